Context: an optimization exercise on an open-source flow, tuned for small area and a short achievable clock period. The choices shown serve that exercise and are no tape-out recipe.
At most, simulation tests tie the RTL to the original design; equivalence was not proved.
The runs stand in the order in which they began. Some may have run side by side, so a run need not build on the results above it, and the first need not be the original design.
The series may have gaps, and a smaller design here may also do less where the tests do not look.
For run 3, only the layout was checked, not whether the RTL still works.
Power is estimated from default activity; no workload was simulated.

<file path="design/flow/config.mk">
export PLATFORM = sky130hd
export DESIGN_NAME = CPU
export DESIGN_NICKNAME = CPU
export VERILOG_FILES = /design/flow/design.v
export SDC_FILE = /design/flow/constraint.sdc
export NUM_CORES = 4
export LEC_CHECK = 0
export CAP_MARGIN = 20
export CORE_MARGIN = 2
export CORE_UTILIZATION = 40
export SLEW_MARGIN = 20
</file>
<file path="design/flow/run.sh">
#!/bin/bash
# synth_recipe.tcl (not shown) runs the flow's synth.tcl, then flattens the netlist and writes it again
# the make line also repeats each setting of config.mk as NAME=value (left out here)
make -C /OpenROAD-flow-scripts/flow DESIGN_CONFIG=/design/flow/config.mk WORK_HOME=/design/flow/orfs CLKGATE_MAP_FILE= SYNTH_SCRIPT=/design/flow/synth_recipe.tcl finish
</file>
<file path="design/flow/constraint.sdc">
create_clock -name core_clock -period 19.0 [get_ports {clk}]
set_input_delay 3.8000 -clock core_clock [delete_from_list [all_inputs] [get_ports {clk}]]
set_output_delay 3.8000 -clock core_clock [all_outputs]
set_load 0.01 [all_outputs]
</file>
<file path="design/flow/design.v">
module ALU (reg_one, reg_two, opcode, zero_flag, out);
	input wire [18:0] reg_one, reg_two;  
	input wire [2:0] opcode;
	output reg zero_flag;
	output reg [18:0] out;
	always @(*)
		begin
		case(opcode)
			3'b000: out = reg_one + reg_two;
			3'b001: out = reg_one - reg_two;
			3'b010: out = reg_one & reg_two;
			3'b011: out = reg_one | reg_two;
			3'b100: out = ($signed(reg_one) < $signed(reg_two)) 
								? 1 : 0;
			default: out = 0;
		endcase
		zero_flag = (out == 0) ? 1'b1 : 1'b0;
	end
endmodule
module ControlUnit(
	input [18:0] instruction,
	output reg [2:0] ALU_Code,
	output reg reg_write,
	output reg mem_write,
	output reg reg_mem_flag,
	output reg branch_flag,
	output reg lea_flag,
	output reg mvz_flag,
	output reg pcm_flag,
	output reg I_Flag,
	output reg J_Flag
);
	wire [1:0] itype = instruction[18:17];  
	wire [1:0] code = instruction[16:15];  
	wire [2:0] funct  = instruction[2:0];
	always @(*) begin
	mem_write = 1'b0;
	lea_flag = 1'b0;
	mvz_flag = 1'b0;
	pcm_flag = 1'b0;
	branch_flag = 1'b0;
	reg_mem_flag = 1'b0;
	ALU_Code = 3'b000;  
		case(itype)
			2'b00: begin  
				reg_write = 1'b1;
				I_Flag = 1'b0;
				J_Flag = 1'b0;
				case(funct) 
					3'b000: ALU_Code = 3'b000;  
					3'b010: ALU_Code = 3'b001;  
					3'b100: ALU_Code = 3'b010;  
					3'b101: ALU_Code = 3'b011;  
					3'b111: ALU_Code = 3'b100;  
					3'b001: begin  
							ALU_Code = 3'b000;
							mvz_flag = 1'b1;
						end
					default: ALU_Code = 3'b000;
				endcase
			end
			2'b01: begin  
				reg_write = 1'b1;
				I_Flag = 1'b1;
				J_Flag = 1'b0;
				case(code)
					2'b00: ALU_Code = 3'b000;  
					2'b01: ALU_Code = 3'b010;  
					2'b10: begin  
							ALU_Code = 3'b000;
							reg_mem_flag = 1'b1;
						end
					2'b11: begin  
						ALU_Code = 3'b000;
						lea_flag = 1'b1;
					end
				endcase
			end
			2'b10: begin  
				reg_write = 1'b0;
				I_Flag = 1'b1;
				J_Flag = 1'b0;
				case(code)
					2'b00: begin  
							ALU_Code = 3'b000;
							mem_write = 1'b1;
						end
					2'b01: begin  
							ALU_Code = 3'b000;
							mem_write = 1'b1;
							pcm_flag = 1'b1;
						end
					2'b10: begin  
							ALU_Code = 3'b001;
							branch_flag = 1'b1;
						end
					default: ;
				endcase
			end
			2'b11: begin  
				reg_write = 1'b0;
				I_Flag = 1'b0;
				J_Flag = 1'b1;
			end
		endcase
    end
endmodule
module RAM (clk, reset, address_write, data_write, 
write_enable, address_read, data_read);
	parameter D_WIDTH = 19;
	parameter A_WIDTH = 5;
	parameter A_MAX = 32;  
	input clk;
	input reset;
	input [A_WIDTH-1:0] address_write;
	input [D_WIDTH-1:0] data_write;
	input write_enable;
	input [A_WIDTH-1:0] address_read;
	output reg [D_WIDTH-1:0] data_read;
	reg [D_WIDTH-1:0] memory [A_MAX-1:0];
	integer i;
	always @(posedge clk or posedge reset) begin
		if (reset) begin
			for (i = 0; i < A_MAX; i = i + 1) begin
				memory[i] <= 19'b0;
			end
		end
		else if (write_enable) begin
			memory[address_write] <= data_write;
		end
	end
	always @(*) begin
		data_read <= memory[address_read];
	end
endmodule
module PC(
	input clk,  
	input reset,  
	input [4:0] address,  
	output reg [4:0] newAddress  
);
    always @(posedge clk or posedge reset) begin
        if (reset) begin
            newAddress <= 5'b0;
        end
        else begin
            newAddress <= address;
        end
    end
endmodule
module Registers(
	input clk,                
	input reset, 				  
	input w_enable,           
	input [2:0] add1,         
	input [2:0] add2,         
	input [2:0] add3,         
	input [18:0] data_in,     
	output reg [18:0] reg1,   
	output reg [18:0] reg2    
);
	reg [18:0] registers [0:7];
	integer i;
	always @(*) begin
		reg1 <= (add1 == 0) ? 19'b0 : registers[add1];
		reg2 <= (add2 == 0) ? 19'b0 : registers[add2];
	end
	always @(posedge clk or posedge reset) begin
		if (reset) begin
			for (i = 0; i < 8; i = i + 1) begin
				registers[i] <= 19'b0;
			end
		end
		else begin
			if (w_enable && (add3 != 0)) begin   
				registers[add3] <= data_in;
			end
		end
	end
endmodule
module CPU(
	input clk,
	input reset,
	output [4:0] instr_addr,
	input [18:0] instr,
	output [18:0] alu_result,
	output rf_we,
	output [2:0] rf_waddr,
	output [18:0] rf_wdata,
	output mem_we,
	output [4:0] mem_waddr,
	output [18:0] mem_wdata
);
	wire [18:0] instruction = instr;
	wire [4:0] instructionAddress;
	wire [4:0] newInstructionAddress;
	wire [2:0] ALU_Code;
	wire reg_write;
	wire mem_write;
	wire reg_write_enable;
	wire I_Flag, J_Flag, branch_flag,
		reg_mem_flag, zero_flag, lea_flag, mvz_flag, pcm_flag;
	wire [1:0] flags;
	wire signed [8:0]  immediate_9bit = instruction[8:0];  
	wire signed [18:0] immediate_19bit;  
	wire [11:0]  jump_address = instruction[11:0];
	wire [2:0] add1 = instruction[14:12];  
	wire [2:0] add2 = instruction[11:9];  
	wire [2:0] add3;  
	assign add3 = I_Flag ? add2 : instruction[8:6];
	wire [18:0] reg_data1;  
	wire [18:0] reg_data2;  
	wire [4:0] read_add;
	wire [4:0] write_add = alu_result[4:0];
	assign read_add = pcm_flag ? reg_data2 : alu_result[4:0];
	reg [18:0] alu_input1;
	reg [18:0] alu_input2;
	wire [18:0] mem_data;
	wire [18:0] mem_data_in;
	wire [18:0] reg_write_data;
	assign reg_write_data = 
		mvz_flag ? reg_data1 :
		reg_mem_flag ? mem_data : alu_result;
	wire [4:0] pc_plus_1 = newInstructionAddress + 1;
	assign instructionAddress = 
		pcm_flag ? mem_data :
		J_Flag ? jump_address :
		(branch_flag && zero_flag) ? pc_plus_1 + immediate_9bit :
		pc_plus_1;
	assign mem_data_in = pcm_flag ? mem_data + 1 : reg_data2;
	assign reg_write_enable = (reg_write & ~mvz_flag) | (reg_write & zero_flag);
	PC pc (
		.clk(clk),
		.reset(reset),
		.address(instructionAddress),
		.newAddress(newInstructionAddress)
	);
	assign instr_addr = newInstructionAddress;
	assign rf_we = reg_write_enable && (add3 != 0);
	assign rf_waddr = add3;
	assign rf_wdata = reg_write_data;
	assign mem_we = mem_write;
	assign mem_waddr = write_add;
	assign mem_wdata = mem_data_in;
	ControlUnit cu (
		.instruction(instruction),
		.ALU_Code(ALU_Code),
		.reg_write(reg_write),
		.mem_write(mem_write),
		.reg_mem_flag(reg_mem_flag),
		.branch_flag(branch_flag),
		.lea_flag(lea_flag),
		.mvz_flag(mvz_flag),
		.pcm_flag(pcm_flag),
		.I_Flag(I_Flag),
		.J_Flag(J_Flag)
	);
	Registers regs (
		.clk(clk),
		.reset(reset),
		.w_enable(reg_write_enable),
		.add1(add1),
		.add2(add2),
		.add3(add3),
		.data_in(reg_write_data),
		.reg1(reg_data1),
		.reg2(reg_data2)
	);
	RAM ram (
		.clk(clk),
		.reset(reset),
		.address_write(write_add),
		.data_write(mem_data_in),
		.write_enable(mem_write),
		.address_read(read_add),
		.data_read(mem_data)
	);
	ALU alu (
		.reg_one(alu_input1),
		.reg_two(alu_input2),
		.opcode(ALU_Code),
		.zero_flag(zero_flag),
		.out(alu_result)
	);
	assign flags = {I_Flag, J_Flag};
	assign immediate_19bit = {{10{immediate_9bit[8]}}, immediate_9bit};
	always @(*) begin
		case(flags)
			2'b00: begin  
				alu_input1 <= mvz_flag ? 0 : reg_data1;
				alu_input2 <= reg_data2;
			end
			2'b10: begin  
				alu_input1 <= reg_data1;
				alu_input2 <= branch_flag ? reg_data2 : 
									lea_flag ? (reg_data2 * immediate_9bit) : immediate_19bit;
			end
			default: begin  
				alu_input1 <= reg_data1;
				alu_input2 <= reg_data2;
			end
		endcase
	end
endmodule
</file>
==> metrics.md, run 1 <==
| Metric | Value |
|---|---|
| Global-route usage over all layers | 30.1% |
| Std cell rows | roughly 120 |
| Pwr Total | 0.0101 W |
| YS warnings | 8 |
| FF+latch count, synth | approximately 750 |
| Crit path from | instr[11] |
| Reg-to-Reg End | ram.memory[23][14] |
| DRC viols | 0 |
| Syn-to-layout area delta | 16.2% |
| Slowest CP cell | fa_1 |
| Post-DP HPWL | ~110,000 µm |
| Critical Path Start Type | input pin |
| Fin. Hold Viols | 0 |
| Clk pwr share | 16.7% |
| Core area | 109,000 µm² |
| Synth cell types | 117 |
| Leakage power | about 23 nW |
| Final Cycle Share | about 98% |
| Switching portion of total power | 46.5% |
| Status | finished clean |
| Crit-path max FO | 18 |
| Worst-path clk slew | around 0.060 ns |
| Final setup fails | 0 |
| R2r startpoint | regs.registers[7][5] |
| Port-buffer cells | between 90 and 100 |
| Layout Nets | 4,956 |
| Peak VDD IR | about 170 µV |
| Antenna Nets Post-Route | 0 |
| CP required | 15.20 ns |
| EDFF count, synth | 0 |
| Drt wl/cell | 27.5 µm |
| FF+latch area | ~19,000 µm² |
| Worst r2r path cells | 54 |
| CTS Buf Count | 85 |
| Period minus WS final | approximately 19 ns |
| Sw power | 0.00469 W |
| Post-synthesis sequential area ratio | a little over two fifths |
| Via Count | 38,100 |
| Fill cells | about 10,000 |
| Syn nets | 4,807 |
| Multi-input gate area | 23,400 µm² |
| RD Place Congestion | 0.929 |
| Crit path kind | input pin to output pin |
| Starting Density | 40.4% |
| Cell Pwr Density | 197 nW/µm² |
| Worst-Skew Late Latency | 0.71 ns |
| TritonCTS clock tree | yes |
| DRT Wirelength | approximately 170,000 µm |
| Share of cells above drive strength 1 | 21.6% |
| Mapped Area | 44,100 µm² |
| Max cap viols | 0 |
| First-pass GRT wire length | 252,000 µm |
| Die Wd | 336 µm |
| H-tree depth | 3 |
| Fmax | approximately 54 MHz |
| Fin Setup TNS | 0 ns |
| Reg2Reg Setup Slack | 7.82 ns |
| Setup crit end kind | output pin |
| Top FF cell, synth | dfrtp_1 |
| Die Area | 113,000 µm² |
| Critical path endpoint | mem_wdata[16] |
| Asr flop ratio synth | 100% |
| Initial antenna violation count | 5 |
| CTS Hold Buffers Added | 0 |
| Clock buffer depth | 3 |
| Slew Limit Fails | 0 |
| Syn_area_per_cell | 9.58 µm² |
| Number of vias per cell | just over 6 |
| Worst-Margin Slew | 1.16 ns |
| CP max stage delay | 0.54 ns |
| Util after Layout | between 40 and 50% |
| Drt first pass iters | 6 |
| Slew margin rel. | between 20 and 25% |
| Number of global-route vias before repair | between 30,000 and 40,000 |
| Clock root cell | clkbuf_16 |
| Sequential share of power | approximately a quarter |
| Initial drt markers | 4,834 |
| I/O pins | 93 |
| Maximum number of pins on one net before global-route repair | 175 |
| CP dominant cell by count | inv_1 |
| Worst min-delay path category | flip-flop to flip-flop |
| Setup Skew | approximately 0.070 ns |
| Overflow after GRT | 0 |
| Die Ht | 336 µm |
| RSZ-0062 raised after global routing | true |
| Mapped Cells | 4,599 |
| Comb pwr share | around three fifths |
| CTS Sinks | roughly 750 |
| Critical path arrival | about 15 ns |
| Internal | roughly 0.0054 W |
-- power groups by stage --
stage	sequential (W)	combinational, W	clock (W)
after detailed placement	0.00253	0.00557	0
after global placement	0.00251	0.00552	0
after CTS	0.00251	0.00560	0.00170
after floorplan	0.00244	0.00333	0
final	0.00253	0.00587	0.00168
after global routing	0.00259	0.00626	0.00176
-- area by class of cell --
| cell class | instances | area share (%) |
|---|---|---|
| clock inverters | 26 | 0.709 |
| well taps | 1414 | 3.46 |
| repair buffers | 429 | 7.19 |
| diodes | 1 | 0.00489 |
| multi-input cells | 3278 | 45.8 |
| inverters | 208 | 1.54 |
| clock buffers | 123 | 4.84 |
| flip-flops and latches | 746 | 36.5 |
-- flip-flops by register name, summed over array words and instances (netlist names) --
register and cells:
pc.newAddress 5, regs.registers 133, ram.memory 608
-- synthesized netlist by cell type (13+ instances only) --
master	count	area, µm²
a221o_1	23	230
buf_4	27	203
mux2_2	269	3030
mux2i_1	86	861
and3_1	41	257
o31ai_1	111	833
xnor2_1	46	403
o21ai_0	406	2030
o22ai_1	38	238
nand3_1	89	445
nor2_1	145	544
a22o_1	17	149
a31oi_1	35	219
o21bai_1	13	97.6
buf_1	17	63.8
o21ai_1	47	235
nand4_1	17	106
o21ai_2	89	780
dfrtp_1	746	18700
buf_6	25	282
a22oi_1	52	390
nand2_1	836	3140
xor2_1	13	114
a32oi_1	14	123
buf_2	71	355
ha_1	96	1200
clkbuf_1	226	848
fa_1	91	1820
a221oi_1	48	420
o211ai_1	17	128
nor3_1	58	290
nor2b_1	19	119
a21o_1	22	165
inv_1	204	766
and2_1	51	319
mux4_2	23	518
a21oi_1	176	881
a211oi_1	25	188
-- cell families (layout without fill, tap and decap cells) --
family | after synthesis | count (layout) | share of synthesized area, %
compound gates | 1299 | 1300 | 19.9
xor+xnor | 59 | 59 | 1.17
fa+ha+maj | 187 | 187 | 6.86
buf+inv | 576 | 786 | 5.78
flops | 746 | 746 | 42.4
mux | 383 | 383 | 10.2
other cells | 0 | 1 | 0
simple gates | 1349 | 1349 | 13.7
-- stage by stage --
stage | setup slack [ns] | cells | hold slack [ns] | area [µm²]
final | 0.328 | 6225 | 0.475 | 51200
after global routing | -0.121 | 6224 | 0.489 | 51200
after CTS | 0.0241 | 6216 | 0.474 | 50800
after detailed placement | -0.122 | 6067 | 0.460 | 47900
after global placement | -0.0592 | 6067 | 0.455 | 47900
after floorplan | 0.314 | 4599 | 0.440 | 44100
-- critical path: cells and delay by family --
kind,cells,cell delay (ns)
simple gates,8,1.89
xor+xnor,2,0.32
buf+inv,15,2.46
mux,1,0.12
fa+ha+maj,7,2.83
compound gates,22,3.39
-- timing repair --
item,CTS,global route
setup buffers,0,5
setup endpoints to repair,6,37
resized for setup,4,59
cloned,0,1
pin swaps,1,22
-- how the worst min path moves through the flow --
stage                        from                  to  cells after the start
6_report       ram.memory[28][14]  ram.memory[28][14]                      2
3_5_place_dp   ram.memory[20][11]  ram.memory[20][11]                      2
5_1_grt         ram.memory[21][0]   ram.memory[21][0]                      2
4_1_cts         ram.memory[1][18]   ram.memory[1][18]                      2
2_1_floorplan   ram.memory[7][15]   ram.memory[7][15]                      2
3_3_place_gp   ram.memory[18][18]  ram.memory[18][18]                      2
-- layer usage --
metal	GRT usage, %	up-vias	wire, µm
met5	0	-	0
met4	13.3	0	8420
met3	6.31	409	17400
met2	44.7	2059	73600
met1	42.2	19000	71700
li1	-	16600	-
-- cells in the final DEF, fill, tap and decap left out, types with 14 or more instances in the layout --
master and count:
a21oi_2 18, a211oi_1 24, o21ai_2 92, a22oi_1 52, nand4_1 17, and3_1 41, inv_1 203, o22ai_1 36
nor2b_1 19, ha_1 95, o31ai_1 109, nor3_1 56, nand2_1 807, dfrtp_1 746, o211ai_1 17, a21o_1 21
mux4_2 23, a221oi_1 48, clkdlybuf4s50_1 88, fa_1 90, a32oi_1 14, clkbuf_1 17, mux2_2 269, and2_1 51
buf_12 15, a21oi_1 158, clkbuf_16 85, o21ai_1 43, a31oi_1 32, a22o_1 17, xnor2_1 43, o21ai_0 404
clkbuf_8 21, a221o_1 22, nor2_1 133, nand2_2 26, mux2i_1 80, buf_4 317, nand3_1 88
==> run 2: changes to the inputs <==
==> design/flow/design.v (replaced) <==
module CPU(
	input clk,
	input reset,
	output [4:0] instr_addr,
	input [18:0] instr,
	output reg [18:0] alu_result,
	output rf_we,
	output [2:0] rf_waddr,
	output reg [18:0] rf_wdata,
	output mem_we,
	output [4:0] mem_waddr,
	output [18:0] mem_wdata
);
	wire [1:0] ty    = instr[18:17];
	wire [1:0] code  = instr[16:15];
	wire [2:0] rs    = instr[14:12];
	wire [2:0] rt    = instr[11:9];
	wire [2:0] rd    = instr[8:6];
	wire [2:0] funct = instr[2:0];
	wire [8:0] imm   = instr[8:0];
	wire [18:0] simm = {{10{imm[8]}}, imm};
	wire t_r = (ty == 2'b00);
	wire t_i = (ty == 2'b01);
	wire t_m = (ty == 2'b10);
	wire t_j = (ty == 2'b11);
	reg [4:0] pc;
	reg [18:0] rf [1:7];
	reg [7:1] rf_v;
	reg [18:0] mem [0:31];
	reg [31:0] mem_v;
	reg [18:0] a, b;
	always @(*) begin
		case (rs)
			3'd1: a = rf_v[1] ? rf[1] : 19'd0;
			3'd2: a = rf_v[2] ? rf[2] : 19'd0;
			3'd3: a = rf_v[3] ? rf[3] : 19'd0;
			3'd4: a = rf_v[4] ? rf[4] : 19'd0;
			3'd5: a = rf_v[5] ? rf[5] : 19'd0;
			3'd6: a = rf_v[6] ? rf[6] : 19'd0;
			3'd7: a = rf_v[7] ? rf[7] : 19'd0;
			default: a = 19'd0;
		endcase
		case (rt)
			3'd1: b = rf_v[1] ? rf[1] : 19'd0;
			3'd2: b = rf_v[2] ? rf[2] : 19'd0;
			3'd3: b = rf_v[3] ? rf[3] : 19'd0;
			3'd4: b = rf_v[4] ? rf[4] : 19'd0;
			3'd5: b = rf_v[5] ? rf[5] : 19'd0;
			3'd6: b = rf_v[6] ? rf[6] : 19'd0;
			3'd7: b = rf_v[7] ? rf[7] : 19'd0;
			default: b = 19'd0;
		endcase
	end
	wire [18:0] sum_rr = a + b;
	wire [18:0] dif_rr = a - b;
	wire [18:0] sum_ri = a + simm;
	wire [18:0] lea    = a + b * imm;
	wire        slt    = (a[18] != b[18]) ? a[18] : dif_rr[18];
	wire        b_zero = (b == 19'd0);
	wire        equal  = (a == b);
	wire pcm = t_m && (code == 2'b01);
	wire [4:0] raddr = pcm ? b[4:0] : sum_ri[4:0];
	wire [18:0] mrd = mem_v[raddr] ? mem[raddr] : 19'd0;
	always @(*) begin
		case (ty)
			2'b00:
				case (funct)
					3'b010: alu_result = dif_rr;
					3'b100: alu_result = a & b;
					3'b101: alu_result = a | b;
					3'b111: alu_result = {18'd0, slt};
					3'b001: alu_result = b;
					default: alu_result = sum_rr;
				endcase
			2'b01:
				case (code)
					2'b01: alu_result = a & simm;
					2'b11: alu_result = lea;
					default: alu_result = sum_ri;
				endcase
			default:
				alu_result = (code == 2'b10) ? dif_rr : sum_ri;
		endcase
	end
	wire mvz = (funct == 3'b001);
	wire [2:0] wa = (t_i || t_m) ? rt : rd;
	wire wen = (t_r && (!mvz || b_zero)) || t_i;
	assign rf_we = wen && (wa != 3'd0);
	assign rf_waddr = wa;
	always @(*) begin
		if (t_r && mvz) rf_wdata = a;
		else if (t_i && code == 2'b10) rf_wdata = mrd;
		else rf_wdata = alu_result;
	end
	assign mem_we = t_m && !code[1];
	assign mem_waddr = sum_ri[4:0];
	assign mem_wdata = pcm ? mrd + 19'd1 : b;
	wire [4:0] pc1 = pc + 5'd1;
	wire beq = t_m && (code == 2'b10);
	wire [4:0] npc = pcm ? mrd[4:0] :
	                 t_j ? instr[4:0] :
	                 (beq && equal) ? pc1 + imm[4:0] : pc1;
	assign instr_addr = pc;
	always @(posedge clk or posedge reset)
		if (reset) pc <= 5'd0;
		else pc <= npc;
	integer i;
	always @(posedge clk)
		for (i = 1; i < 8; i = i + 1)
			if (rf_we && wa == i) rf[i] <= rf_wdata;
	always @(posedge clk or posedge reset)
		if (reset) rf_v <= 7'd0;
		else if (rf_we) rf_v[wa] <= 1'b1;
	integer j;
	always @(posedge clk)
		for (j = 0; j < 32; j = j + 1)
			if (mem_we && mem_waddr == j) mem[j] <= mem_wdata;
	always @(posedge clk or posedge reset)
		if (reset) mem_v <= 32'd0;
		else if (mem_we) mem_v[mem_waddr] <= 1'b1;
endmodule
==> run 2 against run 1 <==
  * Clock power shrank 5%
  * Cell count shrank 16%
  * Die area shrank 3.4%
  * Utilization shrank 0.89 points
  * Count of clock-buffer cells in the layout shrank 12
  * Critical endpoint is now mem_wdata[12]
  * First-iteration DRC count grew 6.0%
  * Sequential power shrank 16%
==> metrics.md, run 2 <==
| Metric | Value |
|---|---|
| Top FF cell, synth | edfxtp_1 |
| Max cap viols | 0 (unchanged) |
| Final setup fails | 0 (unchanged) |
| Fill cells | 9,589 (-6.9%) |
| Antenna Nets Post-Route | 0 (unchanged) |
| Via Count | 33,900 (-11%) |
| Period minus WS final | 17.08 ns (-1.59 ns) |
| RD Place Congestion | 0.990 (+6.6%) |
| Mapped Area | 42,600 µm² (-3.4%) |
| Critical path arrival | 13.28 ns (-1.59 ns) |
| Peak VDD IR | 78.6 µV (-55%) |
| YS warnings | 3 (-5) |
| Most frequent cells in the layout | edfxtp_1, nand2_1, nor2_1 |
| H-tree depth | 3 (unchanged) |
| Maximum number of pins on one net before global-route repair | 45 (-74%) |
| Cts repair resizes | 0 (-4) |
| Fmax | 58.5 MHz (+9.3%) |
| Worst-path clk slew | 0.06 ns (about the same) |
| Post-DP HPWL | 113,000 µm (+1.2%) |
| Post-synth top area cell | edfxtp_1 |
| Share of cells above drive strength 1 | 11.4% (-10 points) |
| FF+latch count, synth | 785 (+5.2%) |
| Crit-path max FO | 33 (+15) |
| Layout Nets | 4,025 (-19%) |
| CP Cell Sequence | clkdlybuf4s50_1, nand3b_1, o21ai_0, nor4_1, inv_1, ha_1, and3_1, o21a_1, o21ai_0, o21a_2, buf_4, nor3_2, a22o_1, a221oi_1, nand4_1, a2111oi_1, nor3_1, ha_1, and2_1, and3_1, nand3_1, o221a_2, clkdlybuf4s50_1 |
| Syn_area_per_cell | 11.7 µm² (+22%) |
| Die Wd | 330 µm (-1.7%) |
| Status | finished clean |
| Worst-Margin Slew | 1.14 ns (-0.0226 ns) |
| Drt wl/cell | 32.1 µm (+17%) |
| Fin Setup TNS | 0 ns (unchanged) |
| Setup Skew | 0.0467 ns (-0.0232 ns) |
| Drt first pass iters | 19 (+13) |
| Fin. Hold Viols | 0 (unchanged) |
| Top cell type's share of synthesized area | 52.3% (+9.9 points) |
| EDFF count, synth | 741 (+741) |
| Slew Limit Fails | 0 (unchanged) |
| Critical Path Start Type | input pin |
| CTS Sinks | 785 (+5.2%) |
| Pre-CTS WS | 2.10 ns (+2.22 ns) |
| Core area | 105,000 µm² (-3.3%) |
| CTS Buf Count | 83 (-2.4%) |
| CTS Hold Buffers Added | 0 (unchanged) |
| Leakage power | 17.2 nW (-24%) |
| Slowest CP cell | a2111oi_1 |
| Cell Pwr Density | 133 nW/µm² (-32%) |
| Global-route usage over all layers | 30.5% (+0.42 points) |
| I/O pins | 93 (unchanged) |
| DRC viols | 0 (unchanged) |
| Clock buffer depth | 3 (unchanged) |
| Commonest non-fill, non-tap cell in the layout | edfxtp_1 |
| Commonest cells in the netlist | edfxtp_1, nand2_1, nor2_1 |
| Overflow after GRT | 0 (unchanged) |
| Synth cell types | 112 (-4.3%) |
| CP max stage delay | 0.96 ns (+0.42 ns) |
| Die Area | 109,000 µm² (-3.4%) |
| Port-buffer cells | 92 (unchanged) |
| Syn nets | 3,895 (-19%) |
| Worst min-delay path category | flip-flop to flip-flop |
| Asr flop ratio synth | 5.61% (-94 points) |
| Worst Slack Setup Final | 1.92 ns (+1.59 ns) |
| Syn-to-layout area delta | 14.1% |
| Reg with most FFs | mem |
| Post-CTS Repair Setup Buffers | 0 (unchanged) |
| DRT Wirelength | 168,000 µm (-1.9%) |
| Clock root cell | clkbuf_16 |
| Initial antenna violation count | 5 (unchanged) |
| Number of global-route vias before repair | 31,700 (-14%) |
| Max FFs per register | 608 (unchanged) |
| Top flop regs | mem: 608 flops, rf: 133 flops, mem_v: 32 flops |
| Std cell rows | 119 (-1.7%) |
| Final Cycle Share | 89.9% (-8.4 points) |
| TritonCTS clock tree | yes |
| Mapped Cells | 3,632 (-21%) |
| First-pass GRT wire length | 238,000 µm (-5.5%) |
| Initial drt markers | 5,126 (+6.0%) |
| Worst-Skew Late Latency | 0.69 ns (-0.02 ns) |
| Setup crit end kind | output pin |
| Top post-synthesis cells by area | edfxtp_1, fa_1, ha_1 |
| Starting Density | 40.4% (-0.047 points) |
| Slew margin rel. | 24.1% (+1.6 points) |
| Crit path kind | input pin to output pin |
| Count leader, synth | edfxtp_1 |
| Die Ht | 330 µm (-1.7%) |
| Number of vias per cell | 6.48 (+5.8%) |
| RSZ-0062 raised after global routing | false |
| Post-synthesis sequential area ratio | 54.9% (+13 points) |
| CP required | 15.20 ns (about the same) |
-- run 2: power breakdown --
group / internal, W / switching, W
logic: 0.000888 / 0.00186
clock network: 0.000904 / 0.000699
registers: 0.00207 / 0.0000496
total: 0.00386 / 0.00261
-- run 2: per-layer routing --
layer  vias to the layer above  global-route usage (%)  part of all wire [%]
met5                         -                       0                 0.024
met4                         6                    15.2                   5.8
met3                       507                    6.25                    11
met2                      2486                    47.4                    45
met1                     16800                    40.7                    38
li1                      14000                       -                     -
-- run 2: per-stage QoR --
stage          total power [W]  util (%)  std cells  cell area, µm²  hold WS (ns)
4_1_cts                0.00641      46.1       5223           48600         0.470
5_1_grt                0.00671      46.1       5223           48600         0.488
2_1_floorplan          0.00375         -       3632           42600         0.421
3_3_place_gp           0.00481      43.5       5067           45900         0.445
6_report               0.00647      46.1       5225           48600         0.466
3_5_place_dp           0.00482      43.5       5068           45900         0.450
-- run 2: path summary, 6_finish.rpt --
check	start	to	slack [ns]	cells past startpoint
worst min register to register	mem_v[11]	mem_v[11]	0.47	1
max in group asynchronous	reset	mem_v[27]	14.94	3
worst max register to register	rf_v[2]	mem[20][10]	10.08	23
worst max-delay path	instr[12]	mem_wdata[12]	1.92	23
worst min-delay path	mem_v[11]	mem_v[11]	0.47	1
min in group asynchronous	reset	rf_v[1]	3.61	3
-- run 2: logic make-up (layout without fill, tap and decap cells) --
group	count (synthesis)	in the layout	synth area share (%)
other	0	2	0
XOR/XNOR	91	91	1.96
flip-flops	785	785	54.9
AND/OR/NAND/NOR	1125	1125	13.1
adder cells (fa/ha/maj)	242	242	9.00
buffers and inverters	400	600	3.98
multiplexers	87	87	2.12
AO/OA/AOI/OAI	902	902	14.9
-- run 2: layout make-up --
| type | count | area (µm²) | area share, % |
|---|---|---|---|
| Tap cell | 1391 | 1740 | 3.58 |
| Clock buffer | 111 | 2270 | 4.68 |
| Antenna cell | 2 | 5.00 | 0.0103 |
| Sequential cell | 785 | 23400 | 48.1 |
| Inverter | 188 | 708 | 1.46 |
| Multi-Input combinational cell | 2447 | 17900 | 36.9 |
| Clock inverter | 44 | 405 | 0.835 |
| Timing Repair Buffer | 257 | 2160 | 4.45 |
-- run 2: critical path, delay by kind of cell --
kind,cells,cell delay (ns)
and+or+nand+nor,9,2.66
adders and majority gates,2,0.71
buffers and inverters,4,2.02
AOI/OAI and AO/OA,8,4.02
==> run 3: changes to the inputs <==
==> design/flow/design.v (replaced) <==
module ALU(
	input [18:0] a,
	input [18:0] b,
	input [18:0] simm,
	input [4:0] one,    
	input [4:0] two,    
	input [4:0] neg,    
	input sel_imm,      
	output [18:0] sum
);
	wire [18:0] pp0;
	assign pp0[0] = ((one[0] & b[0]) | (sel_imm & simm[0])) ^ neg[0];
	assign pp0[1] = ((one[0] & b[1]) | (two[0] & b[0]) | (sel_imm & simm[1])) ^ neg[0];
	assign pp0[2] = ((one[0] & b[2]) | (two[0] & b[1]) | (sel_imm & simm[2])) ^ neg[0];
	assign pp0[3] = ((one[0] & b[3]) | (two[0] & b[2]) | (sel_imm & simm[3])) ^ neg[0];
	assign pp0[4] = ((one[0] & b[4]) | (two[0] & b[3]) | (sel_imm & simm[4])) ^ neg[0];
	assign pp0[5] = ((one[0] & b[5]) | (two[0] & b[4]) | (sel_imm & simm[5])) ^ neg[0];
	assign pp0[6] = ((one[0] & b[6]) | (two[0] & b[5]) | (sel_imm & simm[6])) ^ neg[0];
	assign pp0[7] = ((one[0] & b[7]) | (two[0] & b[6]) | (sel_imm & simm[7])) ^ neg[0];
	assign pp0[8] = ((one[0] & b[8]) | (two[0] & b[7]) | (sel_imm & simm[8])) ^ neg[0];
	assign pp0[9] = ((one[0] & b[9]) | (two[0] & b[8]) | (sel_imm & simm[9])) ^ neg[0];
	assign pp0[10] = ((one[0] & b[10]) | (two[0] & b[9]) | (sel_imm & simm[10])) ^ neg[0];
	assign pp0[11] = ((one[0] & b[11]) | (two[0] & b[10]) | (sel_imm & simm[11])) ^ neg[0];
	assign pp0[12] = ((one[0] & b[12]) | (two[0] & b[11]) | (sel_imm & simm[12])) ^ neg[0];
	assign pp0[13] = ((one[0] & b[13]) | (two[0] & b[12]) | (sel_imm & simm[13])) ^ neg[0];
	assign pp0[14] = ((one[0] & b[14]) | (two[0] & b[13]) | (sel_imm & simm[14])) ^ neg[0];
	assign pp0[15] = ((one[0] & b[15]) | (two[0] & b[14]) | (sel_imm & simm[15])) ^ neg[0];
	assign pp0[16] = ((one[0] & b[16]) | (two[0] & b[15]) | (sel_imm & simm[16])) ^ neg[0];
	assign pp0[17] = ((one[0] & b[17]) | (two[0] & b[16]) | (sel_imm & simm[17])) ^ neg[0];
	assign pp0[18] = ((one[0] & b[18]) | (two[0] & b[17]) | (sel_imm & simm[18])) ^ neg[0];
	wire [18:0] pp1;
	assign pp1[2] = ((one[1] & b[0])) ^ neg[1];
	assign pp1[3] = ((one[1] & b[1]) | (two[1] & b[0])) ^ neg[1];
	assign pp1[4] = ((one[1] & b[2]) | (two[1] & b[1])) ^ neg[1];
	assign pp1[5] = ((one[1] & b[3]) | (two[1] & b[2])) ^ neg[1];
	assign pp1[6] = ((one[1] & b[4]) | (two[1] & b[3])) ^ neg[1];
	assign pp1[7] = ((one[1] & b[5]) | (two[1] & b[4])) ^ neg[1];
	assign pp1[8] = ((one[1] & b[6]) | (two[1] & b[5])) ^ neg[1];
	assign pp1[9] = ((one[1] & b[7]) | (two[1] & b[6])) ^ neg[1];
	assign pp1[10] = ((one[1] & b[8]) | (two[1] & b[7])) ^ neg[1];
	assign pp1[11] = ((one[1] & b[9]) | (two[1] & b[8])) ^ neg[1];
	assign pp1[12] = ((one[1] & b[10]) | (two[1] & b[9])) ^ neg[1];
	assign pp1[13] = ((one[1] & b[11]) | (two[1] & b[10])) ^ neg[1];
	assign pp1[14] = ((one[1] & b[12]) | (two[1] & b[11])) ^ neg[1];
	assign pp1[15] = ((one[1] & b[13]) | (two[1] & b[12])) ^ neg[1];
	assign pp1[16] = ((one[1] & b[14]) | (two[1] & b[13])) ^ neg[1];
	assign pp1[17] = ((one[1] & b[15]) | (two[1] & b[14])) ^ neg[1];
	assign pp1[18] = ((one[1] & b[16]) | (two[1] & b[15])) ^ neg[1];
	wire [18:0] pp2;
	assign pp2[4] = ((one[2] & b[0])) ^ neg[2];
	assign pp2[5] = ((one[2] & b[1]) | (two[2] & b[0])) ^ neg[2];
	assign pp2[6] = ((one[2] & b[2]) | (two[2] & b[1])) ^ neg[2];
	assign pp2[7] = ((one[2] & b[3]) | (two[2] & b[2])) ^ neg[2];
	assign pp2[8] = ((one[2] & b[4]) | (two[2] & b[3])) ^ neg[2];
	assign pp2[9] = ((one[2] & b[5]) | (two[2] & b[4])) ^ neg[2];
	assign pp2[10] = ((one[2] & b[6]) | (two[2] & b[5])) ^ neg[2];
	assign pp2[11] = ((one[2] & b[7]) | (two[2] & b[6])) ^ neg[2];
	assign pp2[12] = ((one[2] & b[8]) | (two[2] & b[7])) ^ neg[2];
	assign pp2[13] = ((one[2] & b[9]) | (two[2] & b[8])) ^ neg[2];
	assign pp2[14] = ((one[2] & b[10]) | (two[2] & b[9])) ^ neg[2];
	assign pp2[15] = ((one[2] & b[11]) | (two[2] & b[10])) ^ neg[2];
	assign pp2[16] = ((one[2] & b[12]) | (two[2] & b[11])) ^ neg[2];
	assign pp2[17] = ((one[2] & b[13]) | (two[2] & b[12])) ^ neg[2];
	assign pp2[18] = ((one[2] & b[14]) | (two[2] & b[13])) ^ neg[2];
	wire [18:0] pp3;
	assign pp3[6] = ((one[3] & b[0])) ^ neg[3];
	assign pp3[7] = ((one[3] & b[1]) | (two[3] & b[0])) ^ neg[3];
	assign pp3[8] = ((one[3] & b[2]) | (two[3] & b[1])) ^ neg[3];
	assign pp3[9] = ((one[3] & b[3]) | (two[3] & b[2])) ^ neg[3];
	assign pp3[10] = ((one[3] & b[4]) | (two[3] & b[3])) ^ neg[3];
	assign pp3[11] = ((one[3] & b[5]) | (two[3] & b[4])) ^ neg[3];
	assign pp3[12] = ((one[3] & b[6]) | (two[3] & b[5])) ^ neg[3];
	assign pp3[13] = ((one[3] & b[7]) | (two[3] & b[6])) ^ neg[3];
	assign pp3[14] = ((one[3] & b[8]) | (two[3] & b[7])) ^ neg[3];
	assign pp3[15] = ((one[3] & b[9]) | (two[3] & b[8])) ^ neg[3];
	assign pp3[16] = ((one[3] & b[10]) | (two[3] & b[9])) ^ neg[3];
	assign pp3[17] = ((one[3] & b[11]) | (two[3] & b[10])) ^ neg[3];
	assign pp3[18] = ((one[3] & b[12]) | (two[3] & b[11])) ^ neg[3];
	wire [18:0] pp4;
	assign pp4[8] = ((one[4] & b[0])) ^ neg[4];
	assign pp4[9] = ((one[4] & b[1]) | (two[4] & b[0])) ^ neg[4];
	assign pp4[10] = ((one[4] & b[2]) | (two[4] & b[1])) ^ neg[4];
	assign pp4[11] = ((one[4] & b[3]) | (two[4] & b[2])) ^ neg[4];
	assign pp4[12] = ((one[4] & b[4]) | (two[4] & b[3])) ^ neg[4];
	assign pp4[13] = ((one[4] & b[5]) | (two[4] & b[4])) ^ neg[4];
	assign pp4[14] = ((one[4] & b[6]) | (two[4] & b[5])) ^ neg[4];
	assign pp4[15] = ((one[4] & b[7]) | (two[4] & b[6])) ^ neg[4];
	assign pp4[16] = ((one[4] & b[8]) | (two[4] & b[7])) ^ neg[4];
	assign pp4[17] = ((one[4] & b[9]) | (two[4] & b[8])) ^ neg[4];
	assign pp4[18] = ((one[4] & b[10]) | (two[4] & b[9])) ^ neg[4];
	wire t1 = a[8] ^ pp0[8];
	wire t2 = a[8] & pp0[8];
	wire t3 = a[9] ^ pp0[9];
	wire t4 = a[9] & pp0[9];
	wire t5 = a[10] ^ pp0[10];
	wire t6 = a[10] & pp0[10];
	wire t7 = a[11] ^ pp0[11];
	wire t8 = a[11] & pp0[11];
	wire t9 = a[12] ^ pp0[12];
	wire t10 = a[12] & pp0[12];
	wire t11 = a[13] ^ pp0[13];
	wire t12 = a[13] & pp0[13];
	wire t13 = a[14] ^ pp0[14];
	wire t14 = a[14] & pp0[14];
	wire t15 = a[15] ^ pp0[15];
	wire t16 = a[15] & pp0[15];
	wire t17 = a[16] ^ pp0[16];
	wire t18 = a[16] & pp0[16];
	wire t19 = a[17] ^ pp0[17];
	wire t20 = a[17] & pp0[17];
	wire t21 = a[18] ^ pp0[18];
	wire t23 = a[4] ^ pp0[4];
	wire t24 = a[4] & pp0[4];
	wire t25 = a[5] ^ pp0[5];
	wire t26 = a[5] & pp0[5];
	wire t27 = a[6] ^ pp0[6] ^ pp1[6];
	wire t28 = (a[6] & pp0[6]) | (a[6] & pp1[6]) | (pp0[6] & pp1[6]);
	wire t29 = pp2[6] ^ pp3[6];
	wire t30 = pp2[6] & pp3[6];
	wire t31 = a[7] ^ pp0[7] ^ pp1[7];
	wire t32 = (a[7] & pp0[7]) | (a[7] & pp1[7]) | (pp0[7] & pp1[7]);
	wire t33 = pp2[7] ^ pp3[7];
	wire t34 = pp2[7] & pp3[7];
	wire t35 = t1 ^ pp1[8] ^ pp2[8];
	wire t36 = (t1 & pp1[8]) | (t1 & pp2[8]) | (pp1[8] & pp2[8]);
	wire t37 = pp3[8] ^ pp4[8] ^ neg[4];
	wire t38 = (pp3[8] & pp4[8]) | (pp3[8] & neg[4]) | (pp4[8] & neg[4]);
	wire t39 = t3 ^ pp1[9] ^ pp2[9];
	wire t40 = (t3 & pp1[9]) | (t3 & pp2[9]) | (pp1[9] & pp2[9]);
	wire t41 = pp3[9] ^ pp4[9] ^ t2;
	wire t42 = (pp3[9] & pp4[9]) | (pp3[9] & t2) | (pp4[9] & t2);
	wire t43 = t5 ^ pp1[10] ^ pp2[10];
	wire t44 = (t5 & pp1[10]) | (t5 & pp2[10]) | (pp1[10] & pp2[10]);
	wire t45 = pp3[10] ^ pp4[10] ^ t4;
	wire t46 = (pp3[10] & pp4[10]) | (pp3[10] & t4) | (pp4[10] & t4);
	wire t47 = t7 ^ pp1[11] ^ pp2[11];
	wire t48 = (t7 & pp1[11]) | (t7 & pp2[11]) | (pp1[11] & pp2[11]);
	wire t49 = pp3[11] ^ pp4[11] ^ t6;
	wire t50 = (pp3[11] & pp4[11]) | (pp3[11] & t6) | (pp4[11] & t6);
	wire t51 = t9 ^ pp1[12] ^ pp2[12];
	wire t52 = (t9 & pp1[12]) | (t9 & pp2[12]) | (pp1[12] & pp2[12]);
	wire t53 = pp3[12] ^ pp4[12] ^ t8;
	wire t54 = (pp3[12] & pp4[12]) | (pp3[12] & t8) | (pp4[12] & t8);
	wire t55 = t11 ^ pp1[13] ^ pp2[13];
	wire t56 = (t11 & pp1[13]) | (t11 & pp2[13]) | (pp1[13] & pp2[13]);
	wire t57 = pp3[13] ^ pp4[13] ^ t10;
	wire t58 = (pp3[13] & pp4[13]) | (pp3[13] & t10) | (pp4[13] & t10);
	wire t59 = t13 ^ pp1[14] ^ pp2[14];
	wire t60 = (t13 & pp1[14]) | (t13 & pp2[14]) | (pp1[14] & pp2[14]);
	wire t61 = pp3[14] ^ pp4[14] ^ t12;
	wire t62 = (pp3[14] & pp4[14]) | (pp3[14] & t12) | (pp4[14] & t12);
	wire t63 = t15 ^ pp1[15] ^ pp2[15];
	wire t64 = (t15 & pp1[15]) | (t15 & pp2[15]) | (pp1[15] & pp2[15]);
	wire t65 = pp3[15] ^ pp4[15] ^ t14;
	wire t66 = (pp3[15] & pp4[15]) | (pp3[15] & t14) | (pp4[15] & t14);
	wire t67 = t17 ^ pp1[16] ^ pp2[16];
	wire t68 = (t17 & pp1[16]) | (t17 & pp2[16]) | (pp1[16] & pp2[16]);
	wire t69 = pp3[16] ^ pp4[16] ^ t16;
	wire t70 = (pp3[16] & pp4[16]) | (pp3[16] & t16) | (pp4[16] & t16);
	wire t71 = t19 ^ pp1[17] ^ pp2[17];
	wire t72 = (t19 & pp1[17]) | (t19 & pp2[17]) | (pp1[17] & pp2[17]);
	wire t73 = pp3[17] ^ pp4[17] ^ t18;
	wire t74 = (pp3[17] & pp4[17]) | (pp3[17] & t18) | (pp4[17] & t18);
	wire t75 = t21 ^ pp1[18] ^ pp2[18];
	wire t77 = pp3[18] ^ pp4[18] ^ t20;
	wire t79 = a[2] ^ pp0[2];
	wire t80 = a[2] & pp0[2];
	wire t81 = a[3] ^ pp0[3];
	wire t82 = a[3] & pp0[3];
	wire t83 = t23 ^ pp1[4] ^ pp2[4];
	wire t84 = (t23 & pp1[4]) | (t23 & pp2[4]) | (pp1[4] & pp2[4]);
	wire t85 = t25 ^ pp1[5] ^ pp2[5];
	wire t86 = (t25 & pp1[5]) | (t25 & pp2[5]) | (pp1[5] & pp2[5]);
	wire t87 = t27 ^ t29 ^ neg[3];
	wire t88 = (t27 & t29) | (t27 & neg[3]) | (t29 & neg[3]);
	wire t89 = t31 ^ t33 ^ t28;
	wire t90 = (t31 & t33) | (t31 & t28) | (t33 & t28);
	wire t91 = t35 ^ t37 ^ t32;
	wire t92 = (t35 & t37) | (t35 & t32) | (t37 & t32);
	wire t93 = t39 ^ t41 ^ t36;
	wire t94 = (t39 & t41) | (t39 & t36) | (t41 & t36);
	wire t95 = t43 ^ t45 ^ t40;
	wire t96 = (t43 & t45) | (t43 & t40) | (t45 & t40);
	wire t97 = t47 ^ t49 ^ t44;
	wire t98 = (t47 & t49) | (t47 & t44) | (t49 & t44);
	wire t99 = t51 ^ t53 ^ t48;
	wire t100 = (t51 & t53) | (t51 & t48) | (t53 & t48);
	wire t101 = t55 ^ t57 ^ t52;
	wire t102 = (t55 & t57) | (t55 & t52) | (t57 & t52);
	wire t103 = t59 ^ t61 ^ t56;
	wire t104 = (t59 & t61) | (t59 & t56) | (t61 & t56);
	wire t105 = t63 ^ t65 ^ t60;
	wire t106 = (t63 & t65) | (t63 & t60) | (t65 & t60);
	wire t107 = t67 ^ t69 ^ t64;
	wire t108 = (t67 & t69) | (t67 & t64) | (t69 & t64);
	wire t109 = t71 ^ t73 ^ t68;
	wire t110 = (t71 & t73) | (t71 & t68) | (t73 & t68);
	wire t111 = t75 ^ t77 ^ t72;
	wire t113 = a[0] ^ pp0[0];
	wire t114 = a[0] & pp0[0];
	wire t115 = a[1] ^ pp0[1];
	wire t116 = a[1] & pp0[1];
	wire t117 = t79 ^ pp1[2] ^ neg[1];
	wire t118 = (t79 & pp1[2]) | (t79 & neg[1]) | (pp1[2] & neg[1]);
	wire t119 = t81 ^ pp1[3] ^ t80;
	wire t120 = (t81 & pp1[3]) | (t81 & t80) | (pp1[3] & t80);
	wire t121 = t83 ^ neg[2] ^ t82;
	wire t122 = (t83 & neg[2]) | (t83 & t82) | (neg[2] & t82);
	wire t123 = t85 ^ t24 ^ t84;
	wire t124 = (t85 & t24) | (t85 & t84) | (t24 & t84);
	wire t125 = t87 ^ t26 ^ t86;
	wire t126 = (t87 & t26) | (t87 & t86) | (t26 & t86);
	wire t127 = t89 ^ t30 ^ t88;
	wire t128 = (t89 & t30) | (t89 & t88) | (t30 & t88);
	wire t129 = t91 ^ t34 ^ t90;
	wire t130 = (t91 & t34) | (t91 & t90) | (t34 & t90);
	wire t131 = t93 ^ t38 ^ t92;
	wire t132 = (t93 & t38) | (t93 & t92) | (t38 & t92);
	wire t133 = t95 ^ t42 ^ t94;
	wire t134 = (t95 & t42) | (t95 & t94) | (t42 & t94);
	wire t135 = t97 ^ t46 ^ t96;
	wire t136 = (t97 & t46) | (t97 & t96) | (t46 & t96);
	wire t137 = t99 ^ t50 ^ t98;
	wire t138 = (t99 & t50) | (t99 & t98) | (t50 & t98);
	wire t139 = t101 ^ t54 ^ t100;
	wire t140 = (t101 & t54) | (t101 & t100) | (t54 & t100);
	wire t141 = t103 ^ t58 ^ t102;
	wire t142 = (t103 & t58) | (t103 & t102) | (t58 & t102);
	wire t143 = t105 ^ t62 ^ t104;
	wire t144 = (t105 & t62) | (t105 & t104) | (t62 & t104);
	wire t145 = t107 ^ t66 ^ t106;
	wire t146 = (t107 & t66) | (t107 & t106) | (t66 & t106);
	wire t147 = t109 ^ t70 ^ t108;
	wire t148 = (t109 & t70) | (t109 & t108) | (t70 & t108);
	wire t149 = t111 ^ t74 ^ t110;
	wire [18:0] r0 = {t149, t147, t145, t143, t141, t139, t137, t135, t133, t131, t129, t127, t125, t123, t121, t119, t117, t115, t113};
	wire [18:0] r1 = {t148, t146, t144, t142, t140, t138, t136, t134, t132, t130, t128, t126, t124, t122, t120, t118, t116, t114, neg[0]};
	assign sum = r0 + r1;
endmodule
module CPU(
	input clk,
	input reset,
	output [4:0] instr_addr,
	input [18:0] instr,
	output reg [18:0] alu_result,
	output rf_we,
	output [2:0] rf_waddr,
	output reg [18:0] rf_wdata,
	output mem_we,
	output [4:0] mem_waddr,
	output [18:0] mem_wdata
);
	wire [1:0] ty    = instr[18:17];
	wire [1:0] code  = instr[16:15];
	wire [2:0] rs    = instr[14:12];
	wire [2:0] rt    = instr[11:9];
	wire [2:0] rd    = instr[8:6];
	wire [2:0] funct = instr[2:0];
	wire [8:0] imm   = instr[8:0];
	wire [18:0] simm = {{10{imm[8]}}, imm};
	wire t_r = (ty == 2'b00);
	wire t_i = (ty == 2'b01);
	wire t_m = (ty == 2'b10);
	wire t_j = (ty == 2'b11);
	wire is_lea = t_i && (code == 2'b11);
	wire is_sub = t_r ? (funct == 3'b010 || funct == 3'b111) : (t_m && code == 2'b10);
	wire is_imm = !t_r && !is_lea && !is_sub;
	reg [4:0] pc;
	reg [18:0] rf [1:7];
	reg [7:1] rf_v;
	reg [18:0] mem [0:31];
	reg [31:0] mem_v;
	reg [18:0] a, b;
	integer x;
	always @(*) begin
		a = 19'd0;
		b = 19'd0;
		for (x = 1; x < 8; x = x + 1) begin
			a = a | ({19{rs == x && rf_v[x]}} & rf[x]);
			b = b | ({19{rt == x && rf_v[x]}} & rf[x]);
		end
	end
	wire [9:0] k = {imm, 1'b0};
	reg [4:0] one, two, neg;
	integer i;
	always @(*) begin
		for (i = 0; i < 5; i = i + 1) begin
			if (is_lea) begin
				one[i] = k[2*i+1] ^ k[2*i];
				if (i < 4) begin
					two[i] = (k[2*i+2] & ~k[2*i+1] & ~k[2*i]) | (~k[2*i+2] & k[2*i+1] & k[2*i]);
					neg[i] = k[2*i+2];
				end else begin
					two[i] = k[2*i+1] & k[2*i];
					neg[i] = 1'b0;
				end
			end else begin
				one[i] = (i == 0) && !is_imm;
				two[i] = 1'b0;
				neg[i] = (i == 0) && is_sub;
			end
		end
	end
	wire [18:0] sum;
	ALU alu (
		.a(a), .b(b), .simm(simm),
		.one(one), .two(two), .neg(neg), .sel_imm(is_imm),
		.sum(sum)
	);
	wire slt    = (a[18] != b[18]) ? a[18] : sum[18];
	wire b_zero = (b == 19'd0);
	wire equal  = (sum == 19'd0);
	wire [4:0] addr = a[4:0] + imm[4:0];
	wire pcm = t_m && (code == 2'b01);
	wire [4:0] raddr = pcm ? b[4:0] : addr;
	reg [18:0] mrd;
	integer y;
	always @(*) begin
		mrd = 19'd0;
		for (y = 0; y < 32; y = y + 1)
			mrd = mrd | ({19{raddr == y && mem_v[y]}} & mem[y]);
	end
	always @(*) begin
		if (t_r && funct == 3'b100) alu_result = a & b;
		else if (t_r && funct == 3'b101) alu_result = a | b;
		else if (t_r && funct == 3'b111) alu_result = {18'd0, slt};
		else if (t_r && funct == 3'b001) alu_result = b;
		else if (t_i && code == 2'b01) alu_result = a & simm;
		else alu_result = sum;
	end
	wire mvz = (funct == 3'b001);
	wire [2:0] wa = (t_i || t_m) ? rt : rd;
	wire wen = (t_r && (!mvz || b_zero)) || t_i;
	assign rf_we = wen && (wa != 3'd0);
	assign rf_waddr = wa;
	always @(*) begin
		if (t_r && mvz) rf_wdata = a;
		else if (t_i && code == 2'b10) rf_wdata = mrd;
		else rf_wdata = alu_result;
	end
	assign mem_we = t_m && !code[1];
	assign mem_waddr = addr;
	assign mem_wdata = pcm ? mrd + 19'd1 : b;
	wire [4:0] pc1 = pc + 5'd1;
	wire beq = t_m && (code == 2'b10);
	wire [4:0] npc = pcm ? mrd[4:0] :
	                 t_j ? instr[4:0] :
	                 (beq && equal) ? pc1 + imm[4:0] : pc1;
	assign instr_addr = pc;
	always @(posedge clk or posedge reset)
		if (reset) pc <= 5'd0;
		else pc <= npc;
	integer w;
	always @(posedge clk)
		for (w = 1; w < 8; w = w + 1)
			if (rf_we && wa == w) rf[w] <= rf_wdata;
	always @(posedge clk or posedge reset)
		if (reset) rf_v <= 7'd0;
		else if (rf_we) rf_v[wa] <= 1'b1;
	integer j;
	always @(posedge clk)
		for (j = 0; j < 32; j = j + 1)
			if (mem_we && addr == j) mem[j] <= mem_wdata;
	always @(posedge clk or posedge reset)
		if (reset) mem_v <= 32'd0;
		else if (mem_we) mem_v[addr] <= 1'b1;
endmodule
==> design/flow/flow/run.sh (new file) <==
#!/bin/bash
# The standard layout (standard.sh) with these changes:
#  - ABC maps the logic with flow/abc.script (area-recovering mapping) instead
#    of ORFS's abc_speed.script; the rest of the synthesis is synth_recipe.tcl;
#  - repair_timing aims for SETUP_SLACK_MARGIN ns of setup slack;
#  - clock tree: no dummy loads, larger sink clusters;
#  - ports are buffered with buf_2 (repair_timing resizes them as needed).
# The SDC (clock period, I/O delays, loads) is the standard flow's, unchanged.
set -euo pipefail
W=$(pwd)
cat > "$W/abc_wrap.tcl" <<EOT
proc abc {args} {
  set i [lsearch \$args -script]
  if {\$i >= 0} { lset args [expr {\$i + 1}] $W/flow/abc.script }
  yosys abc {*}\$args
}
source $W/synth_recipe.tcl
EOT
sed "s#SYNTH_SCRIPT=[^ ]*#SYNTH_SCRIPT=$W/abc_wrap.tcl#" standard.sh > my_standard.sh
export SETUP_SLACK_MARGIN=${MARGIN:-5}
export CTS_ARGS="-sink_clustering_enable -repair_clock_nets -dont_use_dummy_load -sink_clustering_size 30 -sink_clustering_max_diameter 80"
export BUFFER_PORTS_ARGS="-buffer_cell sky130_fd_sc_hd__buf_2"
bash my_standard.sh finish > standard.log 2>&1
==> design/flow/flow/abc.script (new file) <==
&get -n
&st
&dch
&nf -R 1000
&st
&dch
&nf -R 1000
&put
buffer -c
topo
stime -c
upsize -c
dnsize -c
==> design/flow/standard.sh (new file) <==
#!/bin/bash
# synth_recipe.tcl (not shown) runs the flow's synth.tcl, then flattens the netlist and writes it again
# the make line also repeats each setting of config.mk as NAME=value (left out here)
make -C /OpenROAD-flow-scripts/flow DESIGN_CONFIG=/design/flow/config.mk WORK_HOME=/design/flow/orfs CLKGATE_MAP_FILE= SYNTH_SCRIPT=/design/flow/synth_recipe.tcl "${@:-finish}"
removed: design/flow/run.sh
==> run 3 against run 2 <==
  * First-iteration DRC count shrank 11%
  * Clock power shrank 45%
  * Synthesized cell count shrank 30%
  * Flip-flop and latch count is the same
  * Fmax grew 23%
  * Total power shrank 30%
  * Clock skew grew 0.085 ns
  * Sequential power grew 2%
  * Design area shrank 17%
  * Global-route usage shrank 3.5 points
  * Area after synthesis shrank 17%
  * Register-to-register slack gained 1.4 ns
  * Critical endpoint is now rf_wdata[18]
==> metrics.md, run 3 <==
| Metric | Value |
|---|---|
| EDFF count, synth | 741 (unchanged) |
| Clock buffer depth | 3 (unchanged) |
| FF+latch area | 23,400 µm² (unchanged) |
| CTS Sinks | 785 (unchanged) |
| Commonest non-fill, non-tap cell in the layout | edfxtp_1 |
| Syn nets | 2,686 (-31%) |
| CP max stage delay | 0.52 ns (-0.44 ns) |
| Top cell type's share of synthesized area | 62.7% (+10 points) |
| Count leader, synth | edfxtp_1 |
| Drt wl/cell | 32.6 µm (+1.3%) |
| Critical Path Start Type | input pin |
| FF+latch count, synth | 785 (unchanged) |
| Antenna Nets Post-Route | 0 (unchanged) |
| Hold_sp | mem_v[27] |
| Initial antenna violation count | 2 (-3) |
| Fin Setup TNS | 0 ns (unchanged) |
| Crit-path max FO | 9 (-73%) |
| Mapped Cells | 2,540 (-30%) |
| Worst r2r path cells | 30 (+30%) |
| First-pass GRT wire length | 177,000 µm (-26%) |
| Post-DP HPWL | 75,900 µm (-33%) |
| Post-synthesis sequential area ratio | 65.8% (+11 points) |
| Worst min-delay path category | flip-flop to flip-flop |
| Crit path kind | input pin to output pin |
| Max FFs per register | 608 (unchanged) |
| Clock root cell | clkbuf_16 |
| Share of cells above drive strength 1 | 19.7% (+8.3 points) |
| Die Area | 91,100 µm² (-16%) |
| Slowest CP cell | fa_1 |
| Top flop regs | mem: 608 flops, rf: 133 flops, mem_v: 32 flops |
| Multi-input gate area | 12,100 µm² (-32%) |
| Maximum number of pins on one net before global-route repair | 49 (+8.9%) |
| H-tree depth | 2 (-1) |
| Number of vias per cell | 6.55 (+1.1%) |
| Top post-synthesis cells by area | edfxtp_1, a22oi_1, a222oi_1 |
| CP required | 15.20 ns (about the same) |
| Fmax | 71.9 MHz (+23%) |
| Final Cycle Share | 73.2% (-17 points) |
| Critical path arrival | 10.11 ns (-3.17 ns) |
| Synth cell types | 70 (-38%) |
| Status | finished clean |
| Top FF cell, synth | edfxtp_1 |
| Drt first pass iters | 10 (-9) |
| Fin. Hold Viols | 0 (unchanged) |
| Cell Pwr Density | 112 nW/µm² (-16%) |
| Std cell rows | 109 (-8.4%) |
| Core area | 88,100 µm² (-16%) |
| YS warnings | 3 (unchanged) |
| Reg-to-Reg End | pc[4] |
| Hold WS | 0.463 ns (-0.00295 ns) |
| CTS Buf Count | 38 (-54%) |
| Starting Density | 40.3% (-0.10 points) |
| Setup Skew | 0.131 ns (+0.0848 ns) |
| I/O pins | 93 (unchanged) |
| Number of global-route vias before repair | 24,400 (-23%) |
| Layout Nets | 2,865 (-29%) |
| Hold path cells | 1 (unchanged) |
| CTS Hold Buffers Added | 0 (unchanged) |
| Peak VDD IR | 72.1 µV (-8.2%) |
| Max cap viols | 0 (unchanged) |
| Slew margin rel. | 22.6% (-1.5 points) |
| Global-route usage over all layers | 27.0% (-3.5 points) |
| Worst-path clk slew | 0.08 ns (+0.02 ns) |
| Most frequent cells in the layout | edfxtp_1, a22oi_1, buf_4 |
| R2r startpoint | rf_v[1] |
| Reg2Reg Setup Slack | 11.53 ns (+1.45 ns) |
| Setup crit end kind | output pin |
| TritonCTS clock tree | yes |
| Syn_area_per_cell | 14.0 µm² (+19%) |
| Initial drt markers | 4,568 (-11%) |
| Mapped Area | 35,500 µm² (-17%) |
| DRT Wirelength | 126,000 µm (-25%) |
| Reg with most FFs | mem |
| Via Count | 25,400 (-25%) |
| Die Wd | 302 µm (-8.6%) |
| Syn-to-layout area delta | 14.2% (about the same) |
| Post-synth top area cell | edfxtp_1 |
| Worst-Skew Late Latency | 0.65 ns (-0.04 ns) |
| Period minus WS final | 13.91 ns (-3.17 ns) |
| RSZ-0062 raised after global routing | true |
| Worst-Margin Slew | 1.16 ns (+0.0224 ns) |
| Asr flop ratio synth | 5.61% (unchanged) |
| Overflow after GRT | 0 (unchanged) |
| Worst hold endpoint | mem_v[27] |
| Fill cells | 7,787 (-19%) |
| Commonest cells in the netlist | edfxtp_1, a22oi_1, nand2_1 |
| Die Ht | 302 µm (-8.6%) |
| Leakage power | 14.1 nW (-18%) |
| DRC viols | 0 (unchanged) |
| Slew Limit Fails | 0 (unchanged) |
| RD Place Congestion | 0.893 (-9.7%) |
| Final setup fails | 0 (unchanged) |
| Port-buffer cells | 92 (unchanged) |
[run 3: changes by cell type in the layout (fill, tap and decap cells not counted), moves of 80 or more]
| cell | change |
|---|---|
| nand2_1 | -211 |
| a222oi_1 | +131 |
| inv_1 | -101 |
| nor2_1 | -96 |
| clkdlybuf4s50_1 | -89 |
| buf_2 | +85 |
| a21oi_1 | -84 |
| a22oi_1 | +83 |
| o22ai_1 | -80 |
[run 3: logic make-up (layout without fill, tap and decap cells)]
logic type | after synthesis | count (layout) | share of synthesized area [%]
mux | 6 | 6 | 0.173
fa+ha+maj | 125 | 125 | 5.53
simple gates | 565 | 567 | 7.80
buf+inv | 253 | 427 | 2.90
compound gates | 690 | 691 | 14.9
other cells | 0 | 3 | 0
xor+xnor | 116 | 116 | 2.86
flops | 785 | 785 | 65.8
[run 3: routing by layer]
metal / track usage, % / routed length (µm) / vias up
met4: 10.8 / 5700 / 0
met1: 34.8 / 45500 / 12800
li1: - / - / 10400
met3: 5.19 / 14700 / 323
met2: 45.1 / 60600 / 1896
met5: 0 / 0 / -
[run 3: final cells by class]
cell class / instances / share of cell area (%)
multi-input combinational: 1505 / 29.9
clock buffer: 38 / 2.35
sequential: 785 / 57.7
tap: 1165 / 3.60
inverter: 88 / 0.828
timing repair buffer: 301 / 5.67
antenna: 3 / 0.0185
[run 3: power breakdown]
group          internal, W  switching [W]  total (W)
sequential         0.00212      0.0000522    0.00217
clock             0.000359       0.000516   0.000875
combinational     0.000534       0.000972    0.00151
total              0.00301        0.00154    0.00455
[run 3: per-stage QoR]
stage | utilization (%) | setup WS [ns] | total power [W] | area, µm² | instances
final | 46.0 | 5.09 | 0.00455 | 40500 | 3885
after global routing | 46.0 | 4.86 | 0.00472 | 40500 | 3883
after CTS | 44.9 | 4.99 | 0.00442 | 39500 | 3823
after detailed placement | 42.9 | 3.61 | 0.00350 | 37800 | 3741
after global placement | 42.9 | 3.57 | 0.00347 | 37800 | 3738
after floorplan | - | 5.09 | 0.00297 | 35500 | 2540
[run 3: worst max path at each step]
| stage | from | to | slack, ns | cells past startpoint |
|---|---|---|---|---|
| detailed placement | instr[10] | rf_wdata[0] | 3.61 | 33 |
| floorplan | instr[11] | rf_wdata[18] | 5.09 | 31 |
| CTS | instr[9] | rf_wdata[17] | 4.99 | 32 |
| finish | instr[10] | rf_wdata[18] | 5.09 | 30 |
| global placement | instr[18] | rf_wdata[18] | 3.57 | 35 |
| global route | instr[1] | rf_wdata[17] | 4.86 | 34 |
[run 3: timing repair]
action | 4_1_cts | 5_1_grt
gates resized for setup | 100 | 108
setup buffers | 42 | 54
cloned | 2 | 3
pin swaps | 30 | 53
endpoints found under the setup margin | 41 | 28
[run 3: critical path, delay by kind of cell]
kind                       cells  cell delay [ns]
AOI/OAI and AO/OA             13             2.38
adders and majority gates      5             2.04
buffers and inverters          6             0.56
xor gates and xnor gates       2             0.48
and+or+nand+nor                4             0.81
==> run 4: changes to the inputs <==
--- a/design/flow/design.v
+++ b/design/flow/design.v
@@ -4,4 +4,6 @@
 	input [18:0] simm,
-	input [4:0] one,    
-	input [4:0] two,    
+	input [4:0] p1,     
+	input [4:0] n1,     
+	input [4:0] p2,     
+	input [4:0] n2,     
 	input [4:0] neg,    
@@ -11,81 +13,81 @@
 	wire [18:0] pp0;
-	assign pp0[0] = ((one[0] & b[0]) | (sel_imm & simm[0])) ^ neg[0];
-	assign pp0[1] = ((one[0] & b[1]) | (two[0] & b[0]) | (sel_imm & simm[1])) ^ neg[0];
-	assign pp0[2] = ((one[0] & b[2]) | (two[0] & b[1]) | (sel_imm & simm[2])) ^ neg[0];
-	assign pp0[3] = ((one[0] & b[3]) | (two[0] & b[2]) | (sel_imm & simm[3])) ^ neg[0];
-	assign pp0[4] = ((one[0] & b[4]) | (two[0] & b[3]) | (sel_imm & simm[4])) ^ neg[0];
-	assign pp0[5] = ((one[0] & b[5]) | (two[0] & b[4]) | (sel_imm & simm[5])) ^ neg[0];
-	assign pp0[6] = ((one[0] & b[6]) | (two[0] & b[5]) | (sel_imm & simm[6])) ^ neg[0];
-	assign pp0[7] = ((one[0] & b[7]) | (two[0] & b[6]) | (sel_imm & simm[7])) ^ neg[0];
-	assign pp0[8] = ((one[0] & b[8]) | (two[0] & b[7]) | (sel_imm & simm[8])) ^ neg[0];
-	assign pp0[9] = ((one[0] & b[9]) | (two[0] & b[8]) | (sel_imm & simm[9])) ^ neg[0];
-	assign pp0[10] = ((one[0] & b[10]) | (two[0] & b[9]) | (sel_imm & simm[10])) ^ neg[0];
-	assign pp0[11] = ((one[0] & b[11]) | (two[0] & b[10]) | (sel_imm & simm[11])) ^ neg[0];
-	assign pp0[12] = ((one[0] & b[12]) | (two[0] & b[11]) | (sel_imm & simm[12])) ^ neg[0];
-	assign pp0[13] = ((one[0] & b[13]) | (two[0] & b[12]) | (sel_imm & simm[13])) ^ neg[0];
-	assign pp0[14] = ((one[0] & b[14]) | (two[0] & b[13]) | (sel_imm & simm[14])) ^ neg[0];
-	assign pp0[15] = ((one[0] & b[15]) | (two[0] & b[14]) | (sel_imm & simm[15])) ^ neg[0];
-	assign pp0[16] = ((one[0] & b[16]) | (two[0] & b[15]) | (sel_imm & simm[16])) ^ neg[0];
-	assign pp0[17] = ((one[0] & b[17]) | (two[0] & b[16]) | (sel_imm & simm[17])) ^ neg[0];
-	assign pp0[18] = ((one[0] & b[18]) | (two[0] & b[17]) | (sel_imm & simm[18])) ^ neg[0];
+	assign pp0[0] = (p1[0] & b[0]) | (n1[0] & ~b[0]) | n2[0] | (sel_imm & simm[0]);
+	assign pp0[1] = (p1[0] & b[1]) | (n1[0] & ~b[1]) | (p2[0] & b[0]) | (n2[0] & ~b[0]) | (sel_imm & simm[1]);
+	assign pp0[2] = (p1[0] & b[2]) | (n1[0] & ~b[2]) | (p2[0] & b[1]) | (n2[0] & ~b[1]) | (sel_imm & simm[2]);
+	assign pp0[3] = (p1[0] & b[3]) | (n1[0] & ~b[3]) | (p2[0] & b[2]) | (n2[0] & ~b[2]) | (sel_imm & simm[3]);
+	assign pp0[4] = (p1[0] & b[4]) | (n1[0] & ~b[4]) | (p2[0] & b[3]) | (n2[0] & ~b[3]) | (sel_imm & simm[4]);
+	assign pp0[5] = (p1[0] & b[5]) | (n1[0] & ~b[5]) | (p2[0] & b[4]) | (n2[0] & ~b[4]) | (sel_imm & simm[5]);
+	assign pp0[6] = (p1[0] & b[6]) | (n1[0] & ~b[6]) | (p2[0] & b[5]) | (n2[0] & ~b[5]) | (sel_imm & simm[6]);
+	assign pp0[7] = (p1[0] & b[7]) | (n1[0] & ~b[7]) | (p2[0] & b[6]) | (n2[0] & ~b[6]) | (sel_imm & simm[7]);
+	assign pp0[8] = (p1[0] & b[8]) | (n1[0] & ~b[8]) | (p2[0] & b[7]) | (n2[0] & ~b[7]) | (sel_imm & simm[8]);
+	assign pp0[9] = (p1[0] & b[9]) | (n1[0] & ~b[9]) | (p2[0] & b[8]) | (n2[0] & ~b[8]) | (sel_imm & simm[9]);
+	assign pp0[10] = (p1[0] & b[10]) | (n1[0] & ~b[10]) | (p2[0] & b[9]) | (n2[0] & ~b[9]) | (sel_imm & simm[10]);
+	assign pp0[11] = (p1[0] & b[11]) | (n1[0] & ~b[11]) | (p2[0] & b[10]) | (n2[0] & ~b[10]) | (sel_imm & simm[11]);
+	assign pp0[12] = (p1[0] & b[12]) | (n1[0] & ~b[12]) | (p2[0] & b[11]) | (n2[0] & ~b[11]) | (sel_imm & simm[12]);
+	assign pp0[13] = (p1[0] & b[13]) | (n1[0] & ~b[13]) | (p2[0] & b[12]) | (n2[0] & ~b[12]) | (sel_imm & simm[13]);
+	assign pp0[14] = (p1[0] & b[14]) | (n1[0] & ~b[14]) | (p2[0] & b[13]) | (n2[0] & ~b[13]) | (sel_imm & simm[14]);
+	assign pp0[15] = (p1[0] & b[15]) | (n1[0] & ~b[15]) | (p2[0] & b[14]) | (n2[0] & ~b[14]) | (sel_imm & simm[15]);
+	assign pp0[16] = (p1[0] & b[16]) | (n1[0] & ~b[16]) | (p2[0] & b[15]) | (n2[0] & ~b[15]) | (sel_imm & simm[16]);
+	assign pp0[17] = (p1[0] & b[17]) | (n1[0] & ~b[17]) | (p2[0] & b[16]) | (n2[0] & ~b[16]) | (sel_imm & simm[17]);
+	assign pp0[18] = (p1[0] & b[18]) | (n1[0] & ~b[18]) | (p2[0] & b[17]) | (n2[0] & ~b[17]) | (sel_imm & simm[18]);
 	wire [18:0] pp1;
-	assign pp1[2] = ((one[1] & b[0])) ^ neg[1];
-	assign pp1[3] = ((one[1] & b[1]) | (two[1] & b[0])) ^ neg[1];
-	assign pp1[4] = ((one[1] & b[2]) | (two[1] & b[1])) ^ neg[1];
-	assign pp1[5] = ((one[1] & b[3]) | (two[1] & b[2])) ^ neg[1];
-	assign pp1[6] = ((one[1] & b[4]) | (two[1] & b[3])) ^ neg[1];
-	assign pp1[7] = ((one[1] & b[5]) | (two[1] & b[4])) ^ neg[1];
-	assign pp1[8] = ((one[1] & b[6]) | (two[1] & b[5])) ^ neg[1];
-	assign pp1[9] = ((one[1] & b[7]) | (two[1] & b[6])) ^ neg[1];
-	assign pp1[10] = ((one[1] & b[8]) | (two[1] & b[7])) ^ neg[1];
-	assign pp1[11] = ((one[1] & b[9]) | (two[1] & b[8])) ^ neg[1];
-	assign pp1[12] = ((one[1] & b[10]) | (two[1] & b[9])) ^ neg[1];
-	assign pp1[13] = ((one[1] & b[11]) | (two[1] & b[10])) ^ neg[1];
-	assign pp1[14] = ((one[1] & b[12]) | (two[1] & b[11])) ^ neg[1];
-	assign pp1[15] = ((one[1] & b[13]) | (two[1] & b[12])) ^ neg[1];
-	assign pp1[16] = ((one[1] & b[14]) | (two[1] & b[13])) ^ neg[1];
-	assign pp1[17] = ((one[1] & b[15]) | (two[1] & b[14])) ^ neg[1];
-	assign pp1[18] = ((one[1] & b[16]) | (two[1] & b[15])) ^ neg[1];
+	assign pp1[2] = (p1[1] & b[0]) | (n1[1] & ~b[0]) | n2[1];
+	assign pp1[3] = (p1[1] & b[1]) | (n1[1] & ~b[1]) | (p2[1] & b[0]) | (n2[1] & ~b[0]);
+	assign pp1[4] = (p1[1] & b[2]) | (n1[1] & ~b[2]) | (p2[1] & b[1]) | (n2[1] & ~b[1]);
+	assign pp1[5] = (p1[1] & b[3]) | (n1[1] & ~b[3]) | (p2[1] & b[2]) | (n2[1] & ~b[2]);
+	assign pp1[6] = (p1[1] & b[4]) | (n1[1] & ~b[4]) | (p2[1] & b[3]) | (n2[1] & ~b[3]);
+	assign pp1[7] = (p1[1] & b[5]) | (n1[1] & ~b[5]) | (p2[1] & b[4]) | (n2[1] & ~b[4]);
+	assign pp1[8] = (p1[1] & b[6]) | (n1[1] & ~b[6]) | (p2[1] & b[5]) | (n2[1] & ~b[5]);
+	assign pp1[9] = (p1[1] & b[7]) | (n1[1] & ~b[7]) | (p2[1] & b[6]) | (n2[1] & ~b[6]);
+	assign pp1[10] = (p1[1] & b[8]) | (n1[1] & ~b[8]) | (p2[1] & b[7]) | (n2[1] & ~b[7]);
+	assign pp1[11] = (p1[1] & b[9]) | (n1[1] & ~b[9]) | (p2[1] & b[8]) | (n2[1] & ~b[8]);
+	assign pp1[12] = (p1[1] & b[10]) | (n1[1] & ~b[10]) | (p2[1] & b[9]) | (n2[1] & ~b[9]);
+	assign pp1[13] = (p1[1] & b[11]) | (n1[1] & ~b[11]) | (p2[1] & b[10]) | (n2[1] & ~b[10]);
+	assign pp1[14] = (p1[1] & b[12]) | (n1[1] & ~b[12]) | (p2[1] & b[11]) | (n2[1] & ~b[11]);
+	assign pp1[15] = (p1[1] & b[13]) | (n1[1] & ~b[13]) | (p2[1] & b[12]) | (n2[1] & ~b[12]);
+	assign pp1[16] = (p1[1] & b[14]) | (n1[1] & ~b[14]) | (p2[1] & b[13]) | (n2[1] & ~b[13]);
+	assign pp1[17] = (p1[1] & b[15]) | (n1[1] & ~b[15]) | (p2[1] & b[14]) | (n2[1] & ~b[14]);
+	assign pp1[18] = (p1[1] & b[16]) | (n1[1] & ~b[16]) | (p2[1] & b[15]) | (n2[1] & ~b[15]);
 	wire [18:0] pp2;
-	assign pp2[4] = ((one[2] & b[0])) ^ neg[2];
-	assign pp2[5] = ((one[2] & b[1]) | (two[2] & b[0])) ^ neg[2];
-	assign pp2[6] = ((one[2] & b[2]) | (two[2] & b[1])) ^ neg[2];
-	assign pp2[7] = ((one[2] & b[3]) | (two[2] & b[2])) ^ neg[2];
-	assign pp2[8] = ((one[2] & b[4]) | (two[2] & b[3])) ^ neg[2];
-	assign pp2[9] = ((one[2] & b[5]) | (two[2] & b[4])) ^ neg[2];
-	assign pp2[10] = ((one[2] & b[6]) | (two[2] & b[5])) ^ neg[2];
-	assign pp2[11] = ((one[2] & b[7]) | (two[2] & b[6])) ^ neg[2];
-	assign pp2[12] = ((one[2] & b[8]) | (two[2] & b[7])) ^ neg[2];
-	assign pp2[13] = ((one[2] & b[9]) | (two[2] & b[8])) ^ neg[2];
-	assign pp2[14] = ((one[2] & b[10]) | (two[2] & b[9])) ^ neg[2];
-	assign pp2[15] = ((one[2] & b[11]) | (two[2] & b[10])) ^ neg[2];
-	assign pp2[16] = ((one[2] & b[12]) | (two[2] & b[11])) ^ neg[2];
-	assign pp2[17] = ((one[2] & b[13]) | (two[2] & b[12])) ^ neg[2];
-	assign pp2[18] = ((one[2] & b[14]) | (two[2] & b[13])) ^ neg[2];
+	assign pp2[4] = (p1[2] & b[0]) | (n1[2] & ~b[0]) | n2[2];
+	assign pp2[5] = (p1[2] & b[1]) | (n1[2] & ~b[1]) | (p2[2] & b[0]) | (n2[2] & ~b[0]);
+	assign pp2[6] = (p1[2] & b[2]) | (n1[2] & ~b[2]) | (p2[2] & b[1]) | (n2[2] & ~b[1]);
+	assign pp2[7] = (p1[2] & b[3]) | (n1[2] & ~b[3]) | (p2[2] & b[2]) | (n2[2] & ~b[2]);
+	assign pp2[8] = (p1[2] & b[4]) | (n1[2] & ~b[4]) | (p2[2] & b[3]) | (n2[2] & ~b[3]);
+	assign pp2[9] = (p1[2] & b[5]) | (n1[2] & ~b[5]) | (p2[2] & b[4]) | (n2[2] & ~b[4]);
+	assign pp2[10] = (p1[2] & b[6]) | (n1[2] & ~b[6]) | (p2[2] & b[5]) | (n2[2] & ~b[5]);
+	assign pp2[11] = (p1[2] & b[7]) | (n1[2] & ~b[7]) | (p2[2] & b[6]) | (n2[2] & ~b[6]);
+	assign pp2[12] = (p1[2] & b[8]) | (n1[2] & ~b[8]) | (p2[2] & b[7]) | (n2[2] & ~b[7]);
+	assign pp2[13] = (p1[2] & b[9]) | (n1[2] & ~b[9]) | (p2[2] & b[8]) | (n2[2] & ~b[8]);
+	assign pp2[14] = (p1[2] & b[10]) | (n1[2] & ~b[10]) | (p2[2] & b[9]) | (n2[2] & ~b[9]);
+	assign pp2[15] = (p1[2] & b[11]) | (n1[2] & ~b[11]) | (p2[2] & b[10]) | (n2[2] & ~b[10]);
+	assign pp2[16] = (p1[2] & b[12]) | (n1[2] & ~b[12]) | (p2[2] & b[11]) | (n2[2] & ~b[11]);
+	assign pp2[17] = (p1[2] & b[13]) | (n1[2] & ~b[13]) | (p2[2] & b[12]) | (n2[2] & ~b[12]);
+	assign pp2[18] = (p1[2] & b[14]) | (n1[2] & ~b[14]) | (p2[2] & b[13]) | (n2[2] & ~b[13]);
 	wire [18:0] pp3;
-	assign pp3[6] = ((one[3] & b[0])) ^ neg[3];
-	assign pp3[7] = ((one[3] & b[1]) | (two[3] & b[0])) ^ neg[3];
-	assign pp3[8] = ((one[3] & b[2]) | (two[3] & b[1])) ^ neg[3];
-	assign pp3[9] = ((one[3] & b[3]) | (two[3] & b[2])) ^ neg[3];
-	assign pp3[10] = ((one[3] & b[4]) | (two[3] & b[3])) ^ neg[3];
-	assign pp3[11] = ((one[3] & b[5]) | (two[3] & b[4])) ^ neg[3];
-	assign pp3[12] = ((one[3] & b[6]) | (two[3] & b[5])) ^ neg[3];
-	assign pp3[13] = ((one[3] & b[7]) | (two[3] & b[6])) ^ neg[3];
-	assign pp3[14] = ((one[3] & b[8]) | (two[3] & b[7])) ^ neg[3];
-	assign pp3[15] = ((one[3] & b[9]) | (two[3] & b[8])) ^ neg[3];
-	assign pp3[16] = ((one[3] & b[10]) | (two[3] & b[9])) ^ neg[3];
-	assign pp3[17] = ((one[3] & b[11]) | (two[3] & b[10])) ^ neg[3];
-	assign pp3[18] = ((one[3] & b[12]) | (two[3] & b[11])) ^ neg[3];
+	assign pp3[6] = (p1[3] & b[0]) | (n1[3] & ~b[0]) | n2[3];
+	assign pp3[7] = (p1[3] & b[1]) | (n1[3] & ~b[1]) | (p2[3] & b[0]) | (n2[3] & ~b[0]);
+	assign pp3[8] = (p1[3] & b[2]) | (n1[3] & ~b[2]) | (p2[3] & b[1]) | (n2[3] & ~b[1]);
+	assign pp3[9] = (p1[3] & b[3]) | (n1[3] & ~b[3]) | (p2[3] & b[2]) | (n2[3] & ~b[2]);
+	assign pp3[10] = (p1[3] & b[4]) | (n1[3] & ~b[4]) | (p2[3] & b[3]) | (n2[3] & ~b[3]);
+	assign pp3[11] = (p1[3] & b[5]) | (n1[3] & ~b[5]) | (p2[3] & b[4]) | (n2[3] & ~b[4]);
+	assign pp3[12] = (p1[3] & b[6]) | (n1[3] & ~b[6]) | (p2[3] & b[5]) | (n2[3] & ~b[5]);
+	assign pp3[13] = (p1[3] & b[7]) | (n1[3] & ~b[7]) | (p2[3] & b[6]) | (n2[3] & ~b[6]);
+	assign pp3[14] = (p1[3] & b[8]) | (n1[3] & ~b[8]) | (p2[3] & b[7]) | (n2[3] & ~b[7]);
+	assign pp3[15] = (p1[3] & b[9]) | (n1[3] & ~b[9]) | (p2[3] & b[8]) | (n2[3] & ~b[8]);
+	assign pp3[16] = (p1[3] & b[10]) | (n1[3] & ~b[10]) | (p2[3] & b[9]) | (n2[3] & ~b[9]);
+	assign pp3[17] = (p1[3] & b[11]) | (n1[3] & ~b[11]) | (p2[3] & b[10]) | (n2[3] & ~b[10]);
+	assign pp3[18] = (p1[3] & b[12]) | (n1[3] & ~b[12]) | (p2[3] & b[11]) | (n2[3] & ~b[11]);
 	wire [18:0] pp4;
-	assign pp4[8] = ((one[4] & b[0])) ^ neg[4];
-	assign pp4[9] = ((one[4] & b[1]) | (two[4] & b[0])) ^ neg[4];
-	assign pp4[10] = ((one[4] & b[2]) | (two[4] & b[1])) ^ neg[4];
-	assign pp4[11] = ((one[4] & b[3]) | (two[4] & b[2])) ^ neg[4];
-	assign pp4[12] = ((one[4] & b[4]) | (two[4] & b[3])) ^ neg[4];
-	assign pp4[13] = ((one[4] & b[5]) | (two[4] & b[4])) ^ neg[4];
-	assign pp4[14] = ((one[4] & b[6]) | (two[4] & b[5])) ^ neg[4];
-	assign pp4[15] = ((one[4] & b[7]) | (two[4] & b[6])) ^ neg[4];
-	assign pp4[16] = ((one[4] & b[8]) | (two[4] & b[7])) ^ neg[4];
-	assign pp4[17] = ((one[4] & b[9]) | (two[4] & b[8])) ^ neg[4];
-	assign pp4[18] = ((one[4] & b[10]) | (two[4] & b[9])) ^ neg[4];
+	assign pp4[8] = (p1[4] & b[0]) | (n1[4] & ~b[0]) | n2[4];
+	assign pp4[9] = (p1[4] & b[1]) | (n1[4] & ~b[1]) | (p2[4] & b[0]) | (n2[4] & ~b[0]);
+	assign pp4[10] = (p1[4] & b[2]) | (n1[4] & ~b[2]) | (p2[4] & b[1]) | (n2[4] & ~b[1]);
+	assign pp4[11] = (p1[4] & b[3]) | (n1[4] & ~b[3]) | (p2[4] & b[2]) | (n2[4] & ~b[2]);
+	assign pp4[12] = (p1[4] & b[4]) | (n1[4] & ~b[4]) | (p2[4] & b[3]) | (n2[4] & ~b[3]);
+	assign pp4[13] = (p1[4] & b[5]) | (n1[4] & ~b[5]) | (p2[4] & b[4]) | (n2[4] & ~b[4]);
+	assign pp4[14] = (p1[4] & b[6]) | (n1[4] & ~b[6]) | (p2[4] & b[5]) | (n2[4] & ~b[5]);
+	assign pp4[15] = (p1[4] & b[7]) | (n1[4] & ~b[7]) | (p2[4] & b[6]) | (n2[4] & ~b[6]);
+	assign pp4[16] = (p1[4] & b[8]) | (n1[4] & ~b[8]) | (p2[4] & b[7]) | (n2[4] & ~b[7]);
+	assign pp4[17] = (p1[4] & b[9]) | (n1[4] & ~b[9]) | (p2[4] & b[8]) | (n2[4] & ~b[8]);
+	assign pp4[18] = (p1[4] & b[10]) | (n1[4] & ~b[10]) | (p2[4] & b[9]) | (n2[4] & ~b[9]);
 	wire t1 = a[8] ^ pp0[8];
@@ -282,4 +284,5 @@
 	end
-	wire [9:0] k = {imm, 1'b0};
-	reg [4:0] one, two, neg;
+	wire [11:0] k = {2'b00, imm, 1'b0};
+	reg [4:0] p1, n1, p2, n2;
+	reg h, m1, l;
 	integer i;
@@ -287,15 +290,15 @@
 		for (i = 0; i < 5; i = i + 1) begin
+			h = k[2*i+2];
+			m1 = k[2*i+1];
+			l = k[2*i];
 			if (is_lea) begin
-				one[i] = k[2*i+1] ^ k[2*i];
-				if (i < 4) begin
-					two[i] = (k[2*i+2] & ~k[2*i+1] & ~k[2*i]) | (~k[2*i+2] & k[2*i+1] & k[2*i]);
-					neg[i] = k[2*i+2];
-				end else begin
-					two[i] = k[2*i+1] & k[2*i];
-					neg[i] = 1'b0;
-				end
+				p1[i] = ~h & (m1 ^ l);
+				n1[i] = h & (m1 ^ l);
+				p2[i] = ~h & m1 & l;
+				n2[i] = h & ~m1 & ~l;
 			end else begin
-				one[i] = (i == 0) && !is_imm;
-				two[i] = 1'b0;
-				neg[i] = (i == 0) && is_sub;
+				p1[i] = (i == 0) && !is_imm && !is_sub;
+				n1[i] = (i == 0) && is_sub;
+				p2[i] = 1'b0;
+				n2[i] = 1'b0;
 			end
@@ -306,3 +309,3 @@
 		.a(a), .b(b), .simm(simm),
-		.one(one), .two(two), .neg(neg), .sel_imm(is_imm),
+		.p1(p1), .n1(n1), .p2(p2), .n2(n2), .neg(n1 | n2), .sel_imm(is_imm),
 		.sum(sum)
@@ -322,11 +325,17 @@
 	end
+	wire mvz   = (funct == 3'b001);
+	wire s_and = t_r && funct == 3'b100;
+	wire s_or  = t_r && funct == 3'b101;
+	wire s_slt = t_r && funct == 3'b111;
+	wire s_mvz = t_r && mvz;
+	wire s_andi = t_i && code == 2'b01;
+	wire s_lw  = t_i && code == 2'b10;
+	wire s_sum = !(s_and || s_or || s_slt || s_mvz || s_andi);
+	wire [18:0] logic_res = ({19{s_and}} & (a & b)) | ({19{s_or}} & (a | b)) |
+	                        ({19{s_andi}} & (a & simm)) | {18'd0, s_slt & slt};
 	always @(*) begin
-		if (t_r && funct == 3'b100) alu_result = a & b;
-		else if (t_r && funct == 3'b101) alu_result = a | b;
-		else if (t_r && funct == 3'b111) alu_result = {18'd0, slt};
-		else if (t_r && funct == 3'b001) alu_result = b;
-		else if (t_i && code == 2'b01) alu_result = a & simm;
-		else alu_result = sum;
+		alu_result = ({19{s_sum}} & sum) | ({19{s_mvz}} & b) | logic_res;
+		rf_wdata = ({19{s_sum && !s_lw}} & sum) | ({19{s_mvz}} & a) |
+		           ({19{s_lw}} & mrd) | logic_res;
 	end
-	wire mvz = (funct == 3'b001);
 	wire [2:0] wa = (t_i || t_m) ? rt : rd;
@@ -335,7 +344,2 @@
 	assign rf_waddr = wa;
-	always @(*) begin
-		if (t_r && mvz) rf_wdata = a;
-		else if (t_i && code == 2'b10) rf_wdata = mrd;
-		else rf_wdata = alu_result;
-	end
 	assign mem_we = t_m && !code[1];
--- a/design/flow/flow/run.sh
+++ b/design/flow/flow/run.sh
@@ -4,2 +4,4 @@
 #    of ORFS's abc_speed.script; the rest of the synthesis is synth_recipe.tcl;
+#  - no full/half-adder cell extraction (ADDER_MAP_FILE empty), so ABC sees
+#    and times the adders together with the rest of the logic;
 #  - repair_timing aims for SETUP_SLACK_MARGIN ns of setup slack;
@@ -19,2 +21,3 @@
 sed "s#SYNTH_SCRIPT=[^ ]*#SYNTH_SCRIPT=$W/abc_wrap.tcl#" standard.sh > my_standard.sh
+export ADDER_MAP_FILE=
 export SETUP_SLACK_MARGIN=${MARGIN:-5}
==> run 4 against run 3 <==
  * First-iteration DRC count is 13% higher
  * Via count is 6.9% higher
  * Global-route usage is 1.3 points higher
  * Fmax is 2.8% lower
  * Count of clock-buffer cells in the layout is 1 lower
  * Non-clock buffer count is 94 higher
  * Critical path depth is 2 higher
  * Register-to-register slack better by 0.08 ns
  * Cell count is 6.5% higher
  * Clock power is 2% lower
  * Clock skew is 0.0071 ns higher
  * Worst hold slack better by 0.013 ns
  * Critical endpoint is now mem_wdata[18]
==> metrics.md, run 4 <==
| Metric | Value |
|---|---|
| Starting Density | 40.5% (+0.20 points) |
| Initial drt markers | 5,162 (+13%) |
| Crit path kind | input pin to output pin |
| Die Ht | 301 µm (-0.36%) |
| Top flop regs | mem: 608 flops, rf: 133 flops, mem_v: 32 flops |
| DRC viols | 0 (unchanged) |
| DRT Wirelength | 133,000 µm (+5.2%) |
| Post-synthesis sequential area ratio | 66.3% (+0.48 points) |
| CTS Buf Count | 37 (-2.6%) |
| Worst-path clk slew | 0.10 ns (+0.02 ns) |
| First-pass GRT wire length | 185,000 µm (+4.4%) |
| Asr flop ratio synth | 5.61% (unchanged) |
| EDFF count, synth | 741 (unchanged) |
| CP max stage delay | 0.46 ns (-0.06 ns) |
| Mux cell area share after synthesis | 0.149% (-0.024 points) |
| Via Count | 27,200 (+6.9%) |
| Std cell rows | 108 (-0.92%) |
| Most frequent cells in the layout | edfxtp_1, nand2_1, buf_4 |
| Post-Synth XOR/XNOR Area | 3.66% (+0.80 points) |
| Fin. Hold Viols | 0 (unchanged) |
| Die Area | 90,400 µm² (-0.72%) |
| Main combinational cell family by area after synthesis | compound AO/OA/AOI/OAI gates |
| Syn nets | 2,744 (+2.2%) |
| Worst-Margin Slew | 1.14 ns (-0.0149 ns) |
| Slew margin rel. | 23.4% (+0.76 points) |
| Mapped Cells | 2,723 (+7.2%) |
| CP bufs+invs | 8 (+2) |
| Fmax | 69.9 MHz (-2.8%) |
| Clock root cell | clkbuf_16 |
| Slowest CP cell | or4_4 |
| Drt wl/cell | 32.2 µm (-1.2%) |
| Top FF cell, synth | edfxtp_1 |
| Post-synth top area cell | edfxtp_1 |
| RSZ-0062 raised after global routing | true |
| Syn-to-layout area delta | 17.4% |
| Pre-CTS WS | 2.91 ns (-0.694 ns) |
| Maximum number of pins on one net before global-route repair | 48 (-2.0%) |
| Setup crit end kind | output pin |
| Commonest cells in the netlist | edfxtp_1, nand2_1, nor2_1 |
| Clock buffer depth | 3 (unchanged) |
| FF+latch count, synth | 785 (unchanged) |
| FF+latch area | 23,400 µm² (unchanged) |
| Leakage power | 14.3 nW (+1.4%) |
| Layout Nets | 3,005 (+4.9%) |
| Die Wd | 301 µm (-0.36%) |
| Slew Limit Fails | 0 (unchanged) |
| Share of cells above drive strength 1 | 22.4% (+2.7 points) |
| H-tree depth | 2 (unchanged) |
| Post-synthesis simple-gate area fraction | 12.3% (+4.5 points) |
| Worst Slack Setup Final | 4.69 ns (-0.401 ns) |
| Status | finished clean |
| Mapped Area | 35,200 µm² (-0.73%) |
| Worst min-delay path category | flip-flop to flip-flop |
| Final setup fails | 0 (unchanged) |
| I/O pins | 93 (unchanged) |
| Max cap viols | 0 (unchanged) |
| Area after DPL | 37,700 µm² (-0.33%) |
| Count leader, synth | edfxtp_1 |
| Critical path arrival | 10.51 ns (+0.40 ns) |
| Core area | 87,000 µm² (-1.2%) |
| Reg with most FFs | mem |
| Post-DP HPWL | 77,100 µm (+1.6%) |
| Synthesized-area fraction occupied by adder cells | 0.547% (-5.0 points) |
| Multi-input gate area | 12,000 µm² (-0.93%) |
| Max FFs per register | 608 (unchanged) |
| CP required | 15.20 ns (about the same) |
| Commonest non-fill, non-tap cell in the layout | edfxtp_1 |
| RD Place Congestion | 0.915 (+2.5%) |
| Port-buffer cells | 92 (unchanged) |
| CP dominant cell by count | buf_12 |
| Antenna Nets Post-Route | 0 (unchanged) |
| Final Cycle Share | 75.3% (+2.1 points) |
| TritonCTS clock tree | yes |
| Peak VDD IR | 230 µV (+220%) |
| Drt first pass iters | 7 (-3) |
| Fill cells | 7,669 (-1.5%) |
| CTS Sinks | 785 (unchanged) |
| Top cell type's share of synthesized area | 63.2% (+0.46 points) |
| Cell Pwr Density | 134 nW/µm² (+19%) |
| Initial antenna violation count | 2 (unchanged) |
| Critical Path Start Type | input pin |
| Number of vias per cell | 6.57 (+0.34%) |
| Period minus WS final | 14.31 ns (+0.401 ns) |
| CP top delay family | simple AND/OR/NAND/NOR gates |
| Crit-path max FO | 8 (-1) |
| Top post-synthesis cells by area | edfxtp_1, a222oi_1, dfrtp_1 |
| Setup Skew | 0.139 ns (+0.00713 ns) |
| Syn_area_per_cell | 12.9 µm² (-7.4%) |
| Number of global-route vias before repair | 25,400 (+4.0%) |
| Compound-Gate Fraction of Synth Area | 14.5% (-0.37 points) |
| Global-route usage over all layers | 28.3% (+1.3 points) |
| Fin Setup TNS | 0 ns (unchanged) |
| Overflow after GRT | 0 (unchanged) |
| Synth cell types | 75 (+7.1%) |
| Worst-Skew Late Latency | 0.65 ns (about the same) |
| YS warnings | 3 (unchanged) |
| Design area | 41,400 µm² (+2.1%) |
==> run 4: power by group <==
part,switching (W),total (W),internal [W]
logic,0.00157,0.00240,0.000832
registers,0.0000508,0.00229,0.00224
clock network,0.000508,0.000858,0.000350
==> run 4: what timing repair did <==
item,in CTS,in global routing
gates resized for setup,188,94
cloned,5,6
endpoints found under the setup margin,34,17
hold buffers,0,0
pin swaps,23,47
setup buffers,100,62
==> run 4: per-stage QoR <==
stage / hold slack [ns] / instances / utilization (%) / total power [W]
global placement: 0.443 / 3926 / 43.3 / 0.00439
global route: 0.489 / 4137 / 47.5 / 0.00575
finish: 0.475 / 4138 / 47.5 / 0.00555
detailed placement: 0.447 / 3926 / 43.3 / 0.00443
floorplan: 0.420 / 2723 / - / 0.00358
CTS: 0.471 / 4068 / 46.3 / 0.00540
==> run 4: final timing paths <==
path,start,endpoint,slack (ns),cells after the start
min in group asynchronous,reset,mem_v[13],3.35,2
worst min-delay path,mem_v[6],mem_v[6],0.48,1
max in group asynchronous,reset,mem_v[22],15.09,2
worst max register to register,rf_v[7],pc[4],11.61,30
worst max-delay path,instr[12],mem_wdata[18],4.69,32
worst min register to register,mem_v[6],mem_v[6],0.48,1
==> run 4: cells by family after synthesis <==
logic type      count (synthesis)
simple gates                  896
flops                         785
compound gates                670
buf+inv                       203
xor+xnor                      145
fa+ha+maj                      19
mux                             5
==> run 4: cell type report <==
type | count | area share, %
well taps | 1155 | 3.49
multi-input cells | 1738 | 29.0
inverters | 27 | 0.248
flip-flops and latches | 785 | 56.5
clock buffers | 37 | 2.24
repair buffers | 395 | 8.54
diodes | 1 | 0.00605
==> run 4: per-layer routing <==
metal	wire length, µm	vias up	GRT usage (%)
met4	6260	0	10.5
met3	16500	344	5.67
met5	0	-	0
met2	62800	2089	47.0
li1	-	11200	-
met1	47600	13600	36.9
==> run 5: changes to the inputs <==
--- a/design/flow/flow/run.sh
+++ b/design/flow/flow/run.sh
@@ -4,4 +4,2 @@
 #    of ORFS's abc_speed.script; the rest of the synthesis is synth_recipe.tcl;
-#  - no full/half-adder cell extraction (ADDER_MAP_FILE empty), so ABC sees
-#    and times the adders together with the rest of the logic;
 #  - repair_timing aims for SETUP_SLACK_MARGIN ns of setup slack;
@@ -21,5 +19,4 @@
 sed "s#SYNTH_SCRIPT=[^ ]*#SYNTH_SCRIPT=$W/abc_wrap.tcl#" standard.sh > my_standard.sh
-export ADDER_MAP_FILE=
 export SETUP_SLACK_MARGIN=${MARGIN:-5}
-export CTS_ARGS="-sink_clustering_enable -repair_clock_nets -dont_use_dummy_load -sink_clustering_size 30 -sink_clustering_max_diameter 80"
+export CTS_ARGS="-sink_clustering_enable -repair_clock_nets -dont_use_dummy_load -sink_clustering_size 24 -sink_clustering_max_diameter 70"
 export BUFFER_PORTS_ARGS="-buffer_cell sky130_fd_sc_hd__buf_2"
--- a/design/flow/config.mk
+++ b/design/flow/config.mk
@@ -9,3 +9,3 @@
 export CORE_MARGIN = 2
-export CORE_UTILIZATION = 40
+export CORE_UTILIZATION = 60
 export SLEW_MARGIN = 20
==> run 5 against run 4 <==
  * Area after synthesis is 0.96% higher
  * Total power is 17% lower
  * Design area is 4.7% lower
  * Cell count is 16% lower
  * Clock power is 4.9% higher
  * Routed wire length is 7.8% lower
  * First-iteration DRC count is 15% lower
  * Non-clock buffer count is 138 lower
  * Highest routed layer is now met5
==> metrics.md, run 5 <==
| Metric | Value |
|---|---|
| Status | finished clean |
| Die Area | 61,200 µm² (-32%) |
| EDFF count, synth | 741 (unchanged) |
| Asr flop ratio synth | 5.61% (unchanged) |
| CP bufs+invs | 7 (-1) |
| CP max stage delay | 0.60 ns (+0.14 ns) |
| Critical Path Start Type | input pin |
| CTS Buf Count | 42 (+14%) |
| Number of vias per cell | 7.33 (+12%) |
| Drt wl/cell | 35.1 µm (+9.2%) |
| Critical path arrival | 10.00 ns (-0.51 ns) |
| Design area | 39,400 µm² (-4.7%) |
| Syn_area_per_cell | 13.7 µm² (+5.6%) |
| Max FFs per register | 608 (unchanged) |
| H-tree depth | 2 (unchanged) |
| Top sig layer | met5 |
| YS warnings | 3 (unchanged) |
| Crit-path max FO | 33 (+25) |
| Top post-synthesis cells by area | edfxtp_1, a222oi_1, dfrtp_1 |
| Worst-Margin Slew | 1.15 ns (+0.00318 ns) |
| Setup crit end kind | output pin |
| Final Cycle Share | 72.6% (-2.7 points) |
| Clock buffer depth | 3 (unchanged) |
| Global-route usage over all layers | 39.9% (+12 points) |
| Die Ht | 247 µm (-18%) |
| Fin Setup TNS | 0 ns (unchanged) |
| Final setup fails | 0 (unchanged) |
| Commonest non-fill, non-tap cell in the layout | edfxtp_1 |
| CP top delay family | simple AND/OR/NAND/NOR gates |
| Hold WS | 0.455 ns (-0.0203 ns) |
| Hold_sp | mem_v[9] |
| DRT Wirelength | 123,000 µm (-7.8%) |
| Pwr Total | 0.00459 W (-17%) |
| Initial antenna violation count | 3 (+1) |
| RD Place Congestion | 0.960 (+4.9%) |
| Top FF cell, synth | edfxtp_1 |
| Period minus WS final | 13.80 ns (-0.514 ns) |
| Wire length on met2 | 56,500 µm (-10%) |
| Post-synth top area cell | edfxtp_1 |
| Cell Pwr Density | 116 nW/µm² (-13%) |
| Via Count | 25,600 (-5.8%) |
| CTS Sinks | 785 (unchanged) |
| Count leader, synth | edfxtp_1 |
| Layout Nets | 2,869 (-4.5%) |
| Initial drt markers | 4,363 (-15%) |
| FF+latch count, synth | 785 (unchanged) |
| Slew Limit Fails | 0 (unchanged) |
| Setup Skew | 0.109 ns (-0.0293 ns) |
| Port-buffer cells | 92 (unchanged) |
| Overflow after GRT | 0 (unchanged) |
| Crit path from | instr[12] |
| Most frequent cells in the layout | edfxtp_1, nand2_1, a222oi_1 |
| Synth cell types | 71 (-5.3%) |
| Top cell type's share of synthesized area | 62.6% (-0.60 points) |
| Mapped Area | 35,600 µm² (+0.96%) |
| Fmax | 72.5 MHz (+3.7%) |
| Area after DPL | 37,400 µm² (-0.79%) |
| Post-synthesis sequential area ratio | 65.7% (-0.63 points) |
| Met3 WL | 15,700 µm (-4.6%) |
| CP dominant cell by count | buf_2 |
| Leakage power | 14.1 nW (-1.6%) |
| Worst min-delay path category | flip-flop to flip-flop |
| Peak VDD IR | 126 µV (-45%) |
| Top flop regs | mem: 608 flops, rf: 133 flops, mem_v: 32 flops |
| Worst-path clk slew | 0.07 ns (-0.03 ns) |
| Worst-Skew Late Latency | 0.63 ns (-0.02 ns) |
| CP required | 15.20 ns (about the same) |
| Antenna Nets Post-Route | 0 (unchanged) |
| Share of cells above drive strength 1 | 16.4% (-6.0 points) |
| Std cell rows | 89 (-18%) |
| Mapped Cells | 2,603 (-4.4%) |
| CTS Hold Buffers Added | 0 (unchanged) |
| Maximum number of pins on one net before global-route repair | 45 (-6.3%) |
| Crit path kind | input pin to output pin |
| RSZ-0062 raised after global routing | true |
| Max cap viols | 0 (unchanged) |
| Drt first pass iters | 8 (+1) |
| Post-DP HPWL | 74,700 µm (-3.1%) |
| Slew margin rel. | 23.4% (+0.046 points) |
| Commonest cells in the netlist | edfxtp_1, nand2_1, a222oi_1 |
| Syn-to-layout area delta | 10.8% |
| Core area | 58,800 µm² (-32%) |
| R2r startpoint | rf_v[5] |
| Met1 WL | 43,100 µm (-9.4%) |
| Clock root cell | clkbuf_16 |
| Die Wd | 247 µm (-18%) |
| Reg with most FFs | mem |
| TritonCTS clock tree | yes |
| Starting Density | 60.5% (+20 points) |
| Number of global-route vias before repair | 24,300 (-4.3%) |
| Syn nets | 2,750 (+0.22%) |
| I/O pins | 93 (unchanged) |
| Fin. Hold Viols | 0 (unchanged) |
| DRC viols | 0 (unchanged) |
| First-pass GRT wire length | 172,000 µm (-6.6%) |
| Slowest CP cell | or4_4 |
==> run 5: cell count changes after synthesis, moves of 38 or more <==
cell	before	now
xnor2_1	92	32
nor3_1	54	11
nand2_1	288	237
fa_1	0	54
inv_1	27	82
ha_1	0	72
nor2_1	189	151
==> run 5: cell type report <==
cell class | instances | area (µm²)
diodes | 1 | 2.50
clock buffers | 42 | 1050
repair buffers | 257 | 2020
fillers | 4236 | 19400
inverters | 82 | 309
flip-flops and latches | 785 | 23400
well taps | 773 | 967
multi-input cells | 1554 | 11700
==> run 5: metal layers <==
metal,vias to the layer above,track usage [%]
met3,365,7.75
met1,12800,53.3
met5,-,0
li1,10500,-
met4,4,19.0
met2,1984,63.6
==> run 5: kinds of logic (layout without fill, tap and decap cells) <==
kind of cell,Yosys count,in the layout,synth area share [%]
buffers and inverters,264,381,3.06
flip-flops,785,785,65.7
multiplexers,13,13,0.373
AND/OR/NAND/NOR,698,698,9.51
XOR/XNOR,54,54,1.33
AO/OA/AOI/OAI,663,663,14.5
other,0,1,0
adder cells (fa/ha/maj),126,126,5.57
==> run 5: final timing paths <==
| check | endpoint | slack [ns] | cells past startpoint |
|---|---|---|---|
| max | mem_wdata[13] | 5.20 | 30 |
| min | mem_v[9] | 0.45 | 1 |
| max reg2reg | pc[4] | 11.88 | 22 |
| min reg2reg | mem_v[9] | 0.45 | 1 |
| max in group asynchronous | pc[0] | 15.05 | 2 |
| min in group asynchronous | mem_v[15] | 3.35 | 2 |
==> run 5: metrics by stage <==
stage	worst slack, ns	util (%)	std cells
after detailed placement	4.03	63.6	3408
after floorplan	5.00	-	2603
after global placement	4.22	63.6	3408
final	5.20	67.0	3494
after CTS	5.00	66.0	3465
after global routing	4.97	67.0	3493
==> run 5: where the power goes <==
part	leakage (nW)	internal [W]	total (W)	switching [W]
Sequential	7.36	0.00214	0.00218	0.0000406
Clock	0.518	0.000394	0.000900	0.000506
Combinational	6.21	0.000470	0.00151	0.00104
==> run 5: repair_timing <==
item	in CTS	in global routing
endpoints found under the hold margin	0	0
resized for setup	64	81
gates cloned	0	3
buffers inserted	15	25
pin swaps	6	26
setup endpoints to repair	30	16
==> run 5: worst register-to-register path: stages, from the launching register on <==
cell,delay (ns)
dfrtp_1,0.42
and4b_4,0.29
a222oi_1,0.41
nand3_2,0.55
a211o_1,0.49
ha_1,0.27
inv_1,0.05
fa_1,0.52
fa_1,0.44
fa_1,0.49
inv_1,0.04
ha_1,0.33
a21oi_1,0.14
nand2_1,0.13
xor2_1,0.22
or4_1,0.62
nor4_1,0.21
nand2_1,0.07
or4_1,0.59
or3_1,0.43
a21oi_1,0.15
a21oi_1,0.06
o21ai_1,0.13
==> run 6: changes to the inputs <==
--- a/design/flow/flow/run.sh
+++ b/design/flow/flow/run.sh
@@ -19,3 +19,3 @@
 sed "s#SYNTH_SCRIPT=[^ ]*#SYNTH_SCRIPT=$W/abc_wrap.tcl#" standard.sh > my_standard.sh
-export SETUP_SLACK_MARGIN=${MARGIN:-5}
+export SETUP_SLACK_MARGIN=5.4
 export CTS_ARGS="-sink_clustering_enable -repair_clock_nets -dont_use_dummy_load -sink_clustering_size 24 -sink_clustering_max_diameter 70"
==> run 6 against run 5 <==
  * Critical path type unchanged
  * Largest cell class unchanged
  * Cell count rose by 2.8%
  * Synthesized cell count stayed put
  * Still clean on timing, DRC and antenna
  * Via count grew 2.9%
  * Total power up 2.9%
==> metrics.md, run 6 <==
| Metric | Value |
|---|---|
| Status | finished clean |
| Peak VDD IR | 113 µV (-10%) |
| Worst min-delay path category | flip-flop to flip-flop |
| Slew margin rel. | 23.0% (-0.39 points) |
| Mapped Area | 35,600 µm² (unchanged) |
| H-tree depth | 2 (unchanged) |
| Syn nets | 2,750 (unchanged) |
| Fill cells | 4,032 (-4.8%) |
| Asr flop ratio synth | 5.61% (unchanged) |
| Port-buffer cells | 92 (unchanged) |
| Die Ht | 247 µm (unchanged) |
| Worst-Margin Slew | 1.15 ns (+0.00589 ns) |
| Worst-Skew Late Latency | 0.61 ns (-0.02 ns) |
| Crit path kind | input pin to output pin |
| Reg with most FFs | mem |
| Setup Skew | 0.106 ns (-0.00302 ns) |
| FF+latch area | 23,400 µm² (unchanged) |
| Cell Count, Final, Fillers Out | 3,592 (+2.8%) |
| Multi-input gate area | 12,000 µm² (+2.6%) |
| Maximum number of pins on one net before global-route repair | 45 (unchanged) |
| Syn_area_per_cell | 13.7 µm² (unchanged) |
| Number of global-route vias before repair | 24,700 (+1.5%) |
| FF+latch count, synth | 785 (unchanged) |
| Share of cells above drive strength 1 | 20.9% (+4.5 points) |
| DRT Wirelength | 127,000 µm (+3.3%) |
| RSZ-0062 raised after global routing | true |
| Max cap viols | 0 (unchanged) |
| Number of vias per cell | 7.34 (about the same) |
| Worst-path clk slew | 0.09 ns (+0.02 ns) |
| RD Place Congestion | 1.00 (+4.6%) |
| Top post-synthesis cells by area | edfxtp_1, a222oi_1, dfrtp_1 |
| Fin Setup TNS | 0 ns (unchanged) |
| CP dominant cell by count | a21o_1 |
| Slew Limit Fails | 0 (unchanged) |
| Max FFs per register | 608 (unchanged) |
| Synth cell types | 71 (unchanged) |
| Commonest cells in the netlist | edfxtp_1, nand2_1, a222oi_1 |
| CP max stage delay | 0.58 ns (-0.02 ns) |
| Commonest non-fill, non-tap cell in the layout | edfxtp_1 |
| Post-Place Cells | 3,410 (+0.059%) |
| CP required | 15.20 ns (about the same) |
| Fin. Hold Viols | 0 (unchanged) |
| Global-route usage over all layers | 40.8% (+0.87 points) |
| Clock buffer depth | 3 (unchanged) |
| Top sig layer | met4 |
| TritonCTS clock tree | yes |
| Std cell rows | 89 (unchanged) |
| I/O pins | 93 (unchanged) |
| Fmax | 73.4 MHz (+1.3%) |
| Leakage power | 14.8 nW (+5.0%) |
| YS warnings | 3 (unchanged) |
| Via Count | 26,400 (+2.9%) |
| Cell Pwr Density | 116 nW/µm² (-0.49%) |
| Most frequent cells in the layout | edfxtp_1, nand2_1, buf_4 |
| Critical path arrival | 9.82 ns (-0.18 ns) |
| Top FF cell, synth | edfxtp_1 |
| Crit-path max FO | 8 (-76%) |
| CTS Sinks | 785 (unchanged) |
| Layout Nets | 2,967 (+3.4%) |
| Starting Density | 60.5% (unchanged) |
| Clock root cell | clkbuf_16 |
| Period minus WS final | 13.62 ns (-0.172 ns) |
| Core area | 58,800 µm² (unchanged) |
| Setup crit end kind | output pin |
| Initial drt markers | 4,853 (+11%) |
| EDFF count, synth | 741 (unchanged) |
| Overflow after GRT | 0 (unchanged) |
| Mapped Cells | 2,603 (unchanged) |
| Top cell type's share of synthesized area | 62.6% (unchanged) |
| Drt first pass iters | 10 (+2) |
| Drt wl/cell | 35.3 µm (+0.50%) |
| Final Cycle Share | 71.7% (-0.90 points) |
| Syn-to-layout area delta | 14.6% |
| Slowest CP cell | fa_1 |
| Critical Path Start Type | input pin |
| Met1 WL | 42,900 µm (-0.36%) |
| Post-synthesis sequential area ratio | 65.7% (unchanged) |
| Final setup fails | 0 (unchanged) |
| Antenna Nets Post-Route | 0 (unchanged) |
| Count leader, synth | edfxtp_1 |
| Post-synth top area cell | edfxtp_1 |
| Initial antenna violation count | 1 (-2) |
| Met3 WL | 16,900 µm (+7.6%) |
| First-pass GRT wire length | 176,000 µm (+1.9%) |
| CTS Buf Count | 41 (-2.4%) |
| Top flop regs | mem: 608 flops, rf: 133 flops, mem_v: 32 flops |
| Die Wd | 247 µm (unchanged) |
| Die Area | 61,200 µm² (unchanged) |
| Wire length on met2 | 57,500 µm (+1.8%) |
| Post-DP HPWL | 74,700 µm (about the same) |
| DRC viols | 0 (unchanged) |
-- run 6: final cells by class --
type                    instances  area share (%)
diodes                          1         0.00614
clock buffers                  41            2.52
inverters                      82           0.758
multi-input cells            1557            29.5
flip-flops and latches        785            57.3
well taps                     773            2.37
repair buffers                353            7.53
-- run 6: routing by layer --
layer / GRT usage (%) / vias up
met5: 0 / -
met4: 24.6 / 0
met3: 8.26 / 470
met2: 63.4 / 2216
met1: 53.4 / 13000
li1: - / 10700
-- run 6: cell families after synthesis --
| group | Yosys count | synth area share [%] |
|---|---|---|
| adders and majority gates | 126 | 5.57 |
| DFF | 785 | 65.7 |
| and+or+nand+nor | 698 | 9.51 |
| xor gates and xnor gates | 54 | 1.33 |
| buffers and inverters | 264 | 3.06 |
| AOI/OAI and AO/OA | 663 | 14.5 |
| muxes | 13 | 0.373 |
-- run 6: power breakdown --
part           internal [W]  switching (W)  leakage [nW]  total (W)
combinational      0.000552        0.00110          6.92    0.00165
clock              0.000385       0.000504         0.505   0.000890
sequential          0.00214      0.0000433          7.36    0.00218
total               0.00307        0.00165          14.8    0.00472
-- run 6: path summary, 6_finish.rpt --
| kind | startpoint | to | slack (ns) | cells after the start |
|---|---|---|---|---|
| max reg2reg | rf_v[6] | pc[4] | 11.62 | 29 |
| min | mem_v[30] | mem_v[30] | 0.46 | 1 |
| min in group asynchronous | reset | mem_v[9] | 3.34 | 2 |
| max in group asynchronous | reset | mem_v[10] | 15.09 | 2 |
| max | instr[10] | alu_result[0] | 5.38 | 31 |
| min reg2reg | mem_v[30] | mem_v[30] | 0.46 | 1 |
-- run 6: timing repair --
action,in CTS,in global routing
gates cloned,6,6
hold buffers,0,0
setup endpoints to repair,39,24
resized for setup,121,114
pin swaps,41,75
setup buffers,42,86
-- run 6: per-stage QoR --
step / total power, W / util [%] / hold slack, ns / setup slack, ns / area (µm²)
global placement: 0.00357 / 63.6 / 0.431 / 4.24 / 37400
finish: 0.00472 / 69.3 / 0.457 / 5.38 / 40700
floorplan: 0.00300 / - / 0.420 / 5.40 / 35600
detailed placement: 0.00360 / 63.6 / 0.439 / 4.03 / 37400
CTS: 0.00455 / 67.1 / 0.460 / 5.39 / 39400
global route: 0.00486 / 69.3 / 0.477 / 5.17 / 40700
-- run 6: critical path, delay by kind of cell --
kind	cells	cell delay, ns
compound gates	12	2.20
simple gates	7	0.87
xor+xnor	1	0.13
fa+ha+maj	5	2.12
buf+inv	6	0.68
==> run 7: changes to the inputs <==
==> design/flow/flow/run.sh (replaced) <==
#!/bin/bash
# The standard layout (standard.sh) with these changes:
#  - ABC maps the logic with flow/abc.script (area-recovering mapping) instead
#    of ORFS's abc_speed.script; the rest of the synthesis is synth_recipe.tcl;
#  - repair_timing aims for 5.3 ns of setup slack up to clock tree synthesis
#    and 4.9 ns after global routing;
#  - clock tree: no dummy loads, larger sink clusters;
#  - ports are buffered with buf_1 (repair_timing resizes them as needed).
# The SDC (clock period, I/O delays, loads) is the standard flow's, unchanged.
set -euo pipefail
W=$(pwd)
cat > "$W/abc_wrap.tcl" <<EOT
proc abc {args} {
  set i [lsearch \$args -script]
  if {\$i >= 0} { lset args [expr {\$i + 1}] $W/flow/abc.script }
  yosys abc {*}\$args
}
source $W/synth_recipe.tcl
EOT
sed "s#SYNTH_SCRIPT=[^ ]*#SYNTH_SCRIPT=$W/abc_wrap.tcl#" standard.sh > my_standard.sh
export SETUP_SLACK_MARGIN=5
export CTS_ARGS="-sink_clustering_enable -repair_clock_nets -dont_use_dummy_load -sink_clustering_size 24 -sink_clustering_max_diameter 70"
export BUFFER_PORTS_ARGS="-buffer_cell sky130_fd_sc_hd__buf_1"
SETUP_SLACK_MARGIN=5.3 bash my_standard.sh cts > standard_to_cts.log 2>&1
SETUP_SLACK_MARGIN=4.9 bash my_standard.sh finish > standard.log 2>&1
==> run 7 against run 6 <==
  * Fmax is 1.4% lower
  * Setup slack worse by 0.20 ns
  * Cell count down 2.6%
  * Critical endpoint is now mem_wdata[15]
==> metrics.md, run 7 <==
| Metric | Value |
|---|---|
| Status | finished clean |
| Cell Count, Final, Fillers Out | 3,497 (-2.6%) |
| Wire length on met2 | 57,100 µm (-0.63%) |
| Clock root cell | clkbuf_16 |
| Overflow after GRT | 0 (unchanged) |
| Comb pwr share | 31.9% (-3.1 points) |
| Sequential share of power | 47.8% (+1.6 points) |
| Leakage power | 13.8 nW (-6.7%) |
| Top cell type's share of synthesized area | 62.6% (unchanged) |
| Asr flop ratio synth | 5.61% (unchanged) |
| Setup crit end kind | output pin |
| YS warnings | 3 (unchanged) |
| Most frequent cells in the layout | edfxtp_1, nand2_1, a222oi_1 |
| CTS Sinks | 785 (unchanged) |
| CP dominant cell by count | nand2_1 |
| Number of global-route vias before repair | 24,600 (-0.25%) |
| Sw power | 0.00159 W (-3.6%) |
| Switching portion of total power | 34.9% (about the same) |
| Post-synth top area cell | edfxtp_1 |
| Crit-path max FO | 33 (+25) |
| Crit path kind | input pin to output pin |
| Fill cells | 4,296 (+6.5%) |
| RD Place Congestion | 1.01 (+0.74%) |
| R2r startpoint | rf_v[4] |
| Reg-to-Reg End | pc[4] |
| Internal | 0.00296 W (-3.5%) |
| Syn nets | 2,750 (unchanged) |
| Worst-path clk slew | 0.07 ns (-0.02 ns) |
| Peak VDD IR | 104 µV (-8.0%) |
| Count leader, synth | edfxtp_1 |
| CTS Hold Buffers Added | 0 (unchanged) |
| Die Ht | 247 µm (unchanged) |
| Top FF cell, synth | edfxtp_1 |
| Initial drt markers | 4,322 (-11%) |
| Syn-to-layout area delta | 10.3% |
| Worst-Margin Slew | 1.09 ns (-0.0613 ns) |
| Mapped Area | 35,600 µm² (unchanged) |
| Worst min-delay path category | flip-flop to flip-flop |
| Port-buffer cells | 92 (unchanged) |
| Reg2Reg Setup Slack | 11.63 ns (about the same) |
| Via Count | 25,800 (-2.2%) |
| Synth cell types | 71 (unchanged) |
| Die Wd | 247 µm (unchanged) |
| Slew margin rel. | 27.1% (+4.1 points) |
| Fmax | 72.3 MHz (-1.4%) |
| Top sig layer | met4 |
| Final Cycle Share | 72.8% (+1.0 points) |
| Critical Path Start Type | input pin |
| Met1 WL | 42,600 µm (-0.74%) |
| Hold_sp | mem_v[18] |
| Max FFs per register | 608 (unchanged) |
| Drt wl/cell | 35.8 µm (+1.5%) |
| DRC viols | 0 (unchanged) |
| Fin. Hold Viols | 0 (unchanged) |
| Setup Skew | 0.0691 ns (-0.0372 ns) |
| DRT Wirelength | 125,000 µm (-1.2%) |
| Clock buffer depth | 3 (unchanged) |
| Antenna Nets Post-Route | 0 (unchanged) |
| Worst-Skew Late Latency | 0.62 ns (about the same) |
| Std cell rows | 89 (unchanged) |
| Clk pwr share | 20.3% (+1.4 points) |
| Top post-synthesis cells by area | edfxtp_1, a222oi_1, dfrtp_1 |
| Share of cells above drive strength 1 | 12.9% (-8.0 points) |
| Fin Setup TNS | 0 ns (unchanged) |
| Reg with most FFs | mem |
| First-pass GRT wire length | 176,000 µm (about the same) |
| Slowest CP cell | ha_1 |
| Global-route usage over all layers | 41.0% (+0.18 points) |
| Worst r2r path cells | 27 (-6.9%) |
| Maximum number of pins on one net before global-route repair | 45 (unchanged) |
| H-tree depth | 2 (unchanged) |
| Final setup fails | 0 (unchanged) |
| CTS Buf Count | 43 (+4.9%) |
| Number of vias per cell | 7.37 (+0.48%) |
| Initial antenna violation count | 0 (-1) |
| Post-DP HPWL | 74,600 µm (-0.24%) |
| CP max stage delay | 0.46 ns (-0.12 ns) |
| Commonest cells in the netlist | edfxtp_1, nand2_1, a222oi_1 |
| Post-Place Cells | 3,419 (+0.26%) |
| Max cap viols | 0 (unchanged) |
| Syn_area_per_cell | 13.7 µm² (unchanged) |
| EDFF count, synth | 741 (unchanged) |
| Hold path cells | 1 (unchanged) |
| Cell Pwr Density | 116 nW/µm² (+0.25%) |
| Critical path arrival | 10.02 ns (+0.20 ns) |
| Top flop regs | mem: 608 flops, rf: 133 flops, mem_v: 32 flops |
| Worst hold endpoint | mem_v[18] |
| TritonCTS clock tree | yes |
| Slew Limit Fails | 0 (unchanged) |
| Core area | 58,800 µm² (unchanged) |
| RSZ-0062 raised after global routing | true |
| FF+latch count, synth | 785 (unchanged) |
| Drt first pass iters | 10 (unchanged) |
| Die Area | 61,200 µm² (unchanged) |
| Commonest non-fill, non-tap cell in the layout | edfxtp_1 |
| I/O pins | 93 (unchanged) |
| Post-synthesis sequential area ratio | 65.7% (unchanged) |
| CP required | 15.20 ns (about the same) |
| Met3 WL | 17,100 µm (+1.1%) |
| Mapped Cells | 2,603 (unchanged) |
| Layout Nets | 2,872 (-3.2%) |
| Starting Density | 60.5% (unchanged) |
| Period minus WS final | 13.82 ns (+0.199 ns) |
## run 7: critical path: cells and delay by family
kind                     cells  cell delay, ns
buffers and inverters        6            1.40
XOR/XNOR                     2            0.29
AND/OR/NAND/NOR             17            3.24
adder cells (fa/ha/maj)      1            0.46
AO/OA/AOI/OAI                4            0.79
## run 7: layout make-up
type | instances | area, µm² | share of cell area (%)
Sequential cell | 785 | 23400 | 59.6
Antenna cell | 1 | 2.50 | 0.00638
Clock buffer | 43 | 1080 | 2.74
Timing Repair Buffer | 258 | 1850 | 4.71
Inverter | 82 | 309 | 0.788
Tap cell | 773 | 967 | 2.47
Multi-Input combinational cell | 1555 | 11700 | 29.7
## run 7: worst max-delay path by stage
stage / from / end / depth (start not counted)
2_1_floorplan: instr[14] / mem_wdata[6] / 24
3_3_place_gp: instr[13] / mem_wdata[13] / 27
3_5_place_dp: instr[14] / mem_wdata[13] / 27
4_1_cts: instr[14] / mem_wdata[13] / 30
5_1_grt: instr[14] / mem_wdata[16] / 30
6_report: instr[13] / mem_wdata[15] / 30
## run 7: logic make-up after synthesis
family,count (synthesis),share of synthesized area [%]
adders and majority gates,126,5.57
AOI/OAI and AO/OA,663,14.5
muxes,13,0.373
xor gates and xnor gates,54,1.33
buffers and inverters,264,3.06
DFF,785,65.7
and+or+nand+nor,698,9.51
## run 7: power by group through the flow
stage	registers [W]	logic, W	clock network [W]
global placement	0.00221	0.00132	0
finish	0.00218	0.00145	0.000922
CTS	0.00217	0.00140	0.000925
global route	0.00218	0.00153	0.000977
floorplan	0.00220	0.000795	0
detailed placement	0.00221	0.00135	0
## run 7: routing by layer
layer / track usage, % / up-vias
met5: 0 / -
met2: 64.3 / 2189
li1: - / 10500
met4: 22.6 / 0
met3: 8.08 / 431
met1: 54.2 / 12700
## run 7: stage by stage
stage          utilization, %  power [W]  area [µm²]  hold WS [ns]  setup slack [ns]
6_report                 66.7    0.00455       39200         0.451              5.18
5_1_grt                  66.7    0.00469       39200         0.470              4.85
4_1_cts                  66.5    0.00450       39100         0.454              5.28
3_5_place_dp             63.5    0.00356       37400         0.437              3.46
3_3_place_gp             63.5    0.00352       37300         0.430              3.75
2_1_floorplan               -    0.00300       35600         0.420              5.32
## run 7: what timing repair did
action | CTS | global route
setup endpoints to repair | 39 | 9
buffers inserted | 30 | 2
cloned | 2 | 0
resized for setup | 103 | 16
pin swaps | 22 | 1
==> run 8: changes to the inputs <==
--- a/design/flow/flow/run.sh
+++ b/design/flow/flow/run.sh
@@ -4,4 +4,3 @@
 #    of ORFS's abc_speed.script; the rest of the synthesis is synth_recipe.tcl;
-#  - repair_timing aims for 5.3 ns of setup slack up to clock tree synthesis
-#    and 4.9 ns after global routing;
+#  - repair_timing aims for SETUP_SLACK_MARGIN ns of setup slack;
 #  - clock tree: no dummy loads, larger sink clusters;
@@ -23,3 +22,2 @@
 export BUFFER_PORTS_ARGS="-buffer_cell sky130_fd_sc_hd__buf_1"
-SETUP_SLACK_MARGIN=5.3 bash my_standard.sh cts > standard_to_cts.log 2>&1
-SETUP_SLACK_MARGIN=4.9 bash my_standard.sh finish > standard.log 2>&1
+bash my_standard.sh finish > standard.log 2>&1
==> run 8 against run 7 <==
  * Flip-flop and latch count unchanged
  * Utilization rose by 0.23 points
  * Global-route usage shrank 0.98 points
  * Highest routed layer unchanged
  * Register-to-register slack improved by 0.15 ns
  * Clock power down 3.8%
  * Count of clock-buffer cells in the layout down 2
  * Die area stayed put
  * Largest cell class unchanged
  * Routed wire length fell by 1.3%
  * Setup slack improved by 0.079 ns
  * First-iteration DRC count up 1.9%
  * Sequential share of layout area is 0.21 points lower
  * Still clean on timing, DRC and antenna
==> metrics.md, run 8 <==
| Metric | Value |
|---|---|
| Top FF cell, synth | edfxtp_1 |
| Post-Place Cells | 3,418 (-0.029%) |
| FF+latch count, synth | 785 (unchanged) |
| Reg-to-Reg End | pc[4] |
| Slew Limit Fails | 0 (unchanged) |
| Fill cells | 4,250 (-1.1%) |
| YS warnings | 3 (unchanged) |
| Synth cell types | 71 (unchanged) |
| Mux cell area share after synthesis | 0.373% (unchanged) |
| Crit path kind | input pin to output pin |
| Critical Path Start Type | input pin |
| Crit-path max FO | 19 (-42%) |
| Commonest cells in the netlist | edfxtp_1, nand2_1, a222oi_1 |
| Clock buffer depth | 3 (unchanged) |
| Critical path arrival | 9.94 ns (-0.08 ns) |
| Max cap viols | 0 (unchanged) |
| Asr flop ratio synth | 5.61% (unchanged) |
| Post-synthesis simple-gate area fraction | 9.51% (unchanged) |
| CP Depth | 33 (+10%) |
| Count leader, synth | edfxtp_1 |
| Number of global-route vias before repair | 24,100 (-2.1%) |
| Peak VDD IR | 95.6 µV (-8.2%) |
| Post-synth top area cell | edfxtp_1 |
| Via Count | 25,500 (-1.2%) |
| CP top delay family | simple AND/OR/NAND/NOR gates |
| Maximum number of pins on one net before global-route repair | 45 (unchanged) |
| Commonest non-fill, non-tap cell in the layout | edfxtp_1 |
| Period minus WS final | 13.74 ns (-0.0794 ns) |
| CTS Buf Count | 41 (-4.7%) |
| Worst Slack Setup Final | 5.26 ns (+0.0794 ns) |
| Synthesized-area fraction occupied by adder cells | 5.57% (unchanged) |
| DRC viols | 0 (unchanged) |
| Core area | 58,800 µm² (unchanged) |
| H-tree depth | 2 (unchanged) |
| Initial drt markers | 4,402 (+1.9%) |
| Syn-to-layout area delta | 10.7% |
| Pwr Total | 0.00457 W (+0.46%) |
| Std cell rows | 89 (unchanged) |
| Setup crit end kind | output pin |
| Worst min-delay path category | flip-flop to flip-flop |
| EDFF count, synth | 741 (unchanged) |
| First-pass GRT wire length | 172,000 µm (-2.0%) |
| CP bufs+invs | 6 (unchanged) |
| Starting Density | 60.5% (unchanged) |
| Pre-CTS WS | 3.88 ns (+0.426 ns) |
| Post-synthesis sequential area ratio | 65.7% (unchanged) |
| Worst r2r path cells | 27 (unchanged) |
| Initial antenna violation count | 0 (unchanged) |
| Die Ht | 247 µm (unchanged) |
| Most frequent cells in the layout | edfxtp_1, nand2_1, a222oi_1 |
| I/O pins | 93 (unchanged) |
| Setup Skew | 0.0780 ns (+0.00889 ns) |
| Worst hold endpoint | mem_v[31] |
| Slowest CP cell | or3_4 |
| Cell Pwr Density | 116 nW/µm² (+0.11%) |
| Top post-synthesis cells by area | edfxtp_1, a222oi_1, dfrtp_1 |
| RSZ-0062 raised after global routing | true |
| Slew margin rel. | 23.2% (-3.9 points) |
| CTS Hold Buffers Added | 0 (unchanged) |
| Top cell type's share of synthesized area | 62.6% (unchanged) |
| Main combinational cell family by area after synthesis | compound AO/OA/AOI/OAI gates |
| Worst-path clk slew | 0.07 ns (about the same) |
| Layout Nets | 2,867 (-0.17%) |
| CP max stage delay | 0.45 ns (about the same) |
| Syn nets | 2,750 (unchanged) |
| Fmax | 72.8 MHz (+0.58%) |
| Worst-Skew Late Latency | 0.61 ns (about the same) |
| Mapped Cells | 2,603 (unchanged) |
| Die Area | 61,200 µm² (unchanged) |
| CP required | 15.20 ns (about the same) |
| Final setup fails | 0 (unchanged) |
| Antenna Nets Post-Route | 0 (unchanged) |
| Hold_sp | mem_v[31] |
| Share of cells above drive strength 1 | 13.0% (+0.13 points) |
| Worst-Margin Slew | 1.15 ns (+0.0592 ns) |
| Status | finished clean |
| Max FFs per register | 608 (unchanged) |
| Final Cycle Share | 72.3% (-0.42 points) |
| Global-route usage over all layers | 40.0% (-0.98 points) |
| Compound-Gate Fraction of Synth Area | 14.5% (unchanged) |
| RD Place Congestion | 0.972 (-4.0%) |
| TritonCTS clock tree | yes |
| Fin. Hold Viols | 0 (unchanged) |
| Die Wd | 247 µm (unchanged) |
| Clock root cell | clkbuf_16 |
| Fin Setup TNS | 0 ns (unchanged) |
| Reg2Reg Setup Slack | 11.78 ns (+0.15 ns) |
| Cell Count, Final, Fillers Out | 3,491 (-0.17%) |
| Syn_area_per_cell | 13.7 µm² (unchanged) |
| Post-DP HPWL | 74,400 µm (-0.27%) |
| Port-buffer cells | 92 (unchanged) |
| Overflow after GRT | 0 (unchanged) |
| Post-Synth XOR/XNOR Area | 1.33% (unchanged) |
| Hold path cells | 1 (unchanged) |
| Leakage power | 13.8 nW (+0.24%) |
| Drt wl/cell | 35.4 µm (-1.1%) |
| Reg with most FFs | mem |
| CTS Sinks | 785 (unchanged) |
| Number of vias per cell | 7.30 (-1.0%) |
| Drt first pass iters | 10 (unchanged) |
| R2r startpoint | rf_v[5] |
| ANT cells | 0 (-1) |
| Top flop regs | mem: 608 flops, rf: 133 flops, mem_v: 32 flops |
| Mapped Area | 35,600 µm² (unchanged) |
| DRT Wirelength | 124,000 µm (-1.3%) |
==> run 8: how the worst max path moves through the flow <==
stage / end / slack, ns / startpoint
6_report: mem_wdata[18] / 5.26 / instr[14]
5_1_grt: mem_wdata[18] / 4.99 / instr[14]
4_1_cts: mem_wdata[18] / 4.99 / instr[14]
3_5_place_dp: mem_wdata[17] / 3.88 / instr[12]
3_3_place_gp: mem_wdata[18] / 4.14 / instr[12]
2_1_floorplan: mem_wdata[14] / 5.00 / instr[14]
==> run 8: kinds of logic after synthesis <==
logic type,count (synthesis)
AO/OA/AOI/OAI,663
XOR/XNOR,54
adder cells (fa/ha/maj),126
buffers and inverters,264
flip-flops,785
multiplexers,13
AND/OR/NAND/NOR,698
==> run 8: layer usage <==
| layer | track usage (%) | share of wire [%] |
|---|---|---|
| met1 | 53.2 | 34 |
| met2 | 64.3 | 47 |
| met3 | 7.00 | 13 |
| met4 | 19.7 | 6.3 |
| met5 | 0 | 0 |
==> run 8: where the power goes <==
part | switching, W | leakage [nW] | internal [W]
Clock | 0.000502 | 0.505 | 0.000386
Combinational | 0.00106 | 5.97 | 0.000453
Sequential | 0.0000417 | 7.36 | 0.00214
==> run 8: metrics by stage <==
stage | utilization (%) | cell area (µm²) | hold slack (ns)
final | 66.9 | 39300 | 0.452
after detailed placement | 63.5 | 37300 | 0.436
after CTS | 65.7 | 38600 | 0.451
after global routing | 66.9 | 39300 | 0.465
after global placement | 63.5 | 37300 | 0.433
after floorplan | - | 35600 | 0.420
==> run 8: final cells by class <==
cell class / instances / area [µm²] / area share (%)
Clock buffer: 41 / 1030 / 2.61
Timing Repair Buffer: 256 / 2000 / 5.08
Multi-Input combinational cell: 1554 / 11700 / 29.7
Inverter: 82 / 308 / 0.782
Tap cell: 773 / 967 / 2.46
Sequential cell: 785 / 23400 / 59.4
==> run 8: timing repair <==
| action | 4_1_cts | 5_1_grt |
|---|---|---|
| setup endpoints to repair | 33 | 18 |
| pin swaps | 6 | 20 |
| cloned | 0 | 5 |
| resized for setup | 54 | 100 |
| setup buffers | 7 | 19 |
==> run 9: changes to the inputs <==
--- a/design/flow/flow/run.sh
+++ b/design/flow/flow/run.sh
@@ -4,3 +4,4 @@
 #    of ORFS's abc_speed.script; the rest of the synthesis is synth_recipe.tcl;
-#  - repair_timing aims for SETUP_SLACK_MARGIN ns of setup slack;
+#  - repair_timing aims for 5.4 ns of setup slack, and is not run again
+#    after global routing (SKIP_INCREMENTAL_REPAIR);
 #  - clock tree: no dummy loads, larger sink clusters;
@@ -19,3 +20,4 @@
 sed "s#SYNTH_SCRIPT=[^ ]*#SYNTH_SCRIPT=$W/abc_wrap.tcl#" standard.sh > my_standard.sh
-export SETUP_SLACK_MARGIN=5
+export SETUP_SLACK_MARGIN=5.4
+export SKIP_INCREMENTAL_REPAIR=1
 export CTS_ARGS="-sink_clustering_enable -repair_clock_nets -dont_use_dummy_load -sink_clustering_size 24 -sink_clustering_max_diameter 70"
==> run 9 against run 8 <==
  * Register-to-register slack got worse by 0.05 ns
  * Synthesized cell count unchanged
  * Routed wire length increased by 0.89%
  * Non-clock buffer count increased by 9
  * Still clean
  * Critical endpoint is now rf_wdata[0]
  * Global-route usage increased by 0.83 points
  * Flip-flop and latch count unchanged
  * Largest power group unchanged
  * Design area about the same
  * Utilization decreased by 0.062 points
==> metrics.md, run 9 <==
| Metric | Value |
|---|---|
| Post-synthesis sequential area ratio | 65.7% (unchanged) |
| Post-synth top area cell | edfxtp_1 |
| Syn nets | 2,750 (unchanged) |
| Status | finished clean |
| Count leader, synth | edfxtp_1 |
| Die Wd | 247 µm (unchanged) |
| Die Area | 61,200 µm² (unchanged) |
| Starting Density | 60.5% (unchanged) |
| Worst hold endpoint | mem_v[9] |
| YS warnings | 3 (unchanged) |
| CP max stage delay | 0.70 ns (+0.25 ns) |
| Reg2Reg Setup Slack | 11.73 ns (-0.05 ns) |
| Mapped Area | 35,600 µm² (unchanged) |
| Peak VDD IR | 141 µV (+47%) |
| CTS Sinks | 785 (unchanged) |
| CTS Buf Count | 42 (+2.4%) |
| Initial drt markers | 4,647 (+5.6%) |
| Clock root cell | clkbuf_16 |
| Worst-path clk slew | 0.09 ns (+0.02 ns) |
| Fmax | 72.7 MHz (about the same) |
| Drt first pass iters | 10 (unchanged) |
| Initial antenna violation count | 0 (unchanged) |
| Die Ht | 247 µm (unchanged) |
| Setup Skew | 0.0685 ns (-0.00949 ns) |
| Fin Setup TNS | 0 ns (unchanged) |
| H-tree depth | 2 (unchanged) |
| DRC viols | 0 (unchanged) |
| Hold path cells | 1 (unchanged) |
| Setup crit end kind | output pin |
| Post-DP HPWL | 75,400 µm (+1.4%) |
| Worst-Margin Slew | 1.15 ns (-0.00342 ns) |
| Max cap viols | 0 (unchanged) |
| Top post-synthesis cells by area | edfxtp_1, a222oi_1, dfrtp_1 |
| Slew margin rel. | 23.4% (+0.23 points) |
| Critical path arrival | 9.95 ns (about the same) |
| Asr flop ratio synth | 5.61% (unchanged) |
| TritonCTS clock tree | yes |
| Reg with most FFs | mem |
| Top cell type's share of synthesized area | 62.6% (unchanged) |
| Std cell rows | 89 (unchanged) |
| ANT cells | 0 (unchanged) |
| R2r startpoint | rf_v[1] |
| CP bufs+invs | 6 (unchanged) |
| First-pass GRT wire length | 175,000 µm (+2.0%) |
| Layout Nets | 2,877 (+0.35%) |
| Period minus WS final | 13.75 ns (+0.00460 ns) |
| EDFF count, synth | 741 (unchanged) |
| Final Cycle Share | 72.4% (about the same) |
| I/O pins | 93 (unchanged) |
| Reg-to-Reg End | pc[4] |
| CTS Hold Buffers Added | 0 (unchanged) |
| Commonest cells in the netlist | edfxtp_1, nand2_1, a222oi_1 |
| CP required | 15.20 ns (about the same) |
| Syn_area_per_cell | 13.7 µm² (unchanged) |
| Cell Pwr Density | 116 nW/µm² (-0.11%) |
| DRT Wirelength | 125,000 µm (+0.89%) |
| Number of global-route vias before repair | 24,500 (+2.0%) |
| Overflow after GRT | 0 (unchanged) |
| FF+latch count, synth | 785 (unchanged) |
| Hold WS | 0.458 ns (+0.00605 ns) |
| Worst r2r path cells | 24 (-11%) |
| Antenna Nets Post-Route | 0 (unchanged) |
| Slowest CP cell | nor3_2 |
| Slew Limit Fails | 0 (unchanged) |
| Global-route usage over all layers | 40.8% (+0.83 points) |
| Top flop regs | mem: 608 flops, rf: 133 flops, mem_v: 32 flops |
| Max FFs per register | 608 (unchanged) |
| Drt wl/cell | 35.6 µm (+0.60%) |
| CP dominant cell by count | a21o_1 |
| Cts repair resizes | 122 (+130%) |
| Mapped Cells | 2,603 (unchanged) |
| Syn-to-layout area delta | 10.6% (about the same) |
| Clock buffer depth | 3 (unchanged) |
| Crit path kind | input pin to output pin |
| Via Count | 25,500 (+0.24%) |
| CP top delay family | compound AO/OA/AOI/OAI gates |
| Hold_sp | mem_v[9] |
| Commonest non-fill, non-tap cell in the layout | edfxtp_1 |
| Most frequent cells in the layout | edfxtp_1, nand2_1, a222oi_1 |
| Critical Path Start Type | input pin |
| Fin. Hold Viols | 0 (unchanged) |
| Post-CTS Repair Setup Buffers | 34 (+27) |
| Port-buffer cells | 92 (unchanged) |
| RD Place Congestion | 0.975 (+0.31%) |
| Leakage power | 13.9 nW (+0.28%) |
| Top FF cell, synth | edfxtp_1 |
| Synth cell types | 71 (unchanged) |
| Maximum number of pins on one net before global-route repair | 45 (unchanged) |
| Worst min-delay path category | flip-flop to flip-flop |
| Core area | 58,800 µm² (unchanged) |
| Crit-path max FO | 11 (-8) |
| Share of cells above drive strength 1 | 13.0% (+0.026 points) |
| Number of vias per cell | 7.30 (about the same) |
| Worst-Skew Late Latency | 0.61 ns (about the same) |
| Final setup fails | 0 (unchanged) |
-- run 9: cell count changes in the layout (fill, tap and decap cells not counted), moves of 3 or more --
cell       previous run  this run
buf_12               14         6
buf_4               113       132
buf_6                28        31
bufbuf_16             0         4
clkbuf_16            46        42
o21ai_0              60        63
o21ai_1               8         5
-- run 9: where the power goes --
group          switching (W)  internal, W
logic                0.00103     0.000449
registers          0.0000416      0.00214
clock network       0.000509     0.000394
-- run 9: worst register-to-register path: stages, from the launching register on --
cell and delay [ns]:
dfrtp_1 0.42, and4bb_1 0.24, buf_8 0.18, a222oi_1 0.41, nand3_2 0.18, buf_12 0.19
nand2_1 0.07, o21ai_1 0.07, a211oi_2 0.26, fa_1 0.47, fa_1 0.49, inv_1 0.05
fa_2 0.55, ha_4 0.21, xnor2_1 0.20, or4_1 0.53, or4_1 0.41, or4_1 0.48
nor4_1 0.23, nand2_1 0.10, or4_1 0.62, or3_1 0.43, a21oi_1 0.15, a21oi_1 0.08
o21ai_1 0.16
-- run 9: cell families (layout without fill, tap and decap cells) --
family	after synthesis	count (layout)	share of synthesized area, %
compound gates	663	663	14.5
simple gates	698	698	9.51
mux	13	13	0.373
flops	785	785	65.7
xor+xnor	54	54	1.33
fa+ha+maj	126	126	5.57
buf+inv	264	389	3.06
-- run 9: cell type report --
cell class / count / area, µm²
sequential: 785 / 23400
tap: 773 / 967
multi-input combinational: 1554 / 11600
fill: 4140 / 19500
inverter: 82 / 308
clock buffer: 42 / 1050
timing repair buffer: 265 / 1980
-- run 9: routing by layer --
layer  wire length, µm  share of wire [%]  track usage [%]
met1             42300                 34             52.7
met2             57900                 46             65.9
met4              8460                6.8             21.9
met5                 0                  0                0
met3             16100                 13             7.94
-- run 9: worst max-delay path by stage --
| stage | start | cells after the start | endpoint | slack [ns] |
|---|---|---|---|---|
| detailed placement | instr[14] | 31 | mem_wdata[18] | 3.77 |
| CTS | instr[10] | 31 | rf_wdata[0] | 5.41 |
| global route | instr[18] | 32 | rf_wdata[0] | 4.93 |
| floorplan | instr[14] | 29 | mem_wdata[16] | 5.40 |
| finish | instr[18] | 31 | rf_wdata[0] | 5.25 |
| global placement | instr[13] | 31 | mem_wdata[18] | 3.95 |
-- run 9: stage by stage --
| step | utilization, % | area [µm²] | instances | total power [W] | setup slack (ns) |
|---|---|---|---|---|---|
| floorplan | - | 35600 | 2603 | 0.00300 | 5.40 |
| global placement | 63.5 | 37400 | 3421 | 0.00353 | 3.95 |
| detailed placement | 63.5 | 37400 | 3421 | 0.00356 | 3.77 |
| CTS | 66.9 | 39300 | 3501 | 0.00452 | 5.41 |
| global route | 66.9 | 39300 | 3501 | 0.00471 | 4.93 |
| finish | 66.9 | 39300 | 3501 | 0.00456 | 5.25 |
==> run 10: changes to the inputs <==
--- a/design/flow/flow/run.sh
+++ b/design/flow/flow/run.sh
@@ -4,3 +4,3 @@
 #    of ORFS's abc_speed.script; the rest of the synthesis is synth_recipe.tcl;
-#  - repair_timing aims for 5.4 ns of setup slack, and is not run again
+#  - repair_timing aims for 5.7 ns of setup slack, and is not run again
 #    after global routing (SKIP_INCREMENTAL_REPAIR);
@@ -20,3 +20,3 @@
 sed "s#SYNTH_SCRIPT=[^ ]*#SYNTH_SCRIPT=$W/abc_wrap.tcl#" standard.sh > my_standard.sh
-export SETUP_SLACK_MARGIN=5.4
+export SETUP_SLACK_MARGIN=5.7
 export SKIP_INCREMENTAL_REPAIR=1
==> run 10 against run 9 <==
  * Area after synthesis did not move
  * Global-route usage is 0.52 points higher
  * Design area rose by 1.5%
  * Register-to-register slack lost 0.07 ns
  * Clock power rose by 1%
  * Combinational power grew 5%
  * Worst hold slack got worse by 0.0037 ns
  * Non-clock buffer count rose by 29
  * Critical path type unchanged
  * Critical endpoint is now rf_wdata[9]
  * Largest cell class unchanged
  * Largest power group unchanged
==> metrics.md, run 10 <==
| Metric | Value |
|---|---|
| Mapped Area | 35,600 µm² (unchanged) |
| Setup crit end kind | output pin |
| Drt wl/cell | 35.6 µm (-0.10%) |
| Syn-to-layout area delta | 12.2% |
| Hold_sp | mem_v[17] |
| Leakage power | 14.2 nW (+2.1%) |
| H-tree depth | 2 (unchanged) |
| Slowest CP cell | nand4_1 |
| Fmax | 73.5 MHz (+1.0%) |
| Top FF cell, synth | edfxtp_1 |
| Initial antenna violation count | 2 (+2) |
| Status | finished clean |
| Worst min-delay path category | flip-flop to flip-flop |
| Worst-path clk slew | 0.08 ns (about the same) |
| CTS Hold Buffers Added | 0 (unchanged) |
| Max cap viols | 0 (unchanged) |
| Via Count | 26,000 (+1.7%) |
| Drt first pass iters | 13 (+3) |
| Die Ht | 247 µm (unchanged) |
| Commonest non-fill, non-tap cell in the layout | edfxtp_1 |
| Post-CTS Repair Setup Buffers | 68 (+100%) |
| Critical Path Start Type | input pin |
| Final Cycle Share | 71.6% (-0.73 points) |
| Mapped Cells | 2,603 (unchanged) |
| YS warnings | 3 (unchanged) |
| Syn nets | 2,750 (unchanged) |
| Die Area | 61,200 µm² (unchanged) |
| DRT Wirelength | 126,000 µm (+0.75%) |
| Area after DPL | 37,300 µm² (-0.14%) |
| ANT cells | 0 (unchanged) |
| Std cell rows | 89 (unchanged) |
| Design area | 39,900 µm² (+1.5%) |
| Util after Layout | 67.9% (+1.0 points) |
| Slew Limit Fails | 0 (unchanged) |
| Post-synth top area cell | edfxtp_1 |
| First-pass GRT wire length | 177,000 µm (+1.1%) |
| Clock buffer depth | 3 (unchanged) |
| Asr flop ratio synth | 5.61% (unchanged) |
| Peak VDD IR | 103 µV (-27%) |
| Overflow after GRT | 0 (unchanged) |
| Hold WS | 0.454 ns (-0.00370 ns) |
| Fin. Hold Viols | 0 (unchanged) |
| Top post-synthesis cells by area | edfxtp_1, a222oi_1, dfrtp_1 |
| Initial drt markers | 4,576 (-1.5%) |
| CP max stage delay | 0.67 ns (-0.03 ns) |
| Crit path kind | input pin to output pin |
| EDFF count, synth | 741 (unchanged) |
| Crit-path max FO | 19 (+8) |
| Final setup fails | 0 (unchanged) |
| Reg2Reg Setup Slack | 11.66 ns (-0.07 ns) |
| Cts repair resizes | 191 (+57%) |
| Worst-Skew Late Latency | 0.62 ns (about the same) |
| Internal | 0.00303 W (+1.7%) |
| Most frequent cells in the layout | edfxtp_1, nand2_1, a222oi_1 |
| Share of cells above drive strength 1 | 15.3% (+2.2 points) |
| Top flop regs | mem: 608 flops, rf: 133 flops, mem_v: 32 flops |
| CP required | 15.20 ns (about the same) |
| Synth cell types | 71 (unchanged) |
| CTS Buf Count | 43 (+2.4%) |
| Worst-Margin Slew | 1.33 ns (+0.184 ns) |
| Number of global-route vias before repair | 24,600 (+0.069%) |
| Sequential share of power | 46.9% (-0.8 points) |
| Die Wd | 247 µm (unchanged) |
| Count leader, synth | edfxtp_1 |
| Layout Nets | 2,907 (+1.0%) |
| CP Cell Sequence | buf_2, and4b_1, buf_4, a222oi_1, nand3_2, ha_2, a21oi_1, xnor2_1, buf_4, nand2_1, and2_1, nand2_2, nor2_1, and3_1, buf_4, a22o_1, a221oi_1, nand3_1, nor2_1, nand4_1, a221oi_1, o21ai_0, buf_1 |
| Post-synthesis sequential area ratio | 65.7% (unchanged) |
| R2r startpoint | rf_v[5] |
| Period minus WS final | 13.61 ns (-0.138 ns) |
| Reg-to-Reg End | pc[4] |
| Starting Density | 60.5% (unchanged) |
| CP dominant cell by count | buf_4 |
| Max FFs per register | 608 (unchanged) |
| Syn_area_per_cell | 13.7 µm² (unchanged) |
| Comb pwr share | 33.5% (+1.0 points) |
| FF+latch count, synth | 785 (unchanged) |
| Setup Skew | 0.0749 ns (+0.00643 ns) |
| DRC viols | 0 (unchanged) |
| Slew margin rel. | 10.4% (-13 points) |
| Fin Setup TNS | 0 ns (unchanged) |
| CP bufs+invs | 5 (-1) |
| Commonest cells in the netlist | edfxtp_1, nand2_1, a222oi_1 |
| Clock root cell | clkbuf_16 |
| Sw power | 0.00162 W (+2.0%) |
| Clk pwr share | 19.7% (about the same) |
| Critical path arrival | 9.81 ns (-0.14 ns) |
| Reg with most FFs | mem |
| CP top delay family | compound AO/OA/AOI/OAI gates |
| Number of vias per cell | 7.36 (+0.89%) |
| Multi-input gate area | 11,800 µm² (+1.1%) |
| Cell Pwr Density | 116 nW/µm² (+0.26%) |
| Core area | 58,800 µm² (unchanged) |
| CTS Sinks | 785 (unchanged) |
| Worst hold endpoint | mem_v[17] |
| Top cell type's share of synthesized area | 62.6% (unchanged) |
| Maximum number of pins on one net before global-route repair | 45 (unchanged) |
| TritonCTS clock tree | yes |
| Worst r2r path cells | 25 (+4.2%) |
| I/O pins | 93 (unchanged) |
| Global-route usage over all layers | 41.3% (+0.52 points) |
| Port-buffer cells | 92 (unchanged) |
| Switching portion of total power | 34.8% (+0.073 points) |
| FF+latch area | 23,400 µm² (unchanged) |
| RD Place Congestion | 0.962 (-1.3%) |
| Hold path cells | 1 (unchanged) |
| Fill cells | 4,145 (+0.12%) |
| Post-DP HPWL | 75,300 µm (-0.18%) |
| Antenna Nets Post-Route | 0 (unchanged) |
-- run 10: cell types whose count changed in the layout (fill, tap and decap cells not counted), sizes merged --
cell    change
buf        +26
clkbuf      +1
bufbuf      +3
-- run 10: area by class of cell --
cell class	count	share of cell area [%]
Clock buffer	43	2.70
Inverter	82	0.771
Multi-Input combinational cell	1554	29.5
Sequential cell	785	58.5
Tap cell	773	2.42
Timing Repair Buffer	294	6.08
-- run 10: how the worst max path moves through the flow --
stage,startpoint,endpoint,depth (start not counted)
2_1_floorplan,instr[14],mem_wdata[14],28
3_3_place_gp,instr[9],rf_wdata[0],31
3_5_place_dp,instr[14],mem_wdata[18],31
4_1_cts,instr[9],rf_wdata[0],33
5_1_grt,instr[9],rf_wdata[0],33
6_report,instr[13],rf_wdata[9],23
-- run 10: cells by family after synthesis --
| kind of cell | count (synthesis) | synth area share [%] |
|---|---|---|
| AOI/OAI and AO/OA | 663 | 14.5 |
| xor gates and xnor gates | 54 | 1.33 |
| adders and majority gates | 126 | 5.57 |
| buffers and inverters | 264 | 3.06 |
| DFF | 785 | 65.7 |
| muxes | 13 | 0.373 |
| and+or+nand+nor | 698 | 9.51 |
-- run 10: layer usage --
layer	GRT usage, %	wire [µm]
met3	7.71	16500
met2	64.9	57600
met1	54.7	42700
met5	0	0
met4	23.5	8880
-- run 10: worst register-to-register path, delay by kind of cell (launching register included) --
kind | cells | cell delay [ns]
DFF | 1 | 0.41
adders and majority gates | 4 | 1.75
AOI/OAI and AO/OA | 6 | 0.99
buffers and inverters | 4 | 0.59
xor gates and xnor gates | 1 | 0.22
and+or+nand+nor | 10 | 3.31
-- run 10: power by group through the flow --
stage	clock, W	sequential [W]	combinational (W)
3_5_place_dp	0	0.00221	0.00136
4_1_cts	0.000914	0.00217	0.00150
5_1_grt	0.000972	0.00218	0.00163
2_1_floorplan	0	0.00220	0.000799
3_3_place_gp	0	0.00221	0.00134
6_report	0.000913	0.00218	0.00155
-- run 10: per-stage QoR --
step | setup WS (ns) | instances | power [W]
2_1_floorplan | 5.52 | 2603 | 0.00300
3_3_place_gp | 4.24 | 3413 | 0.00355
3_5_place_dp | 4.12 | 3413 | 0.00358
4_1_cts | 5.56 | 3531 | 0.00459
5_1_grt | 5.05 | 3531 | 0.00479
6_report | 5.39 | 3531 | 0.00464

==> port drivers added, routing unchanged <==
Ports are ideal in the flow. The routed layouts listed here were re-timed in OpenROAD. Step 1 (the two cells are an assumption about what drives the block):
set clk [get_ports {clk}]
set_driving_cell -lib_cell sky130_fd_sc_hd__clkbuf_16 $clk
set_driving_cell -lib_cell sky130_fd_sc_hd__buf_2 [delete_from_list [all_inputs] $clk]
Step 2, shift: input delay + t, output delay - t, t = (earliest + latest rising clock arrival at the registers) / 2. This alone moves slack from input paths to output paths. a / b / c = no drivers / after step 1 / after step 2; a / b = the first two.
run	t, ns	slack for setup (ns)	clock arrival spread, ns	worst slew at a driven data input, ns
run 1	0.745	0.328 / 0.306 / 0.306	0.070 / 0.070	0.04
run 2	0.742	1.920 / 1.876 / 1.876	0.047 / 0.047	0.05
run 3	0.645	5.091 / 5.055 / 5.055	0.137 / 0.137	0.11
run 4	0.639	4.689 / 4.620 / 4.620	0.138 / 0.139	0.13
run 5	0.650	5.204 / 5.182 / 5.182	0.109 / 0.110	0.04
run 6	0.617	5.376 / 5.328 / 5.328	0.106 / 0.107	0.07
run 7	0.653	5.177 / 5.150 / 5.150	0.069 / 0.069	0.07
run 8	0.637	5.256 / 5.234 / 5.234	0.078 / 0.078	0.05
run 9	0.647	5.251 / 5.222 / 5.222	0.071 / 0.071	0.05
run 10	0.649	5.390 / 5.349 / 5.349	0.075 / 0.075	0.06
After both steps every run listed still meets setup and hold. The setup slack of run 4, which loses most, moves by -0.069 ns with the drivers and by -0.069 ns with both steps.
